This design comes from an exercise in tuning for small area, a short achievable clock period and few clock cycles on the open sky130 flow, not from production work.
Where RTL was checked, it was by simulation tests only, not by an equivalence proof against the original.
The runs stand in the order in which they began. Some may have run side by side, so a run need not build on the results above it, and the first need not be the original design.
Not every run is shown, and edits may drop behaviour that the tests do not exercise.
For run 7, only the layout was checked, not whether the RTL still works.
Power figures rest on the tool's default switching activity, not on a simulated workload.

==> flow/design.v <==
`timescale 1ns / 1ps
module multiplier(
	output [63:0] partial_product_0,
	output [63:0] partial_product_1,
	output [63:0] partial_product_2,
	output [63:0] partial_product_3,
	output [63:0] partial_product_4,
	output [63:0] partial_product_5,
	output [63:0] partial_product_6,
	output [63:0] partial_product_7,
	output [63:0] partial_product_8,
	output [63:0] partial_product_9,
	output [63:0] partial_product_10,
	output [63:0] partial_product_11,
	output [63:0] partial_product_12,
	output [63:0] partial_product_13,
	output [63:0] partial_product_14,
	output [63:0] partial_product_15,
	output [63:0] debug0,
	output [63:0] debug1,
	input [31:0] mul_a,
	input [31:0] mul_b,
	output [63:0] mul_res
);
assign mul_res = adder_sum;
assign partial_product_0 = partial_product[0];
assign partial_product_1 = partial_product[1];
assign partial_product_2 = partial_product[2];
assign partial_product_3 = partial_product[3];
assign partial_product_4 = partial_product[4];
assign partial_product_5 = partial_product[5];
assign partial_product_6 = partial_product[6];
assign partial_product_7 = partial_product[7];
assign partial_product_8 = partial_product[8];
assign partial_product_9 = partial_product[9];
assign partial_product_10 = partial_product[10];
assign partial_product_11 = partial_product[11];
assign partial_product_12 = partial_product[12];
assign partial_product_13 = partial_product[13];
assign partial_product_14 = partial_product[14];
assign partial_product_15 = partial_product[15];
assign debug0 = adder_a;
assign debug1 = adder_b;
wire [63:0] x = {{32{mul_a[31]}}, mul_a};
wire [32:0] y = {mul_b, 1'b0};
wire [63:0] partial_product[15:0];
wire [63:0] partial_product_ori[15:0];
genvar i;
generate
	for(i=0;i<16;i=i+1) begin : gen
		partial_product_generate inst(
			.x(x),
			.y(y[2*(i+1):2*i]),
			.product(partial_product_ori[i])
		);
	end
endgenerate
assign partial_product[0] = partial_product_ori[0];
assign partial_product[1] = {partial_product_ori[1][61:0], 2'b0};
assign partial_product[2] = {partial_product_ori[2][59:0], 4'b0};
assign partial_product[3] = {partial_product_ori[3][57:0], 6'b0};
assign partial_product[4] = {partial_product_ori[4][55:0], 8'b0};
assign partial_product[5] = {partial_product_ori[5][53:0], 10'b0};
assign partial_product[6] = {partial_product_ori[6][51:0], 12'b0};
assign partial_product[7] = {partial_product_ori[7][49:0], 14'b0};
assign partial_product[8] = {partial_product_ori[8][47:0], 16'b0};
assign partial_product[9] = {partial_product_ori[9][45:0], 18'b0};
assign partial_product[10] = {partial_product_ori[10][43:0], 20'b0};
assign partial_product[11] = {partial_product_ori[11][41:0], 22'b0};
assign partial_product[12] = {partial_product_ori[12][39:0], 24'b0};
assign partial_product[13] = {partial_product_ori[13][37:0], 26'b0};
assign partial_product[14] = {partial_product_ori[14][35:0], 28'b0};
assign partial_product[15] = {partial_product_ori[15][33:0], 30'b0};
wire [63:0] adder_a;
wire [64:0] adder_b;
wire [63:0] adder_sum;
assign adder_b[0] = 1'b0;
assign adder_sum = adder_a + adder_b[63:0];
wire[13:0] carries[64:0];
assign carries[0] = 14'b0;
generate
	for(i=0;i<64;i=i+1) begin : tree
		wallace_tree_16_2 inst(
			.in({partial_product[0][i],
				  partial_product[1][i],
				  partial_product[2][i],
				  partial_product[3][i],
				  partial_product[4][i],
				  partial_product[5][i],
				  partial_product[6][i],
				  partial_product[7][i],
				  partial_product[8][i],
				  partial_product[9][i],
				  partial_product[10][i],
				  partial_product[11][i],
				  partial_product[12][i],
				  partial_product[13][i],
				  partial_product[14][i],
				  partial_product[15][i]}
				),
			.c(adder_b[i+1]),
			.s(adder_a[i]),
			.cin(carries[i]),
			.cout(carries[i+1])
		);
	end
endgenerate
endmodule  
module wallace_tree_16_2(
	input [15:0] in,
	input [13:0] cin,
	output [13:0] cout,
	output c,
	output s
);
wire [4:0] layer0;
carry_save_adder adder0_0(
	.a(in[15]),
	.b(in[14]),
	.cin(in[13]),
	.cout(cout[0]),
	.s(layer0[4])
);
carry_save_adder adder0_1(
	.a(in[12]),
	.b(in[11]),
	.cin(in[10]),
	.cout(cout[1]),
	.s(layer0[3])
);
carry_save_adder adder0_2(
	.a(in[9]),
	.b(in[8]),
	.cin(in[7]),
	.cout(cout[2]),
	.s(layer0[2])
);
carry_save_adder adder0_3(
	.a(in[6]),
	.b(in[5]),
	.cin(in[4]),
	.cout(cout[3]),
	.s(layer0[1])
);
carry_save_adder adder0_4(
	.a(in[3]),
	.b(in[2]),
	.cin(in[1]),
	.cout(cout[4]),
	.s(layer0[0])
);
wire [3:0] layer1;
carry_save_adder adder1_0(
	.a(layer0[4]),
	.b(layer0[3]),
	.cin(layer0[2]),
	.cout(cout[5]),
	.s(layer1[3])
);
carry_save_adder adder1_1(
	.a(layer0[1]),
	.b(layer0[0]),
	.cin(in[0]),
	.cout(cout[6]),
	.s(layer1[2])
);
carry_save_adder adder1_2(
	.a(1'b0),
	.b(cin[4]),
	.cin(cin[3]),
	.cout(cout[7]),
	.s(layer1[1])
);
carry_save_adder adder1_3(
	.a(cin[2]),
	.b(cin[1]),
	.cin(cin[0]),
	.cout(cout[8]),
	.s(layer1[0])
);
wire [1:0] layer2;
carry_save_adder adder2_0(
	.a(layer1[3]),
	.b(layer1[2]),
	.cin(layer1[1]),
	.cout(cout[9]),
	.s(layer2[1])
);
carry_save_adder adder2_1(
	.a(layer1[0]),
	.b(cin[6]),
	.cin(cin[5]),
	.cout(cout[10]),
	.s(layer2[0])
);
wire [1:0] layer3;
carry_save_adder adder3_0(
	.a(layer2[1]),
	.b(layer2[0]),
	.cin(cin[10]),
	.cout(cout[11]),
	.s(layer3[1])
);
carry_save_adder adder3_1(
	.a(cin[9]),
	.b(cin[8]),
	.cin(cin[7]),
	.cout(cout[12]),
	.s(layer3[0])
);
wire layer4;
carry_save_adder adder4_0(
	.a(layer3[1]),
	.b(layer3[0]),
	.cin(cin[11]),
	.cout(cout[13]),
	.s(layer4)
);
carry_save_adder adder5_0(
	.a(layer4),
	.b(cin[13]),
	.cin(cin[12]),
	.cout(c),
	.s(s)
);
endmodule  
module carry_save_adder(
	input a,
	input b,
	input cin,
	output s,
	output cout
);
assign s = a ^ b ^ cin;
assign cout = (a & b) | (cin & (a | b));
endmodule  
module partial_product_generate(
	input [63:0] x,
	input [2:0] y,
	output [63:0] product
);
wire [63:0] minus_x = -x;
assign product = 0 & {64{y[2:0] == 3'b000}}
					| x & {64{y[2:0] == 3'b001}}
					| x & {64{y[2:0] == 3'b010}}
					| {x[62:0], 1'b0} & {64{y[2:0] == 3'b011}}
					| {minus_x[62:0], 1'b0} & {64{y[2:0] == 3'b100}}
					| minus_x & {64{y[2:0] == 3'b101}}
					| minus_x & {64{y[2:0] == 3'b110}}
					| 0 & {64{y[2:0] == 3'b111}}
					;
endmodule  
module divider(
	input clk,
	input reset_n,
	input ready_i,
	output valid_o,
	output [1:0] debug_state,
	output [62:0] debug_shift_reg,
	output [31:0] debug_divisor,
	input [31:0] dividend_i,
	input [31:0] divisor_i,
	output [31:0] quotient_o,
	output [31:0] remainder_o
);
assign valid_o = valid;
assign remainder_o = (sub_res[32] ? shift_reg[62:31] : sub_res[31:0]);
assign quotient_o = {shift_reg[30:0], ~sub_res[32]};
assign debug_state = state;
assign debug_shift_reg = shift_reg;
assign debug_divisor = divisor;
wire valid = (state == OUTPUT);
reg [4:0] counter;
reg [62:0] shift_reg;
reg [31:0] divisor;
reg [1:0] state;
parameter IDLE = 2'b00, 
			 READ_OP = 2'b01, 
			 COMPUTING = 2'b10,
			 OUTPUT = 2'b11;
always @(posedge clk)
begin
	if(reset_n == 0)
		state <= IDLE;
	else
		case(state)
			IDLE:
				if(ready_i)
					state <= READ_OP;
			READ_OP:
				state <= COMPUTING;
			COMPUTING:
				if(counter == 0)
					state <= OUTPUT;
			OUTPUT:
				state <= IDLE;
		endcase
end
always @(posedge clk)
begin
	if(state == READ_OP)
		divisor <= divisor_i;
end
always @(posedge clk)
begin
	counter <= {5{state == READ_OP}} & 5'b11110
				| {5{state == COMPUTING}} & (counter - 1)
				;
end
always @(posedge clk)
begin
	if(state == READ_OP)
		shift_reg <= {31'b0, dividend_i};	 
	else if(state == COMPUTING) begin
		shift_reg[0] <= ~sub_res[32];
		shift_reg[31:1] <= shift_reg[30:0];
		shift_reg[62:32] <= (sub_res[32] ? shift_reg[61:31] : sub_res[30:0]);
	end
end
wire [32:0] sub_res = {1'b0, shift_reg[62:31]} - {1'b0, divisor};
endmodule  
module dc_data_array(
  input clka,
  input [3:0] wea,
  input [3:0] addra,
  input [31:0] dina,
  output reg [31:0] douta
);
reg [31:0] mem [0:15];
integer b;
always @(posedge clka) begin
  douta <= mem[addra];
  for (b = 0; b < 4; b = b + 1)
    if (wea[b]) mem[addra][8*b +: 8] <= dina[8*b +: 8];
end
endmodule
module dc_tag_array(
  input clka,
  input wea,
  input [1:0] addra,
  input [25:0] dina,
  output reg [25:0] douta
);
reg [25:0] mem [0:3];
always @(posedge clka) begin
  if (wea) begin
    mem[addra] <= dina;
    douta <= dina;
  end else
    douta <= mem[addra];
end
endmodule
module dc_ws_array(
  input clka,
  input rst_n,
  input wea,
  input [1:0] addra,
  input dina,
  output reg douta
);
reg [3:0] mem;
always @(posedge clka) begin
  if (!rst_n) begin
    mem <= 4'b0;
    douta <= 1'b0;
  end else if (wea) begin
    mem[addra] <= dina;
    douta <= dina;
  end else
    douta <= mem[addra];
end
endmodule
module dc_lru_array(
  input clka,
  input rst_n,
  input wea,
  input [1:0] addra,
  input dina,
  input clkb,
  input [1:0] addrb,
  output reg doutb
);
reg [3:0] mem;
always @(posedge clka) begin
  if (!rst_n) begin
    mem <= 4'b0;
    doutb <= 1'b0;
  end else begin
    if (wea) mem[addra] <= dina;
    doutb <= mem[addrb];
  end
end
endmodule
module fairy_dc(
	input clk,
	input reset_n,
	input [31:0] dc_addr_i,
	input [31:0] dc_wdata_i,
	input [3:0] dc_cen_i,
	input dc_wr_i,
	output [31:0] dc_rdata_o,
	input [31:0] dc_addr_latch_i,
	input dc_en_i,
	input dc_lru_we_i,
	output dc_stall_o,
	output [31:0] debug_rdata0,
	output [31:0] debug_rdata1,
	output [31:0] debug_rtag0,
	output [31:0] debug_rtag1,
	output [31:0] debug_valid0,
	output [31:0] debug_valid1,
	output [31:0] debug_state,
	output [31:0] debug_miss,
	output [31:0] debug_counter,
	input [31:0] data_sram_rdata_i,
	output [31:0] data_sram_addr_o,
	output [3:0] data_sram_cen_o,
	output [31:0] data_sram_wdata_o,
	output data_sram_wr_o
);
assign dc_rdata_o = mux_data;
assign dc_stall_o = cache_miss | write_stall;
assign debug_rdata0 = rdata0;
assign debug_rdata1 = rdata1;
assign debug_rtag0 = {{6'b0}, rtag0};
assign debug_rtag1 = {{6'b0}, rtag1};
assign debug_valid0 = {32{valid0}};
assign debug_valid1 = {32{valid1}};
assign debug_state = {{29'b0}, state};
assign debug_miss = {32{cache_miss}};
assign debug_counter = {{30'b0}, counter};
wire [3:0] data_index_i = dc_addr_i[5:2];
wire [3:0] data_index_latch_i = dc_addr_latch_i[5:2];
wire [1:0] block_index_i = dc_addr_i[5:4];
wire [1:0] block_index_latch_i = dc_addr_latch_i[5:4];
wire [25:0] addr_tag_i = dc_addr_i[31:6];
wire [25:0] addr_tag_latch_i = dc_addr_latch_i[31:6];
wire cache_write = dc_wr_i;
wire [31:0] rdata0, rdata1;
wire [25:0] rtag0, rtag1;
wire rws0, rws1;
wire valid0 = rws0;
wire valid1 = rws1;
wire lru_bit;
reg [25:0] addr_tag;
always@(posedge clk)
begin
	if(reset_n == 0)
		addr_tag <= 0;
	else if(state == NORMAL || state == MISS)
		addr_tag <= {26{state == NORMAL}} & addr_tag_i
					|{26{state == MISS}} & addr_tag_latch_i
					;
end
wire hit0 = valid0 & (rtag0 == addr_tag);
wire hit1 = valid1 & (rtag1 == addr_tag);
wire cache_hit = hit0 | hit1;
wire cache_miss = dc_en_i & (~cache_hit | (state != NORMAL));
wire [31:0] mux_data = {32{hit0}} & rdata0
                    | {32{hit1}} & rdata1
                    ;
wire [3:0] data_index = {4{state == NORMAL}} & data_index_i
								|{4{state == REFILL || state == MISS}} & replace_data_index
								|{4{state == READ || state == WRITE}} & data_index_latch_i
								;
wire [1:0] block_index = cache_miss ? block_index_latch_i : block_index_i;
wire w0_we = w0_refill_we | w0_store_we;
wire w1_we = w1_refill_we | w1_store_we;
reg w0_refill_we, w1_refill_we;
always @(posedge clk)
begin
	if(reset_n == 0)
		w0_refill_we <= 0;
	else if(state == MISS || state == REFILL)
		w0_refill_we <= (state == MISS) & ((~valid0 & valid1) | ((valid0 ^~ valid1) & ~lru_bit))
				|(state == REFILL) & (counter != 0) & w0_refill_we
				;
end
always @(posedge clk)
begin
	if(reset_n == 0)
		w1_refill_we <= 0;
	else if(state == MISS || state == REFILL)
		w1_refill_we <= (state == MISS) & ((valid0 & ~valid1) | ((valid0 ^~ valid1) & lru_bit))
				|(state == REFILL) & (counter != 0) & w1_refill_we
				;
end
wire [31:0] wdata0 = {32{state == REFILL}} & mem_data
						| {32{state == WRITE}} & write_buffer
						;
wire [31:0] wdata1 = wdata0;
wire [25:0] wtag0 = addr_tag_latch_i;
wire [25:0] wtag1 = addr_tag_latch_i;
wire wws0 = 1'b1;
wire wws1 = 1'b1;
wire lru_we = ~cache_miss & dc_lru_we_i;
wire lru_wbit = hit0 ? 1'b1 : 1'b0;
dc_data_array darray_w0(
  .clka(clk),
  .wea({4{w0_refill_we}} | {4{w0_store_we}} & data_sram_cen),
  .addra(data_index),
  .dina(wdata0),
  .douta(rdata0)
);
dc_data_array darray_w1(
  .clka(clk),
  .wea({4{w1_refill_we}} | {4{w1_store_we}} & data_sram_cen),
  .addra(data_index),
  .dina(wdata1),
  .douta(rdata1)
);
dc_tag_array tarray_w0(
  .clka(clk),
  .wea(w0_refill_we),
  .addra(block_index),
  .dina(wtag0),
  .douta(rtag0)
);
dc_tag_array tarray_w1(
  .clka(clk),
  .wea(w1_refill_we),
  .addra(block_index),
  .dina(wtag1),
  .douta(rtag1)
);
dc_ws_array ws_array_w0(
  .rst_n(reset_n),
  .clka(clk),
  .wea(w0_refill_we),
  .addra(block_index),
  .dina(wws0),
  .douta(rws0)
);
dc_ws_array ws_array_w1(
  .rst_n(reset_n),
  .clka(clk),
  .wea(w1_refill_we),
  .addra(block_index),
  .dina(wws1),
  .douta(rws1)
);
dc_lru_array lru_array(
  .rst_n(reset_n),
	.clka(clk),
	.wea(lru_we),
	.addra(block_index_latch_i),
	.dina(lru_wbit),
	.clkb(clk),
	.addrb(block_index),
	.doutb(lru_bit)
);
parameter NORMAL = 3'b000,
			MISS = 3'b010,
			REFILL = 3'b011,
			READ = 3'b001,
			WRITE = 3'b100
			;
reg [2:0] state;
always@(posedge clk)
begin
	if(reset_n == 0)
		state <= NORMAL;
	else
		case(state)
			NORMAL:
				if(cache_miss)
					state <= MISS;
				else if(cache_write)
					state <= WRITE;
			MISS:
				state <= REFILL;
			REFILL:
				if(counter == 0)
					state <= READ;
			READ:
				state <= NORMAL;
			WRITE:
				state <= NORMAL;
		endcase
end
wire [31:0] mem_data = data_sram_rdata_i;
wire [3:0] replace_data_index = {4{counter == 0}} & {block_index_latch_i, 2'b11}
					| {4{counter == 1}} & {block_index_latch_i, 2'b00}
					| {4{counter == 2}} & {block_index_latch_i, 2'b01}
					| {4{counter == 3}} & {block_index_latch_i, 2'b10}
					;
reg [1:0] counter;
always@(posedge clk)
begin
	if(reset_n == 0)
		counter <= 0;
	else if(state == NORMAL && cache_miss == 1)
		counter <= 0;
	else if(state != NORMAL)
		counter <= counter + 1;
end
wire write_stall = state == WRITE;
wire w0_store_we = (state == WRITE) & hit0;
wire w1_store_we = (state == WRITE) & hit1;
reg [31:0] write_buffer;
always@(posedge clk)
begin
	if(reset_n == 0)
		write_buffer <= 0;
	else if(cache_write)
		write_buffer <= dc_wdata_i;
end
reg [3:0] data_sram_cen;
always @(posedge clk)
begin
	if(reset_n == 0)
		data_sram_cen <= 0;
	else
		data_sram_cen <= dc_cen_i;
end
wire [31:0] data_sram_addr = state == WRITE ? dc_addr_latch_i : {dc_addr_latch_i[31:4], counter, 2'b00};
assign data_sram_addr_o = data_sram_addr;
assign data_sram_cen_o = data_sram_cen;
assign data_sram_wdata_o = write_buffer;
assign data_sram_wr_o = state == WRITE;
endmodule  
`timescale 1ns / 1ps
module fairy_fetch_stage(
   input clk,
   input reset_n,
	input   [31:0]  inst_sram_rdata_i,
	output  [31:0]  inst_sram_addr_o,	
	output [31:0] inst_o,
	output [31:0] pc_o,
	output unaligned_addr_o,
	input exception_i,
	input eret_i,
	input [31:0] epc_i,	
	input [31:0] branch_target_i,
	input branch_valid_i,
	input stall_i
);
assign inst_o = bubble ? 0 : inst_sram_rdata_i;
assign inst_sram_addr_o = stall_i ? oldpc : pc;
assign pc_o = oldpc;
assign unaligned_addr_o = unaligned_addr;
wire clear = exception_i | eret_i | ~reset_n;
reg [31:0] pc;	 
reg bubble;
reg [31:0] oldpc;
reg unaligned_addr;
always @(posedge clk)
begin
	if(clear)
		unaligned_addr <= 0;
	else if(stall_i == 0)
		unaligned_addr <= (|inst_sram_addr_o[1:0]);
end
always @(posedge clk)
begin
	if(clear)
		oldpc <= 0;
	else if(stall_i == 0)
		oldpc <= pc;
end
always @(posedge clk)
begin
	if(reset_n == 0)
		pc <= 32'hbfc00000;
	else if(exception_i || eret_i)
		pc <= {32{exception_i}} & 32'hbfc00380
			| {32{eret_i}} & epc_i
			;
	else if(stall_i == 0)
		pc <= branch_valid_i ? branch_target_i : (pc+4);
end
always @(posedge clk)
begin
	if(clear)
		bubble <= 1;
	else
		bubble <= 0;
end
endmodule  
`timescale 1ns / 1ps
module fairy_decode_stage(
   input clk,
	input reset_n,
	input [4:0] reg_waddr_i,
	input [63:0] reg_wdata_i,
	input	reg_we_i,
	input [1:0] hilo_we_i,
	output [4:0] reg_waddr_o,
	output reg_we_o,
	output [1:0] hilo_we_o,
	input [4:0] conflict_addr0_i,
	input [4:0] conflict_addr1_i,
	input [1:0] conflict_hilo0_i,
	input [1:0] conflict_hilo1_i,
	input stall_i,
	output stall_o,
	input exception_i,
	input eret_i,
	output illegal_inst_o,
	output branch_valid_o,
	output [31:0] branch_target_o,
	output delayslot_o,
	output [31:0] op0_o,
	output [31:0] op1_o,
	input [31:0] pc_i,
	output [31:0] pc_o,
	input [31:0] inst_i,	
	output [31:0] inst_o,
	input unaligned_addr_i,
	output unaligned_addr_o,
	output [31:0] debug_reg_raddr0,
	output [31:0] debug_reg_raddr1,
	output [31:0] debug_imm_op,
	output [31:0] debug_reg_rdata1,
	output [31:0] debug_lo,
	output [31:0] debug_hi,
	output [31:0] debug_delayslot_mark,
	output [31:0]  regfile_00,
	output [31:0]  regfile_01,
	output [31:0]  regfile_02,
	output [31:0]  regfile_03,
	output [31:0]  regfile_04,
	output [31:0]  regfile_05,
	output [31:0]  regfile_06,
	output [31:0]  regfile_07,
	output [31:0]  regfile_08,
	output [31:0]  regfile_09,
	output [31:0]  regfile_10,
	output [31:0]  regfile_11,
	output [31:0]  regfile_12,
	output [31:0]  regfile_13,
	output [31:0]  regfile_14,
	output [31:0]  regfile_15,
	output [31:0]  regfile_16,
	output [31:0]  regfile_17,
	output [31:0]  regfile_18,
	output [31:0]  regfile_19,
	output [31:0]  regfile_20,
	output [31:0]  regfile_21,
	output [31:0]  regfile_22,
	output [31:0]  regfile_23,
	output [31:0]  regfile_24,
	output [31:0]  regfile_25,
	output [31:0]  regfile_26,
	output [31:0]  regfile_27,
	output [31:0]  regfile_28,
	output [31:0]  regfile_29,
	output [31:0]  regfile_30,
	output [31:0]  regfile_31
);
assign inst_o = inst;
assign op0_o = op0;
assign op1_o = op1;
assign pc_o = pc;
assign branch_target_o = branch_target;
assign branch_valid_o = branch_valid;
assign reg_waddr_o = reg_waddr;
assign reg_we_o = reg_we;
assign stall_o = stall | stall_i;
assign delayslot_o = delayslot;
assign hilo_we_o = hilo_we;
assign unaligned_addr_o = unaligned_addr;
assign illegal_inst_o = illegal_inst;
assign debug_reg_raddr0 = reg_raddr0;
assign debug_reg_raddr1 = reg_raddr1;
assign debug_imm_op = {32{imm_op}};
assign debug_reg_rdata1 = reg_rdata1;
assign debug_lo = lo;
assign debug_hi = hi;
assign debug_delayslot_mark = {32{delayslot_mark}};
wire clear = ~reset_n | exception_i | eret_i;
wire stall = conflict_stall & ~stall_i;
wire inst_op_rs = inst_ADDIU | inst_ADDI | inst_SLTI | inst_SLTIU
					| inst_ANDI | inst_ORI | inst_XORI
					| inst_LB | inst_LBU | inst_LH | inst_LHU | inst_LW
					| inst_BGEZ | inst_BGTZ | inst_BLEZ | inst_BLTZ
					| inst_JR
					| inst_BGEZAL | inst_BLTZAL | inst_JALR
					| inst_MTLO | inst_MTHI
					;
wire inst_op_rt = inst_SLL | inst_SRL | inst_SRA | inst_MTC0;
wire inst_op_rs_rt = inst_ADDU | inst_SUBU | inst_ADD | inst_SUB
						| inst_SLT | inst_SLTU | inst_SLLV | inst_SRLV | inst_SRAV
						| inst_AND | inst_OR | inst_XOR | inst_NOR
						| inst_SB | inst_SH | inst_SW
						| inst_BEQ | inst_BNE
						| inst_LWL | inst_LWR
						| inst_SWL | inst_SWR
						| inst_MULT | inst_DIVU
						;
wire conflict_stall = (inst_op_rs | inst_op_rs_rt) & (inst_i[25:21] == reg_waddr) & (|reg_waddr)
				| (inst_op_rs | inst_op_rs_rt) & (inst_i[25:21] == conflict_addr0_i) & (|conflict_addr0_i)
				| (inst_op_rs | inst_op_rs_rt) & (inst_i[25:21] == conflict_addr1_i) & (|conflict_addr1_i)
				| (inst_op_rt | inst_op_rs_rt) & (inst_i[20:16] == reg_waddr) & (|reg_waddr)
				| (inst_op_rt | inst_op_rs_rt) & (inst_i[20:16] == conflict_addr0_i) & (|conflict_addr0_i)
				| (inst_op_rt | inst_op_rs_rt) & (inst_i[20:16] == conflict_addr1_i) & (|conflict_addr1_i)
				| inst_MFHI & conflict_hilo0_i[1]
				| inst_MFHI & conflict_hilo1_i[1]
				| inst_MFHI & hilo_we[1]
				| inst_MFLO & conflict_hilo0_i[0]
				| inst_MFLO & conflict_hilo1_i[0]
				| inst_MFLO & hilo_we[0]
				;
wire inst_MTC0 = inst_i[31:21] == 11'b01000000100 &&
						inst_i[10:3] == 8'b00000000;
wire inst_ADDU = inst_i[31:26] == 6'b000000 && inst_i[10:6] == 5'b00000
						&& inst_i[5:0] == 6'b100001;
wire inst_ADDIU = inst_i[31:26] == 6'b001001;
wire inst_SUBU = inst_i[31:26] == 6'b000000 && inst_i[10:6] == 5'b00000
						&& inst_i[5:0] == 6'b100011;
wire inst_ADD = inst_i[31:26] == 6'b000000 && inst_i[10:6] == 5'b00000
						&& inst_i[5:0] == 6'b100000;
wire inst_ADDI = inst_i[31:26] == 6'b001000;
wire inst_SUB = inst_i[31:26] == 6'b000000 && inst_i[10:6] == 5'b00000
						&& inst_i[5:0] == 6'b100010;
wire inst_SLT = inst_i[31:26] == 6'b000000 && inst_i[10:6] == 5'b00000
						&& inst_i[5:0] == 6'b101010;
wire inst_SLTI = inst_i[31:26] == 6'b001010;
wire inst_SLTIU = inst_i[31:26] == 6'b001011;
wire inst_SLTU = inst_i[31:26] == 6'b000000 && inst_i[10:6] == 5'b00000
						&& inst_i[5:0] == 6'b101011;
wire slt_op = inst_SLT | inst_SLTI | inst_SLTIU | inst_SLTU;
wire add_op = inst_ADDU | inst_ADDIU | inst_ADD | inst_ADDI;
wire sub_op = inst_SUBU | inst_SUB;
wire inst_LB = inst_i[31:26] == 6'b100000;
wire inst_LBU = inst_i[31:26] == 6'b100100;
wire inst_LH = inst_i[31:26] == 6'b100001;
wire inst_LHU = inst_i[31:26] == 6'b100101;
wire inst_LW = inst_i[31:26] == 6'b100011;
wire inst_SB = inst_i[31:26] == 6'b101000;
wire inst_SH = inst_i[31:26] == 6'b101001;
wire inst_SW = inst_i[31:26] == 6'b101011;
wire inst_LWL = inst_i[31:26] == 6'b100010;
wire inst_LWR = inst_i[31:26] == 6'b100110;
wire inst_SWL = inst_i[31:26] == 6'b101010;
wire inst_SWR = inst_i[31:26] == 6'b101110;
wire mem_op = mem_load_op | mem_store_op;
wire mem_load_op = inst_LB | inst_LBU | inst_LH | inst_LHU | inst_LW |
						inst_LWL | inst_LWR
						;
wire mem_store_op = inst_SB | inst_SH | inst_SW |
						inst_SWL | inst_SWR
						;
wire inst_BEQ = inst_i[31:26] == 6'b000100;
wire inst_BNE = inst_i[31:26] == 6'b000101;
wire inst_BGEZ = inst_i[31:26] == 6'b000001 && inst_i[20:16] == 5'b00001;
wire inst_BGTZ = inst_i[31:26] == 6'b000111 && inst_i[20:16] == 5'b00000;
wire inst_BLEZ = inst_i[31:26] == 6'b000110 && inst_i[20:16] == 5'b00000;
wire inst_BLTZ = inst_i[31:26] == 6'b000001 && inst_i[20:16] == 5'b00000;
wire inst_J = inst_i[31:26] == 6'b000010;
wire inst_JR = inst_i[31:26] == 6'b000000 && inst_i[20:11] == 10'b0000000000
					&& inst_i[5:0] == 6'b001000;
wire inst_BGEZAL = inst_i[31:26] == 6'b000001 && inst_i[20:16] == 5'b10001;
wire inst_BLTZAL = inst_i[31:26] == 6'b000001 && inst_i[20:16] == 5'b10000;
wire inst_JAL = inst_i[31:26] == 6'b000011;
wire inst_JALR = inst_i[31:26] == 6'b000000 && inst_i[20:16] == 5'b00000
					&& inst_i[5:0] == 6'b001001;					
wire branch_op = inst_BEQ | inst_BNE | inst_BGEZ | inst_BGTZ
					| inst_BLEZ | inst_BLTZ
					| inst_BGEZAL | inst_BLTZAL
					;
wire jump_op = inst_J | inst_JR
					| inst_JAL | inst_JALR
					;
wire branch_valid = (inst_BEQ & (branch_a == branch_b))
					| (inst_BNE & ~(branch_a == branch_b))
					| ((inst_BGEZ | inst_BGEZAL) & ~branch_a[31])
					| (inst_BGTZ & ~branch_a[31] & (|branch_a))
					| (inst_BLEZ & (branch_a[31] | ~(|branch_a)))
					| ((inst_BLTZ | inst_BLTZAL) & branch_a[31])
					| jump_op
					;
wire [31:0] branch_target = {32{branch_op}} & (pc_i + 4 + {{14{inst_i[15]}}, inst_i[15:0], 2'b00})
									| {32{inst_J | inst_JAL}} & {pc_i[31:28], inst_i[25:0], 2'b00}
									| {32{inst_JR | inst_JALR}} & branch_a
									;
wire [31:0] branch_a = reg_rdata0;
wire [31:0] branch_b = reg_rdata1;
wire inst_MFLO = inst_i[31:16] == 16'b0 && inst_i[10:6] == 5'b00000
					&& inst_i[5:0] == 6'b010010;
wire inst_MFHI = inst_i[31:16] == 16'b0 && inst_i[10:6] == 5'b00000
					&& inst_i[5:0] == 6'b010000;
wire inst_MTLO = inst_i[31:26] == 6'b0 && inst_i[20:6] == 15'b0
					&& inst_i[5:0] == 6'b010011;
wire inst_MTHI = inst_i[31:26] == 6'b0 && inst_i[20:6] == 15'b0
					&& inst_i[5:0] == 6'b010001;
wire hilo_op = inst_MFLO | inst_MFHI | inst_MTLO | inst_MTHI;
wire inst_SLL = inst_i[31:26] == 6'b000000 && inst_i[25:21] == 5'b00000
						&& inst_i[5:0] == 6'b000000;
wire inst_SLLV = inst_i[31:26] == 6'b000000 && inst_i[10:6] == 5'b00000
						&& inst_i[5:0] == 6'b000100;
wire inst_SRL = inst_i[31:26] == 6'b000000 && inst_i[25:21] == 5'b00000
						&& inst_i[5:0] == 6'b000010;
wire inst_SRLV = inst_i[31:26] == 6'b000000 && inst_i[10:6] == 5'b00000
						&& inst_i[5:0] == 6'b000110;
wire inst_SRA = inst_i[31:26] == 6'b000000 && inst_i[25:21] == 5'b00000
						&& inst_i[5:0] == 6'b000011;
wire inst_SRAV = inst_i[31:26] == 6'b000000 && inst_i[10:6] == 5'b00000
						&& inst_i[5:0] == 6'b000111;
wire shift_op = inst_SLL | inst_SLLV | inst_SRL | inst_SRLV | inst_SRA | inst_SRAV;
wire inst_AND = inst_i[31:26] == 6'b000000 && inst_i[10:6] == 5'b00000
						&& inst_i[5:0] == 6'b100100;
wire inst_ANDI = inst_i[31:26] == 6'b001100;
wire inst_OR = inst_i[31:26] == 6'b000000 && inst_i[10:6] == 5'b00000
						&& inst_i[5:0] == 6'b100101;
wire inst_ORI = inst_i[31:26] == 6'b001101;
wire inst_XOR = inst_i[31:26] == 6'b000000 && inst_i[10:6] == 5'b00000
						&& inst_i[5:0] == 6'b100110;
wire inst_XORI = inst_i[31:26] == 6'b001110;
wire inst_NOR = inst_i[31:26] == 6'b000000 && inst_i[10:6] == 5'b00000
						&& inst_i[5:0] == 6'b100111;
wire logic_op = inst_AND | inst_ANDI | inst_OR | inst_ORI | inst_XOR
						| inst_XORI | inst_NOR;
wire inst_LUI = inst_i[31:26] == 6'b001111 && inst_i[25:21] == 5'b00000;
wire inst_MULT = inst_i[31:26] == 6'b000000 && inst_i[15:6] == 10'b0000000000
					&& inst_i[5:0] == 6'b011000;
wire inst_DIVU = inst_i[31:26] == 6'b000000 && inst_i[15:6] == 10'b0000000000
					&& inst_i[5:0] == 6'b011011;
wire [4:0] reg_raddr0, reg_raddr1;
wire [31:0] reg_rdata0, reg_rdata1;
assign reg_raddr0 = inst_i[25:21];	 
assign reg_raddr1 = inst_i[20:16];	 
reg [31:0] inst;
reg [31:0] op0, op1;
reg [31:0] pc;
reg [4:0] reg_waddr;
reg reg_we;
reg [31:0] hi;
reg [31:0] lo;
reg delayslot_mark;
reg delayslot;
reg [1:0] hilo_we;
reg unaligned_addr;
reg illegal_inst;
always @(posedge clk)
begin
	if(clear || stall)
		illegal_inst <= 0;
	else if(stall_i == 0)
		illegal_inst <= ~(
					add_op | sub_op | slt_op |
					mem_op | branch_op | jump_op |
					hilo_op |
					inst_MTC0 | inst_MFC0 |
					shift_op | logic_op | inst_LUI
					| inst_MULT | inst_DIVU
					);
end
always @(posedge clk)
begin
	if(clear || stall)
		unaligned_addr <= 0;
	else if(stall_i == 0)
		unaligned_addr <= unaligned_addr_i;
end
always @(posedge clk)
begin
	if(clear || stall)
		hilo_we <= 0;
	else if(stall_i == 0) begin
		hilo_we[1] <= inst_MTHI | inst_MULT | inst_DIVU;
		hilo_we[0] <= inst_MTLO | inst_MULT | inst_DIVU;
	end
end
always @(posedge clk)
begin
	if(clear || stall)
		delayslot <= 0;
	else if(stall_i == 0)
		delayslot <= delayslot_mark;
end
always @(posedge clk)
begin
	if(clear)
		delayslot_mark <= 0;
	else if(stall || stall_i)
		delayslot_mark <= delayslot_mark;
	else
		delayslot_mark <= branch_op | jump_op;
end
always @(posedge clk)
begin
	if(reset_n == 0)
		hi <= 32'b0;
	else if(hilo_we_i[1])
		hi <= reg_wdata_i[63:32];
end
always @(posedge clk)
begin
	if(reset_n == 0)
		lo <= 32'b0;
	else if(hilo_we_i[0])
		lo <= reg_wdata_i[31:0];
end
always @(posedge clk)
begin
	if(clear || stall)
		reg_we <= 0;
	else if(stall_i == 0)
		reg_we <= (|inst_i) & 
					(add_op | sub_op | slt_op | shift_op
					| logic_op | inst_LUI
					| mem_load_op
					| link_op
					| inst_MFC0
					| inst_MFLO | inst_MFHI)
					;
end
wire link_op = inst_BGEZAL | inst_BLTZAL | inst_JAL | inst_JALR;
wire imm_op = inst_ADDIU | inst_ADDI | inst_SLTI | inst_SLTIU
				| inst_ANDI | inst_ORI | inst_XORI
				| inst_LUI
				| mem_load_op
				;
wire inst_MFC0 = inst_i[31:21] == 11'b01000000000 &&
						inst_i[10:3] == 8'b00000000;
wire rt_op = imm_op | inst_MFC0;
always @(posedge clk)
begin
	if(clear || stall)
		reg_waddr <= 32'b0;
	else if(stall_i == 0)
		reg_waddr <= rt_op ? inst_i[20:16] :
					link_op ? 5'd31 : inst_i[15:11];
end
always @(posedge clk)
begin
	if(clear || stall)
		inst <= 32'b0;
	else if(stall_i == 0)
		inst <= inst_i;
end
always @(posedge clk)
begin
	if(clear || stall)
		op0 <= 32'b0;
	else if(stall_i == 0)
		op0 <= reg_rdata0;
end
always @(posedge clk)
begin
	if(clear || stall)
		op1 <= 32'b0;
	else if(stall_i == 0)
		op1 <= {32{inst_MFLO}} & lo
				|{32{inst_MFHI}} & hi
				|{32{inst_MTLO | inst_MTHI}} & reg_rdata0
				|{32{~inst_MFLO & ~inst_MFHI}} & reg_rdata1;
end
always @(posedge clk)
begin
	if(clear || stall)
		pc <= 32'b0;
	else if(stall_i == 0)
		pc <= pc_i;
end
rf2r1w u0_rf(
	.clock(clk),
	.raddr0(reg_raddr0),
	.rdata0(reg_rdata0),
	.raddr1(reg_raddr1),
	.rdata1(reg_rdata1),
	.we(reg_we_i),
	.waddr(reg_waddr_i),
	.wdata(reg_wdata_i[31:0]),
	.regfile_00(regfile_00),
	.regfile_01(regfile_01),
	.regfile_02(regfile_02),
	.regfile_03(regfile_03),
	.regfile_04(regfile_04),
	.regfile_05(regfile_05),
	.regfile_06(regfile_06),
	.regfile_07(regfile_07),
	.regfile_08(regfile_08),
	.regfile_09(regfile_09),
	.regfile_10(regfile_10),
	.regfile_11(regfile_11),
	.regfile_12(regfile_12),
	.regfile_13(regfile_13),
	.regfile_14(regfile_14),
	.regfile_15(regfile_15),
	.regfile_16(regfile_16),
	.regfile_17(regfile_17),
	.regfile_18(regfile_18),
	.regfile_19(regfile_19),
	.regfile_20(regfile_20),
	.regfile_21(regfile_21),
	.regfile_22(regfile_22),
	.regfile_23(regfile_23),
	.regfile_24(regfile_24),
	.regfile_25(regfile_25),
	.regfile_26(regfile_26),
	.regfile_27(regfile_27),
	.regfile_28(regfile_28),
	.regfile_29(regfile_29),
	.regfile_30(regfile_30),
	.regfile_31(regfile_31)
);
endmodule  
module rf2r1w(
	clock,
	raddr0, rdata0,
	raddr1, rdata1,
	we, waddr, wdata,
	regfile_00,
	regfile_01,
	regfile_02,
	regfile_03,
	regfile_04,
	regfile_05,
	regfile_06,
	regfile_07,
	regfile_08,
	regfile_09,
	regfile_10,
	regfile_11,
	regfile_12,
	regfile_13,
	regfile_14,
	regfile_15,
	regfile_16,
	regfile_17,
	regfile_18,
	regfile_19,
	regfile_20,
	regfile_21,
	regfile_22,
	regfile_23,
	regfile_24,
	regfile_25,
	regfile_26,
	regfile_27,
	regfile_28,
	regfile_29,
	regfile_30,
	regfile_31
);
input           clock;
input   [ 4:0]  raddr0;
output  [31:0]  rdata0;
input   [ 4:0]  raddr1;
output  [31:0]  rdata1;
input           we;
input   [ 4:0]  waddr;
input   [31:0]  wdata;
output [31:0]  regfile_00;
output [31:0]  regfile_01;
output [31:0]  regfile_02;
output [31:0]  regfile_03;
output [31:0]  regfile_04;
output [31:0]  regfile_05;
output [31:0]  regfile_06;
output [31:0]  regfile_07;
output [31:0]  regfile_08;
output [31:0]  regfile_09;
output [31:0]  regfile_10;
output [31:0]  regfile_11;
output [31:0]  regfile_12;
output [31:0]  regfile_13;
output [31:0]  regfile_14;
output [31:0]  regfile_15;
output [31:0]  regfile_16;
output [31:0]  regfile_17;
output [31:0]  regfile_18;
output [31:0]  regfile_19;
output [31:0]  regfile_20;
output [31:0]  regfile_21;
output [31:0]  regfile_22;
output [31:0]  regfile_23;
output [31:0]  regfile_24;
output [31:0]  regfile_25;
output [31:0]  regfile_26;
output [31:0]  regfile_27;
output [31:0]  regfile_28;
output [31:0]  regfile_29;
output [31:0]  regfile_30;
output [31:0]  regfile_31;
reg [31:0] regfile[31:0];
always @(posedge clock)
begin
	if (we) begin
		regfile[waddr] <= wdata;
	end
	regfile[0] <= 32'b0;
end
assign rdata0 = raddr0 == 5'b0 ? 0 : regfile[raddr0];
assign rdata1 = raddr1 == 5'b0 ? 0 : regfile[raddr1];
assign regfile_00 = regfile[0];
assign regfile_01 = regfile[1];
assign regfile_02 = regfile[2];
assign regfile_03 = regfile[3];
assign regfile_04 = regfile[4];
assign regfile_05 = regfile[5];
assign regfile_06 = regfile[6];
assign regfile_07 = regfile[7];
assign regfile_08 = regfile[8];
assign regfile_09 = regfile[9];
assign regfile_10 = regfile[10];
assign regfile_11 = regfile[11];
assign regfile_12 = regfile[12];
assign regfile_13 = regfile[13];
assign regfile_14 = regfile[14];
assign regfile_15 = regfile[15];
assign regfile_16 = regfile[16];
assign regfile_17 = regfile[17];
assign regfile_18 = regfile[18];
assign regfile_19 = regfile[19];
assign regfile_20 = regfile[20];
assign regfile_21 = regfile[21];
assign regfile_22 = regfile[22];
assign regfile_23 = regfile[23];
assign regfile_24 = regfile[24];
assign regfile_25 = regfile[25];
assign regfile_26 = regfile[26];
assign regfile_27 = regfile[27];
assign regfile_28 = regfile[28];
assign regfile_29 = regfile[29];
assign regfile_30 = regfile[30];
assign regfile_31 = regfile[31];
endmodule  
`timescale 1ns / 1ps
module fairy_exe_stage(
   input clk,
   input reset_n,
	input [31:0] op0_i,
	input [31:0] op1_i,
	output [63:0] data_o,
	input eret_i,
	input exception_i,
	output overflow_o,
	input stall_i,
	output stall_o,
	output [31:0] debug_adder_a,
	output [31:0] debug_adder_b,
	output [31:0] debug_imm_op,
	output [31:0] debug_adder_b0,
	output [31:0] debug_shift_emptybit,
	output [31:0] debug_adder_sum,
	input [1:0] hilo_we_i,
	output [1:0] hilo_we_o,
	input unaligned_addr_i,
	output unaligned_addr_o,
	input illegal_inst_i,
	output illegal_inst_o,
	input [31:0] pc_i,
	output [31:0] pc_o,
	output [31:0] op1_o,
	input [31:0] inst_i,
	output [31:0] inst_o,
	input [4:0] reg_waddr_i,
	output [4:0] reg_waddr_o,
	input reg_we_i,
	output reg_we_o,
	input delayslot_i,
	output delayslot_o
);
assign data_o = data;
assign inst_o = inst;
assign pc_o = pc;
assign overflow_o = overflow;
assign op1_o = op1;
assign reg_waddr_o = reg_waddr;
assign reg_we_o = reg_we;
assign delayslot_o = delayslot;
assign hilo_we_o = hilo_we;
assign unaligned_addr_o = unaligned_addr;
assign illegal_inst_o = illegal_inst;
assign stall_o = stall | stall_i;
assign debug_adder_a = adder_a;
assign debug_adder_b = adder_b;
assign debug_imm_op = {32{imm_op}};
assign debug_adder_b0 = adder_b0;
assign debug_shift_emptybit = {32{shift_emptybit}};
assign debug_adder_sum = adder_sum;
wire reset = ~reset_n | exception_i | eret_i;
wire stall = div_stall & ~stall_i;
reg [31:0] inst;
reg [63:0] data;
reg overflow;
reg [31:0] pc;
reg [31:0] op1;
reg [4:0] reg_waddr;
reg [1:0] reg_we;
reg delayslot;
reg [1:0] hilo_we;
reg unaligned_addr;
reg illegal_inst;
always @(posedge clk)
begin
	if(reset || stall)
		illegal_inst <= 0;
	else if(stall_i == 0)
		illegal_inst <= illegal_inst_i;
end
always @(posedge clk)
begin
	if(reset || stall)
		unaligned_addr <= 0;
	else if(stall_i == 0)
		unaligned_addr <= unaligned_addr_i;
end
always @(posedge clk)
begin
	if(reset || stall)
		hilo_we <= 0;
	else if(stall_i == 0)
		hilo_we <= hilo_we_i;
end
always @(posedge clk)
begin
	if(reset || stall)
		delayslot <= 0;
	else if(stall_i == 0)
		delayslot <= delayslot_i;
end
always @(posedge clk)
begin
	if(reset || stall)
		reg_we <= 0;
	else if(stall_i == 0)
		reg_we <= reg_we_i;
end
always @(posedge clk)
begin
	if(reset || stall)
		reg_waddr <= 0;
	else if(stall_i == 0)
		reg_waddr <= reg_waddr_i;
end
always @(posedge clk)
begin
	if(reset || stall)
		op1 <= 0;
	else if(stall_i == 0)
		op1 <= op1_i;
end
always @(posedge clk)
begin
	if(reset || stall)
		pc <= 0;
	else if(stall_i == 0)
		pc <= pc_i;
end
always @(posedge clk)
begin
	if(reset || stall)
		inst <= 0;
	else if(stall_i == 0)
		inst <= inst_i;
end
wire [63:0] result = {63'b0, lt} & {64{slt_op}}
					| {32'b0, adder_sum} & {64{add_op | sub_op | mem_op | link_op}}
					| {32'b0, shift_result} & {64{shift_op}}
					| {32'b0, logic_result} & {64{logic_op}}
					| {32'b0, lui_result} & {64{inst_LUI}}
					| {32'b0, op1_i} & {64{inst_MTC0}}
					| mul_result & {64{inst_MULT}}
					| {div_r, div_q} & {64{inst_DIVU}}
					;
always @(posedge clk)
begin
	if(reset || stall)
		data <= 0;
	else if(stall_i == 0)
		data <= result;
end
always @(posedge clk)
begin
	if(reset || stall)
		overflow <= 0;
	else if(stall_i == 0)
		overflow <= adder_overflow & overflow_op;
end
wire inst_SLT = inst_i[31:26] == 6'b000000 && inst_i[10:6] == 5'b00000
						&& inst_i[5:0] == 6'b101010;
wire inst_SLTI = inst_i[31:26] == 6'b001010;
wire inst_SLTIU = inst_i[31:26] == 6'b001011;
wire inst_SLTU = inst_i[31:26] == 6'b000000 && inst_i[10:6] == 5'b00000
						&& inst_i[5:0] == 6'b101011;
wire slt_op = slts_op | sltu_op;
wire slts_op = inst_SLT | inst_SLTI;
wire sltu_op = inst_SLTIU | inst_SLTU;
wire lt;		 
assign lt = sltu_op & (		 
				(~adder_a[31] & adder_b0[31])
				| ((adder_a[31] ^~ adder_b0[31]) & adder_sum[31])
			)
			| slts_op & (		 
				(adder_a[31] ^~ adder_b0[31]) & adder_sum[31]		 
				| (adder_a[31] ^ adder_b0[31]) & (adder_a[31] ? 1'b1 : 1'b0)	 
			);
wire inst_ADDU = inst_i[31:26] == 6'b000000 && inst_i[10:6] == 5'b00000
						&& inst_i[5:0] == 6'b100001;
wire inst_ADDIU = inst_i[31:26] == 6'b001001;
wire inst_SUBU = inst_i[31:26] == 6'b000000 && inst_i[10:6] == 5'b00000
						&& inst_i[5:0] == 6'b100011;
wire inst_ADD = inst_i[31:26] == 6'b000000 && inst_i[10:6] == 5'b00000
						&& inst_i[5:0] == 6'b100000;
wire inst_ADDI = inst_i[31:26] == 6'b001000;
wire inst_SUB = inst_i[31:26] == 6'b000000 && inst_i[10:6] == 5'b00000
						&& inst_i[5:0] == 6'b100010;
wire overflow_op = inst_ADD | inst_ADDI | inst_SUB;
wire add_op = inst_ADDU | inst_ADDIU | inst_ADD | inst_ADDI;
wire imm_op = inst_ADDIU | inst_ADDI 
				| inst_SLTI | inst_SLTIU
				| inst_ANDI | inst_ORI | inst_XORI
				| inst_LUI
				| mem_op
				;
wire sub_op = inst_SUBU | inst_SUB;
wire [31:0] adder_a, adder_b, adder_sum, adder_b0;
wire adder_c0;
wire adder_overflow = (~adder_a[31] & ~adder_b[31] & adder_sum[31])
							| (adder_a[31] & adder_b[31] & ~adder_sum[31]);
wire carry_op = sub_op | slt_op;
assign adder_a = link_op ? pc_i : op0_i;
assign adder_b0 = imm_op ? {{16{inst_i[15]}},inst_i[15:0]} : op1_i;
assign adder_b = {32{sub_op | slt_op}} & ~adder_b0
					| {32{add_op | mem_op}} & adder_b0
					| {32{link_op}} & 32'd8
					;
assign adder_c0 = carry_op ? 1'b1 : 1'b0;
assign adder_sum = adder_a + adder_b + {31'b0, adder_c0};
wire inst_SLL = inst_i[31:26] == 6'b000000 && inst_i[25:21] == 5'b00000
						&& inst_i[5:0] == 6'b000000;
wire inst_SLLV = inst_i[31:26] == 6'b000000 && inst_i[10:6] == 5'b00000
						&& inst_i[5:0] == 6'b000100;
wire inst_SRL = inst_i[31:26] == 6'b000000 && inst_i[25:21] == 5'b00000
						&& inst_i[5:0] == 6'b000010;
wire inst_SRLV = inst_i[31:26] == 6'b000000 && inst_i[10:6] == 5'b00000
						&& inst_i[5:0] == 6'b000110;
wire inst_SRA = inst_i[31:26] == 6'b000000 && inst_i[25:21] == 5'b00000
						&& inst_i[5:0] == 6'b000011;
wire inst_SRAV = inst_i[31:26] == 6'b000000 && inst_i[10:6] == 5'b00000
						&& inst_i[5:0] == 6'b000111;
wire [31:0] shift_result;
wire shift_op = inst_SLL | inst_SRL | inst_SRA | shift_var_op;
wire shift_var_op = inst_SLLV | inst_SRLV | inst_SRAV;
wire shift_logic = inst_SLL | inst_SLLV | inst_SRL | inst_SRLV;
wire shift_emptybit = shift_logic ? 1'b0 : shift_operand[31];
wire shift_left = inst_SLL | inst_SLLV;
wire [31:0] shift_operand = op1_i;	 
wire [4:0] shift_count = shift_var_op ? op0_i[4:0] : inst_i[10:6];	 
wire [31:0] shift_arith = $signed(shift_operand) >>> shift_count;
assign shift_result = shift_left ? (shift_operand << shift_count)
					: shift_logic ? (shift_operand >> shift_count)
					: shift_arith;
wire inst_AND = inst_i[31:26] == 6'b000000 && inst_i[10:6] == 5'b00000
						&& inst_i[5:0] == 6'b100100;
wire inst_ANDI = inst_i[31:26] == 6'b001100;
wire inst_OR = inst_i[31:26] == 6'b000000 && inst_i[10:6] == 5'b00000
						&& inst_i[5:0] == 6'b100101;
wire inst_ORI = inst_i[31:26] == 6'b001101;
wire inst_XOR = inst_i[31:26] == 6'b000000 && inst_i[10:6] == 5'b00000
						&& inst_i[5:0] == 6'b100110;
wire inst_XORI = inst_i[31:26] == 6'b001110;
wire inst_NOR = inst_i[31:26] == 6'b000000 && inst_i[10:6] == 5'b00000
						&& inst_i[5:0] == 6'b100111;
wire inst_LUI = inst_i[31:26] == 6'b001111 && inst_i[25:21] == 5'b00000;
wire logic_op = inst_AND | inst_ANDI | inst_OR | inst_ORI | inst_XOR
						| inst_XORI | inst_NOR;
wire [31:0] logic_a, logic_b, logic_result;
assign logic_a = op0_i;
assign logic_b = imm_op ? {16'b0,inst_i[15:0]} : op1_i;
assign logic_result = (logic_a & logic_b) & {32{inst_AND | inst_ANDI}}
							|(logic_a | logic_b) & {32{inst_OR | inst_ORI}}
							|(logic_a ^ logic_b) & {32{inst_XOR | inst_XORI}}
							|~(logic_a | logic_b) & {32{inst_NOR}};
wire [31:0] lui_result = {inst_i[15:0], 16'b0};
wire inst_LB = inst_i[31:26] == 6'b100000;
wire inst_LBU = inst_i[31:26] == 6'b100100;
wire inst_LH = inst_i[31:26] == 6'b100001;
wire inst_LHU = inst_i[31:26] == 6'b100101;
wire inst_LW = inst_i[31:26] == 6'b100011;
wire inst_SB = inst_i[31:26] == 6'b101000;
wire inst_SH = inst_i[31:26] == 6'b101001;
wire inst_SW = inst_i[31:26] == 6'b101011;
wire inst_LWL = inst_i[31:26] == 6'b100010;
wire inst_LWR = inst_i[31:26] == 6'b100110;
wire inst_SWL = inst_i[31:26] == 6'b101010;
wire inst_SWR = inst_i[31:26] == 6'b101110;
wire mem_op = mem_load_op | mem_store_op;
wire mem_load_op = inst_LB | inst_LBU | inst_LH | inst_LHU | inst_LW |
					inst_LWL | inst_LWR
					;
wire mem_store_op = inst_SB | inst_SH | inst_SW |
					inst_SWL | inst_SWR
					;
wire inst_BGEZAL = inst_i[31:26] == 6'b000001 && inst_i[20:16] == 5'b10001;
wire inst_BLTZAL = inst_i[31:26] == 6'b000001 && inst_i[20:16] == 5'b10000;
wire inst_JAL = inst_i[31:26] == 6'b000011;
wire inst_JALR = inst_i[31:26] == 6'b000000 && inst_i[20:16] == 5'b00000
					&& inst_i[5:0] == 6'b001001;
wire link_op = inst_BGEZAL | inst_BLTZAL | inst_JAL | inst_JALR;
wire inst_MTC0 = inst_i[31:21] == 11'b01000000100 &&
						inst_i[10:3] == 8'b00000000;
wire inst_MULT = inst_i[31:26] == 6'b000000 && inst_i[15:6] == 10'b0000000000
					&& inst_i[5:0] == 6'b011000;
wire [63:0] mul_result;
multiplier mul32(
	.mul_a(op0_i),
	.mul_b(op1_i),
	.mul_res(mul_result)
);
wire inst_DIVU = inst_i[31:26] == 6'b000000 && inst_i[15:6] == 10'b0000000000
					&& inst_i[5:0] == 6'b011011;
wire [31:0] div_q, div_r;
wire div_valid;
wire div_stall = inst_DIVU & ~div_valid;
wire [31:0] div_x = op0_i;
wire [31:0] div_y = op1_i;
divider div32(
	.clk(clk),
	.reset_n(reset_n),
	.ready_i(inst_DIVU),
	.valid_o(div_valid),
	.dividend_i(div_x),
	.divisor_i(div_y),
	.quotient_o(div_q),
	.remainder_o(div_r)
);
endmodule  
`timescale 1ns / 1ps
module fairy_mem_stage(
   input clk,
   input reset_n,
	input [31:0] data_sram_rdata_i,
	output [31:0] data_sram_addr_o,
	output [3:0] data_sram_cen_o,
	output [31:0] data_sram_wdata_o,
	output data_sram_wr_o,
	input [31:0] op1_i,
	input illegal_inst_i,
	output illegal_inst_o,
	input [1:0] hilo_we_i,
	output [1:0] hilo_we_o,
	input [63:0] data_i,
	output [63:0] data_o,
   input [31:0] inst_i,
	output [31:0] inst_o,
	input [31:0] pc_i,
	output [31:0] pc_o,
	input overflow_i,
	output overflow_o,
	input unaligned_addr_i,
	output unaligned_addr_o,
	input [4:0] reg_waddr_i,
	output [4:0] reg_waddr_o,
	input reg_we_i,
	output reg_we_o,
	input delayslot_i,
	output delayslot_o,
	output [31:0] debug_load_data,
	output [31:0] debug_data,
	output [31:0] debug_dc_rdata0,
	output [31:0] debug_dc_rdata1,
	output [31:0] debug_dc_rtag0,
	output [31:0] debug_dc_rtag1,
	output [31:0] debug_dc_valid0,
	output [31:0] debug_dc_valid1,
	output [31:0] debug_dc_state,
	output [31:0] debug_dc_miss,
	output [31:0] debug_dc_counter,
	output [31:0] debug_inst,
	output stall_o,
	input exception_i,
	input eret_i
);
wire [31:0] mem_rdata = dc_rdata;
assign inst_o = stall ? 0 : inst;
assign pc_o = stall ? 0 : pc;
assign overflow_o = stall ? 0 : overflow;
assign unaligned_addr_o = stall ? 0 : unaligned_addr;
assign data_o = {64{mem_load_next_op}} & {32'b0, load_data}
					|{64{stall}} & 0
					|{64{~mem_load_next_op & ~stall}} & data;
assign reg_waddr_o = stall ? 0 : reg_waddr;
assign reg_we_o = stall ? 0 : reg_we;
assign delayslot_o = stall ? 0 : delayslot;
assign hilo_we_o = stall ? 0 : hilo_we;
assign illegal_inst_o = stall ? 0 : illegal_inst;
assign stall_o = stall;
assign debug_load_data = load_data;
assign debug_data = data;
assign debug_inst = inst;
wire reset = ~reset_n | exception_i | eret_i;
wire stall = dc_stall;
reg [31:0] inst;
reg [63:0] data;
reg [31:0] pc;
reg overflow;
reg [4:0] reg_waddr;
reg reg_we;
reg delayslot;
reg [1:0] hilo_we;
reg unaligned_addr;
reg illegal_inst;
reg [31:0] op1;
always @(posedge clk)
begin
	if(reset)
		op1 <= 0;
	else if(stall == 0)
		op1 <= op1_i;
end
always @(posedge clk)
begin
	if(reset)
		illegal_inst <= 0;
	else if(stall == 0)
		illegal_inst <= illegal_inst_i;
end
always @(posedge clk)
begin
	if(reset)
		unaligned_addr <= 0;
	else if(stall == 0)
		unaligned_addr <= (inst_LH & data_i[0])
							|	(inst_LHU & data_i[0])
							|	(inst_SH & data_i[0])
							|	(inst_LW & (|data_i[1:0]))
							|	(inst_SW & (|data_i[1:0]))
							|	unaligned_addr_i
							;
end
always @(posedge clk)
begin
	if(reset)
		hilo_we <= 0;
	else if(stall == 0)
		hilo_we <= hilo_we_i;
end
always @(posedge clk)
begin
	if(reset)
		delayslot <= 0;
	else if(stall == 0)
		delayslot <= delayslot_i;
end
always @(posedge clk)
begin
	if(reset)
		reg_we <= 0;
	else if(stall == 0)
		reg_we <= reg_we_i;
end
always @(posedge clk)
begin
	if(reset)
		reg_waddr <= 0;
	else if(stall == 0)
		reg_waddr <= reg_waddr_i;
end
always @(posedge clk)
begin
	if(reset)
		overflow <= 0;
	else if(stall == 0)
		overflow <= overflow_i;
end
always @(posedge clk)
begin
	if(reset)
		pc <= 0;
	else if(stall == 0)
		pc <= pc_i;
end
always @(posedge clk)
begin
	if(reset)
		inst <= 0;
	else if(stall == 0)
		inst <= inst_i;
end
always @(posedge clk)
begin
	if(reset)
		data <= 0;
	else if(stall == 0)
		data <= {64{inst_MFHI | inst_MFLO}} & {32'b0, op1_i}
				| {64{inst_MTHI}} & {op1_i, 32'b0}
				| {64{inst_MTLO}} & {32'b0, op1_i}
				| {64{~inst_MFLO & ~inst_MFHI & ~inst_MTLO & ~inst_MTHI}} & data_i;
end
wire inst_LB = inst_i[31:26] == 6'b100000;
wire inst_LBU = inst_i[31:26] == 6'b100100;
wire inst_LH = inst_i[31:26] == 6'b100001;
wire inst_LHU = inst_i[31:26] == 6'b100101;
wire inst_LW = inst_i[31:26] == 6'b100011;
wire inst_LB_next = inst[31:26] == 6'b100000;
wire inst_LBU_next = inst[31:26] == 6'b100100;
wire inst_LH_next = inst[31:26] == 6'b100001;
wire inst_LHU_next = inst[31:26] == 6'b100101;
wire inst_LW_next = inst[31:26] == 6'b100011;
wire inst_SB = inst_i[31:26] == 6'b101000;
wire inst_SH = inst_i[31:26] == 6'b101001;
wire inst_SW = inst_i[31:26] == 6'b101011;
wire inst_LWL = inst_i[31:26] == 6'b100010;
wire inst_LWR = inst_i[31:26] == 6'b100110;
wire inst_LWL_next = inst[31:26] == 6'b100010;
wire inst_LWR_next = inst[31:26] == 6'b100110;
wire inst_SWL = inst_i[31:26] == 6'b101010;
wire inst_SWR = inst_i[31:26] == 6'b101110;
wire mem_load_next_op = inst_LB_next | inst_LBU_next | inst_LH_next
							| inst_LHU_next | inst_LW_next
							| inst_LWL_next | inst_LWR_next
							;
wire mem_load_op = inst_LB | inst_LBU | inst_LH
							| inst_LHU | inst_LW
							| inst_LWL | inst_LWR
							;
wire mem_store_op = inst_SB | inst_SH | inst_SW |
						inst_SWL | inst_SWR
						;
wire [31:0] load_data = ({32{inst_LB_next}} & {32{data[1:0] == 2'b00}} & {{28{mem_rdata[7]}}, mem_rdata[7:0]})
							|({32{inst_LB_next}} & {32{data[1:0] == 2'b01}} & {{28{mem_rdata[15]}}, mem_rdata[15:8]})
							|({32{inst_LB_next}} & {32{data[1:0] == 2'b10}} & {{28{mem_rdata[23]}}, mem_rdata[23:16]})
							|({32{inst_LB_next}} & {32{data[1:0] == 2'b11}} & {{28{mem_rdata[31]}}, mem_rdata[31:24]})
							|({32{inst_LBU_next}} & {32{data[1:0] == 2'b00}} & {28'b0, mem_rdata[7:0]})
							|({32{inst_LBU_next}} & {32{data[1:0] == 2'b01}} & {28'b0, mem_rdata[15:8]})
							|({32{inst_LBU_next}} & {32{data[1:0] == 2'b10}} & {28'b0, mem_rdata[23:16]})
							|({32{inst_LBU_next}} & {32{data[1:0] == 2'b11}} & {28'b0, mem_rdata[31:24]})
							|({32{inst_LH_next}} & {32{data[1] == 0}} & {{16{mem_rdata[15]}}, mem_rdata[15:0]})
							|({32{inst_LH_next}} & {32{data[1] == 1}} & {{16{mem_rdata[31]}}, mem_rdata[31:16]})
							|({32{inst_LHU_next}} & {32{data[1] == 0}} & {16'b0, mem_rdata[15:0]})
							|({32{inst_LHU_next}} & {32{data[1] == 1}} & {16'b0, mem_rdata[31:16]})
							|({32{inst_LW_next}} & mem_rdata)
							|({32{inst_LWL_next}} & {32{data[1:0] == 2'b00}} & {mem_rdata[7:0], op1[23:0]})
							|({32{inst_LWL_next}} & {32{data[1:0] == 2'b01}} & {mem_rdata[15:0], op1[15:0]})
							|({32{inst_LWL_next}} & {32{data[1:0] == 2'b10}} & {mem_rdata[23:0], op1[7:0]})
							|({32{inst_LWL_next}} & {32{data[1:0] == 2'b11}} & mem_rdata)
							|({32{inst_LWR_next}} & {32{data[1:0] == 2'b00}} & mem_rdata)
							|({32{inst_LWR_next}} & {32{data[1:0] == 2'b01}} & {op1[31:24], mem_rdata[31:8]})
							|({32{inst_LWR_next}} & {32{data[1:0] == 2'b10}} & {op1[31:16], mem_rdata[31:16]})
							|({32{inst_LWR_next}} & {32{data[1:0] == 2'b11}} & {op1[31:8], mem_rdata[31:24]})
							;
wire [3:0] mem_cen = {4{inst_SB}} & {4{data_i[1:0] == 2'b00}} & 4'b0001
							| {4{inst_SB}} & {4{data_i[1:0] == 2'b01}} & 4'b0010
							| {4{inst_SB}} & {4{data_i[1:0] == 2'b10}} & 4'b0100
							| {4{inst_SB}} & {4{data_i[1:0] == 2'b11}} & 4'b1000
							| {4{inst_SH}} & {4{data_i[1] == 0}} & 4'b0011
							| {4{inst_SH}} & {4{data_i[1] == 1}} & 4'b1100
							| {4{inst_SW}} & 4'b1111
							| {4{inst_SWL}} & {4{data_i[1:0] == 2'b00}} & 4'b0001
							| {4{inst_SWL}} & {4{data_i[1:0] == 2'b01}} & 4'b0011
							| {4{inst_SWL}} & {4{data_i[1:0] == 2'b10}} & 4'b0111
							| {4{inst_SWL}} & {4{data_i[1:0] == 2'b11}} & 4'b1111
							| {4{inst_SWR}} & {4{data_i[1:0] == 2'b00}} & 4'b1111
							| {4{inst_SWR}} & {4{data_i[1:0] == 2'b01}} & 4'b1110
							| {4{inst_SWR}} & {4{data_i[1:0] == 2'b10}} & 4'b1100
							| {4{inst_SWR}} & {4{data_i[1:0] == 2'b11}} & 4'b1000
							;
wire mem_wr = ~(exception_i | unaligned_addr_store) & mem_store_op;
wire [31:0] mem_wdata = {32{inst_SB}} & {4{op1_i[7:0]}}
								|{32{inst_SH}} & {2{op1_i[15:0]}}
								|{32{inst_SW}} & op1_i[31:0]
								|{32{inst_SWL & (data_i[1:0] == 2'b00)}} & {24'b0, op1_i[31:24]}
								|{32{inst_SWL & (data_i[1:0] == 2'b01)}} & {16'b0, op1_i[31:16]}
								|{32{inst_SWL & (data_i[1:0] == 2'b10)}} & {8'b0, op1_i[31:8]}
								|{32{inst_SWL & (data_i[1:0] == 2'b11)}} & op1_i[31:0]
								|{32{inst_SWR & (data_i[1:0] == 2'b00)}} & op1_i[31:0]
								|{32{inst_SWR & (data_i[1:0] == 2'b01)}} & {op1_i[23:0], 8'b0}
								|{32{inst_SWR & (data_i[1:0] == 2'b10)}} & {op1_i[15:0], 16'b0}
								|{32{inst_SWR & (data_i[1:0] == 2'b11)}} & {op1_i[7:0], 24'b0}
								;
wire unaligned_addr_store = (inst_SH & data_i[0])
							|	(inst_SW & (|data_i[1:0]))
							;
wire inst_MFLO = inst_i[31:16] == 16'b0 && inst_i[10:6] == 5'b00000
					&& inst_i[5:0] == 6'b010010;
wire inst_MFHI = inst_i[31:16] == 16'b0 && inst_i[10:6] == 5'b00000
					&& inst_i[5:0] == 6'b010000;
wire inst_MTHI = inst_i[31:26] == 6'b0 && inst_i[20:6] == 15'b0
					&& inst_i[5:0] == 6'b010001;
wire inst_MTLO = inst_i[31:26] == 6'b0 && inst_i[20:6] == 15'b0
					&& inst_i[5:0] == 6'b010011;
wire [31:0] dc_addr = data_i[31:0];
wire [31:0] dc_rdata;
wire [31:0] dc_wdata = mem_wdata;
wire [3:0] dc_cen = mem_cen;
wire dc_wr = mem_wr;
wire dc_stall;
wire dc_en = mem_load_next_op;
wire dc_lru_we = mem_load_next_op;
fairy_dc data_cache(
	.clk(clk),
	.reset_n(reset_n),
	.dc_addr_i(dc_addr),
	.dc_rdata_o(dc_rdata),
	.dc_wdata_i(dc_wdata),
	.dc_cen_i(dc_cen),
	.dc_wr_i(dc_wr),
	.dc_addr_latch_i(data),
	.dc_en_i(dc_en),
	.dc_stall_o(dc_stall),
	.dc_lru_we_i(dc_lru_we),
	.debug_rdata0(debug_dc_rdata0),
	.debug_rdata1(debug_dc_rdata1),
	.debug_rtag0(debug_dc_rtag0),
	.debug_rtag1(debug_dc_rtag1),
	.debug_valid0(debug_dc_valid0),
	.debug_valid1(debug_dc_valid1),
	.debug_state(debug_dc_state),
	.debug_miss(debug_dc_miss),
	.debug_counter(debug_dc_counter),
	.data_sram_rdata_i(data_sram_rdata_i),
	.data_sram_addr_o(data_sram_addr_o),
	.data_sram_cen_o(data_sram_cen_o),
	.data_sram_wdata_o(data_sram_wdata_o),
	.data_sram_wr_o(data_sram_wr_o)
);
endmodule  
`timescale 1ns / 1ps
module fairy_writeback_stage(
	input clk,
	input reset_n,
	input [1:0] hilo_we_i,
	output [1:0] hilo_we_o,
	input overflow_i,
	input unaligned_addr_i,
	input delayslot_i,
	input illegal_inst_i,
	output [31:0] epc_o,
	output exception_o,
	output eret_o,
   input [63:0] data_i,
   input [31:0] inst_i,
	input [31:0] pc_i,
	output [31:0] debug_mfc0_data,
	output [31:0] debug_cp0_cause_value,
	output reg_we_o,
	input [4:0] reg_waddr_i,
	input reg_we_i,
	output [63:0] reg_wdata_o,
	output [4:0] reg_waddr_o
 );
wire [31:0] inst = inst_i;
wire overflow = overflow_i;
wire unaligned_addr = unaligned_addr_i;
assign reg_wdata_o = inst_MFC0 ? {32'b0, mfc0_data} : data_i;
assign reg_waddr_o = reg_waddr_i;
assign reg_we_o = ~exception & reg_we_i;
assign exception_o = exception;
assign epc_o = cp0_epc;
assign eret_o = inst_ERET;
assign hilo_we_o = hilo_we_i;
assign debug_mfc0_data = mfc0_data;
assign debug_cp0_cause_value = cp0_cause_value;
wire inst_LB = inst_i[31:26] == 6'b100000;
wire inst_LBU = inst_i[31:26] == 6'b100100;
wire inst_LH = inst_i[31:26] == 6'b100001;
wire inst_LHU = inst_i[31:26] == 6'b100101;
wire inst_LW = inst_i[31:26] == 6'b100011;
wire inst_SB = inst_i[31:26] == 6'b101000;
wire inst_SH = inst_i[31:26] == 6'b101001;
wire inst_SW = inst_i[31:26] == 6'b101011;
wire mem_load_op = inst_LB | inst_LBU | inst_LH | inst_LHU | inst_LW;
wire mem_store_op = inst_SB | inst_SH | inst_SW;
wire inst_BREAK = inst_i[31:26] == 6'b000000 && inst_i[5:0] == 6'b001101;
wire inst_SYSCALL = inst_i[31:26] == 6'b000000 && inst_i[5:0] == 6'b001100;
wire inst_MFC0 = inst_i[31:21] == 11'b01000000000 &&
						inst_i[10:3] == 8'b00000000;
wire [31:0] mfc0_data = {32{inst_i[15:11] == 5'd14}} & cp0_epc
							| {32{inst_i[15:11] == 5'd12}} & cp0_status_value
							| {32{inst_i[15:11] == 5'd13}} & cp0_cause_value
							| {32{inst_i[15:11] == 5'd8}} & cp0_badvaddr
							| {32{inst_i[15:11] == 5'd9}} & cp0_count
							;
wire inst_MTC0 = inst_i[31:21] == 11'b01000000100 &&
						inst_i[10:3] == 8'b00000000;
wire inst_ERET = inst_i[31:0] == 32'h42000018;
wire illegal_inst = illegal_inst_i & 
					~inst_ERET & ~inst_BREAK & ~inst_SYSCALL
					;
wire exception = overflow | unaligned_addr
					| inst_BREAK | inst_SYSCALL
					| illegal_inst
					;
reg [31:0] cp0_epc;
always @(posedge clk)
begin
	if(reset_n == 0)
		cp0_epc <= 0;
	else if(exception)
		if(delayslot_i)
			cp0_epc <= pc_i - 4;
		else
			cp0_epc <= pc_i;
	else if(inst_MTC0 && inst_i[15:11] == 5'd14)
		cp0_epc <= data_i[31:0];
end
wire [31:0] cp0_status_value;
reg cp0_status_bev;
always @(posedge clk)
begin
	if(reset_n == 0)
		cp0_status_bev <= 0;
	else if(inst_MTC0 && inst_i[15:11] == 5'd12)
		cp0_status_bev <= data_i[22];
end
reg	cp0_status_exl;
always @(posedge clk)
begin
	if(reset_n == 0)
		cp0_status_exl <= 0;
	else if(exception || (inst_MTC0 && inst_i[15:11] == 5'd12) || inst_ERET)
		cp0_status_exl <= exception
							| (inst_MTC0 && inst_i[15:11] == 5'd12) & data_i[1]
							| ~inst_ERET
							;
end
assign cp0_status_value = {9'b0, cp0_status_bev, 20'b0, cp0_status_exl, 1'b0};
wire [31:0] cp0_cause_value;
reg [4:0] cp0_cause_exccode;
reg cp0_cause_bd;
always @(posedge clk)
begin
	if(reset_n == 0)
		cp0_cause_bd <= 0;
	else if((inst_MTC0 && inst_i[15:11] == 5'd13) || exception)
		cp0_cause_bd <= (inst_MTC0 && inst_i[15:11] == 5'd13) & data_i[31] 
							| delayslot_i;
end
always @(posedge clk)
begin
	if(reset_n == 0)
		cp0_cause_exccode <= 0;
	else if(overflow || unaligned_addr || inst_BREAK || inst_SYSCALL
			|| (inst_MTC0 && inst_i[15:11] == 5'd13)
			|| illegal_inst
			)
		cp0_cause_exccode <= {5{overflow}} & 5'd12
								| {5{unaligned_addr & mem_load_op}} & 5'd4
								| {5{unaligned_addr & mem_store_op}} & 5'd5
								| {5{unaligned_addr & ~mem_load_op & ~mem_store_op}} & 5'd4
								| {5{inst_BREAK}} & 5'd9
								| {5{inst_SYSCALL}} & 5'd8
								| {5{inst_MTC0 && inst_i[15:11] == 5'd13}} & data_i[6:2]
								| {5{illegal_inst}} & 5'd10
								;
end
assign cp0_cause_value = {cp0_cause_bd,24'b0, cp0_cause_exccode, 2'b0};
reg [31:0] cp0_badvaddr;
always @(posedge clk)
begin
	if(reset_n == 0)
		cp0_badvaddr <= 0;
	else if(unaligned_addr ||
		(inst_MTC0 && inst_i[15:11] == 5'd8))
		cp0_badvaddr <= data_i[31:0];
end
reg [31:0] cp0_count;
always @(posedge clk)
begin
	if(reset_n == 0)
		cp0_count <= 0;
	else if(inst_MTC0 && inst_i[15:11] == 5'd9)
		cp0_count <= data_i[31:0];
	else
		cp0_count <= cp0_count + cp0_count_step;
end
reg cp0_count_step;
always @(posedge clk)
begin
	if(reset_n == 0)
		cp0_count_step <= 0;
	else
		cp0_count_step <= ~cp0_count_step;
end
endmodule  
module fairy_top(
	aclk,
	areset_n,
	inst_sram_cen,
	inst_sram_wr,
	inst_sram_addr,
	inst_sram_wdata,
	inst_sram_ack,
	inst_sram_rrdy,
	inst_sram_rdata,
	data_sram_cen,
	data_sram_wr,
	data_sram_addr,
	data_sram_wdata,
	data_sram_ack,
	data_sram_rrdy,
	data_sram_rdata,
	regfile_00,
   regfile_01,
   regfile_02,
   regfile_03,
   regfile_04,
	regfile_05,
	regfile_06,
	regfile_07,
	regfile_08,
	regfile_09,
	regfile_10,
	regfile_11,
	regfile_12,
	regfile_13,
	regfile_14,
	regfile_15,
	regfile_16,
	regfile_17,
	regfile_18,
	regfile_19,
	regfile_20,
	regfile_21,
	regfile_22,
	regfile_23,
	regfile_24,
	regfile_25,
	regfile_26,
	regfile_27,
	regfile_28,
	regfile_29,
	regfile_30,
	regfile_31,
	ex_pc,
	rs_valid
);
input           aclk;
input           areset_n;
output  [ 3:0]  inst_sram_cen;
output  [31:0]  inst_sram_wdata;
input   [31:0]  inst_sram_rdata;
output          inst_sram_wr;
output  [31:0]  inst_sram_addr;
input           inst_sram_ack;		 
input           inst_sram_rrdy;		 
output  [ 3:0]  data_sram_cen;
output  [31:0]  data_sram_wdata;
input   [31:0]  data_sram_rdata;
output          data_sram_wr;
output  [31:0]  data_sram_addr;
input           data_sram_ack;		 
input           data_sram_rrdy;		 
output [31:0]  regfile_00;
output [31:0]  regfile_01;
output [31:0]  regfile_02;
output [31:0]  regfile_03;
output [31:0]  regfile_04;
output [31:0]  regfile_05;
output [31:0]  regfile_06;
output [31:0]  regfile_07;
output [31:0]  regfile_08;
output [31:0]  regfile_09;
output [31:0]  regfile_10;
output [31:0]  regfile_11;
output [31:0]  regfile_12;
output [31:0]  regfile_13;
output [31:0]  regfile_14;
output [31:0]  regfile_15;
output [31:0]  regfile_16;
output [31:0]  regfile_17;
output [31:0]  regfile_18;
output [31:0]  regfile_19;
output [31:0]  regfile_20;
output [31:0]  regfile_21;
output [31:0]  regfile_22;
output [31:0]  regfile_23;
output [31:0]  regfile_24;
output [31:0]  regfile_25;
output [31:0]  regfile_26;
output [31:0]  regfile_27;
output [31:0]  regfile_28;
output [31:0]  regfile_29;
output [31:0]  regfile_30;
output [31:0]  regfile_31;
output [31:0]  ex_pc;
output rs_valid;
assign inst_sram_cen = 4'b0000;
assign inst_sram_wr = 0;
wire wb_exception;
wire [31:0] decode_branch_target;
wire decode_branch_valid;
wire fetch_stall;
wire wb_eret;
wire [31:0] wb_epc;
wire [31:0] fetch_inst;
wire [31:0] fetch_pc;
wire fetch_unaligned_addr;
fairy_fetch_stage fetch_stage(
	.clk(aclk),
	.reset_n(areset_n),
	.inst_sram_rdata_i(inst_sram_rdata),
	.inst_sram_addr_o(inst_sram_addr),
	.exception_i(wb_exception),
	.stall_i(fetch_stall),
	.eret_i(wb_eret),
	.epc_i(wb_epc),
	.branch_target_i(decode_branch_target),
	.branch_valid_i(decode_branch_valid),
	.inst_o(fetch_inst),
	.pc_o(fetch_pc),
	.unaligned_addr_o(fetch_unaligned_addr)
);
wire [31:0] decode_op0, decode_op1;
wire [31:0] decode_inst;
wire [31:0] decode_pc;
wire wb_reg_we;
wire [63:0] wb_reg_wdata;
wire [4:0] wb_reg_waddr;
wire [4:0] decode_reg_waddr;
wire [4:0] exe_reg_waddr;
wire [4:0] mem_reg_waddr;
wire decode_reg_we;
wire decode_delayslot;
wire [1:0] wb_hilo_we;
wire [1:0] exe_hilo_we;
wire [1:0] mem_hilo_we;
wire [1:0] decode_hilo_we;
wire decode_unaligned_addr;
wire decode_illegal_inst;
wire decode_stall;
wire [31:0] debug_decode_delayslot_mark;
wire [31:0] debug_decode_hi;
wire [31:0] debug_decode_lo;
fairy_decode_stage decode_stage(
	.clk(aclk),
	.reset_n(areset_n),
	.inst_i(fetch_inst),
	.reg_we_i(wb_reg_we),
	.reg_waddr_i(wb_reg_waddr),
	.reg_wdata_i(wb_reg_wdata),
	.illegal_inst_o(decode_illegal_inst),
	.exception_i(wb_exception),
	.branch_target_o(decode_branch_target),
	.branch_valid_o(decode_branch_valid),
	.pc_i(fetch_pc),
	.pc_o(decode_pc),
	.eret_i(wb_eret),
	.unaligned_addr_i(fetch_unaligned_addr),
	.unaligned_addr_o(decode_unaligned_addr),
	.hilo_we_i(wb_hilo_we),
	.hilo_we_o(decode_hilo_we),
	.op0_o(decode_op0),
	.op1_o(decode_op1),
	.inst_o(decode_inst),
	.stall_i(decode_stall),
	.stall_o(fetch_stall),
	.conflict_addr0_i(exe_reg_waddr),
	.conflict_addr1_i(mem_reg_waddr),
	.conflict_hilo0_i(exe_hilo_we),
	.conflict_hilo1_i(mem_hilo_we),
	.reg_waddr_o(decode_reg_waddr),
	.reg_we_o(decode_reg_we),
	.delayslot_o(decode_delayslot),
	.debug_delayslot_mark(debug_decode_delayslot_mark),
	.debug_hi(debug_decode_hi),
	.debug_lo(debug_decode_lo),
	.regfile_00(regfile_00),
	.regfile_01(regfile_01),
	.regfile_02(regfile_02),
	.regfile_03(regfile_03),
	.regfile_04(regfile_04),
	.regfile_05(regfile_05),
	.regfile_06(regfile_06),
	.regfile_07(regfile_07),
	.regfile_08(regfile_08),
	.regfile_09(regfile_09),
	.regfile_10(regfile_10),
	.regfile_11(regfile_11),
	.regfile_12(regfile_12),
	.regfile_13(regfile_13),
	.regfile_14(regfile_14),
	.regfile_15(regfile_15),
	.regfile_16(regfile_16),
	.regfile_31(regfile_31)
);
wire [63:0] exe_data;
wire [31:0] exe_inst;
wire [31:0] exe_pc;
wire [31:0] exe_op1;
wire exe_overflow;
wire exe_reg_we;
wire exe_delayslot;
wire exe_unaligned_addr;
wire exe_illegal_inst;
wire [31:0] debug_exe_adder_sum;
wire exe_stall;
fairy_exe_stage exe_stage(
	.clk(aclk),
	.reset_n(areset_n),
	.op0_i(decode_op0),
	.op1_i(decode_op1),
	.inst_i(decode_inst),
	.pc_i(decode_pc),
	.exception_i(wb_exception),
	.delayslot_i(decode_delayslot),
	.eret_i(wb_eret),
	.stall_o(decode_stall),
	.stall_i(exe_stall),
	.unaligned_addr_i(decode_unaligned_addr),
	.unaligned_addr_o(exe_unaligned_addr),
	.illegal_inst_i(decode_illegal_inst),
	.illegal_inst_o(exe_illegal_inst),
	.debug_adder_sum(debug_exe_adder_sum),
	.hilo_we_i(decode_hilo_we),
	.hilo_we_o(exe_hilo_we),
	.reg_waddr_i(decode_reg_waddr),
	.reg_we_i(decode_reg_we),
	.reg_waddr_o(exe_reg_waddr),
	.reg_we_o(exe_reg_we),
	.pc_o(exe_pc),
	.data_o(exe_data),
	.inst_o(exe_inst),
	.overflow_o(exe_overflow),
	.op1_o(exe_op1),
	.delayslot_o(exe_delayslot)
);
wire [31:0] mem_inst;
wire [63:0] mem_data;
wire [31:0] mem_pc;
wire mem_overflow;
wire mem_unaligned_addr;
wire mem_reg_we;
wire mem_delayslot;
wire mem_illegal_inst;
wire [31:0] debug_mem_dc_rdata0, debug_mem_dc_rdata1;
wire [31:0] debug_mem_dc_rtag0, debug_mem_dc_rtag1;
wire [31:0] debug_mem_dc_valid0, debug_mem_dc_valid1;
wire [31:0] debug_mem_dc_state, debug_mem_dc_miss;
wire [31:0] debug_mem_dc_counter;
wire [31:0] debug_mem_inst;
fairy_mem_stage mem_stage(
	.clk(aclk),
	.reset_n(areset_n),
	.data_i(exe_data),
	.inst_i(exe_inst),
	.pc_i(exe_pc),
	.op1_i(exe_op1),
	.overflow_i(exe_overflow),
	.exception_i(wb_exception),
	.delayslot_i(exe_delayslot),
	.unaligned_addr_o(mem_unaligned_addr),
	.eret_i(wb_eret),
	.unaligned_addr_i(exe_unaligned_addr),
	.stall_o(exe_stall),
	.hilo_we_i(exe_hilo_we),
	.hilo_we_o(mem_hilo_we),
	.illegal_inst_i(exe_illegal_inst),
	.illegal_inst_o(mem_illegal_inst),
	.reg_waddr_i(exe_reg_waddr),
	.reg_we_i(exe_reg_we),
	.reg_waddr_o(mem_reg_waddr),
	.reg_we_o(mem_reg_we),
	.data_sram_cen_o(data_sram_cen),
	.data_sram_wdata_o(data_sram_wdata),
	.data_sram_wr_o(data_sram_wr),
	.data_sram_rdata_i(data_sram_rdata),
	.data_sram_addr_o(data_sram_addr),
	.debug_dc_rdata0(debug_mem_dc_rdata0),
	.debug_dc_rdata1(debug_mem_dc_rdata1),
	.debug_dc_rtag0(debug_mem_dc_rtag0),
	.debug_dc_rtag1(debug_mem_dc_rtag1),
	.debug_dc_valid0(debug_mem_dc_valid0),
	.debug_dc_valid1(debug_mem_dc_valid1),
	.debug_dc_state(debug_mem_dc_state),
	.debug_dc_miss(debug_mem_dc_miss),
	.debug_dc_counter(debug_mem_dc_counter),
	.debug_inst(debug_mem_inst),
	.inst_o(mem_inst),
	.data_o(mem_data),
	.pc_o(mem_pc),
	.overflow_o(mem_overflow),
	.delayslot_o(mem_delayslot)
);
wire [31:0] debug_wb_mfc0_data;
wire [31:0] debug_wb_cp0_cause_value;
fairy_writeback_stage wb_stage(
	.clk(aclk),
	.reset_n(areset_n),
	.data_i(mem_data),
	.inst_i(mem_inst),
	.pc_i(mem_pc),
	.overflow_i(mem_overflow),
	.unaligned_addr_i(mem_unaligned_addr),
	.reg_waddr_i(mem_reg_waddr),
	.reg_we_i(mem_reg_we),
	.delayslot_i(mem_delayslot),
	.hilo_we_i(mem_hilo_we),
	.hilo_we_o(wb_hilo_we),
	.illegal_inst_i(mem_illegal_inst),
	.debug_mfc0_data(debug_wb_mfc0_data),
	.debug_cp0_cause_value(debug_wb_cp0_cause_value),
	.reg_we_o(wb_reg_we),
	.reg_wdata_o(wb_reg_wdata),
	.reg_waddr_o(wb_reg_waddr),
	.exception_o(wb_exception),
	.epc_o(wb_epc),
	.eret_o(wb_eret)
);
assign regfile_17 = mem_inst;
assign regfile_18 = exe_inst;
assign regfile_19 = decode_inst;
assign regfile_20 = debug_mem_inst;
assign regfile_21 = mem_data;
assign regfile_22 = debug_mem_dc_counter;
assign regfile_23 = debug_mem_dc_rdata0;
assign regfile_24 = debug_mem_dc_rdata1;
assign regfile_25 = debug_mem_dc_rtag0;
assign regfile_26 = debug_mem_dc_rtag1;
assign regfile_27 = debug_mem_dc_valid0;
assign regfile_28 = debug_mem_dc_valid1;
assign regfile_29 = debug_mem_dc_state;
assign regfile_30 = debug_mem_dc_miss;
endmodule  
module fairy_core(
	input         clk,
	input         resetn,
	output [31:0] inst_sram_addr,
	input  [31:0] inst_sram_rdata,
	output [ 3:0] data_sram_cen,
	output        data_sram_wr,
	output [31:0] data_sram_addr,
	output [31:0] data_sram_wdata,
	input  [31:0] data_sram_rdata
);
fairy_top fairy(
	.aclk            (clk),
	.areset_n        (resetn),
	.inst_sram_cen   (),
	.inst_sram_wr    (),
	.inst_sram_addr  (inst_sram_addr),
	.inst_sram_wdata (),
	.inst_sram_ack   (1'b1),
	.inst_sram_rrdy  (1'b1),
	.inst_sram_rdata (inst_sram_rdata),
	.data_sram_cen   (data_sram_cen),
	.data_sram_wr    (data_sram_wr),
	.data_sram_addr  (data_sram_addr),
	.data_sram_wdata (data_sram_wdata),
	.data_sram_ack   (1'b1),
	.data_sram_rrdy  (1'b1),
	.data_sram_rdata (data_sram_rdata),
	.regfile_00(), .regfile_01(), .regfile_02(), .regfile_03(),
	.regfile_04(), .regfile_05(), .regfile_06(), .regfile_07(),
	.regfile_08(), .regfile_09(), .regfile_10(), .regfile_11(),
	.regfile_12(), .regfile_13(), .regfile_14(), .regfile_15(),
	.regfile_16(), .regfile_17(), .regfile_18(), .regfile_19(),
	.regfile_20(), .regfile_21(), .regfile_22(), .regfile_23(),
	.regfile_24(), .regfile_25(), .regfile_26(), .regfile_27(),
	.regfile_28(), .regfile_29(), .regfile_30(), .regfile_31(),
	.ex_pc(),
	.rs_valid()
);
endmodule
==> flow/constraint.sdc <==
create_clock -name core_clock -period 15.0 [get_ports {clk}]
set_input_delay 3.0000 -clock core_clock [delete_from_list [all_inputs] [get_ports {clk}]]
set_output_delay 3.0000 -clock core_clock [all_outputs]
set_load 0.01 [all_outputs]
==> flow/config.mk <==
export PLATFORM = sky130hd
export DESIGN_NAME = fairy_core
export DESIGN_NICKNAME = fairy_core
export VERILOG_FILES = /design/flow/design.v
export SDC_FILE = /design/flow/constraint.sdc
export NUM_CORES = 4
export LEC_CHECK = 0
export CAP_MARGIN = 20
export CORE_MARGIN = 2
export CORE_UTILIZATION = 25
export GPL_ROUTABILITY_DRIVEN = 1
export PLACE_DENSITY = 0.5
export SLEW_MARGIN = 20
==> flow/run.sh <==
#!/bin/bash
# synth_recipe.tcl (not shown) runs the flow's synth.tcl, then flattens the netlist and writes it again
# the make line also repeats each setting of config.mk as NAME=value (left out here)
make -C /OpenROAD-flow-scripts/flow DESIGN_CONFIG=/design/flow/config.mk WORK_HOME=/design/flow/orfs CLKGATE_MAP_FILE= SYNTH_SCRIPT=/design/flow/synth_recipe.tcl finish
==> flow_summary.ini, run 1 <==
[routing]
vias = 168300
viasPerCell = 5.684
wl_per_cell_microns = 32.94
drc = 0
drtAntennaViolNets = 0
wirelength_microns = 975400
drtIter0Drc = 25430
drt_first_pass_iters = 9

[timing]
unrepaired_setup_endpoints_after_global_routing = false
postLayoutSetupSlackWorst_ps = 2115
period_share = 0.8590
worst_clock_skew_ps = 119.7
final.hold.worst_slack_ps = 408.2
timing.max_slew.rel_slack = 0.08754
totalNegativeSetupSlack_ps = 0
hold_viol = 0
timing.final.setup_violations = 0
final.min_clock_period_ps = 12890
worst_slew_pin_slew_ps = 1369
slew_violations = 0
max_clock_freq_mhz = 77.61

[layout]
largest_register_ff_count = 992
top_register = fairy.decode_stage.u0_rf.regfile
nets = 19910
synthToLayoutAreaGrowth_pct = 13.68
filler_cell_count = 81680
final_layout_size_suffix_gt1_frac = 0.1200
final_core_utilization = 0.2853
layout_top_registers = fairy.decode_stage.u0_rf.regfile: 992 flops, fairy.mem_stage.data_cache.darray_w0.mem: 512 flops, fairy.mem_stage.data_cache.darray_w1.mem: 512 flops
multiInputGateArea_sq_um = 100600
ff_latch_area_sq_um = 87020

[hold_path]
whs_path_depth = 1
holdCritPathClass = flop to flop

[synthesis]
yosys.cell_types.count = 106
netlist_instances = 19330
postSynthRegisterBits = 3195
synth-edff-count = 2288
post_synth_instance_area_sq_um = 196800
synth_common_cells = 2,288 x sky130_fd_sc_hd__edfxtp_1, 2,084 x sky130_fd_sc_hd__nand2_1, 1,618 x sky130_fd_sc_hd__nor2_1
synthDominantAreaCellType = sky130_fd_sc_hd__edfxtp_1
post-synth-top-area-fraction = 0.3491
synthArstFlopShare = 0
sequential_cell_area_fraction_in_the_yosys_report = 0.4414
avg_synthesized_cell_area_sq_um = 10.18
netlist_top_cells_area = sky130_fd_sc_hd__edfxtp_1 35%, sky130_fd_sc_hd__dfxtp_1 9.2%, sky130_fd_sc_hd__fa_1 6.5%, sky130_fd_sc_hd__mux4_2 4.8%, sky130_fd_sc_hd__nand2_1 4.0%
yosys_warnings = 14
synth_top_flop_cell = sky130_fd_sc_hd__edfxtp_1
yosys.cell_count.top_type = sky130_fd_sc_hd__edfxtp_1

[clocking]
clock-sinks = 3195
postCtsResizedCells = 0
max-clock-path-buffers = 4
clk_transition_reported_paths_ps = 60
clk_root_buffer_cell = sky130_fd_sc_hd__clkbuf_16
htree_levels = 5
cts_made_buffers = 339
worstSkewPairLatency_ps = 1060
cts_setup_buffers = 0
ctsHoldBuffers = 0
tritoncts = done

[placed_design]
dp_hpwl_microns = 667700
pre_cts_slack_ps = 2452
gp_routability_congestion = 0.9981
port-buffer-count = 166

[floorplan]
fp.coreArea_sq_um = 784000
chipHeight_microns = 891.2
die_area_sq_um = 794200
std_cell_rows = 325
initial_utilization = 0.2510
die_width_microns = 891.2
io_pins = 167

[global_route]
grt_use_total = 0.2345
grtUsageMet1 = 0.3046
use_met3 = 0.06228
grt_start_max_net_pins = 176
gr-total-overflow = 0
global_route.usage.met2 = 0.3488
grt_pass1_wl_microns = 1332000
antenna_found_initial = 102
first_global_vias = 159200
grt.busiest_layer = met2

[power_and_ir_drop]
irDropWorstVdd_v = 0.0006496
total_power_mw = 48.60
power_density_nw_per_um2 = 217.2
leakagePower_nw = 78.36

[run]
max-cap-violations = 0

[critical_path]
worst_setup_path_end_kind = flop
critPathMaxFanout = 32
slowest_delay_ps = 960
critPathRequiredTime_ps = 15840
reg2regPathDepth = 37
cp_common_cell = sky130_fd_sc_hd__fa_1
cpMaxStageDelayCell = sky130_fd_sc_hd__o311ai_0
timing.critical_path.arrival_ps = 13730
worst_setup_path_start_kind = flop
setup.worst_path.class = flop to flop

[status]
outcome = no timing/DRC/antenna violations
final cells by class:
class,count,area share
Multi-Input combinational cell,13310,0.4496
Inverter,1089,0.01835
Sequential cell,3195,0.3890
Tap cell,10460,0.05853
Clock inverter,177,0.009055
Clock buffer,437,0.04145
Antenna cell,55,0.0006153
Timing Repair Buffer,885,0.03342
layout by cell type, fill, tap and decap left out, drive strengths merged, types with 105 or more instances in the layout:
cell type / instances
mux4: 419
and2: 131
mux2i: 741
xor2: 105
ha: 387
buf: 727
a22o: 132
nand3: 199
clkdlybuf4s50: 158
inv: 1084
o22ai: 275
nor2b: 133
clkbuf: 437
nor2: 1618
xnor2: 511
o211ai: 260
o221ai: 198
nand2: 2084
a22oi: 205
edfxtp: 2288
fa: 638
dfxtp: 907
a21oi: 1441
a21o: 207
o21ai: 1036
clkinv: 133
mux2: 157
a211oi: 351
a31oi: 262
a221oi: 339
nor3: 230
path summary, 6_finish.rpt:
path                                                    start                             to  slack (ps)
worst max-delay path                fairy.decode_stage.op0[4]       fairy.exe_stage.data[59]        2110
worst min-delay path            fairy.wb_stage.cp0_count_step  fairy.wb_stage.cp0_count_step         410
worst max register to register      fairy.decode_stage.op0[4]       fairy.exe_stage.data[59]        2110
worst min register to register  fairy.wb_stage.cp0_count_step  fairy.wb_stage.cp0_count_step         410
power breakdown:
group	switching, mW	total (mW)	internal, mW
registers	0.476	10.2	9.73
clock network	3.85	8.82	4.96
logic	19.7	29.6	9.93
total	24.0	48.6	24.6
critical path, delay by kind of cell, from the launching register on:
family | cells | cell delay (ps)
buffers and inverters | 7 | 1790
AOI/OAI and AO/OA | 10 | 3720
DFF | 1 | 300
adders and majority gates | 7 | 3640
xor gates and xnor gates | 2 | 750
and+or+nand+nor | 11 | 2470
routing by layer:
layer / part of all wire / wire, microns
met1: 0.39 / 382100
met2: 0.42 / 414300
met3: 0.11 / 107300
met4: 0.073 / 71470
met5: 0.00028 / 272
per-stage QoR:
step	std cells	cell area (sq um)
floorplan	19330	196800
global placement	28920	211800
detailed placement	28930	212000
CTS	29550	223300
global route	29570	223600
finish	29610	223700
cell families (layout without fill, tap and decap cells):
kind of cell    Yosys count  in the layout  synth area share
fa+ha+maj              1025           1025           0.08951
compound gates         5414           5414            0.1817
flops                  3195           3195            0.4414
mux                    1317           1317           0.09490
buf+inv                2830           2588           0.05633
xor+xnor                618            618           0.02765
other cells               0             55                 0
simple gates           4935           4935            0.1085
Testbench counts, summed over its fixed seeds: cycles 70,260.
==> run 2, diff against run 1 <==
==> flow/design.v (replaced) <==
module fairy_mdu(
	input         clk,
	input         resetn,
	input         start,      
	input         isdiv,
	input  [31:0] opa,        
	input  [31:0] opb,        
	input         wr_hi,      
	input         wr_lo,      
	output        busy,
	output [31:0] hi,
	output [31:0] lo
);
reg [31:0] hi_r, lo_r, m_r;
reg        busy_r, div_r, bprev;
reg [3:0]  cnt;
assign busy = busy_r;
assign hi = hi_r;
assign lo = lo_r;
function [34:0] booth;
	input [2:0] bits;
	input [31:0] m;
	reg [34:0] ms;
	begin
		ms = {{3{m[31]}}, m};
		case (bits)
			3'b001, 3'b010: booth = ms;
			3'b011:         booth = ms << 1;
			3'b100:         booth = -(ms << 1);
			3'b101, 3'b110: booth = -ms;
			default:        booth = 35'd0;
		endcase
	end
endfunction
wire [34:0] p0 = booth({lo_r[1:0], bprev}, m_r);
wire [34:0] p1 = booth(lo_r[3:1], m_r);
wire [35:0] macc = {{4{hi_r[31]}}, hi_r} + {p0[34], p0} + {p1[33:0], 2'b00};
wire [33:0] d1 = {1'b0, hi_r, lo_r[31]} - {2'b0, m_r};
wire [31:0] r1 = d1[33] ? {hi_r[30:0], lo_r[31]} : d1[31:0];
wire [33:0] d2 = {1'b0, r1, lo_r[30]} - {2'b0, m_r};
wire [31:0] r2 = d2[33] ? {r1[30:0], lo_r[30]} : d2[31:0];
always @(posedge clk) begin
	if (!resetn) begin
		busy_r <= 1'b0;
	end else if (start) begin
		busy_r <= 1'b1;
	end else if (busy_r && cnt == (div_r ? 4'd15 : 4'd7)) begin
		busy_r <= 1'b0;
	end
end
always @(posedge clk) begin
	if (start) begin
		cnt   <= 4'd0;
		div_r <= isdiv;
		m_r   <= opb;
		lo_r  <= opa;
		hi_r  <= 32'd0;
		bprev <= 1'b0;
	end else if (busy_r) begin
		cnt <= cnt + 4'd1;
		if (div_r) begin
			hi_r <= r2;
			lo_r <= {lo_r[29:0], ~d1[33], ~d2[33]};
		end else begin
			hi_r  <= macc[35:4];
			lo_r  <= {macc[3:0], lo_r[31:4]};
			bprev <= lo_r[3];
		end
	end else begin
		if (wr_hi) hi_r <= opa;
		if (wr_lo) lo_r <= opa;
	end
end
endmodule
module fairy_rf(
	input         clk,
	input  [4:0]  ra0,
	output [31:0] rd0,
	input  [4:0]  ra1,
	output [31:0] rd1,
	input         we,
	input  [4:0]  wa,
	input  [3:0]  wbe,
	input  [31:0] wd
);
reg [31:0] r [1:31];
wire [1023:0] flat;
assign flat[31:0] = 32'd0;
genvar i, b;
generate
	for (i = 1; i < 32; i = i + 1) begin : g_reg
		for (b = 0; b < 4; b = b + 1) begin : g_byte
			always @(posedge clk)
				if (we && wa == i && wbe[b])
					r[i][8*b+7:8*b] <= wd[8*b+7:8*b];
		end
		assign flat[32*i+31:32*i] = r[i];
	end
endgenerate
assign rd0 = flat[32*ra0 +: 32];
assign rd1 = flat[32*ra1 +: 32];
endmodule
module fairy_core(
	input         clk,
	input         resetn,
	output [31:0] inst_sram_addr,
	input  [31:0] inst_sram_rdata,
	output [ 3:0] data_sram_cen,
	output        data_sram_wr,
	output [31:0] data_sram_addr,
	output [31:0] data_sram_wdata,
	input  [31:0] data_sram_rdata
);
reg [31:2] pc;           
reg [31:0] ir, sk;       
reg        ir_v, sk_v;
reg [31:2] pc_d;         
reg        rep;          
reg        kill;         
assign inst_sram_addr = {pc, 2'b00};
wire a_v = ~rep & ~kill;
reg        e_we, e_load, e_st, e_md, e_isdiv, e_mthi, e_mtlo, e_mem;
reg [4:0]  e_rd;
reg [2:0]  e_ldt, e_stt;
reg [1:0]  e_sel, e_lop, e_sop;
reg        e_sub, e_sgn, e_fwdA, e_fwdB;
reg [31:0] e_A, e_B;
reg [15:0] e_imm;
reg        m_we, m_load, m_wr;
reg [4:0]  m_rd;
reg [2:0]  m_ldt;
reg [31:0] m_res, m_wdata;
reg [3:0]  m_cen;
reg        w_we, w_load;
reg [4:0]  w_rd;
reg [2:0]  w_ldt;
reg [31:0] w_res;
reg        x_we, x_load;
reg [4:0]  x_rd;
reg [2:0]  x_ldt;
reg [1:0]  x_a;
reg [31:0] x_val;
assign data_sram_addr  = m_res;
assign data_sram_wdata = m_wdata;
assign data_sram_cen   = m_cen;
assign data_sram_wr    = m_wr;
wire [5:0] op = ir[31:26];
wire [4:0] rs = ir[25:21];
wire [4:0] rt = ir[20:16];
wire [4:0] rdf = ir[15:11];
wire [4:0] sa = ir[10:6];
wire [5:0] fn = ir[5:0];
wire [15:0] imm = ir[15:0];
wire sp = (op == 6'h00);
wire i_sll  = sp & (fn == 6'h00);
wire i_srl  = sp & (fn == 6'h02);
wire i_sra  = sp & (fn == 6'h03);
wire i_sllv = sp & (fn == 6'h04);
wire i_srlv = sp & (fn == 6'h06);
wire i_srav = sp & (fn == 6'h07);
wire i_mfhi = sp & (fn == 6'h10);
wire i_mthi = sp & (fn == 6'h11);
wire i_mflo = sp & (fn == 6'h12);
wire i_mtlo = sp & (fn == 6'h13);
wire i_mult = sp & (fn == 6'h18);
wire i_divu = sp & (fn == 6'h1b);
wire i_addu = sp & (fn == 6'h21);
wire i_subu = sp & (fn == 6'h23);
wire i_and  = sp & (fn == 6'h24);
wire i_or   = sp & (fn == 6'h25);
wire i_xor  = sp & (fn == 6'h26);
wire i_nor  = sp & (fn == 6'h27);
wire i_slt  = sp & (fn == 6'h2a);
wire i_sltu = sp & (fn == 6'h2b);
wire i_regimm = (op == 6'h01);
wire i_bltz   = i_regimm & (rt[0] == 1'b0);
wire i_bgez   = i_regimm & (rt[0] == 1'b1);
wire i_bal    = i_regimm & rt[4];
wire i_j      = (op == 6'h02);
wire i_jal    = (op == 6'h03);
wire i_beq    = (op == 6'h04);
wire i_bne    = (op == 6'h05);
wire i_blez   = (op == 6'h06);
wire i_bgtz   = (op == 6'h07);
wire i_addiu  = (op == 6'h09);
wire i_slti   = (op == 6'h0a);
wire i_sltiu  = (op == 6'h0b);
wire i_andi   = (op == 6'h0c);
wire i_ori    = (op == 6'h0d);
wire i_xori   = (op == 6'h0e);
wire i_lui    = (op == 6'h0f);
wire i_load   = (op[5:3] == 3'b100);
wire i_store  = (op[5:3] == 3'b101);
wire shift_imm = i_sll | i_srl | i_sra;
wire shift_var = i_sllv | i_srlv | i_srav;
wire r_alu = i_addu | i_subu | i_and | i_or | i_xor | i_nor | i_slt | i_sltu
           | shift_imm | shift_var;
wire i_alu = i_addiu | i_slti | i_sltiu | i_andi | i_ori | i_xori | i_lui;
wire link  = i_jal | i_bal;
wire is_br = i_regimm | i_beq | i_bne | i_blez | i_bgtz;
wire is_hl = i_mfhi | i_mflo | i_mthi | i_mtlo | i_mult | i_divu;
wire uses_rs = (r_alu & ~shift_imm) | (i_alu & ~i_lui) | i_load | i_store
             | is_br | i_mult | i_divu | i_mthi | i_mtlo;
wire uses_rt = r_alu | i_store | i_beq | i_bne | i_mult | i_divu;
wire need_d_rt = i_beq | i_bne;
wire has_dest = r_alu | i_alu | i_load | link | i_mfhi | i_mflo;
wire [4:0] dest = link ? 5'd31 : (i_alu | i_load) ? rt : rdf;
wire d_we = has_dest & (dest != 5'd0);
wire [31:0] rf0, rf1;
wire [31:0] x_wval;
wire [3:0]  x_be;
fairy_rf rf(
	.clk(clk),
	.ra0(rs), .rd0(rf0),
	.ra1(rt), .rd1(rf1),
	.we(x_we), .wa(x_rd), .wbe(x_be), .wd(x_wval)
);
wire x_part = x_load & (x_ldt == 3'd5 || x_ldt == 3'd6);
wire hE0 = e_we & (e_rd == rs), hM0 = m_we & (m_rd == rs);
wire hW0 = w_we & (w_rd == rs), hX0 = x_we & (x_rd == rs);
wire hE1 = e_we & (e_rd == rt), hM1 = m_we & (m_rd == rt);
wire hW1 = w_we & (w_rd == rt), hX1 = x_we & (x_rd == rt);
wire st0 = uses_rs & (hE0 ? (e_load | is_br) : hM0 ? m_load : hW0 ? w_load : hX0 & x_part);
wire st1 = uses_rt & (hE1 ? (e_load | need_d_rt) : hM1 ? m_load : hW1 ? w_load : hX1 & x_part);
wire [31:0] v0 = hM0 ? m_res : hW0 ? w_res : hX0 ? x_wval : rf0;
wire [31:0] v1 = hM1 ? m_res : hW1 ? w_res : hX1 ? x_wval : rf1;
wire md_busy;
wire [31:0] hi, lo;
wire st_hl = is_hl & (md_busy | e_md | e_mthi | e_mtlo);
wire stall = ir_v & (st0 | st1 | st_hl);
wire issue = ir_v & ~stall;
wire eq   = (v0 == v1);
wire neg  = v0[31];
wire zero = (v0 == 32'd0);
wire cond = (i_beq & eq) | (i_bne & ~eq) | (i_blez & (neg | zero))
          | (i_bgtz & ~neg & ~zero) | (i_bltz & neg) | (i_bgez & ~neg)
          | i_j | i_jal;
wire taken = issue & cond;
wire [31:2] pc_d4 = pc_d + 30'd1;
wire [31:2] br_target = (i_j | i_jal) ? {pc_d4[31:28], ir[25:0]}
                                       : pc_d4 + {{14{imm[15]}}, imm};
wire sk_next = stall & (sk_v | a_v);
always @(posedge clk) begin
	if (!resetn) begin
		pc   <= 30'h2ff00000;    
		ir_v <= 1'b0;
		sk_v <= 1'b0;
		rep  <= 1'b1;
		kill <= 1'b0;
	end else begin
		if (taken)
			pc <= br_target;
		else if (!sk_next)
			pc <= pc + 30'd1;
		rep  <= sk_next;
		kill <= taken;
		sk_v <= sk_next;
		if (!stall) begin
			ir_v <= sk_v | a_v;
		end
	end
end
always @(posedge clk) begin
	if (!stall) begin
		ir   <= sk_v ? sk : inst_sram_rdata;
		pc_d <= pc - 30'd1;
	end
	if (stall & ~sk_v)
		sk <= inst_sram_rdata;
end
wire [31:0] pc_d8 = {pc_d + 30'd2, 2'b00};
wire [31:0] immx = i_lui ? {imm, 16'd0}
                 : (i_andi | i_ori | i_xori) ? {16'd0, imm}
                 : {{16{imm[15]}}, imm};
always @(posedge clk) begin
	if (!resetn || !issue) begin
		e_we   <= 1'b0;
		e_load <= 1'b0;
		e_st   <= 1'b0;
		e_md   <= 1'b0;
		e_mthi <= 1'b0;
		e_mtlo <= 1'b0;
	end else begin
		e_we   <= d_we;
		e_load <= i_load;
		e_st   <= i_store;
		e_md   <= i_mult | i_divu;
		e_mthi <= i_mthi;
		e_mtlo <= i_mtlo;
	end
end
always @(posedge clk) begin
	e_rd    <= dest;
	e_isdiv <= i_divu;
	e_mem   <= i_load | i_store;
	e_ldt   <= (op[2:0] == 3'b000) ? 3'd0 :    
	           (op[2:0] == 3'b100) ? 3'd1 :    
	           (op[2:0] == 3'b001) ? 3'd2 :    
	           (op[2:0] == 3'b101) ? 3'd3 :    
	           (op[2:0] == 3'b010) ? 3'd5 :    
	           (op[2:0] == 3'b110) ? 3'd6 :    
	                                 3'd4;     
	e_stt   <= (op[2:0] == 3'b000) ? 3'd0 :    
	           (op[2:0] == 3'b001) ? 3'd1 :    
	           (op[2:0] == 3'b010) ? 3'd3 :    
	           (op[2:0] == 3'b110) ? 3'd4 :    
	                                 3'd2;     
	e_sel   <= (i_slt | i_sltu | i_slti | i_sltiu) ? 2'd1 :
	           (i_and | i_or | i_xor | i_nor | i_andi | i_ori | i_xori) ? 2'd2 :
	           (shift_imm | shift_var) ? 2'd3 : 2'd0;
	e_sub   <= i_subu | i_slt | i_sltu | i_slti | i_sltiu;
	e_sgn   <= i_slt | i_slti;
	e_lop   <= (i_and | i_andi) ? 2'd0 : (i_or | i_ori) ? 2'd1 :
	           (i_xor | i_xori) ? 2'd2 : 2'd3;
	e_sop   <= (i_sll | i_sllv) ? 2'd0 : (i_srl | i_srlv) ? 2'd1 : 2'd2;
	e_imm   <= imm;
	e_fwdA  <= hE0 & ~(link | shift_imm | i_mfhi | i_mflo | i_lui);
	e_fwdB  <= hE1 & (r_alu | i_store | i_mult | i_divu);
	e_A     <= link ? pc_d8 :
	           shift_imm ? {27'd0, sa} :
	           i_mfhi ? hi :
	           i_mflo ? lo :
	           i_lui ? 32'd0 : v0;
	e_B     <= i_alu ? immx :
	           (link | i_mfhi | i_mflo) ? 32'd0 : v1;
end
wire [31:0] A = e_fwdA ? m_res : e_A;
wire [31:0] B = e_fwdB ? m_res : e_B;
wire [31:0] bx = e_mem ? {{16{e_imm[15]}}, e_imm} : B;
wire [32:0] sum = {e_sgn & A[31], A} + ({e_sgn & bx[31], bx} ^ {33{e_sub}}) + {32'd0, e_sub};
reg [31:0] lres;
always @(*) begin
	case (e_lop)
		2'd0: lres = A & B;
		2'd1: lres = A | B;
		2'd2: lres = A ^ B;
		default: lres = ~(A | B);
	endcase
end
wire [4:0] shamt = A[4:0];
wire sleft = (e_sop == 2'd0);
wire [31:0] brev, sres;
genvar k;
generate for (k = 0; k < 32; k = k + 1) begin : g_rev
	assign brev[k] = B[31-k];
	assign sres[k] = sleft ? sext[31-k] : sext[k];
end endgenerate
wire [31:0] sin = sleft ? brev : B;
wire sfill = (e_sop == 2'd2) & B[31];
wire [63:0] sext = {{32{sfill}}, sin} >> shamt;
reg [31:0] res;
always @(*) begin
	case (e_sel)
		2'd0: res = sum[31:0];
		2'd1: res = {31'd0, sum[32]};
		2'd2: res = lres;
		default: res = sres;
	endcase
end
wire [1:0] ea = sum[1:0];
reg [31:0] wdata;
reg [3:0]  cen;
always @(*) begin
	case (e_stt)
		3'd0: begin wdata = {4{B[7:0]}};  cen = 4'b0001 << ea; end
		3'd1: begin wdata = {2{B[15:0]}}; cen = ea[1] ? 4'b1100 : 4'b0011; end
		3'd3: begin wdata = B >> (8 * (3 - ea)); cen = 4'b1111 >> (3 - ea); end
		3'd4: begin wdata = B << (8 * ea);       cen = 4'b1111 << ea; end
		default: begin wdata = B; cen = 4'b1111; end
	endcase
end
fairy_mdu mdu(
	.clk(clk), .resetn(resetn),
	.start(e_md), .isdiv(e_isdiv),
	.opa(A), .opb(B),
	.wr_hi(e_mthi), .wr_lo(e_mtlo),
	.busy(md_busy), .hi(hi), .lo(lo)
);
always @(posedge clk) begin
	if (!resetn) begin
		m_we <= 1'b0; m_load <= 1'b0; m_wr <= 1'b0;
		w_we <= 1'b0; w_load <= 1'b0;
		x_we <= 1'b0; x_load <= 1'b0;
	end else begin
		m_we <= e_we; m_load <= e_load; m_wr <= e_st;
		w_we <= m_we; w_load <= m_load;
		x_we <= w_we; x_load <= w_load;
	end
end
always @(posedge clk) begin
	m_rd <= e_rd; m_ldt <= e_ldt; m_res <= res; m_wdata <= wdata; m_cen <= cen;
	w_rd <= m_rd; w_ldt <= m_ldt; w_res <= m_res;
	x_rd <= w_rd; x_ldt <= w_ldt; x_a <= w_res[1:0];
	x_val <= w_load ? data_sram_rdata : w_res;
end
wire [1:0] rot = (x_ldt == 3'd5) ? x_a + 2'd1 : x_a;
wire [31:0] xr = {x_val, x_val} >> (8 * rot);
reg [31:0] lval;
always @(*) begin
	case (x_ldt)
		3'd0: lval = {{24{xr[7]}}, xr[7:0]};
		3'd1: lval = {24'd0, xr[7:0]};
		3'd2: lval = {{16{xr[15]}}, xr[15:0]};
		3'd3: lval = {16'd0, xr[15:0]};
		default: lval = xr;
	endcase
end
assign x_wval = x_load ? lval : x_val;
assign x_be = ~x_load ? 4'b1111 :
              (x_ldt == 3'd5) ? (4'b1111 << (3 - x_a)) :
              (x_ldt == 3'd6) ? (4'b1111 >> x_a) : 4'b1111;
endmodule
==> run 2 against run 1 <==
Still clean; non-clock buffer count decreased by 438; sequential cell count decreased by 1698; clock power decreased by 51%; power decreased by 73%; cell area decreased by 54%; fmax increased by 38%; area after synthesis decreased by 54%; core utilization increased by 0.41 points; via count decreased by 58%; setup slack improved by 3600 ps; critical path type unchanged; highest routed layer unchanged.
==> flow_summary.ini, run 2 <==
[routing]
drt_first_pass_iters = 7
drtAntennaViolNets = 0
wl_per_cell_microns = 30.71
vias = 70320
viasPerCell = 5.506
drc = 0
wirelength_microns = 392200
drtIter0Drc = 8458

[global_route]
first_global_vias = 68360
grt_pass1_wl_microns = 542500
antenna_found_initial = 22
gr-total-overflow = 0
grt_use_total = 0.2082
grt_start_max_net_pins = 90

[synthesis]
post_synth_instance_area_sq_um = 89730
synthDominantAreaCellType = sky130_fd_sc_hd__edfxtp_1
avg_synthesized_cell_area_sq_um = 11.49
synth_common_cells = 1,151 x sky130_fd_sc_hd__edfxtp_1, 660 x sky130_fd_sc_hd__nand2_1, 565 x sky130_fd_sc_hd__nor2_1
synth-edff-count = 1151
synthArstFlopShare = 0
yosys.cell_types.count = 97
postSynthRegisterBits = 1497
netlist_instances = 7807
netlist_top_cells_area = sky130_fd_sc_hd__edfxtp_1 39%, sky130_fd_sc_hd__mux4_2 13%, sky130_fd_sc_hd__dfxtp_1 7.7%, sky130_fd_sc_hd__mux2i_1 3.5%, sky130_fd_sc_hd__ha_1 3.2%
synth_top_flop_cell = sky130_fd_sc_hd__edfxtp_1
post-synth-top-area-fraction = 0.3852
sequential_cell_area_fraction_in_the_yosys_report = 0.4624
yosys_warnings = 4
yosys.cell_count.top_type = sky130_fd_sc_hd__edfxtp_1

[power_and_ir_drop]
irDropWorstVdd_v = 0.00009006
total_power_mw = 13.10
power_density_nw_per_um2 = 127.0
leakagePower_nw = 36.30

[floorplan]
initial_utilization = 0.2517
fp.coreArea_sq_um = 356500
std_cell_rows = 219
chipHeight_microns = 603.1
io_pins = 167
die_area_sq_um = 363700
die_width_microns = 603.1

[critical_path]
worst_setup_path_end_kind = flop
worst_setup_path_start_kind = flop
critPathMaxFanout = 42
timing.critical_path.arrival_ps = 9970
cpMaxStageDelayCell = sky130_fd_sc_hd__buf_4
critPathRequiredTime_ps = 15660
reg2regPathDepth = 28
slowest_delay_ps = 560
setup.worst_path.class = flop to flop

[status]
outcome = no timing/DRC/antenna violations

[layout]
mostFrequentLayoutCell = sky130_fd_sc_hd__edfxtp_1
synthToLayoutAreaGrowth_pct = 14.99
nets = 8198
layout.cell_area.non_filler_sq_um = 103200
final_layout_size_suffix_gt1_frac = 0.1726
top_register = rf.r
mostFrequentLayoutCells = 1,151 x sky130_fd_sc_hd__edfxtp_1, 658 x sky130_fd_sc_hd__nand2_1, 538 x sky130_fd_sc_hd__nor2_1
largest_register_ff_count = 992

[placed_design]
detailed_place.area_sq_um = 97300
gp_routability_congestion = 0.9497
dp_hpwl_microns = 283700
port-buffer-count = 164

[hold_path]
whs_path_depth = 0
holdCritPathClass = flop to flop

[run]
max-cap-violations = 0

[timing]
worst_slew_pin_slew_ps = 1246
period_share = 0.6204
totalNegativeSetupSlack_ps = 0
unrepaired_setup_endpoints_after_global_routing = false
hold_viol = 0
timing.final.setup_violations = 0
slew_violations = 0
final.min_clock_period_ps = 9306
timing.max_slew.rel_slack = 0.1626
max_clock_freq_mhz = 107.5
worst_clock_skew_ps = 97.40

[clocking]
postCtsResizedCells = 0
max-clock-path-buffers = 4
clk_root_buffer_cell = sky130_fd_sc_hd__clkbuf_16
clock-sinks = 1497
cts_made_buffers = 175
clk_transition_reported_paths_ps = 60
ctsHoldBuffers = 0
worstSkewPairLatency_ps = 900
cts_setup_buffers = 0
htree_levels = 4
tritoncts = done
==> run 2: changes by cell type after synthesis, sizes merged, moves of 777 or more <==
cell	delta
a21oi	-1025
clkbuf	-916
edfxtp	-1137
inv	-777
nand2	-1424
nor2	-1052
==> run 2: cell type report <==
cell class / instances / area, sq um
Inverter: 294 / 1105
Timing Repair Buffer: 447 / 3892
Fill cell: 36390 / 253300
Multi-Input combinational cell: 5447 / 44980
Clock inverter: 100 / 1007
Clock buffer: 220 / 4713
Tap cell: 4751 / 5944
Sequential cell: 1497 / 41500
Antenna cell: 14 / 35.03
==> run 2: power by group <==
| part | switching [mW] | total (mW) | internal [mW] |
|---|---|---|---|
| Combinational | 2.11 | 3.16 | 1.04 |
| Clock | 1.85 | 4.36 | 2.51 |
| Sequential | 0.480 | 5.59 | 5.11 |
==> run 2: per-layer routing <==
layer  wire length (microns)  vias up  track usage
met1                  152600    35830       0.2580
met5                     115        -            0
li1                        -    30000            -
met3                   31600      893      0.04179
met4                   27160       14       0.1235
met2                  180700     3575       0.3353
==> run 2: worst paths after layout <==
check                      to       start  slack (ps)
hold / removal       x_ldt[0]    w_ldt[0]         320
hold reg to reg      x_ldt[0]    w_ldt[0]         320
setup / recovery  mdu.hi_r[3]  mdu.m_r[1]        5690
setup reg to reg  mdu.hi_r[3]  mdu.m_r[1]        5690
==> run 2: cell families after synthesis <==
| group | synth area share |
|---|---|
| AOI/OAI and AO/OA | 0.1405 |
| xor gates and xnor gates | 0.03681 |
| adders and majority gates | 0.04083 |
| buffers and inverters | 0.04026 |
| DFF | 0.4624 |
| muxes | 0.1834 |
| other | 0.00004179 |
| and+or+nand+nor | 0.09582 |
==> run 2: critical path: cells and delay by family, from the launching register on <==
kind / cells / cell delay, ps
DFF: 1 / 490
muxes: 2 / 790
AOI/OAI and AO/OA: 20 / 6010
buffers and inverters: 3 / 1110
and+or+nand+nor: 1 / 130
adders and majority gates: 2 / 590
==> run 2: stage by stage <==
stage	hold WS [ps]	std cells	util	worst slack, ps
after detailed placement	312.1	12430	0.2729	5947
after floorplan	309.6	7808	-	7175
final	321.5	12770	0.2894	5694
after global placement	316.3	12420	0.2726	5760
after global routing	326.2	12760	0.2894	5164
after CTS	324.8	12750	0.2890	5887
Testbench counts for the RTL of run 2, summed over its fixed seeds: cycles 40,064.
==> run 3, diff against run 2 <==
--- a/flow/design.v
+++ b/flow/design.v
@@ -12,39 +12,29 @@
 	output [31:0] lo
 );
 reg [31:0] hi_r, lo_r, m_r;
-reg        busy_r, div_r, bprev;
+reg [33:0] m3_r;
+reg        busy_r, div_r, prep;
+reg        b_one, b_two, b_neg;    
 reg [3:0]  cnt;
 assign busy = busy_r;
 assign hi = hi_r;
 assign lo = lo_r;
-function [34:0] booth;
-	input [2:0] bits;
-	input [31:0] m;
-	reg [34:0] ms;
-	begin
-		ms = {{3{m[31]}}, m};
-		case (bits)
-			3'b001, 3'b010: booth = ms;
-			3'b011:         booth = ms << 1;
-			3'b100:         booth = -(ms << 1);
-			3'b101, 3'b110: booth = -ms;
-			default:        booth = 35'd0;
-		endcase
-	end
-endfunction
-wire [34:0] p0 = booth({lo_r[1:0], bprev}, m_r);
-wire [34:0] p1 = booth(lo_r[3:1], m_r);
-wire [35:0] macc = {{4{hi_r[31]}}, hi_r} + {p0[34], p0} + {p1[33:0], 2'b00};
-wire [33:0] d1 = {1'b0, hi_r, lo_r[31]} - {2'b0, m_r};
-wire [31:0] r1 = d1[33] ? {hi_r[30:0], lo_r[31]} : d1[31:0];
-wire [33:0] d2 = {1'b0, r1, lo_r[30]} - {2'b0, m_r};
-wire [31:0] r2 = d2[33] ? {r1[30:0], lo_r[30]} : d2[31:0];
+wire [33:0] ms  = {{2{m_r[31]}}, m_r};
+wire [33:0] mag = ({34{b_one}} & ms) | ({34{b_two}} & {ms[32:0], 1'b0});
+wire [33:0] macc = {{2{hi_r[31]}}, hi_r} + (mag ^ {34{b_neg}}) + {33'd0, b_neg};
+wire [34:0] dx = {1'b0, hi_r, lo_r[31:30]};
+wire [34:0] t1 = dx - {3'b0, m_r};
+wire [34:0] t2 = dx - {2'b0, m_r, 1'b0};
+wire [34:0] t3 = dx - {1'b0, m3_r};
+wire q1 = ~t1[34], q2 = ~t2[34], q3 = ~t3[34];
+wire [31:0] rnext = q3 ? t3[31:0] : q2 ? t2[31:0] : q1 ? t1[31:0] : dx[31:0];
+wire [1:0] qbits = q3 ? 2'd3 : q2 ? 2'd2 : q1 ? 2'd1 : 2'd0;
 always @(posedge clk) begin
 	if (!resetn) begin
 		busy_r <= 1'b0;
 	end else if (start) begin
 		busy_r <= 1'b1;
-	end else if (busy_r && cnt == (div_r ? 4'd15 : 4'd7)) begin
+	end else if (busy_r && !prep && cnt == 4'd15) begin
 		busy_r <= 1'b0;
 	end
 end
@@ -52,19 +42,29 @@
 	if (start) begin
 		cnt   <= 4'd0;
 		div_r <= isdiv;
+		prep  <= isdiv;
 		m_r   <= opb;
 		lo_r  <= opa;
 		hi_r  <= 32'd0;
-		bprev <= 1'b0;
+		b_one <= opa[0];
+		b_two <= opa[1] & ~opa[0];
+		b_neg <= opa[1];
 	end else if (busy_r) begin
-		cnt <= cnt + 4'd1;
-		if (div_r) begin
-			hi_r <= r2;
-			lo_r <= {lo_r[29:0], ~d1[33], ~d2[33]};
+		if (prep) begin
+			prep <= 1'b0;
+			m3_r <= {2'b0, m_r} + {1'b0, m_r, 1'b0};
 		end else begin
-			hi_r  <= macc[35:4];
-			lo_r  <= {macc[3:0], lo_r[31:4]};
-			bprev <= lo_r[3];
+			cnt <= cnt + 4'd1;
+			if (div_r) begin
+				hi_r <= rnext;
+				lo_r <= {lo_r[29:0], qbits};
+			end else begin
+				hi_r  <= macc[33:2];
+				lo_r  <= {macc[1:0], lo_r[31:2]};
+				b_one <= lo_r[2] ^ lo_r[1];
+				b_two <= (lo_r[3] & ~lo_r[2] & ~lo_r[1]) | (~lo_r[3] & lo_r[2] & lo_r[1]);
+				b_neg <= lo_r[3] & ~(lo_r[2] & lo_r[1]);
+			end
 		end
 	end else begin
 		if (wr_hi) hi_r <= opa;
@@ -74,9 +74,9 @@
 endmodule
 module fairy_rf(
 	input         clk,
-	input  [4:0]  ra0,
+	input  [31:1] sel0,
 	output [31:0] rd0,
-	input  [4:0]  ra1,
+	input  [31:1] sel1,
 	output [31:0] rd1,
 	input         we,
 	input  [4:0]  wa,
@@ -84,8 +84,10 @@
 	input  [31:0] wd
 );
 reg [31:0] r [1:31];
-wire [1023:0] flat;
-assign flat[31:0] = 32'd0;
+wire [31:0] p0 [0:31];
+wire [31:0] p1 [0:31];
+assign p0[0] = 32'd0;
+assign p1[0] = 32'd0;
 genvar i, b;
 generate
 	for (i = 1; i < 32; i = i + 1) begin : g_reg
@@ -94,11 +96,12 @@
 				if (we && wa == i && wbe[b])
 					r[i][8*b+7:8*b] <= wd[8*b+7:8*b];
 		end
-		assign flat[32*i+31:32*i] = r[i];
+		assign p0[i] = p0[i-1] | ({32{sel0[i]}} & r[i]);
+		assign p1[i] = p1[i-1] | ({32{sel1[i]}} & r[i]);
 	end
 endgenerate
-assign rd0 = flat[32*ra0 +: 32];
-assign rd1 = flat[32*ra1 +: 32];
+assign rd0 = p0[31];
+assign rd1 = p1[31];
 endmodule
 module fairy_core(
 	input         clk,
@@ -119,13 +122,12 @@
 reg        kill;         
 assign inst_sram_addr = {pc, 2'b00};
 wire a_v = ~rep & ~kill;
-reg        e_we, e_load, e_st, e_md, e_isdiv, e_mthi, e_mtlo, e_mem;
+reg        e_we, e_load, e_st, e_md, e_isdiv, e_mthi, e_mtlo;
 reg [4:0]  e_rd;
 reg [2:0]  e_ldt, e_stt;
 reg [1:0]  e_sel, e_lop, e_sop;
-reg        e_sub, e_sgn, e_fwdA, e_fwdB;
-reg [31:0] e_A, e_B;
-reg [15:0] e_imm;
+reg        e_sub, e_sgn, e_fwdA, e_fwdB, e_fwdS;
+reg [31:0] e_A, e_B, e_sd;
 reg        m_we, m_load, m_wr;
 reg [4:0]  m_rd;
 reg [2:0]  m_ldt;
@@ -134,6 +136,7 @@
 reg        w_we, w_load;
 reg [4:0]  w_rd;
 reg [2:0]  w_ldt;
+reg [1:0]  w_rot;
 reg [31:0] w_res;
 reg        x_we, x_load;
 reg [4:0]  x_rd;
@@ -211,15 +214,13 @@
 wire [3:0]  x_be;
 fairy_rf rf(
 	.clk(clk),
-	.ra0(rs), .rd0(rf0),
-	.ra1(rt), .rd1(rf1),
+	.sel0(sel0), .rd0(rf0),
+	.sel1(sel1), .rd1(rf1),
 	.we(x_we), .wa(x_rd), .wbe(x_be), .wd(x_wval)
 );
 wire x_part = x_load & (x_ldt == 3'd5 || x_ldt == 3'd6);
-wire hE0 = e_we & (e_rd == rs), hM0 = m_we & (m_rd == rs);
-wire hW0 = w_we & (w_rd == rs), hX0 = x_we & (x_rd == rs);
-wire hE1 = e_we & (e_rd == rt), hM1 = m_we & (m_rd == rt);
-wire hW1 = w_we & (w_rd == rt), hX1 = x_we & (x_rd == rt);
+reg hE0, hM0, hW0, hX0, hE1, hM1, hW1, hX1;
+reg [31:1] sel0, sel1;    
 wire st0 = uses_rs & (hE0 ? (e_load | is_br) : hM0 ? m_load : hW0 ? w_load : hX0 & x_part);
 wire st1 = uses_rt & (hE1 ? (e_load | need_d_rt) : hM1 ? m_load : hW1 ? w_load : hX1 & x_part);
 wire [31:0] v0 = hM0 ? m_res : hW0 ? w_res : hX0 ? x_wval : rf0;
@@ -260,12 +261,29 @@
 		end
 	end
 end
+wire [31:0] nx = sk_v ? sk : inst_sram_rdata;    
+wire [4:0] nrs = nx[25:21];
+wire [4:0] nrt = nx[20:16];
+wire iss_we = issue & d_we;
 always @(posedge clk) begin
 	if (!stall) begin
-		ir   <= sk_v ? sk : inst_sram_rdata;
+		ir   <= nx;
 		pc_d <= pc - 30'd1;
+		sel0 <= (32'd1 << nrs) >> 1;
+		sel1 <= (32'd1 << nrt) >> 1;
+		hE0 <= iss_we & (dest == nrs);
+		hM0 <= e_we & (e_rd == nrs);
+		hW0 <= m_we & (m_rd == nrs);
+		hX0 <= w_we & (w_rd == nrs);
+		hE1 <= iss_we & (dest == nrt);
+		hM1 <= e_we & (e_rd == nrt);
+		hW1 <= m_we & (m_rd == nrt);
+		hX1 <= w_we & (w_rd == nrt);
+	end else begin
+		hE0 <= 1'b0; hM0 <= hE0; hW0 <= hM0; hX0 <= hW0;
+		hE1 <= 1'b0; hM1 <= hE1; hW1 <= hM1; hX1 <= hW1;
 	end
-	if (stall & ~sk_v)
+	if (!sk_v)
 		sk <= inst_sram_rdata;
 end
 wire [31:0] pc_d8 = {pc_d + 30'd2, 2'b00};
@@ -292,7 +310,6 @@
 always @(posedge clk) begin
 	e_rd    <= dest;
 	e_isdiv <= i_divu;
-	e_mem   <= i_load | i_store;
 	e_ldt   <= (op[2:0] == 3'b000) ? 3'd0 :    
 	           (op[2:0] == 3'b100) ? 3'd1 :    
 	           (op[2:0] == 3'b001) ? 3'd2 :    
@@ -313,20 +330,22 @@
 	e_lop   <= (i_and | i_andi) ? 2'd0 : (i_or | i_ori) ? 2'd1 :
 	           (i_xor | i_xori) ? 2'd2 : 2'd3;
 	e_sop   <= (i_sll | i_sllv) ? 2'd0 : (i_srl | i_srlv) ? 2'd1 : 2'd2;
-	e_imm   <= imm;
 	e_fwdA  <= hE0 & ~(link | shift_imm | i_mfhi | i_mflo | i_lui);
-	e_fwdB  <= hE1 & (r_alu | i_store | i_mult | i_divu);
+	e_fwdB  <= hE1 & (r_alu | i_mult | i_divu);
+	e_fwdS  <= hE1 & i_store;
+	e_sd    <= v1;
 	e_A     <= link ? pc_d8 :
 	           shift_imm ? {27'd0, sa} :
 	           i_mfhi ? hi :
 	           i_mflo ? lo :
 	           i_lui ? 32'd0 : v0;
-	e_B     <= i_alu ? immx :
+	e_B     <= (i_alu | i_load | i_store) ? immx :
 	           (link | i_mfhi | i_mflo) ? 32'd0 : v1;
 end
 wire [31:0] A = e_fwdA ? m_res : e_A;
 wire [31:0] B = e_fwdB ? m_res : e_B;
-wire [31:0] bx = e_mem ? {{16{e_imm[15]}}, e_imm} : B;
+wire [31:0] bx = B;
+wire [31:0] SD = e_fwdS ? m_res : e_sd;
 wire [32:0] sum = {e_sgn & A[31], A} + ({e_sgn & bx[31], bx} ^ {33{e_sub}}) + {32'd0, e_sub};
 reg [31:0] lres;
 always @(*) begin
@@ -362,11 +381,11 @@
 reg [3:0]  cen;
 always @(*) begin
 	case (e_stt)
-		3'd0: begin wdata = {4{B[7:0]}};  cen = 4'b0001 << ea; end
-		3'd1: begin wdata = {2{B[15:0]}}; cen = ea[1] ? 4'b1100 : 4'b0011; end
-		3'd3: begin wdata = B >> (8 * (3 - ea)); cen = 4'b1111 >> (3 - ea); end
-		3'd4: begin wdata = B << (8 * ea);       cen = 4'b1111 << ea; end
-		default: begin wdata = B; cen = 4'b1111; end
+		3'd0: begin wdata = {4{SD[7:0]}};  cen = 4'b0001 << ea; end
+		3'd1: begin wdata = {2{SD[15:0]}}; cen = ea[1] ? 4'b1100 : 4'b0011; end
+		3'd3: begin wdata = SD >> (8 * (3 - ea)); cen = 4'b1111 >> (3 - ea); end
+		3'd4: begin wdata = SD << (8 * ea);       cen = 4'b1111 << ea; end
+		default: begin wdata = SD; cen = 4'b1111; end
 	endcase
 end
 fairy_mdu mdu(
@@ -390,11 +409,11 @@
 always @(posedge clk) begin
 	m_rd <= e_rd; m_ldt <= e_ldt; m_res <= res; m_wdata <= wdata; m_cen <= cen;
 	w_rd <= m_rd; w_ldt <= m_ldt; w_res <= m_res;
+	w_rot <= (m_ldt == 3'd5) ? m_res[1:0] + 2'd1 : m_res[1:0];
 	x_rd <= w_rd; x_ldt <= w_ldt; x_a <= w_res[1:0];
-	x_val <= w_load ? data_sram_rdata : w_res;
+	x_val <= w_load ? ({data_sram_rdata, data_sram_rdata} >> (8 * w_rot)) : w_res;
 end
-wire [1:0] rot = (x_ldt == 3'd5) ? x_a + 2'd1 : x_a;
-wire [31:0] xr = {x_val, x_val} >> (8 * rot);
+wire [31:0] xr = x_val;
 reg [31:0] lval;
 always @(*) begin
 	case (x_ldt)
==> run 3 against run 2 <==
Still clean on timing, DRC and antenna; core utilization grew 0.17 points; critical path depth shrank 13; via count grew 10%; fmax grew 37%; sequential share of layout area grew 4.1 points; hold slack gained 13 ps; sequential cell count grew 125; wire length grew 14%; combinational power shrank 3%; sequential power grew 7.9%; setup slack gained 2500 ps; register-to-register slack gained 2500 ps; highest routed layer unchanged.
==> flow_summary.ini, run 3 <==
[layout]
nets = 8600
final_layout_size_suffix_gt1_frac = 0.1005
mostFrequentLayoutCell = sky130_fd_sc_hd__edfxtp_1
top_register = rf.r
filler_cell_count = 35620
layout_top_registers = rf.r: 992 flops, mdu.m3_r: 34 flops
mostFrequentLayoutCells = 1,219 x sky130_fd_sc_hd__edfxtp_1, 586 x sky130_fd_sc_hd__a22oi_1, 551 x sky130_fd_sc_hd__nand2_1
largest_register_ff_count = 992
synthToLayoutAreaGrowth_pct = 15.85

[placed_design]
port-buffer-count = 164
gp_routability_congestion = 0.9855
dp_hpwl_microns = 301100

[power_and_ir_drop]
irDropWorstVdd_v = 0.00008670
power_density_nw_per_um2 = 136.0
total_power_mw = 13.72
leakagePower_nw = 36.32

[global_route]
grt_start_max_net_pins = 95
grt.busiest_layer = met2
first_global_vias = 73440
grt_use_total = 0.2421
grt_pass1_wl_microns = 604600
gr-total-overflow = 0
antenna_found_initial = 30
grtUsageMet1 = 0.2854
global_route.usage.met2 = 0.3877
use_met3 = 0.07114

[floorplan]
chipHeight_microns = 594.2
die_width_microns = 594.2
io_pins = 167
std_cell_rows = 216
initial_utilization = 0.2513
die_area_sq_um = 353000
fp.coreArea_sq_um = 346500

[clocking]
cts_setup_buffers = 0
max-clock-path-buffers = 4
htree_levels = 4
clock-sinks = 1622
worstSkewPairLatency_ps = 950
postCtsResizedCells = 0
tritoncts = done
clk_root_buffer_cell = sky130_fd_sc_hd__clkbuf_16
cts_made_buffers = 186
ctsHoldBuffers = 0
clk_transition_reported_paths_ps = 60

[hold_path]
whs_path_depth = 0
whs_endpoint = m_ldt[1]
timing.hold.worst.start = e_ldt[1]
holdCritPathClass = flop to flop

[timing]
timing.max_slew.rel_slack = 0.1535
final.min_clock_period_ps = 6776
period_share = 0.4518
worst_clock_skew_ps = 108.0
timing.final.setup_violations = 0
totalNegativeSetupSlack_ps = 0
slew_violations = 0
unrepaired_setup_endpoints_after_global_routing = false
max_clock_freq_mhz = 147.6
worst_slew_pin_slew_ps = 1267
hold_viol = 0

[critical_path]
rr_startpoint = sel0[15]
reg2regPathDepth = 15
worst_path_dominant_cell_family = compound AO/OA/AOI/OAI gates
setup.worst_path.class = flop to flop
timing.critical_path.arrival_ps = 7520
r2r_end = pc[12]
worst_setup_path_start_kind = flop
worst_setup_path_end_kind = flop
critPathRequiredTime_ps = 15750
critical_path_buf_inv_count = 2
slowest_delay_ps = 890
crit_path_cell_trace = buf_4 -> a22o_1 -> a221oi_1 -> nand3_1 -> or4_1 -> a222oi_1 -> nand4_1 -> or4_1 -> a2111oi_4 -> a211oi_1 -> a211oi_2 -> a21o_1 -> buf_4 -> mux2i_1 -> a311o_1
cpMaxStageDelayCell = sky130_fd_sc_hd__a222oi_1
critPathMaxFanout = 47
rrSetupSlack_ps = 8220

[run]
max-cap-violations = 0

[synthesis]
synth-edff-count = 1219
largest_family_of_logic_cells_by_synthesized_area = compound AO/OA/AOI/OAI gates
yosys_warnings = 4
sequential_cell_area_fraction_in_the_yosys_report = 0.5130
synth_top_flop_cell = sky130_fd_sc_hd__edfxtp_1
synthDominantAreaCellType = sky130_fd_sc_hd__edfxtp_1
yosys.cell_count.top_type = sky130_fd_sc_hd__edfxtp_1
synth_common_cells = 1,219 x sky130_fd_sc_hd__edfxtp_1, 586 x sky130_fd_sc_hd__a22oi_1, 581 x sky130_fd_sc_hd__nor2_1
post-synth-top-area-fraction = 0.4204
synth_compound_gate_area_share = 0.2083
synthAdderAreaFrac = 0.04371
yosys.area_share.simple = 0.1117
synthArstFlopShare = 0
netlist_top_cells_area = sky130_fd_sc_hd__edfxtp_1 42%, sky130_fd_sc_hd__dfxtp_1 9.3%, sky130_fd_sc_hd__a22oi_1 5.1%, sky130_fd_sc_hd__ha_1 4.2%, sky130_fd_sc_hd__mux2i_1 3.1%
avg_synthesized_cell_area_sq_um = 10.69
yosys.cell_types.count = 89
netlist_instances = 8143
yosys-mux-area-fraction = 0.04640
postSynthRegisterBits = 1622
post_synth_instance_area_sq_um = 87080
synthXorXnorAreaFrac = 0.04084

[routing]
drtIter0Drc = 13230
vias = 77460
drc = 0
wirelength_microns = 448900
drt_first_pass_iters = 11
wl_per_cell_microns = 34.62
drtAntennaViolNets = 0
viasPerCell = 5.973

[status]
outcome = no timing/DRC/antenna violations
[run 3: cell families after synthesis]
logic type               count (synthesis)
AO/OA/AOI/OAI                         2560
XOR/XNOR                               406
adder cells (fa/ha/maj)                300
buffers and inverters                  811
flip-flops                            1622
multiplexers                           389
other                                    1
AND/OR/NAND/NOR                       2054
[run 3: worst max-delay path by stage]
stage                   from  endpoint  cells after the start
global placement         hW0    pc[29]                     12
CTS                      hW0    pc[29]                     12
floorplan             ir[29]     ir[0]                     10
global route        sel0[15]    pc[12]                     15
detailed placement       hW0    pc[29]                     12
finish              sel0[15]    pc[12]                     15
[run 3: per-stage QoR]
stage | setup WS, ps | hold slack [ps] | std cells | cell area (sq um) | utilization
2_1_floorplan | 9581 | 309.6 | 8144 | 87080 | -
3_3_place_gp | 8292 | 317.2 | 12620 | 94680 | 0.2733
3_5_place_dp | 8296 | 313.5 | 12620 | 94740 | 0.2735
4_1_cts | 8240 | 336.9 | 12950 | 100800 | 0.2909
5_1_grt | 8177 | 345.1 | 12960 | 100900 | 0.2911
6_report | 8224 | 334.9 | 12970 | 100900 | 0.2912
[run 3: worst register-to-register path, delay by kind of cell, from the launching register on]
family | cells | cell delay (ps)
buffers and inverters | 2 | 1030
AOI/OAI and AO/OA | 8 | 2960
DFF | 1 | 860
muxes | 1 | 170
and+or+nand+nor | 4 | 1610
[run 3: layout make-up]
| type | count | area (sq um) | share of cell area |
|---|---|---|---|
| clock buffer | 227 | 4950 | 0.04907 |
| sequential | 1622 | 44700 | 0.4431 |
| tap | 4578 | 5728 | 0.05678 |
| antenna | 9 | 22.52 | 0.0002232 |
| multi-input combinational | 5711 | 39630 | 0.3929 |
| clock inverter | 107 | 1091 | 0.01082 |
| timing repair buffer | 437 | 3722 | 0.03690 |
| inverter | 276 | 1039 | 0.01029 |
[run 3: layer usage]
layer / part of all wire / routed length [microns]
met1: 0.36 / 162500
met2: 0.45 / 201300
met3: 0.11 / 50840
met4: 0.076 / 33920
met5: 0.00072 / 323
[run 3: power by group]
group	internal [mW]	leakage [nW]	switching (mW)
Clock	2.60	2.94	2.03
Sequential	5.50	14.6	0.529
Combinational	0.964	18.7	2.09
Testbench counts for the RTL of run 3, summed over its fixed seeds: cycles 41,327.
==> run 4, diff against run 3 <==
--- a/flow/design.v
+++ b/flow/design.v
@@ -221,10 +221,10 @@
 wire x_part = x_load & (x_ldt == 3'd5 || x_ldt == 3'd6);
 reg hE0, hM0, hW0, hX0, hE1, hM1, hW1, hX1;
 reg [31:1] sel0, sel1;    
-wire st0 = uses_rs & (hE0 ? (e_load | is_br) : hM0 ? m_load : hW0 ? w_load : hX0 & x_part);
-wire st1 = uses_rt & (hE1 ? (e_load | need_d_rt) : hM1 ? m_load : hW1 ? w_load : hX1 & x_part);
-wire [31:0] v0 = hM0 ? m_res : hW0 ? w_res : hX0 ? x_wval : rf0;
-wire [31:0] v1 = hM1 ? m_res : hW1 ? w_res : hX1 ? x_wval : rf1;
+wire st0 = uses_rs & ((hE0 & (e_load | is_br)) | (hM0 & m_load) | (hW0 & w_load) | (hX0 & x_part));
+wire st1 = uses_rt & ((hE1 & (e_load | need_d_rt)) | (hM1 & m_load) | (hW1 & w_load) | (hX1 & x_part));
+wire [31:0] v0 = ({32{hM0}} & m_res) | ({32{hW0}} & w_res) | ({32{hX0}} & x_wval) | rf0;
+wire [31:0] v1 = ({32{hM1}} & m_res) | ({32{hW1}} & w_res) | ({32{hX1}} & x_wval) | rf1;
 wire md_busy;
 wire [31:0] hi, lo;
 wire st_hl = is_hl & (md_busy | e_md | e_mthi | e_mtlo);
@@ -265,21 +265,21 @@
 wire [4:0] nrs = nx[25:21];
 wire [4:0] nrt = nx[20:16];
 wire iss_we = issue & d_we;
+wire nE0 = iss_we & (dest == nrs), nM0 = e_we & (e_rd == nrs);
+wire nW0 = m_we & (m_rd == nrs),   nX0 = w_we & (w_rd == nrs);
+wire nE1 = iss_we & (dest == nrt), nM1 = e_we & (e_rd == nrt);
+wire nW1 = m_we & (m_rd == nrt),   nX1 = w_we & (w_rd == nrt);
 always @(posedge clk) begin
 	if (!stall) begin
 		ir   <= nx;
 		pc_d <= pc - 30'd1;
-		sel0 <= (32'd1 << nrs) >> 1;
-		sel1 <= (32'd1 << nrt) >> 1;
-		hE0 <= iss_we & (dest == nrs);
-		hM0 <= e_we & (e_rd == nrs);
-		hW0 <= m_we & (m_rd == nrs);
-		hX0 <= w_we & (w_rd == nrs);
-		hE1 <= iss_we & (dest == nrt);
-		hM1 <= e_we & (e_rd == nrt);
-		hW1 <= m_we & (m_rd == nrt);
-		hX1 <= w_we & (w_rd == nrt);
+		sel0 <= ((32'd1 << nrs) >> 1) & {31{~(nE0 | nM0 | nW0 | nX0)}};
+		sel1 <= ((32'd1 << nrt) >> 1) & {31{~(nE1 | nM1 | nW1 | nX1)}};
+		hE0 <= nE0; hM0 <= nM0 & ~nE0; hW0 <= nW0 & ~nE0 & ~nM0; hX0 <= nX0 & ~nE0 & ~nM0 & ~nW0;
+		hE1 <= nE1; hM1 <= nM1 & ~nE1; hW1 <= nW1 & ~nE1 & ~nM1; hX1 <= nX1 & ~nE1 & ~nM1 & ~nW1;
 	end else begin
+		sel0 <= ((32'd1 << rs) >> 1) & {31{~(hE0 | hM0 | hW0)}};
+		sel1 <= ((32'd1 << rt) >> 1) & {31{~(hE1 | hM1 | hW1)}};
 		hE0 <= 1'b0; hM0 <= hE0; hW0 <= hM0; hX0 <= hW0;
 		hE1 <= 1'b0; hM1 <= hE1; hW1 <= hM1; hX1 <= hW1;
 	end
==> run 4 against run 3 <==
Sequential power shrank 1%; largest power group unchanged; clock skew rose by 7.4 ps; count of clock-buffer cells in the layout rose by 13; area after synthesis decreased by 0.59%; first-iteration DRC count up 7.1%; clock power about the same; critical path type unchanged; final cell count fell by 0.11%; still clean on timing, DRC and antenna; fmax up 4.0%; hold slack got worse by 6.5 ps; synthesized cell count decreased by 0.29%; combinational power barely moved.
==> flow_summary.ini, run 4 <==
[status]
outcome = no timing/DRC/antenna violations

[global_route]
grt_start_max_net_pins = 88
antenna_found_initial = 48
grt_use_total = 0.2553
first_global_vias = 74460
grt_pass1_wl_microns = 625100
gr-total-overflow = 0

[layout]
synthToLayoutAreaGrowth_pct = 16.12
ff_latch_area_sq_um = 44280
nets = 8540
mostFrequentLayoutCell = sky130_fd_sc_hd__edfxtp_1
mostFrequentLayoutCells = 1,157 x sky130_fd_sc_hd__edfxtp_1, 593 x sky130_fd_sc_hd__a22oi_1, 572 x sky130_fd_sc_hd__nand2_1
layout_top_registers = rf.r: 992 flops, mdu.m3_r: 34 flops
filler_cell_count = 35470
final_core_utilization = 0.2910
largest_register_ff_count = 992
multiInputGateArea_sq_um = 40060
top_register = rf.r
final_layout_size_suffix_gt1_frac = 0.1096
final_cells = 12950

[placed_design]
port-buffer-count = 164
dp_hpwl_microns = 309700
post-place-cells = 12560
gp_routability_congestion = 1.006

[synthesis]
yosys.cell_types.count = 93
yosys.cell_count.top_type = sky130_fd_sc_hd__edfxtp_1
postSynthRegisterBits = 1622
synthArstFlopShare = 0
yosys_warnings = 4
synth_top_flop_cell = sky130_fd_sc_hd__edfxtp_1
synthDominantAreaCellType = sky130_fd_sc_hd__edfxtp_1
netlist_top_cells_area = sky130_fd_sc_hd__edfxtp_1 40%, sky130_fd_sc_hd__dfxtp_1 11%, sky130_fd_sc_hd__a22oi_1 5.1%, sky130_fd_sc_hd__ha_1 4.2%, sky130_fd_sc_hd__mux2i_1 3.0%
netlist_instances = 8119
post_synth_instance_area_sq_um = 86560
post-synth-top-area-fraction = 0.4014
synth-edff-count = 1157
sequential_cell_area_fraction_in_the_yosys_report = 0.5089
avg_synthesized_cell_area_sq_um = 10.66
synth_common_cells = 1,157 x sky130_fd_sc_hd__edfxtp_1, 595 x sky130_fd_sc_hd__nor2_1, 593 x sky130_fd_sc_hd__a22oi_1

[floorplan]
io_pins = 167
fp.coreArea_sq_um = 345400
initial_utilization = 0.2506
die_width_microns = 592.4
std_cell_rows = 216
chipHeight_microns = 592.4
die_area_sq_um = 351000

[power_and_ir_drop]
irDropWorstVdd_v = 0.00008316
power_density_nw_per_um2 = 135.2
register_share_of_total_power = 0.437
leakagePower_nw = 35.84
total_power_mw = 13.59
power.share.combinational = 0.223
switching_share = 0.3393
intPower_mw = 8.978
clkPwrFrac = 0.340
power_switching_mw = 4.611

[timing]
unrepaired_setup_endpoints_after_global_routing = false
max_clock_freq_mhz = 153.4
worst_slew_pin_slew_ps = 1316
final.hold.worst_slack_ps = 328.4
final.min_clock_period_ps = 6518
timing.max_slew.rel_slack = 0.1217
worst_clock_skew_ps = 115.4
period_share = 0.4346
timing.final.setup_violations = 0
slew_violations = 0
hold_viol = 0
totalNegativeSetupSlack_ps = 0

[clocking]
tritoncts = done
clk_transition_reported_paths_ps = 60
clk_root_buffer_cell = sky130_fd_sc_hd__clkbuf_16
cts_made_buffers = 184
max-clock-path-buffers = 4
postCtsResizedCells = 0
cts_setup_buffers = 0
clock-sinks = 1622
worstSkewPairLatency_ps = 940
ctsHoldBuffers = 0
htree_levels = 4

[critical_path]
critPathRequiredTime_ps = 15740
critPathMaxFanout = 71
setup.worst_path.class = flop to flop
crit_path_cell_trace = nand2b_1 -> buf_4 -> or3_1 -> buf_4 -> nand2_1 -> a211o_1 -> xor2_1 -> nor4_1 -> nand2_1 -> nor3_1 -> mux2i_1 -> a31oi_4 -> buf_4 -> o211ai_1 -> a211o_1
cp_common_cell = sky130_fd_sc_hd__buf_4
timing.critical_path.arrival_ps = 7250
cpMaxStageDelayCell = sky130_fd_sc_hd__nor4_1
worst_setup_path_start_kind = flop
slowest_delay_ps = 950
worst_setup_path_end_kind = flop

[routing]
drt_first_pass_iters = 12
viasPerCell = 6.117
wirelength_microns = 466600
drc = 0
drtAntennaViolNets = 0
drtIter0Drc = 14170
vias = 79230
wl_per_cell_microns = 36.02

[hold_path]
holdCritPathClass = flop to flop

[run]
max-cap-violations = 0
-- run 4: through the flow --
step / setup WS (ps) / area, sq um
2_1_floorplan: 9754 / 86560
3_3_place_gp: 8460 / 94290
3_5_place_dp: 8562 / 94340
4_1_cts: 8616 / 100300
5_1_grt: 8412 / 100400
6_report: 8482 / 100500
-- run 4: kinds of logic after synthesis --
family	share of synthesized area
AO/OA/AOI/OAI	0.2137
AND/OR/NAND/NOR	0.1095
flip-flops	0.5089
buffers and inverters	0.03465
XOR/XNOR	0.04209
multiplexers	0.04712
adder cells (fa/ha/maj)	0.04397
other	0.00004332
-- run 4: worst max-delay path: cells and delay by family, from the launching register on --
kind / cells / cell delay (ps)
xor gates and xnor gates: 1 / 210
muxes: 1 / 210
buffers and inverters: 3 / 1540
and+or+nand+nor: 6 / 2580
AOI/OAI and AO/OA: 4 / 1350
DFF: 1 / 380
-- run 4: power groups by stage --
stage | Clock, mW | Combinational (mW) | Sequential (mW)
global route | 4.80 | 3.16 | 5.96
global placement | 0 | 2.88 | 6.01
floorplan | 0 | 1.52 | 5.79
finish | 4.62 | 3.03 | 5.94
detailed placement | 0 | 2.90 | 6.01
CTS | 4.63 | 2.92 | 5.92
-- run 4: final timing paths --
check	start	slack (ps)	end	depth (start not counted)
max	x_ldt[2]	8480	pc[28]	15
min	e_ldt[2]	330	m_ldt[2]	0
max reg2reg	x_ldt[2]	8480	pc[28]	15
min reg2reg	e_ldt[2]	330	m_ldt[2]	0
-- run 4: layout make-up --
type | count | share of cell area
Clock inverter | 90 | 0.008826
Inverter | 247 | 0.009224
Antenna cell | 57 | 0.001419
Tap cell | 4578 | 0.05699
Timing Repair Buffer | 400 | 0.03418
Multi-Input combinational cell | 5719 | 0.3986
Sequential cell | 1622 | 0.4405
Clock buffer | 240 | 0.05028
-- run 4: layer usage --
layer / GRT usage / up-vias / routed length, microns
li1: - / 31700 / -
met1: 0.2896 / 38470 / 160800
met5: 0.002841 / - / 328
met2: 0.3884 / 6885 / 199000
met3: 0.09778 / 2159 / 61110
met4: 0.1924 / 18 / 45350
Testbench counts for the RTL of run 4, summed over its fixed seeds: cycles 41,327.
==> run 5, diff against run 4 <==
--- a/flow/config.mk
+++ b/flow/config.mk
@@ -5,9 +5,9 @@
 export SDC_FILE = /design/flow/constraint.sdc
 export NUM_CORES = 4
 export LEC_CHECK = 0
-export CAP_MARGIN = 20
+export CAP_MARGIN = 60
 export CORE_MARGIN = 2
 export CORE_UTILIZATION = 25
 export GPL_ROUTABILITY_DRIVEN = 1
 export PLACE_DENSITY = 0.5
-export SLEW_MARGIN = 20
+export SLEW_MARGIN = 60
==> run 5 against run 4 <==
Global-route usage rose by 0.077 points; hold slack improved by 3.9 ps; area after synthesis unchanged; final cell count is 0.64% higher; sequential power barely moved; wire length is 0.16% higher; critical endpoint is now pc[2]; largest power group unchanged.
==> flow_summary.ini, run 5 <==
[layout]
final_cells = 13040
mostFrequentLayoutCells = 1,157 x sky130_fd_sc_hd__edfxtp_1, 593 x sky130_fd_sc_hd__a22oi_1, 557 x sky130_fd_sc_hd__nand2_1
synthToLayoutAreaGrowth_pct = 19.47
nets = 8645
mostFrequentLayoutCell = sky130_fd_sc_hd__edfxtp_1
final_layout_size_suffix_gt1_frac = 0.1411
final_core_utilization = 0.2994
filler_cell_count = 35130
top_register = rf.r
largest_register_ff_count = 992
layout_top_registers = rf.r: 992 flops, mdu.m3_r: 34 flops

[hold_path]
holdCritPathClass = flop to flop

[floorplan]
die_area_sq_um = 351000
std_cell_rows = 216
chipHeight_microns = 592.4
io_pins = 167
initial_utilization = 0.2506
die_width_microns = 592.4
fp.coreArea_sq_um = 345400

[routing]
wl_per_cell_microns = 35.85
wl_met2_microns = 200000
drtAntennaViolNets = 0
drc = 0
viasPerCell = 6.103
drt_first_pass_iters = 14
wl_met1_microns = 160500
top_layer = met5
wirelength_microns = 467300
vias = 79550
met3RoutedLength_microns = 59290
drtIter0Drc = 13800

[global_route]
grt_use_total = 0.2560
grt_pass1_wl_microns = 627900
antenna_found_initial = 32
first_global_vias = 74820
grt_start_max_net_pins = 72
gr-total-overflow = 0

[clocking]
clock-sinks = 1622
ctsHoldBuffers = 0
clk_transition_reported_paths_ps = 60
clk_root_buffer_cell = sky130_fd_sc_hd__clkbuf_16
max-clock-path-buffers = 4
cts_setup_buffers = 0
tritoncts = done
worstSkewPairLatency_ps = 930
htree_levels = 4
cts_made_buffers = 180
postCtsResizedCells = 0

[critical_path]
slowest_delay_ps = 910
critPathMaxFanout = 71
worst_setup_path_end_kind = flop
cp_capture_point = pc[2]
rrSetupSlack_ps = 9170
critPathRequiredTime_ps = 15780
timing.critical_path.arrival_ps = 6600
worstSetupStartpoint = sel0[28]
worst_setup_path_start_kind = flop
rr_startpoint = sel0[28]
reg2regPathDepth = 14
setup.worst_path.class = flop to flop
cpMaxStageDelayCell = sky130_fd_sc_hd__or4_1
crit_path_cell_trace = buf_6 -> a22o_1 -> a221oi_1 -> nand4_1 -> or4_1 -> xor2_1 -> nor4_1 -> nand4_1 -> nor3_1 -> mux2i_1 -> a31oi_4 -> buf_6 -> a211oi_1 -> a2111oi_2
r2r_end = pc[2]

[run]
max-cap-violations = 0

[synthesis]
post-synth-top-area-fraction = 0.4014
yosys.cell_count.top_type = sky130_fd_sc_hd__edfxtp_1
synth_top_flop_cell = sky130_fd_sc_hd__edfxtp_1
post_synth_instance_area_sq_um = 86560
synthDominantAreaCellType = sky130_fd_sc_hd__edfxtp_1
yosys_warnings = 4
postSynthRegisterBits = 1622
yosys.cell_types.count = 93
avg_synthesized_cell_area_sq_um = 10.66
netlist_instances = 8119
netlist_top_cells_area = sky130_fd_sc_hd__edfxtp_1 40%, sky130_fd_sc_hd__dfxtp_1 11%, sky130_fd_sc_hd__a22oi_1 5.1%, sky130_fd_sc_hd__ha_1 4.2%, sky130_fd_sc_hd__mux2i_1 3.0%
synth-edff-count = 1157
synth_common_cells = 1,157 x sky130_fd_sc_hd__edfxtp_1, 595 x sky130_fd_sc_hd__nor2_1, 593 x sky130_fd_sc_hd__a22oi_1
synthArstFlopShare = 0
sequential_cell_area_fraction_in_the_yosys_report = 0.5089

[placed_design]
gp_routability_congestion = 1.006
dp_hpwl_microns = 319700
post-place-cells = 12660
port-buffer-count = 164

[timing]
period_share = 0.3884
slew_violations = 0
hold_viol = 0
max_clock_freq_mhz = 171.6
totalNegativeSetupSlack_ps = 0
worst_clock_skew_ps = 65.83
unrepaired_setup_endpoints_after_global_routing = false
timing.max_slew.rel_slack = 0.4914
timing.final.setup_violations = 0
final.hold.worst_slack_ps = 332.4
final.min_clock_period_ps = 5827
worst_slew_pin_slew_ps = 762.9

[power_and_ir_drop]
irDropWorstVdd_v = 0.00008631
power_density_nw_per_um2 = 132.2
total_power_mw = 13.67
leakagePower_nw = 36.83

[status]
outcome = no timing/DRC/antenna violations
-- run 5: cell counts after synthesis --
No cell type changed its count.
-- run 5: worst min path at each step --
stage                        start        to  cells past startpoint
after floorplan           e_ldt[0]  m_ldt[0]                      0
after global placement    e_ldt[2]  m_ldt[2]                      0
after detailed placement  w_ldt[0]  x_ldt[0]                      0
after CTS                 w_ldt[1]  x_ldt[1]                      0
after global routing      w_ldt[1]  x_ldt[1]                      0
final                     w_ldt[1]  x_ldt[1]                      0
-- run 5: cells by family (layout without fill, tap and decap cells) --
family                     count (synthesis)  after routing  synth area share
buffers and inverters                    779           1087           0.03465
other                                      1             32        0.00004332
DFF                                     1622           1622            0.5089
muxes                                    390            390           0.04712
and+or+nand+nor                         2014           2014            0.1095
xor gates and xnor gates                 416            416           0.04209
adders and majority gates                300            300           0.04397
AOI/OAI and AO/OA                       2597           2597            0.2137
-- run 5: power breakdown --
part	internal [mW]	switching, mW
sequential	5.46	0.478
combinational	0.987	2.16
clock	2.56	2.03
-- run 5: critical path, delay by kind of cell (launching register included) --
family | cells | cell delay [ps]
and+or+nand+nor | 5 | 2540
AOI/OAI and AO/OA | 5 | 1240
buffers and inverters | 2 | 850
DFF | 1 | 510
xor gates and xnor gates | 1 | 300
muxes | 1 | 230
-- run 5: through the flow --
step | worst slack [ps] | area, sq um
2_1_floorplan | 9754 | 86560
3_3_place_gp | 8460 | 94290
3_5_place_dp | 8911 | 97010
4_1_cts | 9469 | 102900
5_1_grt | 9246 | 103400
6_report | 9173 | 103400
-- run 5: area by class of cell --
type | count | area [sq um] | share of cell area
multi-input cells | 5719 | 41400 | 0.4004
repair buffers | 509 | 5019 | 0.04853
clock buffers | 221 | 4852 | 0.04692
well taps | 4578 | 5728 | 0.05539
clock inverters | 110 | 1069 | 0.01033
diodes | 30 | 75.07 | 0.0007259
flip-flops and latches | 1622 | 44340 | 0.4287
inverters | 247 | 930.9 | 0.009002
-- run 5: per-layer routing --
metal,GRT usage,up-vias
li1,-,31890
met1,0.2894,38610
met2,0.3904,6837
met3,0.09434,2210
met4,0.2003,10
met5,0.003517,-
==> run 6, diff against run 5 <==
--- a/flow/design.v
+++ b/flow/design.v
@@ -128,6 +128,8 @@
 reg [1:0]  e_sel, e_lop, e_sop;
 reg        e_sub, e_sgn, e_fwdA, e_fwdB, e_fwdS;
 reg [31:0] e_A, e_B, e_sd;
+reg [4:0]  e_sa;         
+reg        e_fwdSA;
 reg        m_we, m_load, m_wr;
 reg [4:0]  m_rd;
 reg [2:0]  m_ldt;
@@ -138,10 +140,10 @@
 reg [2:0]  w_ldt;
 reg [1:0]  w_rot;
 reg [31:0] w_res;
-reg        x_we, x_load;
+reg        x_we;
 reg [4:0]  x_rd;
-reg [2:0]  x_ldt;
-reg [1:0]  x_a;
+reg [3:0]  x_be;
+reg        x_part;
 reg [31:0] x_val;
 assign data_sram_addr  = m_res;
 assign data_sram_wdata = m_wdata;
@@ -211,26 +213,34 @@
 wire d_we = has_dest & (dest != 5'd0);
 wire [31:0] rf0, rf1;
 wire [31:0] x_wval;
-wire [3:0]  x_be;
 fairy_rf rf(
 	.clk(clk),
 	.sel0(sel0), .rd0(rf0),
 	.sel1(sel1), .rd1(rf1),
 	.we(x_we), .wa(x_rd), .wbe(x_be), .wd(x_wval)
 );
-wire x_part = x_load & (x_ldt == 3'd5 || x_ldt == 3'd6);
 reg hE0, hM0, hW0, hX0, hE1, hM1, hW1, hX1;
 reg [31:1] sel0, sel1;    
-wire st0 = uses_rs & ((hE0 & (e_load | is_br)) | (hM0 & m_load) | (hW0 & w_load) | (hX0 & x_part));
-wire st1 = uses_rt & ((hE1 & (e_load | need_d_rt)) | (hM1 & m_load) | (hW1 & w_load) | (hX1 & x_part));
+wire e_add = (e_sel == 2'd0) & ~e_load;
+wire fast0 = (i_beq | i_bne) & ~hE1 & e_add;
+wire fast1 = (i_beq | i_bne) & ~hE0 & e_add;
+wire st0 = uses_rs & ((hE0 & (e_load | (is_br & ~fast0))) | (hM0 & m_load) | (hW0 & w_load) | (hX0 & x_part));
+wire st1 = uses_rt & ((hE1 & (e_load | (need_d_rt & ~fast1))) | (hM1 & m_load) | (hW1 & w_load) | (hX1 & x_part));
 wire [31:0] v0 = ({32{hM0}} & m_res) | ({32{hW0}} & w_res) | ({32{hX0}} & x_wval) | rf0;
 wire [31:0] v1 = ({32{hM1}} & m_res) | ({32{hW1}} & w_res) | ({32{hX1}} & x_wval) | rf1;
 wire md_busy;
 wire [31:0] hi, lo;
-wire st_hl = is_hl & (md_busy | e_md | e_mthi | e_mtlo);
+wire st_hl = ((i_mfhi | i_mflo) & (md_busy | e_md | e_mthi | e_mtlo))
+           | ((i_mthi | i_mtlo) & (md_busy | e_md));
 wire stall = ir_v & (st0 | st1 | st_hl);
 wire issue = ir_v & ~stall;
-wire eq   = (v0 == v1);
+wire [31:0] fa = e_fwdA ? m_res : e_A;
+wire [31:0] fb = (e_fwdB ? m_res : e_B) ^ {32{e_sub}};
+wire [31:0] fv = hE0 ? v1 : v0;
+wire [31:0] fc = fa ^ fb ^ fv;
+wire [31:0] fo = (fa & fb) | (fa & fc) | (fb & fc);
+wire eq_sum = (fc[0] == e_sub) & (fc[31:1] == fo[30:0]);
+wire eq   = (hE0 | hE1) ? eq_sum : (v0 == v1);
 wire neg  = v0[31];
 wire zero = (v0 == 32'd0);
 wire cond = (i_beq & eq) | (i_bne & ~eq) | (i_blez & (neg | zero))
@@ -240,6 +250,10 @@
 wire [31:2] pc_d4 = pc_d + 30'd1;
 wire [31:2] br_target = (i_j | i_jal) ? {pc_d4[31:28], ir[25:0]}
                                        : pc_d4 + {{14{imm[15]}}, imm};
+reg  ir_j;
+wire a_jump = a_v & (inst_sram_rdata[31:27] == 5'b00001);
+wire [31:2] a_tgt = {pc[31:28], inst_sram_rdata[25:0]};
+wire redirect = taken & ~ir_j & ~(is_br & (imm == 16'd1));
 wire sk_next = stall & (sk_v | a_v);
 always @(posedge clk) begin
 	if (!resetn) begin
@@ -249,18 +263,21 @@
 		rep  <= 1'b1;
 		kill <= 1'b0;
 	end else begin
-		if (taken)
+		if (redirect)
 			pc <= br_target;
 		else if (!sk_next)
-			pc <= pc + 30'd1;
+			pc <= a_jump ? a_tgt : pc + 30'd1;
 		rep  <= sk_next;
-		kill <= taken;
+		kill <= redirect;
 		sk_v <= sk_next;
 		if (!stall) begin
 			ir_v <= sk_v | a_v;
 		end
 	end
 end
+always @(posedge clk)
+	if (!stall)
+		ir_j <= ~sk_v & a_jump;
 wire [31:0] nx = sk_v ? sk : inst_sram_rdata;    
 wire [4:0] nrs = nx[25:21];
 wire [4:0] nrt = nx[20:16];
@@ -334,8 +351,9 @@
 	e_fwdB  <= hE1 & (r_alu | i_mult | i_divu);
 	e_fwdS  <= hE1 & i_store;
 	e_sd    <= v1;
+	e_sa    <= shift_imm ? sa : v0[4:0];
+	e_fwdSA <= hE0 & shift_var;
 	e_A     <= link ? pc_d8 :
-	           shift_imm ? {27'd0, sa} :
 	           i_mfhi ? hi :
 	           i_mflo ? lo :
 	           i_lui ? 32'd0 : v0;
@@ -356,7 +374,7 @@
 		default: lres = ~(A | B);
 	endcase
 end
-wire [4:0] shamt = A[4:0];
+wire [4:0] shamt = e_fwdSA ? m_res[4:0] : e_sa;
 wire sleft = (e_sop == 2'd0);
 wire [31:0] brev, sres;
 genvar k;
@@ -399,24 +417,28 @@
 	if (!resetn) begin
 		m_we <= 1'b0; m_load <= 1'b0; m_wr <= 1'b0;
 		w_we <= 1'b0; w_load <= 1'b0;
-		x_we <= 1'b0; x_load <= 1'b0;
+		x_we <= 1'b0;
 	end else begin
 		m_we <= e_we; m_load <= e_load; m_wr <= e_st;
 		w_we <= m_we; w_load <= m_load;
-		x_we <= w_we; x_load <= w_load;
+		x_we <= w_we;
 	end
 end
 always @(posedge clk) begin
 	m_rd <= e_rd; m_ldt <= e_ldt; m_res <= res; m_wdata <= wdata; m_cen <= cen;
 	w_rd <= m_rd; w_ldt <= m_ldt; w_res <= m_res;
 	w_rot <= (m_ldt == 3'd5) ? m_res[1:0] + 2'd1 : m_res[1:0];
-	x_rd <= w_rd; x_ldt <= w_ldt; x_a <= w_res[1:0];
-	x_val <= w_load ? ({data_sram_rdata, data_sram_rdata} >> (8 * w_rot)) : w_res;
+	x_rd  <= w_rd;
+	x_val <= w_load ? lval : w_res;
+	x_be  <= ~w_load ? 4'b1111 :
+	         (w_ldt == 3'd5) ? (4'b1111 << (3 - w_res[1:0])) :
+	         (w_ldt == 3'd6) ? (4'b1111 >> w_res[1:0]) : 4'b1111;
+	x_part <= w_load & (w_ldt == 3'd5 || w_ldt == 3'd6);
 end
-wire [31:0] xr = x_val;
+wire [31:0] xr = {data_sram_rdata, data_sram_rdata} >> (8 * w_rot);
 reg [31:0] lval;
 always @(*) begin
-	case (x_ldt)
+	case (w_ldt)
 		3'd0: lval = {{24{xr[7]}}, xr[7:0]};
 		3'd1: lval = {24'd0, xr[7:0]};
 		3'd2: lval = {{16{xr[15]}}, xr[15:0]};
@@ -424,8 +446,5 @@
 		default: lval = xr;
 	endcase
 end
-assign x_wval = x_load ? lval : x_val;
-assign x_be = ~x_load ? 4'b1111 :
-              (x_ldt == 3'd5) ? (4'b1111 << (3 - x_a)) :
-              (x_ldt == 3'd6) ? (4'b1111 >> x_a) : 4'b1111;
+assign x_wval = x_val;
 endmodule
==> run 6 against run 5 <==
Fmax down 2.0%; area after synthesis up 2.5%; count of clock-buffer cells in the layout up 30; sequential share of layout area down 0.35 points; die area up 2.5%; sequential power up 1%; critical path depth up 2; non-clock buffer count down 50.
==> flow_summary.ini, run 6 <==
[timing]
unrepaired_setup_endpoints_after_global_routing = false
period_share = 0.3964
worst_slew_pin_slew_ps = 719.9
max_clock_freq_mhz = 168.2
worst_clock_skew_ps = 124.8
slew_violations = 0
final.hold.worst_slack_ps = 328.2
timing.max_slew.rel_slack = 0.5201
hold_viol = 0
final.min_clock_period_ps = 5946
totalNegativeSetupSlack_ps = 0
timing.final.setup_violations = 0

[clocking]
cts_setup_buffers = 0
cts_made_buffers = 191
tritoncts = done
clk_root_buffer_cell = sky130_fd_sc_hd__clkbuf_16
postCtsResizedCells = 0
worstSkewPairLatency_ps = 970
clk_transition_reported_paths_ps = 70
ctsHoldBuffers = 0
htree_levels = 4
max-clock-path-buffers = 4
clock-sinks = 1628

[synthesis]
synth-edff-count = 1158
synth_compound_gate_area_share = 0.1999
postSynthRegisterBits = 1628
largest_family_of_logic_cells_by_synthesized_area = compound AO/OA/AOI/OAI gates
yosys-mux-area-fraction = 0.05079
synth_top_flop_cell = sky130_fd_sc_hd__edfxtp_1
post_synth_instance_area_sq_um = 88720
avg_synthesized_cell_area_sq_um = 10.74
synthDominantAreaCellType = sky130_fd_sc_hd__edfxtp_1
synthArstFlopShare = 0
netlist_top_cells_area = sky130_fd_sc_hd__edfxtp_1 39%, sky130_fd_sc_hd__dfxtp_1 11%, sky130_fd_sc_hd__a22oi_1 8.9%, sky130_fd_sc_hd__ha_1 4.1%, sky130_fd_sc_hd__xnor2_1 2.8%
synth_common_cells = 1,158 x sky130_fd_sc_hd__edfxtp_1, 1,053 x sky130_fd_sc_hd__a22oi_1, 554 x sky130_fd_sc_hd__nand2_1
post-synth-top-area-fraction = 0.3920
yosys.cell_count.top_type = sky130_fd_sc_hd__edfxtp_1
synthAdderAreaFrac = 0.05004
yosys.cell_types.count = 89
yosys_warnings = 4
synthXorXnorAreaFrac = 0.04492
netlist_instances = 8257
sequential_cell_area_fraction_in_the_yosys_report = 0.4980
yosys.area_share.simple = 0.1175

[layout]
largest_register_ff_count = 992
synthToLayoutAreaGrowth_pct = 17.75
final_layout_size_suffix_gt1_frac = 0.1419
filler_cell_count = 36060
top_register = rf.r
multiInputGateArea_sq_um = 42250
mostFrequentLayoutCell = sky130_fd_sc_hd__edfxtp_1
final_core_utilization = 0.2960
nets = 8779
layout_top_registers = rf.r: 992 flops, mdu.m3_r: 34 flops
ff_latch_area_sq_um = 44420
mostFrequentLayoutCells = 1,158 x sky130_fd_sc_hd__edfxtp_1, 1,053 x sky130_fd_sc_hd__a22oi_1, 543 x sky130_fd_sc_hd__nand2_1

[global_route]
grt_start_max_net_pins = 91
first_global_vias = 75640
grtUsageMet1 = 0.3040
antenna_found_initial = 17
grt.busiest_layer = met2
global_route.usage.met2 = 0.3904
gr-total-overflow = 0
grt_use_total = 0.2580
use_met3 = 0.08693
grt_pass1_wl_microns = 645200

[power_and_ir_drop]
irDropWorstVdd_v = 0.00009874
leakagePower_nw = 35.98
power_density_nw_per_um2 = 138.2
total_power_mw = 14.43

[critical_path]
worst_setup_path_end_kind = flop
critPathMaxFanout = 51
critPathRequiredTime_ps = 15750
worstSetupStartpoint = sel0[15]
cpMaxStageDelayCell = sky130_fd_sc_hd__nand4_1
worst_setup_path_start_kind = flop
setup.worst_path.class = flop to flop
worst_path_dominant_cell_family = simple AND/OR/NAND/NOR gates
timing.critical_path.arrival_ps = 6690
cp_common_cell = sky130_fd_sc_hd__nand4_1
rr_startpoint = sel0[15]
slowest_delay_ps = 600
critical_path_buf_inv_count = 1
crit_path_cell_trace = buf_4 -> a22oi_1 -> nand4_1 -> nor4_1 -> nand4_1 -> mux2i_1 -> fa_1 -> xnor2_1 -> nor4_2 -> nand4_1 -> nor3_2 -> nor3b_1 -> mux2i_1 -> a21o_4 -> a221oi_1 -> a211oi_1

[floorplan]
die_area_sq_um = 359600
initial_utilization = 0.2514
die_width_microns = 599.7
std_cell_rows = 218
chipHeight_microns = 599.7
fp.coreArea_sq_um = 353000
io_pins = 167

[routing]
vias = 80010
wirelength_microns = 484000
drc = 0
wl_per_cell_microns = 36.43
drt_first_pass_iters = 10
drtIter0Drc = 13880
viasPerCell = 6.022
drtAntennaViolNets = 0

[placed_design]
gp_routability_congestion = 0.9984
port-buffer-count = 164
dp_hpwl_microns = 329200

[status]
outcome = no timing/DRC/antenna violations

[run]
max-cap-violations = 0

[hold_path]
holdCritPathClass = flop to flop
timing.hold.worst.start = e_ldt[2]
==> run 6: layout make-up <==
class | count | share of cell area
multi-input cells | 5842 | 0.4044
inverters | 259 | 0.009330
flip-flops and latches | 1628 | 0.4252
well taps | 4730 | 0.05665
clock inverters | 102 | 0.01127
repair buffers | 459 | 0.04136
diodes | 15 | 0.0003593
clock buffers | 251 | 0.05136
==> run 6: report_power, final <==
group	leakage (nW)	internal [mW]	total, mW	switching (mW)
Combinational	18.3	1.12	3.44	2.32
Clock	3.16	2.88	4.97	2.09
Sequential	14.5	5.48	6.02	0.542
Total	36.0	9.48	14.4	4.95
==> run 6: path summary, 6_finish.rpt <==
path / to / cells after the start / slack, ps
hold / removal: m_ldt[2] / 0 / 330
hold reg to reg: m_ldt[2] / 0 / 330
setup / recovery: pc[6] / 16 / 9050
setup reg to reg: pc[6] / 16 / 9050
==> run 6: logic make-up after synthesis <==
group                      count (synthesis)
muxes                                    369
adders and majority gates                332
other                                      1
xor gates and xnor gates                 455
buffers and inverters                    788
DFF                                     1628
and+or+nand+nor                         2111
AOI/OAI and AO/OA                       2573
==> run 6: stage by stage <==
stage / std cells / cell area, sq um / worst slack (ps)
3_5_place_dp: 12900 / 97470 / 8833
6_report: 13290 / 104500 / 9054
4_1_cts: 13260 / 104000 / 9367
3_3_place_gp: 12840 / 95670 / 8050
2_1_floorplan: 8258 / 88720 / 10060
5_1_grt: 13270 / 104400 / 9022
==> run 6: per-layer routing <==
layer | wire [microns] | share of wire
met1 | 174000 | 0.36
met2 | 207300 | 0.43
met3 | 58690 | 0.12
met4 | 43820 | 0.091
met5 | 223 | 0.00046
==> run 6: worst register-to-register path: stages, from the launching register on <==
cell and delay [ps]:
sky130_fd_sc_hd__dfxtp_4 450, sky130_fd_sc_hd__buf_4 450, sky130_fd_sc_hd__a22oi_1 300, sky130_fd_sc_hd__nand4_1 130, sky130_fd_sc_hd__nor4_1 350, sky130_fd_sc_hd__nand4_1 600
sky130_fd_sc_hd__mux2i_1 430, sky130_fd_sc_hd__fa_1 480, sky130_fd_sc_hd__xnor2_1 160, sky130_fd_sc_hd__nor4_2 510, sky130_fd_sc_hd__nand4_1 180, sky130_fd_sc_hd__nor3_2 440
sky130_fd_sc_hd__nor3b_1 140, sky130_fd_sc_hd__mux2i_1 200, sky130_fd_sc_hd__a21o_4 500, sky130_fd_sc_hd__a221oi_1 150, sky130_fd_sc_hd__a211oi_1 310
Testbench counts for the RTL of run 6, summed over its fixed seeds: cycles 37,960.
==> run 7, diff against run 6 <==
--- a/flow/design.v
+++ b/flow/design.v
@@ -223,9 +223,8 @@
 reg [31:1] sel0, sel1;    
 wire e_add = (e_sel == 2'd0) & ~e_load;
 wire fast0 = (i_beq | i_bne) & ~hE1 & e_add;
-wire fast1 = (i_beq | i_bne) & ~hE0 & e_add;
 wire st0 = uses_rs & ((hE0 & (e_load | (is_br & ~fast0))) | (hM0 & m_load) | (hW0 & w_load) | (hX0 & x_part));
-wire st1 = uses_rt & ((hE1 & (e_load | (need_d_rt & ~fast1))) | (hM1 & m_load) | (hW1 & w_load) | (hX1 & x_part));
+wire st1 = uses_rt & ((hE1 & (e_load | need_d_rt)) | (hM1 & m_load) | (hW1 & w_load) | (hX1 & x_part));
 wire [31:0] v0 = ({32{hM0}} & m_res) | ({32{hW0}} & w_res) | ({32{hX0}} & x_wval) | rf0;
 wire [31:0] v1 = ({32{hM1}} & m_res) | ({32{hW1}} & w_res) | ({32{hX1}} & x_wval) | rf1;
 wire md_busy;
@@ -236,11 +235,10 @@
 wire issue = ir_v & ~stall;
 wire [31:0] fa = e_fwdA ? m_res : e_A;
 wire [31:0] fb = (e_fwdB ? m_res : e_B) ^ {32{e_sub}};
-wire [31:0] fv = hE0 ? v1 : v0;
-wire [31:0] fc = fa ^ fb ^ fv;
+wire [31:0] fc = fa ^ fb ^ v1;
 wire [31:0] fo = (fa & fb) | (fa & fc) | (fb & fc);
 wire eq_sum = (fc[0] == e_sub) & (fc[31:1] == fo[30:0]);
-wire eq   = (hE0 | hE1) ? eq_sum : (v0 == v1);
+wire eq   = hE0 ? eq_sum : (v0 == v1);
 wire neg  = v0[31];
 wire zero = (v0 == 32'd0);
 wire cond = (i_beq & eq) | (i_bne & ~eq) | (i_blez & (neg | zero))
==> flow/flow/run.sh (new file) <==
#!/bin/bash
# Layout: the standard flow (standard synthesis, floorplan, placement,
# CTS, routing) unchanged, except that the buffers ORFS puts on the input and
# output ports (buffer_ports) are sky130_fd_sc_hd__buf_4 cells.
set -euo pipefail
export BUFFER_PORTS_ARGS="-buffer_cell sky130_fd_sc_hd__buf_4"
bash standard.sh > standard.log 2>&1
==> flow/standard.sh (new file) <==
#!/bin/bash
# synth_recipe.tcl (not shown) runs the flow's synth.tcl, then flattens the netlist and writes it again
# the make line also repeats each setting of config.mk as NAME=value (left out here)
make -C /OpenROAD-flow-scripts/flow DESIGN_CONFIG=/design/flow/config.mk WORK_HOME=/design/flow/orfs CLKGATE_MAP_FILE= SYNTH_SCRIPT=/design/flow/synth_recipe.tcl "${@:-finish}"
removed: flow/run.sh
==> run 7 against run 6 <==
Sequential share of layout area up 0.31 points; clock skew down 12 ps; hold slack worse by 0.66 ps; sequential power up 0.8%; synthesized cell count down 0.62%; global-route usage down 0.22 points; die area about the same; core utilization down 0.15 points; via count up 0.48%.
==> flow_summary.ini, run 7 <==
[layout]
mostFrequentLayoutCells = 1,158 x sky130_fd_sc_hd__edfxtp_1, 485 x sky130_fd_sc_hd__nand2_1, 478 x sky130_fd_sc_hd__nor2_1
final_layout_size_suffix_gt1_frac = 0.1513
layout.cell_area.non_filler_sq_um = 103800
largest_register_ff_count = 992
layout_top_registers = rf.r: 992 flops, mdu.m3_r: 34 flops
multiInputGateArea_sq_um = 42220
ff_latch_area_sq_um = 44480
nets = 8672
top_register = rf.r
filler_cell_count = 36010
synthToLayoutAreaGrowth_pct = 17.16
mostFrequentLayoutCell = sky130_fd_sc_hd__edfxtp_1
final_cells = 13190

[timing]
period_share = 0.3794
slew_violations = 0
final.min_clock_period_ps = 5691
totalNegativeSetupSlack_ps = 0
timing.final.setup_violations = 0
hold_viol = 0
worst_slew_pin_slew_ps = 713.3
max_clock_freq_mhz = 175.7
worst_clock_skew_ps = 112.9
unrepaired_setup_endpoints_after_global_routing = false
timing.max_slew.rel_slack = 0.5201
final.hold.worst_slack_ps = 327.5

[routing]
wirelength_microns = 478900
wl_per_cell_microns = 36.32
vias = 80400
drtAntennaViolNets = 0
drtIter0Drc = 13550
viasPerCell = 6.097
drc = 0
drt_first_pass_iters = 8

[global_route]
grt_start_max_net_pins = 97
grt_use_total = 0.2558
gr-total-overflow = 0
antenna_found_initial = 33
grt_pass1_wl_microns = 639100
first_global_vias = 75660

[synthesis]
netlist_instances = 8206
synth_top_flop_cell = sky130_fd_sc_hd__edfxtp_1
post_synth_instance_area_sq_um = 88640
yosys_warnings = 4
synth_common_cells = 1,158 x sky130_fd_sc_hd__edfxtp_1, 495 x sky130_fd_sc_hd__nand2_1, 493 x sky130_fd_sc_hd__nor2_1
yosys.cell_count.top_type = sky130_fd_sc_hd__edfxtp_1
synthDominantAreaCellType = sky130_fd_sc_hd__edfxtp_1
avg_synthesized_cell_area_sq_um = 10.80
post-synth-top-area-fraction = 0.3923
sequential_cell_area_fraction_in_the_yosys_report = 0.4985
yosys.cell_types.count = 94
netlist_top_cells_area = sky130_fd_sc_hd__edfxtp_1 39%, sky130_fd_sc_hd__dfxtp_1 11%, sky130_fd_sc_hd__ha_1 4.2%, sky130_fd_sc_hd__a22o_1 4.1%, sky130_fd_sc_hd__a221oi_1 3.9%
synthArstFlopShare = 0
postSynthRegisterBits = 1628
synth-edff-count = 1158

[status]
outcome = no timing/DRC/antenna violations

[hold_path]
holdCritPathClass = flop to flop
timing.hold.worst.start = e_ldt[2]

[clocking]
clk_root_buffer_cell = sky130_fd_sc_hd__clkbuf_16
htree_levels = 4
clk_transition_reported_paths_ps = 60
max-clock-path-buffers = 4
worstSkewPairLatency_ps = 950
clock-sinks = 1628
ctsHoldBuffers = 0
tritoncts = done
cts_made_buffers = 187
cts_setup_buffers = 0
postCtsResizedCells = 0

[power_and_ir_drop]
leakagePower_nw = 36.63
irDropWorstVdd_v = 0.00009752
power_density_nw_per_um2 = 136.0

[floorplan]
die_width_microns = 599.4
std_cell_rows = 218
initial_utilization = 0.2513
fp.coreArea_sq_um = 352700
chipHeight_microns = 599.4
die_area_sq_um = 359300
io_pins = 167

[critical_path]
rr_startpoint = sel1[3]
critPathMaxFanout = 39
timing.critical_path.arrival_ps = 6410
worst_setup_path_start_kind = flop
worst_setup_path_end_kind = flop
worstSetupStartpoint = sel1[3]
setup.worst_path.class = flop to flop
critPathRequiredTime_ps = 15720

[placed_design]
post-place-cells = 12800
port-buffer-count = 164
gp_routability_congestion = 0.9967
dp_hpwl_microns = 322000
detailed_place.area_sq_um = 97010

[run]
max-cap-violations = 0
-- run 7: cell count changes in the layout (fill, tap and decap cells not counted), sizes merged, moves of 114 or more --
cell           change
a22oi            -688
clkdlybuf4s50    -164
buf              +130
nand4            -114
a221oi           +316
a22o             +361
-- run 7: worst paths after layout --
check        cells after the start  slack [ps]        to
max                             18        9310    pc[11]
min                              0         330  m_ldt[2]
max reg2reg                     18        9310    pc[11]
min reg2reg                      0         330  m_ldt[2]
-- run 7: through the flow --
stage / power (mW) / worst slack, ps / utilization
after floorplan: 7.457 / 9932 / -
after global placement: 9.135 / 9257 / 0.2703
after detailed placement: 9.222 / 9445 / 0.2751
after CTS: 13.97 / 9617 / 0.2928
after global routing: 14.46 / 9248 / 0.2943
final: 14.13 / 9309 / 0.2944
-- run 7: layout make-up --
| cell class | instances | area share |
|---|---|---|
| clock buffer | 250 | 0.04999 |
| multi-input combinational | 5768 | 0.4066 |
| inverter | 263 | 0.009519 |
| sequential | 1628 | 0.4284 |
| antenna | 27 | 0.0006506 |
| timing repair buffer | 426 | 0.03782 |
| clock inverter | 94 | 0.01010 |
| tap | 4730 | 0.05699 |
-- run 7: power breakdown --
group	switching (mW)	total (mW)	internal, mW	leakage [nW]
sequential	0.584	6.07	5.49	14.5
clock	2.08	4.81	2.73	3.02
combinational	2.23	3.25	1.02	19.1
-- run 7: routing by layer --
metal | routed length, microns | up-vias | track usage
met5 | 207 | - | 0
met4 | 45080 | 16 | 0.1932
met3 | 61430 | 2076 | 0.09193
met2 | 205700 | 6739 | 0.3900
met1 | 166500 | 39510 | 0.2932
li1 | - | 32060 | -
-- run 7: cells by family (layout without fill, tap and decap cells) --
kind of cell	after synthesis	count (layout)	synth area share
other cells	1	29	0.00004231
simple gates	2001	2001	0.1098
mux	306	306	0.04228
buf+inv	811	1033	0.03727
fa+ha+maj	332	332	0.05008
compound gates	2670	2670	0.2169
xor+xnor	457	457	0.04516
flops	1628	1628	0.4985
-- run 7: worst max-delay path, cell delays in order (launching register included) --
cell and delay, ps:
sky130_fd_sc_hd__dfxtp_4 780, sky130_fd_sc_hd__buf_4 580, sky130_fd_sc_hd__a22o_1 270, sky130_fd_sc_hd__a221oi_1 60
sky130_fd_sc_hd__nand4_1 170, sky130_fd_sc_hd__or3_1 440, sky130_fd_sc_hd__inv_1 140, sky130_fd_sc_hd__fa_1 580
sky130_fd_sc_hd__xor2_1 160, sky130_fd_sc_hd__nand4_1 170, sky130_fd_sc_hd__nor4_1 350, sky130_fd_sc_hd__a31oi_2 270
sky130_fd_sc_hd__o211ai_1 290, sky130_fd_sc_hd__o21ai_1 140, sky130_fd_sc_hd__o21ai_4 190, sky130_fd_sc_hd__buf_4 280
sky130_fd_sc_hd__buf_12 250, sky130_fd_sc_hd__a2bb2oi_1 230, sky130_fd_sc_hd__a21oi_1 80
==> run 8, diff against run 7 <==
--- a/flow/design.v
+++ b/flow/design.v
@@ -222,7 +222,7 @@
 reg hE0, hM0, hW0, hX0, hE1, hM1, hW1, hX1;
 reg [31:1] sel0, sel1;    
 wire e_add = (e_sel == 2'd0) & ~e_load;
-wire fast0 = (i_beq | i_bne) & ~hE1 & e_add;
+wire fast0 = (i_beq | i_bne) & (rt == 5'd0) & e_add;
 wire st0 = uses_rs & ((hE0 & (e_load | (is_br & ~fast0))) | (hM0 & m_load) | (hW0 & w_load) | (hX0 & x_part));
 wire st1 = uses_rt & ((hE1 & (e_load | need_d_rt)) | (hM1 & m_load) | (hW1 & w_load) | (hX1 & x_part));
 wire [31:0] v0 = ({32{hM0}} & m_res) | ({32{hW0}} & w_res) | ({32{hX0}} & x_wval) | rf0;
@@ -234,9 +234,9 @@
 wire stall = ir_v & (st0 | st1 | st_hl);
 wire issue = ir_v & ~stall;
 wire [31:0] fa = e_fwdA ? m_res : e_A;
-wire [31:0] fb = (e_fwdB ? m_res : e_B) ^ {32{e_sub}};
-wire [31:0] fc = fa ^ fb ^ v1;
-wire [31:0] fo = (fa & fb) | (fa & fc) | (fb & fc);
+wire [31:0] fb = e_fwdB ? (m_res ^ {32{e_sub}}) : e_B;
+wire [31:0] fc = fa ^ fb;
+wire [31:0] fo = fa & fb | (fa | fb) & fc;
 wire eq_sum = (fc[0] == e_sub) & (fc[31:1] == fo[30:0]);
 wire eq   = hE0 ? eq_sum : (v0 == v1);
 wire neg  = v0[31];
@@ -301,6 +301,7 @@
 	if (!sk_v)
 		sk <= inst_sram_rdata;
 end
+wire d_sub = i_subu | i_slt | i_sltu | i_slti | i_sltiu;
 wire [31:0] pc_d8 = {pc_d + 30'd2, 2'b00};
 wire [31:0] immx = i_lui ? {imm, 16'd0}
                  : (i_andi | i_ori | i_xori) ? {16'd0, imm}
@@ -340,7 +341,7 @@
 	e_sel   <= (i_slt | i_sltu | i_slti | i_sltiu) ? 2'd1 :
 	           (i_and | i_or | i_xor | i_nor | i_andi | i_ori | i_xori) ? 2'd2 :
 	           (shift_imm | shift_var) ? 2'd3 : 2'd0;
-	e_sub   <= i_subu | i_slt | i_sltu | i_slti | i_sltiu;
+	e_sub   <= d_sub;
 	e_sgn   <= i_slt | i_slti;
 	e_lop   <= (i_and | i_andi) ? 2'd0 : (i_or | i_ori) ? 2'd1 :
 	           (i_xor | i_xori) ? 2'd2 : 2'd3;
@@ -355,14 +356,14 @@
 	           i_mfhi ? hi :
 	           i_mflo ? lo :
 	           i_lui ? 32'd0 : v0;
-	e_B     <= (i_alu | i_load | i_store) ? immx :
-	           (link | i_mfhi | i_mflo) ? 32'd0 : v1;
+	e_B     <= {32{d_sub}} ^ ((i_alu | i_load | i_store) ? immx :
+	           (link | i_mfhi | i_mflo) ? 32'd0 : v1);
 end
 wire [31:0] A = e_fwdA ? m_res : e_A;
-wire [31:0] B = e_fwdB ? m_res : e_B;
+wire [31:0] B = e_fwdB ? (m_res ^ {32{e_sub}}) : e_B;
 wire [31:0] bx = B;
 wire [31:0] SD = e_fwdS ? m_res : e_sd;
-wire [32:0] sum = {e_sgn & A[31], A} + ({e_sgn & bx[31], bx} ^ {33{e_sub}}) + {32'd0, e_sub};
+wire [32:0] sum = {e_sgn & A[31], A} + {e_sgn ? bx[31] : e_sub, bx} + {32'd0, e_sub};
 reg [31:0] lres;
 always @(*) begin
 	case (e_lop)
==> run 8 against run 7 <==
Still clean; combinational power shrank 14%; die area shrank 1.6%; setup slack gained 130 ps; critical path depth shrank 3; via count shrank 0.74%; cell area shrank 1.6%; fmax grew 2.3%; critical endpoint is now pc[12]; largest cell class unchanged.
==> flow_summary.ini, run 8 <==
[layout]
mostFrequentLayoutCells = 1,158 x sky130_fd_sc_hd__edfxtp_1, 918 x sky130_fd_sc_hd__a22oi_1, 563 x sky130_fd_sc_hd__nand2_1
final_cells = 13020
filler_cell_count = 35460
largest_register_ff_count = 992
layout.cell_area.non_filler_sq_um = 102100
mostFrequentLayoutCell = sky130_fd_sc_hd__edfxtp_1
final_layout_size_suffix_gt1_frac = 0.1564
synthToLayoutAreaGrowth_pct = 17.17
top_register = rf.r
layout_top_registers = rf.r: 992 flops, mdu.m3_r: 34 flops
nets = 8596

[placed_design]
dp_hpwl_microns = 317000
port-buffer-count = 164
post-place-cells = 12640
detailed_place.area_sq_um = 95330
gp_routability_congestion = 0.9980

[routing]
wirelength_microns = 470500
drt_first_pass_iters = 13
met3RoutedLength_microns = 61900
vias = 79810
drtAntennaViolNets = 0
top_layer = met5
drtIter0Drc = 13950
wl_met1_microns = 163300
drc = 0
wl_met2_microns = 202400
wl_per_cell_microns = 36.13
viasPerCell = 6.129

[synthesis]
synthDominantAreaCellType = sky130_fd_sc_hd__edfxtp_1
synth_compound_gate_area_share = 0.2100
synth-edff-count = 1158
yosys.area_share.simple = 0.1148
yosys-mux-area-fraction = 0.04596
synth_common_cells = 1,158 x sky130_fd_sc_hd__edfxtp_1, 918 x sky130_fd_sc_hd__a22oi_1, 568 x sky130_fd_sc_hd__nand2_1
post_synth_instance_area_sq_um = 87160
synth_top_flop_cell = sky130_fd_sc_hd__edfxtp_1
netlist_top_cells_area = sky130_fd_sc_hd__edfxtp_1 40%, sky130_fd_sc_hd__dfxtp_1 11%, sky130_fd_sc_hd__a22oi_1 7.9%, sky130_fd_sc_hd__ha_1 3.8%, sky130_fd_sc_hd__xnor2_1 3.4%
netlist_instances = 8155
sequential_cell_area_fraction_in_the_yosys_report = 0.5069
yosys.cell_types.count = 92
synthAdderAreaFrac = 0.03959
synthArstFlopShare = 0
post-synth-top-area-fraction = 0.3989
yosys.cell_count.top_type = sky130_fd_sc_hd__edfxtp_1
avg_synthesized_cell_area_sq_um = 10.69
largest_family_of_logic_cells_by_synthesized_area = compound AO/OA/AOI/OAI gates
yosys_warnings = 4
synthXorXnorAreaFrac = 0.04873
postSynthRegisterBits = 1628

[power_and_ir_drop]
register_share_of_total_power = 0.449
clkPwrFrac = 0.350
leakagePower_nw = 35.78
power.share.combinational = 0.201
switching_share = 0.3354
irDropWorstVdd_v = 0.0001011
intPower_mw = 9.250
total_power_mw = 13.92
power_density_nw_per_um2 = 136.3
power_switching_mw = 4.668

[timing]
final.min_clock_period_ps = 5563
worst_clock_skew_ps = 119.4
worst_slew_pin_slew_ps = 707.9
slew_violations = 0
timing.final.setup_violations = 0
timing.max_slew.rel_slack = 0.5281
unrepaired_setup_endpoints_after_global_routing = false
max_clock_freq_mhz = 179.8
totalNegativeSetupSlack_ps = 0
period_share = 0.3708
hold_viol = 0

[global_route]
grt_use_total = 0.2537
antenna_found_initial = 18
first_global_vias = 75170
gr-total-overflow = 0
grt_pass1_wl_microns = 630100
grt_start_max_net_pins = 95

[status]
outcome = no timing/DRC/antenna violations

[clocking]
clk_transition_reported_paths_ps = 60
clk_root_buffer_cell = sky130_fd_sc_hd__clkbuf_16
postCtsResizedCells = 0
tritoncts = done
cts_setup_buffers = 0
ctsHoldBuffers = 0
clock-sinks = 1628
htree_levels = 4
worstSkewPairLatency_ps = 960
cts_made_buffers = 187
max-clock-path-buffers = 4

[floorplan]
chipHeight_microns = 594.5
io_pins = 167
die_area_sq_um = 353400
fp.coreArea_sq_um = 346500
std_cell_rows = 216
initial_utilization = 0.2516
die_width_microns = 594.5

[critical_path]
timing.critical_path.arrival_ps = 6300
critPathMaxFanout = 36
worst_setup_path_start_kind = flop
worst_setup_path_end_kind = flop
r2r_end = pc[12]
rrSetupSlack_ps = 9440
reg2regPathDepth = 15
setup.worst_path.class = flop to flop
critPathRequiredTime_ps = 15740
rr_startpoint = e_fwdB

[run]
max-cap-violations = 0

[hold_path]
holdCritPathClass = flop to flop
timing.hold.worst.start = e_ldt[0]
whs_endpoint = m_ldt[0]
whs_path_depth = 0
run 8: final cells by class:
cell class | count | area (sq um) | share of cell area
diodes | 26 | 65.06 | 0.0006370
clock buffers | 244 | 5147 | 0.05040
clock inverters | 103 | 1197 | 0.01172
inverters | 242 | 910.9 | 0.008918
multi-input cells | 5763 | 40960 | 0.4010
flip-flops and latches | 1628 | 44480 | 0.4355
well taps | 4578 | 5728 | 0.05608
repair buffers | 437 | 3645 | 0.03569
run 8: logic make-up (layout without fill, tap and decap cells):
kind of cell | after synthesis | in the layout
AO/OA/AOI/OAI | 2642 | 2642
XOR/XNOR | 485 | 485
adder cells (fa/ha/maj) | 271 | 271
buffers and inverters | 765 | 1026
flip-flops | 1628 | 1628
multiplexers | 313 | 313
other | 1 | 28
AND/OR/NAND/NOR | 2050 | 2050
run 8: worst max-delay path: stages (launching register included):
cell and delay (ps):
sky130_fd_sc_hd__dfxtp_4 670, sky130_fd_sc_hd__buf_4 400, sky130_fd_sc_hd__nor2_1 110, sky130_fd_sc_hd__a21oi_2 300, sky130_fd_sc_hd__fa_4 850, sky130_fd_sc_hd__inv_2 360
sky130_fd_sc_hd__nand3_1 110, sky130_fd_sc_hd__nor4_1 210, sky130_fd_sc_hd__nand4_1 440, sky130_fd_sc_hd__nand3_1 270, sky130_fd_sc_hd__a31oi_1 60, sky130_fd_sc_hd__a41o_1 240
sky130_fd_sc_hd__nor3_2 410, sky130_fd_sc_hd__or2_2 560, sky130_fd_sc_hd__o21ai_0 180, sky130_fd_sc_hd__o21a_1 200
run 8: power groups by stage:
stage | sequential, mW | combinational [mW] | clock, mW
3_5_place_dp | 6.30 | 2.67 | 0
3_3_place_gp | 6.29 | 2.61 | 0
4_1_cts | 6.21 | 2.69 | 4.88
5_1_grt | 6.26 | 2.91 | 5.05
6_report | 6.25 | 2.80 | 4.87
2_1_floorplan | 5.96 | 1.40 | 0
run 8: how the worst max path moves through the flow:
stage	startpoint	endpoint	slack (ps)	cells past startpoint
6_report	e_fwdB	pc[12]	9440	15
5_1_grt	e_fwdB	pc[5]	9150	15
4_1_cts	e_fwdB	pc[12]	9230	15
3_5_place_dp	inst_sram_rdata[25]	sel0[11]	8980	10
3_3_place_gp	e_sub	pc[12]	8120	15
2_1_floorplan	inst_sram_rdata[17]	sel1[24]	10110	11
run 8: per-layer routing:
metal / global-route usage / vias up
met4: 0.1827 / 4
li1: - / 31870
met5: 0.006220 / -
met2: 0.3881 / 6831
met1: 0.2899 / 39050
met3: 0.09532 / 2059
run 8: metrics by stage:
step           utilization  hold WS, ps  setup WS (ps)
5_1_grt             0.2946        344.1           9150
6_report            0.2948        343.7           9437
3_3_place_gp        0.2708        320.4           8124
2_1_floorplan            -        309.6          10110
4_1_cts             0.2934        335.2           9232
3_5_place_dp        0.2751        321.5           8984
Testbench counts for the RTL of run 8, summed over its fixed seeds: cycles 37,966.
==> run 9, diff against run 8 <==
--- a/flow/design.v
+++ b/flow/design.v
@@ -114,7 +114,10 @@
 	output [31:0] data_sram_wdata,
 	input  [31:0] data_sram_rdata
 );
-reg [31:2] pc;           
+reg [31:2] pc_seq;       
+reg [31:2] pc_tgt;       
+reg        take;         
+wire [31:2] pc = take ? pc_tgt : pc_seq;    
 reg [31:0] ir, sk;       
 reg        ir_v, sk_v;
 reg [31:2] pc_d;         
@@ -129,6 +132,7 @@
 reg        e_sub, e_sgn, e_fwdA, e_fwdB, e_fwdS;
 reg [31:0] e_A, e_B, e_sd;
 reg [4:0]  e_sa;         
+reg        e_zero;        
 reg        e_fwdSA;
 reg        m_we, m_load, m_wr;
 reg [4:0]  m_rd;
@@ -221,8 +225,7 @@
 );
 reg hE0, hM0, hW0, hX0, hE1, hM1, hW1, hX1;
 reg [31:1] sel0, sel1;    
-wire e_add = (e_sel == 2'd0) & ~e_load;
-wire fast0 = (i_beq | i_bne) & (rt == 5'd0) & e_add;
+wire fast0 = (i_beq | i_bne) & (rt == 5'd0) & (e_sel == 2'd0) & ~e_load & ~e_fwdA & ~e_fwdB;
 wire st0 = uses_rs & ((hE0 & (e_load | (is_br & ~fast0))) | (hM0 & m_load) | (hW0 & w_load) | (hX0 & x_part));
 wire st1 = uses_rt & ((hE1 & (e_load | need_d_rt)) | (hM1 & m_load) | (hW1 & w_load) | (hX1 & x_part));
 wire [31:0] v0 = ({32{hM0}} & m_res) | ({32{hW0}} & w_res) | ({32{hX0}} & x_wval) | rf0;
@@ -233,12 +236,7 @@
            | ((i_mthi | i_mtlo) & (md_busy | e_md));
 wire stall = ir_v & (st0 | st1 | st_hl);
 wire issue = ir_v & ~stall;
-wire [31:0] fa = e_fwdA ? m_res : e_A;
-wire [31:0] fb = e_fwdB ? (m_res ^ {32{e_sub}}) : e_B;
-wire [31:0] fc = fa ^ fb;
-wire [31:0] fo = fa & fb | (fa | fb) & fc;
-wire eq_sum = (fc[0] == e_sub) & (fc[31:1] == fo[30:0]);
-wire eq   = hE0 ? eq_sum : (v0 == v1);
+wire eq   = hE0 ? e_zero : (v0 == v1);
 wire neg  = v0[31];
 wire zero = (v0 == 32'd0);
 wire cond = (i_beq & eq) | (i_bne & ~eq) | (i_blez & (neg | zero))
@@ -253,18 +251,18 @@
 wire [31:2] a_tgt = {pc[31:28], inst_sram_rdata[25:0]};
 wire redirect = taken & ~ir_j & ~(is_br & (imm == 16'd1));
 wire sk_next = stall & (sk_v | a_v);
+wire [31:2] pc_inc = take ? pc_tgt + 30'd1 : pc_seq + 30'd1;
 always @(posedge clk) begin
 	if (!resetn) begin
-		pc   <= 30'h2ff00000;    
-		ir_v <= 1'b0;
-		sk_v <= 1'b0;
-		rep  <= 1'b1;
-		kill <= 1'b0;
+		pc_seq <= 30'h2ff00000;    
+		take   <= 1'b0;
+		ir_v   <= 1'b0;
+		sk_v   <= 1'b0;
+		rep    <= 1'b1;
+		kill   <= 1'b0;
 	end else begin
-		if (redirect)
-			pc <= br_target;
-		else if (!sk_next)
-			pc <= a_jump ? a_tgt : pc + 30'd1;
+		take   <= redirect;
+		pc_seq <= sk_next ? pc : a_jump ? a_tgt : pc_inc;
 		rep  <= sk_next;
 		kill <= redirect;
 		sk_v <= sk_next;
@@ -274,6 +272,8 @@
 	end
 end
 always @(posedge clk)
+	pc_tgt <= br_target;
+always @(posedge clk)
 	if (!stall)
 		ir_j <= ~sk_v & a_jump;
 wire [31:0] nx = sk_v ? sk : inst_sram_rdata;    
@@ -302,6 +302,15 @@
 		sk <= inst_sram_rdata;
 end
 wire d_sub = i_subu | i_slt | i_sltu | i_slti | i_sltiu;
+wire [31:0] dA = link ? pc_d8 :
+                 i_mfhi ? hi :
+                 i_mflo ? lo :
+                 i_lui ? 32'd0 : v0;
+wire [31:0] dB = {32{d_sub}} ^ ((i_alu | i_load | i_store) ? immx :
+                 (link | i_mfhi | i_mflo) ? 32'd0 : v1);
+wire [31:0] zc = dA ^ dB;
+wire [31:0] zo = dA & dB | (dA | dB) & zc;
+wire d_zero = (zc[0] == d_sub) & (zc[31:1] == zo[30:0]);
 wire [31:0] pc_d8 = {pc_d + 30'd2, 2'b00};
 wire [31:0] immx = i_lui ? {imm, 16'd0}
                  : (i_andi | i_ori | i_xori) ? {16'd0, imm}
@@ -352,12 +361,9 @@
 	e_sd    <= v1;
 	e_sa    <= shift_imm ? sa : v0[4:0];
 	e_fwdSA <= hE0 & shift_var;
-	e_A     <= link ? pc_d8 :
-	           i_mfhi ? hi :
-	           i_mflo ? lo :
-	           i_lui ? 32'd0 : v0;
-	e_B     <= {32{d_sub}} ^ ((i_alu | i_load | i_store) ? immx :
-	           (link | i_mfhi | i_mflo) ? 32'd0 : v1);
+	e_A     <= dA;
+	e_B     <= dB;
+	e_zero  <= d_zero;
 end
 wire [31:0] A = e_fwdA ? m_res : e_A;
 wire [31:0] B = e_fwdB ? (m_res ^ {32{e_sub}}) : e_B;
--- a/flow/config.mk
+++ b/flow/config.mk
@@ -8,6 +8,8 @@
 export CAP_MARGIN = 60
 export CORE_MARGIN = 2
 export CORE_UTILIZATION = 25
+export CTS_CLUSTER_DIAMETER = 100
+export CTS_CLUSTER_SIZE = 22
 export GPL_ROUTABILITY_DRIVEN = 1
 export PLACE_DENSITY = 0.5
 export SLEW_MARGIN = 60
==> run 9 against run 8 <==
Area after synthesis increased by 2.1%; synthesized cell count grew 1.5%; cell area fell by 1.0%; core utilization decreased by 1.0 points; fmax decreased by 2.1%; critical endpoint is now inst_sram_addr[18]; largest power group unchanged; highest routed layer unchanged.
==> flow_summary.ini, run 9 <==
[status]
outcome = no timing/DRC/antenna violations

[synthesis]
yosys-mux-area-fraction = 0.05245
yosys.cell_types.count = 108
synth_common_cells = 1,158 x sky130_fd_sc_hd__edfxtp_1, 760 x sky130_fd_sc_hd__a22oi_1, 525 x sky130_fd_sc_hd__nand2_1
yosys.cell_count.top_type = sky130_fd_sc_hd__edfxtp_1
synthXorXnorAreaFrac = 0.04614
synth_top_flop_cell = sky130_fd_sc_hd__edfxtp_1
yosys_warnings = 4
synth-edff-count = 1158
netlist_top_cells_area = sky130_fd_sc_hd__edfxtp_1 39%, sky130_fd_sc_hd__dfxtp_1 11%, sky130_fd_sc_hd__a22oi_1 6.4%, sky130_fd_sc_hd__ha_1 4.1%, sky130_fd_sc_hd__xnor2_1 3.1%
synth_compound_gate_area_share = 0.2073
avg_synthesized_cell_area_sq_um = 10.76
synthArstFlopShare = 0
largest_family_of_logic_cells_by_synthesized_area = compound AO/OA/AOI/OAI gates
yosys.area_share.simple = 0.1114
post-synth-top-area-fraction = 0.3906
synthDominantAreaCellType = sky130_fd_sc_hd__edfxtp_1
synthAdderAreaFrac = 0.04298
post_synth_instance_area_sq_um = 89020
sequential_cell_area_fraction_in_the_yosys_report = 0.5033
postSynthRegisterBits = 1659
netlist_instances = 8276

[run]
max-cap-violations = 0

[critical_path]
crit_path_cell_trace = buf_6 -> mux2i_2 -> inv_1 -> buf_4
slowest_delay_ps = 560
critPathMaxFanout = 46
critPathRequiredTime_ps = 12000
worst_setup_path_start_kind = flop
worst_setup_path_end_kind = primary output
critical_path_buf_inv_count = 3
cpMaxStageDelayCell = sky130_fd_sc_hd__mux2i_2
setup.worst_path.class = flop to primary output
timing.critical_path.arrival_ps = 2680
worst_path_dominant_cell_family = buffers and inverters

[placed_design]
pre_cts_slack_ps = 9626
dp_hpwl_microns = 319200
port-buffer-count = 164
detailed_place.area_sq_um = 97500
post-place-cells = 12940
gp_routability_congestion = 0.9978

[clocking]
worstSkewPairLatency_ps = 950
max-clock-path-buffers = 4
cts_made_buffers = 102
clock-sinks = 1659
htree_levels = 3
cts_setup_buffers = 0
ctsHoldBuffers = 0
clk_root_buffer_cell = sky130_fd_sc_hd__clkbuf_16
postCtsResizedCells = 0
clk_transition_reported_paths_ps = 100
tritoncts = done

[power_and_ir_drop]
clkPwrFrac = 0.254
switching_share = 0.3583
intPower_mw = 7.954
total_power_mw = 12.40
leakagePower_nw = 35.26
power_density_nw_per_um2 = 122.6
irDropWorstVdd_v = 0.00009237
register_share_of_total_power = 0.508
power.share.combinational = 0.238
power_switching_mw = 4.442

[floorplan]
io_pins = 167
initial_utilization = 0.2507
std_cell_rows = 219
chipHeight_microns = 600.7
die_area_sq_um = 360900
fp.coreArea_sq_um = 355100
die_width_microns = 600.7

[global_route]
grt_start_max_net_pins = 96
first_global_vias = 75750
antenna_found_initial = 24
grt_use_total = 0.2500
grt_pass1_wl_microns = 636500
gr-total-overflow = 0

[timing]
worst_slew_pin_slew_ps = 707.7
period_share = 0.3790
unrepaired_setup_endpoints_after_global_routing = false
timing.max_slew.rel_slack = 0.5282
timing.final.setup_violations = 0
worst_clock_skew_ps = 100.8
postLayoutSetupSlackWorst_ps = 9316
totalNegativeSetupSlack_ps = 0
slew_violations = 0
final.min_clock_period_ps = 5684
max_clock_freq_mhz = 175.9
hold_viol = 0

[routing]
wirelength_microns = 472100
drc = 0
viasPerCell = 6.013
wl_per_cell_microns = 35.86
vias = 79150
drt_first_pass_iters = 7
drtIter0Drc = 13040
drtAntennaViolNets = 0

[layout]
layout_top_registers = rf.r: 992 flops, mdu.m3_r: 34 flops
final_layout_size_suffix_gt1_frac = 0.1396
final_cells = 13160
layout.cell_area.non_filler_sq_um = 101100
filler_cell_count = 36800
top_register = rf.r
nets = 8675
synthToLayoutAreaGrowth_pct = 13.57
mostFrequentLayoutCells = 1,158 x sky130_fd_sc_hd__edfxtp_1, 758 x sky130_fd_sc_hd__a22oi_1, 521 x sky130_fd_sc_hd__nand2_1
largest_register_ff_count = 992
mostFrequentLayoutCell = sky130_fd_sc_hd__edfxtp_1

[hold_path]
holdCritPathClass = flop to flop
## run 9: path summary, 6_finish.rpt
path / start / end / slack [ps] / cells after the start
worst max-delay path: take / inst_sram_addr[18] / 9320 / 4
worst min-delay path: e_ldt[2] / m_ldt[2] / 340 / 0
worst max register to register: m_res[0] / m_res[20] / 9880 / 18
worst min register to register: e_ldt[2] / m_ldt[2] / 340 / 0
## run 9: cell type report
cell class	count	area (sq um)	area share
sequential	1659	45090	0.4460
clock inverter	30	384.1	0.003799
timing repair buffer	431	3735	0.03694
multi-input combinational	5778	41840	0.4138
inverter	336	1261	0.01247
tap	4751	5944	0.05880
antenna	23	57.56	0.0005693
clock buffer	155	2793	0.02762
## run 9: logic make-up after synthesis
logic type / after synthesis
fa+ha+maj: 301
xor+xnor: 469
buf+inv: 840
compound gates: 2614
other cells: 1
simple gates: 2014
mux: 378
flops: 1659
## run 9: per-layer routing
metal | global-route usage | part of all wire | routed length (microns) | up-vias
met3 | 0.07028 | 0.11 | 53730 | 1816
li1 | - | - | - | 32020
met4 | 0.1802 | 0.088 | 41460 | 10
met2 | 0.3935 | 0.44 | 209200 | 6097
met1 | 0.2920 | 0.36 | 167700 | 39210
met5 | 0 | 0.00014 | 66 | -
## run 9: metrics by stage
stage	hold slack [ps]	util
after floorplan	309.6	-
after global placement	321.6	0.2704
after detailed placement	320.0	0.2746
after CTS	342.5	0.2835
after global routing	350.0	0.2846
final	342.6	0.2847
## run 9: power by group through the flow
stage	logic, mW	registers, mW	clock network [mW]
floorplan	1.44	6.09	0
global placement	2.77	6.34	0
detailed placement	2.84	6.36	0
CTS	2.86	6.25	3.16
global route	3.08	6.32	3.31
finish	2.95	6.30	3.15
Testbench counts for the RTL of run 9, summed over its fixed seeds: cycles 37,966.
==> run 10, diff against run 9 <==
--- a/flow/design.v
+++ b/flow/design.v
@@ -81,8 +81,19 @@
 	input         we,
 	input  [4:0]  wa,
 	input  [3:0]  wbe,
-	input  [31:0] wd
+	input  [31:0] wd,
+	input         wz,
+	output        z0,
+	output        zk0
 );
+reg [31:1] zf, zk;
+always @(posedge clk)
+	if (we && wa != 5'd0) begin
+		zf[wa] <= wz;
+		zk[wa] <= &wbe;
+	end
+assign z0  = |(sel0 & zf);
+assign zk0 = |(sel0 & zk);
 reg [31:0] r [1:31];
 wire [31:0] p0 [0:31];
 wire [31:0] p1 [0:31];
@@ -114,10 +125,7 @@
 	output [31:0] data_sram_wdata,
 	input  [31:0] data_sram_rdata
 );
-reg [31:2] pc_seq;       
-reg [31:2] pc_tgt;       
-reg        take;         
-wire [31:2] pc = take ? pc_tgt : pc_seq;    
+reg [31:2] pc;           
 reg [31:0] ir, sk;       
 reg        ir_v, sk_v;
 reg [31:2] pc_d;         
@@ -216,12 +224,14 @@
 wire [4:0] dest = link ? 5'd31 : (i_alu | i_load) ? rt : rdf;
 wire d_we = has_dest & (dest != 5'd0);
 wire [31:0] rf0, rf1;
+wire rf_z0, rf_zk0;
 wire [31:0] x_wval;
 fairy_rf rf(
 	.clk(clk),
 	.sel0(sel0), .rd0(rf0),
 	.sel1(sel1), .rd1(rf1),
-	.we(x_we), .wa(x_rd), .wbe(x_be), .wd(x_wval)
+	.we(x_we), .wa(x_rd), .wbe(x_be), .wd(x_wval),
+	.wz(x_wval == 32'd0), .z0(rf_z0), .zk0(rf_zk0)
 );
 reg hE0, hM0, hW0, hX0, hE1, hM1, hW1, hX1;
 reg [31:1] sel0, sel1;    
@@ -234,11 +244,25 @@
 wire [31:0] hi, lo;
 wire st_hl = ((i_mfhi | i_mflo) & (md_busy | e_md | e_mthi | e_mtlo))
            | ((i_mthi | i_mtlo) & (md_busy | e_md));
-wire stall = ir_v & (st0 | st1 | st_hl);
+wire beqz  = (i_beq | i_bne) & (rt == 5'd0);
+wire byp0  = hM0 | hW0 | hX0;
+wire zero0 = hM0 ? (m_res == 32'd0) : hW0 ? (w_res == 32'd0) : hX0 ? (x_wval == 32'd0) : rf_z0;
+wire zk0   = byp0 | rf_zk0;
+wire slow  = ((i_beq | i_bne) & (rt != 5'd0))
+           | (((beqz & ~hE0) | i_blez | i_bgtz) & ~zk0);
+reg  br2, eq_r, zero_r;
+wire st_br = slow & ~br2;
+wire st_other = st0 | st1 | st_hl;
+wire stall = ir_v & (st_other | st_br);
 wire issue = ir_v & ~stall;
-wire eq   = hE0 ? e_zero : (v0 == v1);
+always @(posedge clk) begin
+	br2    <= resetn & ir_v & st_br & ~st_other;
+	eq_r   <= (v0 == v1);
+	zero_r <= (v0 == 32'd0);
+end
 wire neg  = v0[31];
-wire zero = (v0 == 32'd0);
+wire eq   = br2 ? eq_r : hE0 ? e_zero : zero0;
+wire zero = br2 ? zero_r : zero0;
 wire cond = (i_beq & eq) | (i_bne & ~eq) | (i_blez & (neg | zero))
           | (i_bgtz & ~neg & ~zero) | (i_bltz & neg) | (i_bgez & ~neg)
           | i_j | i_jal;
@@ -251,18 +275,18 @@
 wire [31:2] a_tgt = {pc[31:28], inst_sram_rdata[25:0]};
 wire redirect = taken & ~ir_j & ~(is_br & (imm == 16'd1));
 wire sk_next = stall & (sk_v | a_v);
-wire [31:2] pc_inc = take ? pc_tgt + 30'd1 : pc_seq + 30'd1;
 always @(posedge clk) begin
 	if (!resetn) begin
-		pc_seq <= 30'h2ff00000;    
-		take   <= 1'b0;
-		ir_v   <= 1'b0;
-		sk_v   <= 1'b0;
-		rep    <= 1'b1;
-		kill   <= 1'b0;
+		pc   <= 30'h2ff00000;    
+		ir_v <= 1'b0;
+		sk_v <= 1'b0;
+		rep  <= 1'b1;
+		kill <= 1'b0;
 	end else begin
-		take   <= redirect;
-		pc_seq <= sk_next ? pc : a_jump ? a_tgt : pc_inc;
+		if (redirect)
+			pc <= br_target;
+		else if (!sk_next)
+			pc <= a_jump ? a_tgt : pc + 30'd1;
 		rep  <= sk_next;
 		kill <= redirect;
 		sk_v <= sk_next;
@@ -272,8 +296,6 @@
 	end
 end
 always @(posedge clk)
-	pc_tgt <= br_target;
-always @(posedge clk)
 	if (!stall)
 		ir_j <= ~sk_v & a_jump;
 wire [31:0] nx = sk_v ? sk : inst_sram_rdata;    
==> run 10 against run 9 <==
Largest cell class unchanged; hold slack lost 9.0 ps; fmax grew 8.7%; global-route usage grew 0.32 points; area after synthesis grew 3.7%; setup slack gained 460 ps; core utilization is essentially flat; still clean; critical path depth grew 14; final cell count grew 2.9%.
==> flow_summary.ini, run 10 <==
[timing]
worst_slew_pin_slew_ps = 719.7
worst_clock_skew_ps = 114.0
final.min_clock_period_ps = 5227
unrepaired_setup_endpoints_after_global_routing = false
totalNegativeSetupSlack_ps = 0
hold_viol = 0
timing.final.setup_violations = 0
postLayoutSetupSlackWorst_ps = 9773
period_share = 0.3485
slew_violations = 0
max_clock_freq_mhz = 191.3
timing.max_slew.rel_slack = 0.5202

[placed_design]
post-place-cells = 13310
gp_routability_congestion = 0.9897
detailed_place.area_sq_um = 101300
pre_cts_slack_ps = 9601
port-buffer-count = 164
dp_hpwl_microns = 336300

[layout]
top_register = rf.r
layout_top_registers = rf.r: 992 flops, mdu.m3_r: 34 flops
mostFrequentLayoutCell = sky130_fd_sc_hd__edfxtp_1
final_core_utilization = 0.2848
mostFrequentLayoutCells = 1,220 x sky130_fd_sc_hd__edfxtp_1, 775 x sky130_fd_sc_hd__a22oi_1, 459 x sky130_fd_sc_hd__nor2_1
synthToLayoutAreaGrowth_pct = 13.64
layout.cell_area.non_filler_sq_um = 104900
largest_register_ff_count = 992
final_cells = 13550
nets = 8965
filler_cell_count = 37970
final_layout_size_suffix_gt1_frac = 0.1537

[floorplan]
initial_utilization = 0.2506
std_cell_rows = 223
fp.coreArea_sq_um = 368300
chipHeight_microns = 611.6
die_area_sq_um = 374100
die_width_microns = 611.6
io_pins = 167

[critical_path]
setup.worst_path.class = flop to flop
critPathMaxFanout = 34
slowest_delay_ps = 570
timing.critical_path.arrival_ps = 5910
cpMaxStageDelayCell = sky130_fd_sc_hd__nor4b_1
rr_startpoint = e_sub
timing.critical_path.depth = 18
critPathRequiredTime_ps = 15690
reg2regPathDepth = 18
worst_path_dominant_cell_family = compound AO/OA/AOI/OAI gates
worst_setup_path_start_kind = flop
rrSetupSlack_ps = 9770
critical_path_buf_inv_count = 3
crit_path_cell_trace = buf_4 -> xnor2_1 -> a21oi_1 -> inv_1 -> fa_2 -> inv_1 -> fa_1 -> a21oi_1 -> o211ai_1 -> nor4_2 -> o31ai_2 -> a41oi_1 -> nor4b_1 -> o31ai_2 -> o31ai_2 -> xnor2_1 -> a21oi_1 -> o221ai_1
r2r_end = m_res[0]
worst_setup_path_end_kind = flop

[clocking]
tritoncts = done
cts_made_buffers = 100
clock-sinks = 1694
worstSkewPairLatency_ps = 850
max-clock-path-buffers = 3
postCtsResizedCells = 0
clk_root_buffer_cell = sky130_fd_sc_hd__clkbuf_16
htree_levels = 3
ctsHoldBuffers = 0
cts_setup_buffers = 0
clk_transition_reported_paths_ps = 100

[global_route]
grt_pass1_wl_microns = 662100
antenna_found_initial = 31
grtUsageMet1 = 0.2999
gr-total-overflow = 0
first_global_vias = 77820
grt.busiest_layer = met2
grt_use_total = 0.2532
use_met3 = 0.08217
global_route.usage.met2 = 0.3853
grt_start_max_net_pins = 78

[routing]
vias = 84060
drtAntennaViolNets = 0
drtIter0Drc = 14230
viasPerCell = 6.206
wl_per_cell_microns = 36.70
drc = 0
drt_first_pass_iters = 8
wirelength_microns = 497200

[synthesis]
synth_top_flop_cell = sky130_fd_sc_hd__edfxtp_1
post-synth-top-area-fraction = 0.3969
synthArstFlopShare = 0
netlist_top_cells_area = sky130_fd_sc_hd__edfxtp_1 40%, sky130_fd_sc_hd__dfxtp_1 10%, sky130_fd_sc_hd__a22oi_1 6.3%, sky130_fd_sc_hd__ha_1 4.1%, sky130_fd_sc_hd__xnor2_1 2.9%
netlist_instances = 8534
synth_common_cells = 1,220 x sky130_fd_sc_hd__edfxtp_1, 775 x sky130_fd_sc_hd__a22oi_1, 477 x sky130_fd_sc_hd__nor2_1
yosys.cell_count.top_type = sky130_fd_sc_hd__edfxtp_1
post_synth_instance_area_sq_um = 92310
postSynthRegisterBits = 1694
yosys_warnings = 4
synth-edff-count = 1220
synthDominantAreaCellType = sky130_fd_sc_hd__edfxtp_1
yosys.cell_types.count = 98
avg_synthesized_cell_area_sq_um = 10.82
sequential_cell_area_fraction_in_the_yosys_report = 0.4997

[hold_path]
timing.hold.worst.start = e_ldt[0]
whs_endpoint = m_ldt[0]
whs_path_depth = 0
holdCritPathClass = flop to flop

[power_and_ir_drop]
switching_share = 0.3851
irDropWorstVdd_v = 0.0001105
clkPwrFrac = 0.235
intPower_mw = 8.468
power_switching_mw = 5.302
register_share_of_total_power = 0.455
leakagePower_nw = 36.55
power.share.combinational = 0.310
power_density_nw_per_um2 = 131.3

[status]
outcome = no timing/DRC/antenna violations

[run]
max-cap-violations = 0
## run 10: cell types whose count changed in the layout (fill, tap and decap cells not counted), sizes merged, moves of 31 or more
cell,delta
mux2,+108
buf,+79
nand2,-73
edfxtp,+62
mux2i,-57
nor3,+56
a221oi,+47
a21oi,-35
a21o,+31
## run 10: cell families after synthesis
family / share of synthesized area
AOI/OAI and AO/OA: 0.2032
DFF: 0.4997
other: 0.00004062
buffers and inverters: 0.03710
muxes: 0.05823
xor gates and xnor gates: 0.04545
adders and majority gates: 0.04321
and+or+nand+nor: 0.1131
## run 10: per-layer routing
metal | share of wire | up-vias
li1 | - | 33250
met1 | 0.36 | 41580
met2 | 0.43 | 7131
met3 | 0.12 | 2081
met4 | 0.089 | 18
met5 | 0.00047 | -
## run 10: worst max-delay path by stage
| stage | endpoint | slack, ps | from |
|---|---|---|---|
| after floorplan | rf.zf[10] | 8920 | x_rd[2] |
| after global placement | sel0[18] | 9330 | inst_sram_rdata[22] |
| after detailed placement | sel1[13] | 9600 | inst_sram_rdata[16] |
| after CTS | m_res[0] | 9830 | e_sub |
| after global routing | m_res[0] | 9470 | e_sub |
| final | m_res[0] | 9770 | e_sub |
## run 10: metrics by stage
stage,hold WS [ps],power (mW)
floorplan,309.6,8.273
global placement,317.8,10.31
detailed placement,319.8,10.42
CTS,344.0,13.56
global route,344.9,14.09
finish,333.6,13.77
## run 10: power groups by stage
stage               combinational (mW)  clock (mW)  sequential [mW]
CTS                               4.09        3.23             6.24
finish                            4.27        3.23             6.27
detailed placement                4.07           0             6.34
global route                      4.44        3.38             6.27
floorplan                         2.03           0             6.24
global placement                  3.98           0             6.34
## run 10: final cells by class
class | instances | area (sq um) | share of cell area
Clock buffer | 159 | 2808 | 0.02677
Antenna cell | 37 | 92.59 | 0.0008826
Tap cell | 4837 | 6052 | 0.05769
Timing Repair Buffer | 514 | 4217 | 0.04020
Multi-Input combinational cell | 5953 | 43720 | 0.4168
Inverter | 322 | 1210 | 0.01153
Clock inverter | 29 | 471.7 | 0.004497
Sequential cell | 1694 | 46330 | 0.4416
Testbench counts for the RTL of run 10, summed over its fixed seeds: cycles 38,386.
==> run 11, diff against run 10 <==
--- a/flow/design.v
+++ b/flow/design.v
@@ -138,6 +138,7 @@
 reg [2:0]  e_ldt, e_stt;
 reg [1:0]  e_sel, e_lop, e_sop;
 reg        e_sub, e_sgn, e_fwdA, e_fwdB, e_fwdS;
+reg        e_fwdBp, e_fwdBn;    
 reg [31:0] e_A, e_B, e_sd;
 reg [4:0]  e_sa;         
 reg        e_zero;        
@@ -379,6 +380,8 @@
 	e_sop   <= (i_sll | i_sllv) ? 2'd0 : (i_srl | i_srlv) ? 2'd1 : 2'd2;
 	e_fwdA  <= hE0 & ~(link | shift_imm | i_mfhi | i_mflo | i_lui);
 	e_fwdB  <= hE1 & (r_alu | i_mult | i_divu);
+	e_fwdBp <= hE1 & (r_alu | i_mult | i_divu) & ~d_sub;
+	e_fwdBn <= hE1 & (r_alu | i_mult | i_divu) & d_sub;
 	e_fwdS  <= hE1 & i_store;
 	e_sd    <= v1;
 	e_sa    <= shift_imm ? sa : v0[4:0];
@@ -388,7 +391,7 @@
 	e_zero  <= d_zero;
 end
 wire [31:0] A = e_fwdA ? m_res : e_A;
-wire [31:0] B = e_fwdB ? (m_res ^ {32{e_sub}}) : e_B;
+wire [31:0] B = ({32{e_fwdBp}} & m_res) | ({32{e_fwdBn}} & ~m_res) | ({32{~e_fwdB}} & e_B);
 wire [31:0] bx = B;
 wire [31:0] SD = e_fwdS ? m_res : e_sd;
 wire [32:0] sum = {e_sgn & A[31], A} + {e_sgn ? bx[31] : e_sub, bx} + {32'd0, e_sub};
==> run 11 against run 10 <==
Register-to-register slack improved by 260 ps; synthesized cell count increased by 0.84%; cell area grew 0.62%; highest routed layer unchanged; area after synthesis up 0.57%; global-route usage fell by 0.12 points.
==> flow_summary.ini, run 11 <==
[status]
outcome = no timing/DRC/antenna violations

[clocking]
htree_levels = 3
tritoncts = done
ctsHoldBuffers = 0
clk_transition_reported_paths_ps = 90
cts_made_buffers = 103
clock-sinks = 1696
worstSkewPairLatency_ps = 960
max-clock-path-buffers = 4
cts_setup_buffers = 0
postCtsResizedCells = 0
clk_root_buffer_cell = sky130_fd_sc_hd__clkbuf_16

[synthesis]
avg_synthesized_cell_area_sq_um = 10.79
synthArstFlopShare = 0
yosys.cell_count.top_type = sky130_fd_sc_hd__edfxtp_1
postSynthRegisterBits = 1696
sequential_cell_area_fraction_in_the_yosys_report = 0.4973
synth-edff-count = 1220
yosys.cell_types.count = 116
synthDominantAreaCellType = sky130_fd_sc_hd__edfxtp_1
yosys_warnings = 4
netlist_instances = 8606
synth_common_cells = 1,220 x sky130_fd_sc_hd__edfxtp_1, 753 x sky130_fd_sc_hd__a22oi_1, 542 x sky130_fd_sc_hd__nor2_1
netlist_top_cells_area = sky130_fd_sc_hd__edfxtp_1 39%, sky130_fd_sc_hd__dfxtp_1 10%, sky130_fd_sc_hd__a22oi_1 6.1%, sky130_fd_sc_hd__ha_1 4.1%, sky130_fd_sc_hd__xnor2_1 2.8%
post-synth-top-area-fraction = 0.3946
post_synth_instance_area_sq_um = 92840
synth_top_flop_cell = sky130_fd_sc_hd__edfxtp_1

[critical_path]
setup.worst_path.class = flop to primary output
worst_setup_path_start_kind = flop
timing.critical_path.arrival_ps = 2150
critPathMaxFanout = 6
cpMaxStageDelayCell = sky130_fd_sc_hd__dfxtp_1
critPathRequiredTime_ps = 12000
rr_startpoint = m_res[0]
cp_common_cell = sky130_fd_sc_hd__buf_4
worst_setup_path_end_kind = primary output
worstSetupStartpoint = m_res[9]
crit_path_cell_trace = buf_4 -> buf_4
slowest_delay_ps = 710

[layout]
largest_register_ff_count = 992
final_cells = 13690
mostFrequentLayoutCells = 1,220 x sky130_fd_sc_hd__edfxtp_1, 753 x sky130_fd_sc_hd__a22oi_1, 521 x sky130_fd_sc_hd__nor2_1
synthToLayoutAreaGrowth_pct = 13.69
final_layout_size_suffix_gt1_frac = 0.1487
top_register = rf.r
layout_top_registers = rf.r: 992 flops, mdu.m3_r: 34 flops
ff_latch_area_sq_um = 46370
multiInputGateArea_sq_um = 44190
nets = 9017
filler_cell_count = 38210
mostFrequentLayoutCell = sky130_fd_sc_hd__edfxtp_1

[timing]
timing.max_slew.rel_slack = 0.5323
worst_slew_pin_slew_ps = 701.6
slew_violations = 0
period_share = 0.3431
final.min_clock_period_ps = 5146
max_clock_freq_mhz = 194.3
unrepaired_setup_endpoints_after_global_routing = false
worst_clock_skew_ps = 146.6
timing.final.setup_violations = 0
totalNegativeSetupSlack_ps = 0
hold_viol = 0

[routing]
wirelength_microns = 493100
drc = 0
wl_per_cell_microns = 36.03
drtIter0Drc = 13760
viasPerCell = 6.048
drt_first_pass_iters = 9
vias = 82780
drtAntennaViolNets = 0

[hold_path]
holdCritPathClass = flop to flop
timing.hold.worst.start = m_ldt[2]

[global_route]
gr-total-overflow = 0
grt_use_total = 0.2520
antenna_found_initial = 23
grt_start_max_net_pins = 67
first_global_vias = 78940
grt_pass1_wl_microns = 663300

[placed_design]
port-buffer-count = 164
dp_hpwl_microns = 333100
post-place-cells = 13470
gp_routability_congestion = 0.9918

[run]
max-cap-violations = 0

[floorplan]
chipHeight_microns = 613.4
std_cell_rows = 223
fp.coreArea_sq_um = 369400
die_area_sq_um = 376200
initial_utilization = 0.2513
io_pins = 167
die_width_microns = 613.4

[power_and_ir_drop]
irDropWorstVdd_v = 0.00009969
leakagePower_nw = 37.06
power_density_nw_per_um2 = 128.9
total_power_mw = 13.60
[run 11: changes by cell type after synthesis, moves of 18 or more]
cell and delta:
sky130_fd_sc_hd__a211oi_1 +40, sky130_fd_sc_hd__o31ai_1 -22, sky130_fd_sc_hd__a22oi_1 -22, sky130_fd_sc_hd__a21o_1 +18, sky130_fd_sc_hd__nor2_1 +65, sky130_fd_sc_hd__mux2_2 -45
sky130_fd_sc_hd__a311oi_1 +27, sky130_fd_sc_hd__a32o_1 +31, sky130_fd_sc_hd__a21oi_1 +53, sky130_fd_sc_hd__a221oi_1 -28, sky130_fd_sc_hd__nand2b_1 -21, sky130_fd_sc_hd__mux2i_1 +62
sky130_fd_sc_hd__o21ai_0 -45, sky130_fd_sc_hd__a21boi_0 +18
[run 11: metal layers]
layer	share of wire	global-route usage	vias to the layer above
met5	0.00062	0.002970	-
met4	0.093	0.1905	24
met3	0.11	0.07579	1980
met2	0.44	0.3947	6317
met1	0.35	0.2891	41050
li1	-	-	33410
[run 11: worst max-delay path, delay by kind of cell, from the launching register on]
kind     cells  cell delay, ps
buf+inv      2             510
flops        1             710
[run 11: cells by family after synthesis]
family,count (synthesis),synth area share
flip-flops,1696,0.4973
other,1,0.00004039
adder cells (fa/ha/maj),314,0.04297
XOR/XNOR,459,0.04330
buffers and inverters,906,0.03865
AND/OR/NAND/NOR,2103,0.1130
multiplexers,447,0.05882
AO/OA/AOI/OAI,2680,0.2060
[run 11: where the power goes]
part,switching [mW],internal [mW]
Sequential,0.459,5.71
Combinational,2.89,1.34
Clock,1.82,1.39
Total,5.17,8.44
[run 11: final cells by class]
class | count | share of cell area
Clock inverter | 28 | 0.003841
Tap cell | 4950 | 0.05868
Multi-Input combinational cell | 6005 | 0.4187
Sequential cell | 1696 | 0.4394
Inverter | 320 | 0.01140
Clock buffer | 158 | 0.02677
Timing Repair Buffer | 511 | 0.04080
Antenna cell | 18 | 0.0004268
[run 11: final timing paths]
path | to | slack (ps) | depth (start not counted)
setup / recovery | data_sram_addr[9] | 9850 | 2
hold / removal | w_ldt[2] | 360 | 0
setup reg to reg | m_res[0] | 10030 | 19
hold reg to reg | w_ldt[2] | 360 | 0
[run 11: through the flow]
stage | area (sq um) | setup slack (ps) | util | hold slack, ps
floorplan | 92840 | 8915 | - | 309.6
global placement | 99990 | 8964 | 0.2707 | 338.1
detailed placement | 101900 | 9280 | 0.2759 | 339.4
CTS | 105200 | 9865 | 0.2847 | 358.3
global route | 105500 | 9669 | 0.2856 | 367.8
finish | 105500 | 9854 | 0.2857 | 361.8
Testbench counts for the RTL of run 11, summed over its fixed seeds: cycles 38,386.
==> run 12, diff against run 11 <==
--- a/flow/config.mk
+++ b/flow/config.mk
@@ -7,9 +7,9 @@
 export LEC_CHECK = 0
 export CAP_MARGIN = 60
 export CORE_MARGIN = 2
-export CORE_UTILIZATION = 25
+export CORE_UTILIZATION = 30
 export CTS_CLUSTER_DIAMETER = 100
 export CTS_CLUSTER_SIZE = 22
 export GPL_ROUTABILITY_DRIVEN = 1
-export PLACE_DENSITY = 0.5
+export PLACE_DENSITY = 0.55
 export SLEW_MARGIN = 60
==> run 12 against run 11 <==
Still clean on timing, DRC and antenna; via count grew 2.0%; register-to-register slack lost 190 ps; final cell count shrank 6.0%; fmax is 0.22% lower; critical endpoint is now m_res[0]; largest power group unchanged.
==> flow_summary.ini, run 12 <==
[synthesis]
synth_common_cells = 1,220 x sky130_fd_sc_hd__edfxtp_1, 753 x sky130_fd_sc_hd__a22oi_1, 542 x sky130_fd_sc_hd__nor2_1
yosys.cell_count.top_type = sky130_fd_sc_hd__edfxtp_1
netlist_top_cells_area = sky130_fd_sc_hd__edfxtp_1 39%, sky130_fd_sc_hd__dfxtp_1 10%, sky130_fd_sc_hd__a22oi_1 6.1%, sky130_fd_sc_hd__ha_1 4.1%, sky130_fd_sc_hd__xnor2_1 2.8%
synthArstFlopShare = 0
synthDominantAreaCellType = sky130_fd_sc_hd__edfxtp_1
netlist_instances = 8606
post-synth-top-area-fraction = 0.3946
postSynthRegisterBits = 1696
yosys.cell_types.count = 116
sequential_cell_area_fraction_in_the_yosys_report = 0.4973
synth_top_flop_cell = sky130_fd_sc_hd__edfxtp_1
synth-edff-count = 1220
post_synth_instance_area_sq_um = 92840
yosys_warnings = 4
avg_synthesized_cell_area_sq_um = 10.79

[clocking]
clk_transition_reported_paths_ps = 100
cts_setup_buffers = 0
htree_levels = 3
worstSkewPairLatency_ps = 860
max-clock-path-buffers = 3
ctsHoldBuffers = 0
tritoncts = done
cts_made_buffers = 100
clock-sinks = 1696
postCtsResizedCells = 0
clk_root_buffer_cell = sky130_fd_sc_hd__clkbuf_16

[global_route]
grt_pass1_wl_microns = 648400
gr-total-overflow = 0
first_global_vias = 79030
grt_start_max_net_pins = 98
grt_use_total = 0.2913
antenna_found_initial = 39

[floorplan]
std_cell_rows = 204
chipHeight_microns = 560.3
fp.coreArea_sq_um = 308300
initial_utilization = 0.3011
io_pins = 167
die_width_microns = 560.3
die_area_sq_um = 313900

[timing]
worst_slew_pin_slew_ps = 760.3
period_share = 0.3439
timing.max_slew.rel_slack = 0.4932
hold_viol = 0
slew_violations = 0
worst_clock_skew_ps = 135.4
max_clock_freq_mhz = 193.9
postLayoutSetupSlackWorst_ps = 9842
timing.final.setup_violations = 0
final.min_clock_period_ps = 5158
totalNegativeSetupSlack_ps = 0
unrepaired_setup_endpoints_after_global_routing = false

[layout]
synthToLayoutAreaGrowth_pct = 12.47
layout_top_registers = rf.r: 992 flops, mdu.m3_r: 34 flops
mostFrequentLayoutCells = 1,220 x sky130_fd_sc_hd__edfxtp_1, 753 x sky130_fd_sc_hd__a22oi_1, 518 x sky130_fd_sc_hd__nor2_1
largest_register_ff_count = 992
final_layout_size_suffix_gt1_frac = 0.1472
filler_cell_count = 30750
nets = 9005
mostFrequentLayoutCell = sky130_fd_sc_hd__edfxtp_1
top_register = rf.r

[power_and_ir_drop]
intPower_mw = 8.414
leakagePower_nw = 36.98
power_density_nw_per_um2 = 130.4
register_share_of_total_power = 0.448
clkPwrFrac = 0.234
switching_share = 0.3820
irDropWorstVdd_v = 0.0001196
power_switching_mw = 5.201
power.share.combinational = 0.318

[run]
max-cap-violations = 0

[routing]
vias = 84400
viasPerCell = 6.562
drtIter0Drc = 15210
wirelength_microns = 478900
drtAntennaViolNets = 0
drt_first_pass_iters = 10
wl_per_cell_microns = 37.23
drc = 0

[critical_path]
reg2regPathDepth = 17
critPathRequiredTime_ps = 15710
setup.worst_path.class = flop to flop
worst_setup_path_start_kind = flop
critPathMaxFanout = 33
worst_setup_path_end_kind = flop
timing.critical_path.arrival_ps = 5870

[placed_design]
dp_hpwl_microns = 321500
port-buffer-count = 164
gp_routability_congestion = 1.017
pre_cts_slack_ps = 9319

[hold_path]
whs_path_depth = 0
holdCritPathClass = flop to flop

[status]
outcome = no timing/DRC/antenna violations
[run 12: changes by cell type in the layout (fill, tap and decap cells not counted), sizes merged]
cell    previous run  this run
clkinv            12        14
buf              507       493
diode             18        29
bufinv             2         1
clkbuf           161       168
[run 12: routing by layer]
metal	global-route usage	part of all wire	vias to the layer above
met5	0.001355	0.00016	-
li1	-	-	33430
met1	0.3378	0.35	41080
met2	0.4367	0.42	7469
met4	0.2182	0.097	14
met3	0.1098	0.13	2406
[run 12: power by group through the flow]
stage | clock [mW] | sequential, mW | combinational (mW)
finish | 3.19 | 6.10 | 4.33
global route | 3.34 | 6.10 | 4.48
CTS | 3.18 | 6.08 | 4.12
detailed placement | 0 | 6.18 | 4.10
global placement | 0 | 6.17 | 3.98
floorplan | 0 | 6.23 | 1.95
[run 12: logic make-up after synthesis]
family	count (synthesis)	synth area share
DFF	1696	0.4973
xor gates and xnor gates	459	0.04330
AOI/OAI and AO/OA	2680	0.2060
other	1	0.00004039
adders and majority gates	314	0.04297
muxes	447	0.05882
buffers and inverters	906	0.03865
and+or+nand+nor	2103	0.1130
[run 12: worst paths after layout]
| kind | startpoint | endpoint | slack, ps |
|---|---|---|---|
| setup / recovery | e_fwdA | m_res[0] | 9840 |
| hold / removal | m_ldt[1] | w_ldt[1] | 390 |
| setup reg to reg | e_fwdA | m_res[0] | 9840 |
| hold reg to reg | m_ldt[1] | w_ldt[1] | 390 |
[run 12: through the flow]
| step | cells | total power [mW] | area, sq um | util | hold slack (ps) |
|---|---|---|---|---|---|
| 6_report | 12860 | 13.61 | 104400 | 0.3386 | 387.2 |
| 5_1_grt | 12830 | 13.93 | 104300 | 0.3384 | 392.5 |
| 4_1_cts | 12820 | 13.37 | 103900 | 0.3370 | 380.2 |
| 3_5_place_dp | 12630 | 10.28 | 100600 | 0.3264 | 360.5 |
| 3_3_place_gp | 12560 | 10.15 | 98960 | 0.3210 | 379.5 |
| 2_1_floorplan | 8607 | 8.183 | 92840 | - | 309.6 |
[run 12: area by class of cell]
class                           count  area (sq um)  area share
Tap cell                         4120          5155     0.04937
Clock buffer                      160          2821     0.02702
Inverter                          320          1204     0.01153
Antenna cell                       29         72.57   0.0006950
Clock inverter                     29         451.7    0.004326
Sequential cell                  1696         46340      0.4438
Timing Repair Buffer              502          4237     0.04057
Multi-Input combinational cell   6005         44130      0.4226
[run 12: critical path, stage by stage (launching register included)]
cell,delay (ps)
sky130_fd_sc_hd__dfxtp_2,330
sky130_fd_sc_hd__buf_6,410
sky130_fd_sc_hd__mux2i_2,490
sky130_fd_sc_hd__inv_1,200
sky130_fd_sc_hd__fa_1,450
sky130_fd_sc_hd__inv_1,110
sky130_fd_sc_hd__fa_2,220
sky130_fd_sc_hd__nor2b_1,50
sky130_fd_sc_hd__o21a_1,190
sky130_fd_sc_hd__a311o_1,430
sky130_fd_sc_hd__o21ai_1,450
sky130_fd_sc_hd__o211ai_1,210
sky130_fd_sc_hd__nand2_1,160
sky130_fd_sc_hd__o211ai_1,220
sky130_fd_sc_hd__a41oi_1,510
sky130_fd_sc_hd__o21ai_0,200
sky130_fd_sc_hd__xnor2_1,160
sky130_fd_sc_hd__o31ai_1,200
==> run 13, diff against run 12 <==
==> flow/config.mk (replaced) <==
export PLATFORM = sky130hd
export DESIGN_NAME = fairy_core
export DESIGN_NICKNAME = fairy_core
export VERILOG_FILES = /design/flow/design.v
export SDC_FILE = /design/flow/constraint.sdc
export NUM_CORES = 4
export LEC_CHECK = 0
export CAP_MARGIN = 75
export CORE_MARGIN = 2
export CORE_UTILIZATION = 25
export CTS_CLUSTER_DIAMETER = 100
export CTS_CLUSTER_SIZE = 22
export GPL_ROUTABILITY_DRIVEN = 1
export PLACE_DENSITY = 0.5
export SLEW_MARGIN = 75
==> run 13 against run 12 <==
Still clean; clock power is 2% higher; sequential cell count stayed put; non-clock buffer count increased by 362; register-to-register slack improved by 70 ps; core utilization shrank 3.5 points; via count is 0.21% lower; area after synthesis did not move; sequential power about the same; power rose by 2.5%; clock skew is 1.5 ps lower; synthesized cell count unchanged; combinational power increased by 6.5%; largest cell class unchanged; highest routed layer unchanged.
==> flow_summary.ini, run 13 <==
[floorplan]
initial_utilization = 0.2513
chipHeight_microns = 613.4
std_cell_rows = 223
die_area_sq_um = 376200
fp.coreArea_sq_um = 369400
io_pins = 167
die_width_microns = 613.4

[layout]
mostFrequentLayoutCell = sky130_fd_sc_hd__edfxtp_1
top_register = rf.r
synthToLayoutAreaGrowth_pct = 20.70
mostFrequentLayoutCells = 1,220 x sky130_fd_sc_hd__edfxtp_1, 752 x sky130_fd_sc_hd__a22oi_1, 480 x sky130_fd_sc_hd__nor2_1
nets = 9371
final_core_utilization = 0.3033
filler_cell_count = 37700
largest_register_ff_count = 992
layout.cell_area.non_filler_sq_um = 112100
layout_top_registers = rf.r: 992 flops, mdu.m3_r: 34 flops
final_layout_size_suffix_gt1_frac = 0.2149

[timing]
timing.final.setup_violations = 0
worst_clock_skew_ps = 133.9
totalNegativeSetupSlack_ps = 0
hold_viol = 0
slew_violations = 0
final.min_clock_period_ps = 5092
max_clock_freq_mhz = 196.4
period_share = 0.3394
unrepaired_setup_endpoints_after_global_routing = false

[clocking]
max-clock-path-buffers = 4
clock-sinks = 1696
ctsHoldBuffers = 0
postCtsResizedCells = 0
tritoncts = done
cts_setup_buffers = 0
clk_transition_reported_paths_ps = 90
htree_levels = 3
clk_root_buffer_cell = sky130_fd_sc_hd__clkbuf_16
cts_made_buffers = 104
worstSkewPairLatency_ps = 970

[critical_path]
timing.critical_path.arrival_ps = 5910
reg2regPathDepth = 18
setup.worst_path.class = flop to flop
worst_setup_path_end_kind = flop
worst_setup_path_start_kind = flop
critPathRequiredTime_ps = 15820
critPathMaxFanout = 9

[synthesis]
synthArstFlopShare = 0
synth_top_flop_cell = sky130_fd_sc_hd__edfxtp_1
avg_synthesized_cell_area_sq_um = 10.79
post-synth-top-area-fraction = 0.3946
netlist_top_cells_area = sky130_fd_sc_hd__edfxtp_1 39%, sky130_fd_sc_hd__dfxtp_1 10%, sky130_fd_sc_hd__a22oi_1 6.1%, sky130_fd_sc_hd__ha_1 4.1%, sky130_fd_sc_hd__xnor2_1 2.8%
post_synth_instance_area_sq_um = 92840
postSynthRegisterBits = 1696
netlist_instances = 8606
yosys.cell_types.count = 116
yosys_warnings = 4
synthDominantAreaCellType = sky130_fd_sc_hd__edfxtp_1
synth-edff-count = 1220
sequential_cell_area_fraction_in_the_yosys_report = 0.4973
synth_common_cells = 1,220 x sky130_fd_sc_hd__edfxtp_1, 753 x sky130_fd_sc_hd__a22oi_1, 542 x sky130_fd_sc_hd__nor2_1
yosys.cell_count.top_type = sky130_fd_sc_hd__edfxtp_1

[global_route]
grt_use_total = 0.2540
gr-total-overflow = 0
first_global_vias = 80710
grt_pass1_wl_microns = 670300
grt_start_max_net_pins = 52
antenna_found_initial = 25

[placed_design]
gp_routability_congestion = 0.9918
dp_hpwl_microns = 355900
port-buffer-count = 164
detailed_place.area_sq_um = 107900

[hold_path]
whs_path_depth = 0
holdCritPathClass = flop to flop

[power_and_ir_drop]
power_density_nw_per_um2 = 124.6
leakagePower_nw = 39.82
irDropWorstVdd_v = 0.00008969

[routing]
drc = 0
drtAntennaViolNets = 0
viasPerCell = 6.000
wirelength_microns = 497700
drtIter0Drc = 13850
drt_first_pass_iters = 9
wl_per_cell_microns = 35.45
vias = 84220

[status]
outcome = no timing/DRC/antenna violations

[run]
max-cap-violations = 0
## run 13: cell counts after synthesis
No cell type changed its count.
## run 13: worst max-delay path: stages (launching register included)
cell	delay, ps
sky130_fd_sc_hd__dfxtp_1	320
sky130_fd_sc_hd__buf_4	310
sky130_fd_sc_hd__mux2i_1	220
sky130_fd_sc_hd__a21boi_1	290
sky130_fd_sc_hd__inv_1	180
sky130_fd_sc_hd__fa_1	480
sky130_fd_sc_hd__a21oi_1	220
sky130_fd_sc_hd__o21bai_2	130
sky130_fd_sc_hd__a2111oi_2	380
sky130_fd_sc_hd__clkdlybuf4s50_1	580
sky130_fd_sc_hd__o41ai_1	80
sky130_fd_sc_hd__buf_4	170
sky130_fd_sc_hd__a2111o_1	460
sky130_fd_sc_hd__nand3_1	120
sky130_fd_sc_hd__a31oi_1	150
sky130_fd_sc_hd__a21o_1	240
sky130_fd_sc_hd__a41o_1	250
sky130_fd_sc_hd__xnor2_1	130
sky130_fd_sc_hd__o31ai_1	250
## run 13: final timing paths
check	startpoint	end	slack [ps]
worst max-delay path	m_res[0]	m_res[31]	9910
worst min-delay path	m_ldt[1]	w_ldt[1]	350
worst max register to register	m_res[0]	m_res[31]	9910
worst min register to register	m_ldt[1]	w_ldt[1]	350
## run 13: metrics by stage
step	instances	power [mW]	hold WS, ps	worst slack [ps]
floorplan	8607	8.183	309.6	8915
global placement	13390	10.18	338.1	8964
detailed placement	13800	10.58	334.0	9451
CTS	13990	13.74	348.4	9914
global route	14030	14.28	360.0	9628
finish	14040	13.96	347.7	9908
## run 13: layout make-up
type / count / area (sq um) / area share
sequential: 1696 / 46500 / 0.4150
multi-input combinational: 6005 / 46160 / 0.4119
timing repair buffer: 864 / 8656 / 0.07725
tap: 4950 / 6193 / 0.05527
clock buffer: 159 / 2904 / 0.02592
inverter: 320 / 1221 / 0.01090
clock inverter: 29 / 382.9 / 0.003417
antenna: 14 / 35.03 / 0.0003126
## run 13: routing by layer
metal	vias to the layer above	global-route usage	routed length, microns
li1	34120	-	-
met1	41580	0.2943	173200
met4	16	0.2002	49200
met5	-	0	145
met3	2010	0.06517	55160
met2	6501	0.3993	219900
## run 13: where the power goes
group          internal (mW)  leakage, nW  switching, mW
sequential              5.71         15.1          0.403
combinational           1.54         23.1           3.06
clock                   1.41         1.58           1.83
total                   8.66         39.8           5.30
## run 13: cells by family (layout without fill, tap and decap cells)
| kind of cell | Yosys count | after routing | synth area share |
|---|---|---|---|
| XOR/XNOR | 459 | 459 | 0.04330 |
| AO/OA/AOI/OAI | 2680 | 2680 | 0.2060 |
| multiplexers | 447 | 447 | 0.05882 |
| other | 1 | 16 | 0.00004039 |
| AND/OR/NAND/NOR | 2103 | 2103 | 0.1130 |
| flip-flops | 1696 | 1696 | 0.4973 |
| adder cells (fa/ha/maj) | 314 | 314 | 0.04297 |
| buffers and inverters | 906 | 1372 | 0.03865 |

==> separate check: timing with driven ports <==
Ports are ideal in the flow. The routed layouts listed here were re-timed in OpenROAD. Step 1 assumes that a clkbuf_16 drives the clock port and a buf_2 every other input. Step 2 moves the port delays by t, midway between the first and last clock arrival at a register: inputs arrive t later, outputs are due t later. That takes back most of the time a late clock gives input paths. Slacks: no drivers / after step 1 / after step 2; pairs: no drivers / after step 1.
| run | t, ns | setup slack, ns | clock arrival spread, ns | pins driven straight from the clock port |
|---|---|---|---|---|
| run 1 | 1.108 | 2.115 / 2.115 / 2.115 | 0.120 / 0.120 | 1 |
| run 2 | 0.943 | 5.694 / 5.694 / 5.694 | 0.102 / 0.102 | 1 |
| run 3 | 0.970 | 8.224 / 8.224 / 8.224 | 0.145 / 0.145 | 1 |
| run 4 | 0.992 | 8.482 / 8.482 / 8.480 | 0.117 / 0.116 | 1 |
| run 5 | 1.002 | 9.173 / 9.173 / 8.917 | 0.069 / 0.069 | 1 |
| run 6 | 1.010 | 9.054 / 9.054 / 8.735 | 0.132 / 0.132 | 1 |
| run 7 | 1.012 | 9.309 / 9.309 / 9.309 | 0.115 / 0.115 | 1 |
| run 8 | 1.007 | 9.437 / 9.437 / 8.834 | 0.127 / 0.128 | 1 |
| run 9 | 1.028 | 9.316 / 9.195 / 9.544 | 0.117 / 0.117 | 1 |
| run 10 | 0.893 | 9.773 / 9.773 / 9.663 | 0.117 / 0.117 | 1 |
| run 11 | 1.001 | 9.854 / 9.745 / 9.382 | 0.149 / 0.148 | 1 |
| run 12 | 0.902 | 9.842 / 9.842 / 9.499 | 0.150 / 0.150 | 1 |
| run 13 | 1.006 | 9.908 / 9.893 / 9.345 | 0.154 / 0.153 | 1 |
After both steps every run listed still meets setup and hold. For run 8, which loses most, drivers alone change the setup slack by 0.000 ns; drivers and shift together by -0.603 ns.
